What follows belongs to an exercise in optimizing a design on an open flow for small area, a short achievable clock period and few clock cycles per item; a production flow would make more cautious choices. RTL that was checked went through simulation tests only; none was proved equivalent to the original. The runs stand in the order in which they began. Some may have run side by side, so a run need not build on the results above it, and the first need not be the original design. The series may have gaps, and a smaller design here may also do less where the tests do not look. The RTL of runs 2, 3, 6, 7, 12, 16, 17, 19 and 26 was laid out without a check of its function. Power figures rest on the tool's default switching activity, not on a simulated workload.

File: flow/config.mk
export PLATFORM = sky130hd
export DESIGN_NAME = seq_gcd
export DESIGN_NICKNAME = seq_gcd
export VERILOG_FILES = /design/flow/design.v
export SDC_FILE = /design/flow/constraint.sdc
export NUM_CORES = 4
export LEC_CHECK = 0
export CAP_MARGIN = 20
export CORE_MARGIN = 2
export CORE_UTILIZATION = 40
export SLEW_MARGIN = 20
File: flow/constraint.sdc
create_clock -name core_clock -period 70.0 [get_ports {clk}]
set_input_delay 14.0000 -clock core_clock [delete_from_list [all_inputs] [get_ports {clk}]]
set_output_delay 14.0000 -clock core_clock [all_outputs]
set_load 0.01 [all_outputs]
File: flow/design.v
`default_nettype none
module seq_gcd (
        clk,
        rst_n,        
	la_write_a,
	la_write_b,
        a_i,
        b_i,
        gcd_o,
	rdata,        
	ready
);
        input wire clk;
        input wire rst_n;        
	input wire [31:0] la_write_a;
	input wire [31:0] la_write_b;
        input wire [31:0] a_i;
        input wire [31:0] b_i;
        output reg [31:0] gcd_o;
	output reg [31:0] rdata;        
	output reg ready;
        reg [31:0] a_q;
        reg [31:0] b_q;
        wire [31:0] a_muxed;
        wire [31:0] b_muxed;
	wire la_load;
	reg done_o;
        reg CS;
        reg NS;
        reg load_int;		
        always @(posedge clk or negedge rst_n) begin : proc_seq
                if (~rst_n) begin
                        a_q <= 0;
                        b_q <= 0;
			gcd_o <= 0;
			rdata <= 0;
			ready <= 0;
                end
                else begin
                        a_q <= a_muxed;
                        b_q <= b_muxed;
			if (done_o) gcd_o <= a_q;
			if (done_o) ready <= 1'b1;
			else if (load_int) ready <= 1'b0;
                end
        end
	assign la_load = (&la_write_a)&(&la_write_b);
        assign a_muxed = (load_int ? a_i : b_q);
        assign b_muxed = (load_int ? b_i : a_q % b_q);		
        always @(posedge clk or negedge rst_n) begin : proc_update_state
                if (~rst_n)
                        CS <= 1'd0;
                else
                        CS <= NS;				
        end
        always @(*) begin : proc_compute_NS
                load_int = 1'b0;
                done_o = 1'b0;
                case (CS)
                        1'd0: begin
                                done_o = 1'b0;
                                load_int = la_load;
                                if (la_load)
                                        NS = 1'd1;
                                else
                                        NS = 1'd0;
                        end
                        1'd1: begin
                                load_int = 1'b0;
                                done_o = b_q == 0;
                                if (b_q == 0)
                                        NS = 1'd0;
                                else
                                        NS = 1'd1;
                        end
                endcase
        end
endmodule   
`default_nettype wire
File: flow/run.sh
#!/bin/bash
# synth_recipe.tcl (not shown) runs the flow's synth.tcl, then flattens the netlist and writes it again
# the make line also repeats each setting of config.mk as NAME=value (left out here)
make -C /OpenROAD-flow-scripts/flow DESIGN_CONFIG=/design/flow/config.mk WORK_HOME=/design/flow/orfs CLKGATE_MAP_FILE= SYNTH_SCRIPT=/design/flow/synth_recipe.tcl finish
==> flow_metrics.py, run 1 <==
metrics = {
    "global_routing": {
        "antenna_found_initial": 5,
        "grt_usage_pct": 33.9,
        "grt_pass1_wl_um": 228000,
        "grt_remaining_overflow": 0,
        "grt_pass1_vias": 36719,
        "grt_max_degree": 63,
    },
    "clocking": {
        "clk_latency_ns": 0.40,
        "clkSlewWorstSetupHoldPaths_ns": 0.09,
        "cts_root_buf": "clkbuf_16",
        "numCtsBuffers": 9,
        "h-tree-depth": 3,
        "cts_tree": "yes",
        "cts_buffer_depth": 2,
        "cts.sinks": 98,
    },
    "synthesis": {
        "syn_inst": 4860,
        "synth-edff-count": 0,
        "synth_seq_cells": 98,
        "postSynthAreaPerCell_um2": 7.05,
        "syn-cell-area_um2": 34200,
        "synth_cell_types": 96,
        "yosysWarnings": 1,
        "synth_xor_area_share_pct": 9.21,
        "synth_top_area_cell": "ha_1",
        "synth_mux_area_share_pct": 3.96,
        "synth_flop_cell": "dfrtp_1",
        "post_synth_main_area_contributors": "ha_1 19%, dfrtp_1 7.2%, a21oi_1 6.2%, xnor2_1 5.7%, nand2_1 5.3%",
        "ys_seq_area_share_pct": 7.16,
        "synth_top_family_by_area": "compound AO/OA/AOI/OAI gates",
        "synthArstFlopShare_pct": 100,
        "synthAdderAreaFrac_pct": 19.4,
        "synth-simple-area-share_pct": 22.7,
        "yosysTopAreaCellShare_pct": 19.3,
        "synth-compound-area-share_pct": 32.7,
    },
    "setup_path": {
        "crit_path_max_incr_delay_ns": 0.70,
        "cp-end-kind": "flip-flop",
        "worstPathArrival_ns": 67.44,
        "r2r_slack_ns": 2.84,
        "reg2reg_depth": 290,
        "required_ns": 70.28,
        "crit_path_start_kind": "flip-flop",
        "critPathMaxFanout": 37,
        "slowest_stage": "or4b_2",
        "critPathKind": "reg2reg",
        "r2r_end": "b_q[29]",
        "cpMostUsedCell": "ha_1",
        "reg2reg_from": "b_q[19]",
    },
    "floorplan": {
        "num_io_pins": 195,
        "start_util_pct": 40.3,
        "die_x_um": 297,
        "core-area_um2": 85000,
        "die-area_um2": 88000,
        "rows": 107,
        "die_h_um": 297,
    },
    "place": {
        "dpl.hpwl_um": 123000,
        "port_buffers": 162,
        "gp_congestion": 1.04,
    },
    "finish": {
        "final_common_cell": "ha_1",
        "nNetsFinal": 5832,
        "final_cell_mix": "526 x ha_1, 478 x nand2_1, 469 x nor2_1",
        "drive_above_1_share_pct": 13.0,
        "synthToLayoutAreaGrowth_pct": 18.0,
    },
    "timing": {
        "slew_headroom_pct": 39.0,
        "tightest_slew_ns": 0.915,
        "min_period_ns": 67.16,
        "hold_slack_ns": 0.483,
        "finalHoldViolCount": 0,
        "max_freq_mhz": 14.9,
        "finalCritPeriodShare_pct": 95.9,
        "setup_violations": 0,
        "finalClockSkew_ns": 0.0209,
        "slew_violations": 0,
    },
    "job": {
        "cap_violations": 0,
    },
    "run_status": {
        "outcome": "timing/DRC/antenna clean",
    },
    "detailed_routing": {
        "drc_errors": 0,
        "dr.pass1.iters": 5,
        "wl_per_cell_um": 24.5,
        "vias": 39758,
        "ant_nets": 0,
        "wl_um": 155000,
        "viasPerCell": 6.29,
        "drt_first_iter_violations": 3938,
    },
    "hold_path": {
        "min_to": "gcd_o[13]",
        "hp-start": "gcd_o[13]",
        "min_path_cells": 2,
        "hold_path.class": "reg2reg",
    },
}
[Yosys cell counts, drive strengths merged (42+ instances only)]
master,instances
a21o,181
o21ai,301
nand3,131
inv,214
o211ai,62
nand2,487
o21a,148
nand4,70
a31oi,76
xor2,138
nor2,483
o21bai,44
dfrtp,98
nor3,155
xnor2,222
clkbuf,135
mux2,84
and3,42
a21oi,424
ha,529
buf,63
a211oi,57
o31ai,44
[metrics by stage]
stage,cells,utilization [%],cell area (um2),TNS [ns],worst slack (ns)
after detailed placement,6254,45.5,38700,-85.92,-3.02
after global routing,6319,47.5,40400,-8.58,-0.390
after global placement,6254,45.5,38700,-83.24,-3.01
after CTS,6275,46.1,39200,0,0.0558
final,6322,47.5,40400,0,2.84
after floorplan,4891,-,34400,0,0.0210
[layer usage]
metal	vias to the layer above	global-route usage [%]	wire length (um)
li1	18766	-	-
met3	347	4.27	12900
met2	1774	55.3	68800
met1	18869	46.2	67300
met5	-	0	7
met4	2	11.2	6030
[area by class of cell]
cell class	count	area, um2
Multi-Input combinational cell	4382	31400
Fill cell	8673	44600
Clock buffer	10	229
Sequential cell	98	2460
Inverter	214	803
Tap cell	1144	1430
Antenna cell	3	7.51
Clock inverter	4	28.8
Timing Repair Buffer	467	4070
[state kept, by name (all words and copies together) (netlist names)]
name   cells
a_q       32
CS         1
gcd_o     32
b_q       32
ready      1
[critical path: cells and delay by family, from the launching register on]
family / cells / cell delay [ns]
compound gates: 153 / 34.97
simple gates: 67 / 14.53
mux: 6 / 1.73
fa+ha+maj: 31 / 9.53
flops: 1 / 0.46
buf+inv: 33 / 5.64
[worst max-delay path by stage]
| stage | end | start |
|---|---|---|
| floorplan | b_q[31] | b_q[31] |
| global placement | b_q[4] | b_q[10] |
| detailed placement | b_q[4] | b_q[10] |
| CTS | b_q[4] | b_q[10] |
| global route | b_q[26] | b_q[19] |
| finish | b_q[29] | b_q[19] |
[what timing repair did]
item,4_1_cts,5_1_grt
resized for setup,41,211
gates cloned,0,1
hold buffers,0,0
setup buffers,7,43
pin swaps,6,49
setup endpoints to repair,32,32
[logic make-up (layout without fill, tap and decap cells)]
logic type / count (synthesis) / count (layout)
buffers and inverters: 412 / 695
AOI/OAI and AO/OA: 1676 / 1677
xor gates and xnor gates: 360 / 360
other: 1 / 35
muxes: 125 / 125
adders and majority gates: 530 / 530
DFF: 98 / 98
and+or+nand+nor: 1658 / 1658
Testbench counts, summed over its fixed seeds: cycles 56,538, items 3,200.
Power of run 1 is not shown: the default activity estimate is doubtful for this run.
==> run 2: changes to the inputs <==
==> flow/design.v (replaced) <==
`default_nettype none
module seq_gcd (
	clk,
	rst_n,
	la_write_a,
	la_write_b,
	a_i,
	b_i,
	gcd_o,
	rdata,
	ready
);
	input wire clk;
	input wire rst_n;
	input wire [31:0] la_write_a;
	input wire [31:0] la_write_b;
	input wire [31:0] a_i;
	input wire [31:0] b_i;
	output wire [31:0] gcd_o;
	output wire [31:0] rdata;
	output reg ready;
	parameter NSTEP = 4;    
	parameter NSH = 1;      
	reg [31:0] a_q;
	reg [31:0] b_q;
	reg busy;
	wire la_load = (&la_write_a) & (&la_write_b);
	wire load = ~busy & la_load;
	wire [31:0] x = a_q | b_q;
	wire [31:0] m = x & (~x + 32'd1);
	wire [31:0] sa [0:NSTEP];
	wire [31:0] sb [0:NSTEP];
	wire ak0 = |(a_q & m);
	assign sa[0] = ak0 ? a_q : b_q;
	assign sb[0] = ak0 ? b_q : a_q;
	genvar i, j;
	generate
		for (i = 0; i < NSTEP; i = i + 1) begin : step
			wire [31:0] a = sa[i];
			wire [31:0] b = sb[i];
			wire bk = |(b & m);
			wire [32:0] d1 = {1'b0, b} - {1'b0, a};
			wire [31:0] d2 = a - b;
			wire ge = ~d1[32];
			wire [31:0] bs [0:NSH];
			assign bs[0] = ~bk ? {1'b0, b[31:1]} :
			               ge  ? {1'b0, d1[31:1]} : {1'b0, d2[31:1]};
			for (j = 0; j < NSH; j = j + 1) begin : sh
				wire k = |(bs[j] & m);
				assign bs[j+1] = k ? bs[j] : {1'b0, bs[j][31:1]};
			end
			assign sa[i+1] = (bk & ~ge) ? b : a;
			assign sb[i+1] = bs[NSH];
		end
	endgenerate
	always @(posedge clk) begin
		if (load) begin
			a_q <= a_i;
			b_q <= b_i;
		end else if (busy) begin
			a_q <= sa[NSTEP];
			b_q <= sb[NSTEP];
		end
	end
	wire fin = ~|sb[NSTEP];
	always @(posedge clk or negedge rst_n) begin
		if (~rst_n) begin
			busy <= 1'b0;
			ready <= 1'b0;
		end else begin
			if (load) begin
				busy <= 1'b1;
				ready <= 1'b0;
			end else if (busy & fin) begin
				busy <= 1'b0;
				ready <= 1'b1;
			end
		end
	end
	assign gcd_o = a_q;
	assign rdata = 32'd0;
endmodule
`default_nettype wire
--- a/flow/config.mk
+++ b/flow/config.mk
@@ -5,6 +5,7 @@
 export SDC_FILE = /design/flow/constraint.sdc
 export NUM_CORES = 4
 export LEC_CHECK = 0
+export ABC_AREA = 1
 export CAP_MARGIN = 20
 export CORE_MARGIN = 2
 export CORE_UTILIZATION = 40
==> flow_metrics.py, run 2 <==
metrics = {
    "setup_path": {
        "path_delay_family": "simple AND/OR/NAND/NOR gates",
        "critPathMaxFanout": 152,
        "r2r_slack_ns": 43.43,
        "reg2reg_depth": 116,
        "cp-end-kind": "flip-flop",
        "slowest_stage": "inv_1",
        "crit_path_max_incr_delay_ns": 0.76,
        "reg2reg_from": "a_q[8]",
        "crit_buf_inv": 10,
        "r2r_end": "busy",
        "crit_start": "a_q[8]",
        "cpMostUsedCell": "nand2_1",
        "crit_path_start_kind": "flip-flop",
        "crit_cells": 116,
        "worstPathArrival_ns": 26.80,
        "endpoint": "busy",
        "critPathKind": "reg2reg",
        "required_ns": 70.23,
    },
    "clocking": {
        "h-tree-depth": 3,
        "cts_tree": "yes",
        "cts_hold_buf": 0,
        "cts_root_buf": "clkbuf_16",
        "cts_setup_buffers": 0,
        "cts_resized": 0,
        "clkSlewWorstSetupHoldPaths_ns": 0.06,
        "clk_latency_ns": 0.34,
        "cts.sinks": 66,
        "numCtsBuffers": 9,
        "cts_buffer_depth": 2,
    },
    "floorplan": {
        "start_util_pct": 40.3,
        "num_io_pins": 195,
        "die_x_um": 275,
        "die-area_um2": 75400,
        "rows": 99,
        "core-area_um2": 72700,
        "die_h_um": 275,
    },
    "synthesis": {
        "post_synth_main_area_contributors": "nand2_1 27%, nand3_1 11%, inv_1 9.8%, ha_1 9.1%, edfxtp_1 6.6%",
        "syn-cell-area_um2": 29300,
        "synth_mux_area_share_pct": 0.205,
        "synth_seq_cells": 66,
        "synth_flop_cell": "edfxtp_1",
        "yosysWarnings": 1,
        "synth_top_area_cell": "nand2_1",
        "synth-compound-area-share_pct": 15.3,
        "synth_most_common_cell": "nand2_1",
        "ys_seq_area_share_pct": 6.74,
        "synthAdderAreaFrac_pct": 9.47,
        "synth_cell_types": 66,
        "synthArstFlopShare_pct": 3.03,
        "postSynthAreaPerCell_um2": 5.13,
        "synth_commonest_cells": "2079 x nand2_1, 766 x inv_1, 651 x nand3_1",
        "synth-edff-count": 64,
        "synth-simple-area-share_pct": 50.6,
        "yosysTopAreaCellShare_pct": 26.7,
        "synth_xor_area_share_pct": 2.78,
        "synth_top_family_by_area": "simple AND/OR/NAND/NOR gates",
        "syn_inst": 5710,
    },
    "detailed_routing": {
        "wl_um": 170000,
        "wl_per_cell_um": 25.2,
        "vias": 39748,
        "drt_first_iter_violations": 5807,
        "drc_errors": 0,
        "dr.pass1.iters": 8,
        "viasPerCell": 5.89,
        "ant_nets": 0,
    },
    "finish": {
        "final_cell_mix": "2078 x nand2_1, 765 x inv_1, 651 x nand3_1",
        "drive_above_1_share_pct": 3.71,
        "top_regs": "a_q (32), b_q (32)",
        "final_common_cell": "nand2_1",
        "synthToLayoutAreaGrowth_pct": 8.53,
        "nNetsFinal": 6131,
        "final_util_pct": 43.7,
    },
    "hold_path": {
        "hold_path.class": "reg2reg",
        "min_path_cells": 2,
    },
    "timing": {
        "finalClockSkew_ns": 0.00608,
        "finalHoldViolCount": 0,
        "slew_headroom_pct": 14.9,
        "max_freq_mhz": 37.6,
        "setup_violations": 0,
        "slew_violations": 0,
        "min_period_ns": 26.57,
        "setup_tns_ns": 0,
        "rsz0062_at_grt": "no",
        "tightest_slew_ns": 1.27,
        "finalCritPeriodShare_pct": 38.0,
    },
    "place": {
        "port_buffers": 162,
        "dpl.hpwl_um": 145000,
        "gp_congestion": 1.11,
    },
    "global_routing": {
        "grt_max_degree": 153,
        "grt_remaining_overflow": 0,
        "antenna_found_initial": 3,
        "grt_usage_pct": 43.4,
        "grt_pass1_wl_um": 240000,
        "grt_pass1_vias": 35104,
    },
    "power": {
        "irDropWorstVdd_uv": 10.5,
        "power.density_nw_per_um2": 4.33,
        "finalPower_w": 0.000138,
        "p_leak_nw": 16.8,
    },
    "job": {
        "cap_violations": 0,
    },
    "run_status": {
        "outcome": "timing/DRC/antenna clean",
    },
}
==> run 2: per-layer routing <==
metal / global-route usage [%] / wire, um
met1: 58.4 / 69900
met2: 65.1 / 70600
met3: 7.53 / 18100
met4: 24.6 / 11700
met5: 0 / 0
==> run 2: tightest hold or removal path, stage by stage, from the launching register on <==
cell and delay [ns]:
dfrtp_1 0.36, nand2_1 0.06, nand2_1 0.06
==> run 2: worst min-delay path by stage <==
stage / from / end / slack [ns]
2_1_floorplan: ready / ready / 0.51
3_3_place_gp: ready / ready / 0.49
3_5_place_dp: ready / ready / 0.48
4_1_cts: ready / ready / 0.50
5_1_grt: ready / ready / 0.54
6_report: ready / ready / 0.51
==> run 2: where the power goes <==
group	internal, W	switching [W]
logic	0.0000158	0.0000274
clock network	0.0000318	0.0000193
registers	0.0000433	0
total	0.0000910	0.0000468
==> run 2: cell families after synthesis <==
group | count (synthesis)
xor+xnor | 93
buf+inv | 1009
other cells | 2
flops | 66
fa+ha+maj | 218
simple gates | 3506
mux | 6
compound gates | 810
==> run 2: final cells by class <==
cell class | instances | area (um2)
Clock inverter | 7 | 105
Sequential cell | 66 | 1970
Antenna cell | 2 | 5.00
Inverter | 811 | 3050
Tap cell | 959 | 1200
Clock buffer | 9 | 225
Fill cell | 8375 | 40900
Multi-Input combinational cell | 4666 | 23100
Timing Repair Buffer | 229 | 2120
==> run 2: metrics by stage <==
step | instance area, um2 | instances | worst slack [ns] | hold slack (ns)
after floorplan | 29400 | 5741 | 53.73 | 0.515
after global placement | 31400 | 6730 | 44.76 | 0.495
after detailed placement | 31400 | 6731 | 44.51 | 0.477
after CTS | 31800 | 6747 | 44.45 | 0.503
after global routing | 31800 | 6747 | 41.44 | 0.539
final | 31800 | 6749 | 43.43 | 0.510
==> run 3: changes to the inputs <==
==> flow/flow/run.sh (new file) <==
#!/bin/bash
# Layout: the standard flow (standard synthesis unchanged), with the
# resizer's setup repair asked to leave MARGIN ns of slack on the design's
# own constraints, so that it sizes and buffers the datapath for speed.
set -euo pipefail
MARGIN=$(cat flow/margin.txt)
bash standard.sh SETUP_SLACK_MARGIN=$MARGIN finish > standard_flow.log 2>&1
==> flow/flow/margin.txt (new file) <==
54
==> flow/standard.sh (new file) <==
#!/bin/bash
# synth_recipe.tcl (not shown) runs the flow's synth.tcl, then flattens the netlist and writes it again
# the make line also repeats each setting of config.mk as NAME=value (left out here)
make -C /OpenROAD-flow-scripts/flow DESIGN_CONFIG=/design/flow/config.mk WORK_HOME=/design/flow/orfs CLKGATE_MAP_FILE= SYNTH_SCRIPT=/design/flow/synth_recipe.tcl "${@:-finish}"
removed: flow/run.sh
==> flow_metrics.py, run 3 <==
metrics = {
    "timing": {
        "max_freq_mhz": 56.7,
        "slew_headroom_pct": 10.2,
        "slew_violations": 0,
        "setup_violations": 0,
        "finalHoldViolCount": 0,
        "finalCritPeriodShare_pct": 25.2,
        "rsz0062_at_grt": "yes",
        "tightest_slew_ns": 1.34,
        "finalClockSkew_ns": 0.00829,
        "setup_tns_ns": 0,
        "min_period_ns": 17.64,
    },
    "power": {
        "seq_power_share_pct": 28.9,
        "intPower_w": 0.0000976,
        "p_comb_share_pct": 37.1,
        "netSwitchingFraction_pct": 34.9,
        "p_leak_nw": 20.6,
        "power.density_nw_per_um2": 3.62,
        "finalPower_w": 0.000150,
        "power.switching_w": 0.0000524,
        "clock_power_share_pct": 34.0,
        "irDropWorstVdd_uv": 11.2,
    },
    "synthesis": {
        "synth-compound-area-share_pct": 15.3,
        "synthAdderAreaFrac_pct": 9.47,
        "synth_mux_area_share_pct": 0.205,
        "yosysWarnings": 1,
        "syn-cell-area_um2": 29300,
        "postSynthAreaPerCell_um2": 5.13,
        "synth_seq_cells": 66,
        "syn_inst": 5710,
        "ys_seq_area_share_pct": 6.74,
        "synth_flop_cell": "edfxtp_1",
        "synth_top_family_by_area": "simple AND/OR/NAND/NOR gates",
        "synth_cell_types": 66,
        "synth-edff-count": 64,
        "synthArstFlopShare_pct": 3.03,
        "yosysTopAreaCellShare_pct": 26.7,
        "synth_top_area_cell": "nand2_1",
        "synth_xor_area_share_pct": 2.78,
        "synth_commonest_cells": "2079 x nand2_1, 766 x inv_1, 651 x nand3_1",
        "synth_most_common_cell": "nand2_1",
        "post_synth_main_area_contributors": "nand2_1 27%, nand3_1 11%, inv_1 9.8%, ha_1 9.1%, edfxtp_1 6.6%",
        "synth-simple-area-share_pct": 50.6,
    },
    "place": {
        "port_buffers": 162,
        "gp_congestion": 1.11,
        "dpl.hpwl_um": 145000,
    },
    "finish": {
        "drive_above_1_share_pct": 24.1,
        "final_cell_mix": "1762 x nand2_1, 724 x inv_1, 528 x nand3_1",
        "nNetsFinal": 6615,
        "regArea_um2": 1970,
        "top_regs": "a_q (32), b_q (32)",
        "final_common_cell": "nand2_1",
        "multi_input_area_um2": 28000,
        "nFillCells": 7504,
        "synthToLayoutAreaGrowth_pct": 41.6,
    },
    "global_routing": {
        "grt_pass1_wl_um": 270000,
        "grt_max_degree": 88,
        "grt_remaining_overflow": 0,
        "grt_pass1_vias": 39819,
        "grt_usage_pct": 48.9,
        "antenna_found_initial": 1,
    },
    "setup_path": {
        "reg2reg_depth": 127,
        "crit_path_max_incr_delay_ns": 0.57,
        "required_ns": 70.29,
        "crit_cells": 127,
        "crit_path_start_kind": "flip-flop",
        "crit_buf_inv": 25,
        "slowest_stage": "edfxtp_1",
        "worstPathArrival_ns": 17.93,
        "cpMostUsedCell": "nand2_1",
        "critPathKind": "reg2reg",
        "path_delay_family": "simple AND/OR/NAND/NOR gates",
        "cp-end-kind": "flip-flop",
        "critPathMaxFanout": 17,
    },
    "clocking": {
        "numCtsBuffers": 9,
        "clkSlewWorstSetupHoldPaths_ns": 0.06,
        "cts_tree": "yes",
        "cts_root_buf": "clkbuf_16",
        "cts.sinks": 66,
        "h-tree-depth": 3,
        "cts_buffer_depth": 2,
        "clk_latency_ns": 0.35,
    },
    "detailed_routing": {
        "wl_per_cell_um": 26.9,
        "vias": 44206,
        "wl_um": 195000,
        "viasPerCell": 6.11,
        "dr.pass1.iters": 9,
        "drt_first_iter_violations": 7380,
        "drc_errors": 0,
        "ant_nets": 0,
    },
    "floorplan": {
        "die_h_um": 275,
        "rows": 99,
        "die_x_um": 275,
        "die-area_um2": 75400,
        "num_io_pins": 195,
        "core-area_um2": 72700,
        "start_util_pct": 40.3,
    },
    "hold_path": {
        "min_path_cells": 2,
        "hold_path.class": "reg2reg",
    },
    "job": {
        "cap_violations": 0,
    },
    "run_status": {
        "outcome": "timing/DRC/antenna clean",
    },
}
[run 3: cell types whose count changed in the layout (fill, tap and decap cells not counted), moves of 62 or more]
cell,before,now
nand2_1,2078,1762
buf_4,67,377
nand2_2,24,258
nand3_1,651,528
o21ai_0,305,183
nand3_2,9,107
ha_1,212,116
nand2_4,5,86
o21ai_2,3,80
ha_4,0,71
nor2_1,488,426
[run 3: worst paths after layout]
path	start	to	slack, ns
setup / recovery	b_q[3]	ready	52.36
hold / removal	ready	ready	0.50
setup reg to reg	b_q[3]	ready	52.36
hold reg to reg	ready	ready	0.50
max in group asynchronous	rst_n	ready	56.06
min in group asynchronous	rst_n	busy	13.81
[run 3: repair_timing]
item                       4_1_cts  5_1_grt
hold buffers                     0        0
setup endpoints to repair      129      129
setup buffers                  312       96
pin swaps                      221      253
resized for setup              836      499
cloned                          65        5
hold endpoints to repair         0        0
[run 3: power by group through the flow]
stage	logic [W]	clock network (W)	registers [W]
finish	0.0000557	0.0000510	0.0000433
global route	0.0000586	0.0000526	0.0000433
CTS	0.0000490	0.0000511	0.0000434
detailed placement	0.0000416	0	0.0000442
global placement	0.0000417	0	0.0000442
floorplan	0.0000246	0	0.0000442
[run 3: per-layer routing]
metal	vias to the layer above	track usage, %	share of wire, %
met1	20277	61.3	37
met3	909	14.0	13
met5	-	0	0.0031
met2	3421	71.4	40
met4	2	35.5	9.5
li1	19597	-	-
[run 3: final cells by class]
class	instances	share of cell area, %
diodes	3	0.0181
clock buffers	9	0.543
clock inverters	7	0.241
inverters	811	7.50
multi-input cells	4703	67.6
flip-flops and latches	66	4.76
well taps	959	2.89
repair buffers	668	16.3
repair inverters	8	0.184
[run 3: worst reg2reg max path, delay by kind of cell, from the launching register on]
kind	cells	cell delay, ns
XOR/XNOR	2	0.57
AND/OR/NAND/NOR	77	9.14
multiplexers	1	0.23
adder cells (fa/ha/maj)	4	1.05
buffers and inverters	25	3.37
AO/OA/AOI/OAI	18	2.63
flip-flops	1	0.57
[run 3: stage by stage]
stage               utilization, %  worst slack (ns)  cell area, um2  instances  hold slack (ns)
floorplan                        -             54.00           29400       5741            0.515
global placement              43.3             44.14           31500       6732            0.470
detailed placement            43.3             43.86           31500       6736            0.476
CTS                           53.3             53.02           38800       7129            0.489
global route                  57.0             51.80           41400       7231            0.541
finish                        57.0             52.36           41500       7234            0.497
[run 3: cells by family (layout without fill, tap and decap cells)]
group           Yosys count  after routing
buf+inv                1009           1503
other cells               2             36
fa+ha+maj               218            218
simple gates           3506           3542
compound gates          810            811
mux                       6              6
xor+xnor                 93             93
flops                    66             66
==> run 4: changes to the inputs <==
==> flow/design.v (replaced) <==
`default_nettype none
module seq_gcd (
	clk,
	rst_n,
	la_write_a,
	la_write_b,
	a_i,
	b_i,
	gcd_o,
	rdata,
	ready
);
	input wire clk;
	input wire rst_n;
	input wire [31:0] la_write_a;
	input wire [31:0] la_write_b;
	input wire [31:0] a_i;
	input wire [31:0] b_i;
	output wire [31:0] gcd_o;
	output wire [31:0] rdata;
	output reg ready;
	parameter NSTEP = 4;    
	reg [31:0] a_q;
	reg [31:0] b_q;
	reg [4:0] k_q;
	reg busy;
	wire la_load = (&la_write_a) & (&la_write_b);
	wire load = ~busy & la_load;
	wire [31:0] sa [0:NSTEP];
	wire [31:0] sb [0:NSTEP];
	wire [4:0] sk [0:NSTEP];
	assign sa[0] = a_q;
	assign sb[0] = b_q;
	assign sk[0] = k_q;
	genvar i, l, j;
	generate
		for (i = 0; i < NSTEP; i = i + 1) begin : step
			wire [31:0] a = sa[i];
			wire [31:0] b = sb[i];
			wire [4:0] k = sk[i];
			wire bz = ~|b;
			wire kz = ~|k;
			wire c_put = bz & ~kz;            
			wire c_two = ~bz & ~a[0] & ~b[0];  
			wire c_bev = ~bz & a[0] & ~b[0];   
			wire c_aev = ~a[0] & b[0];         
			wire c_sub = a[0] & b[0];          
			wire [31:0] p0 = ~(a ^ b);
			wire [31:0] G [0:5];
			wire [31:0] P [0:5];
			assign G[0] = b & ~a;
			assign P[0] = p0;
			for (l = 0; l < 5; l = l + 1) begin : lv
				for (j = 0; j < 32; j = j + 1) begin : bt
					if (j & (1 << l)) begin : op
						localparam integer q = ((j >> l) << l) - 1;
						assign G[l+1][j] = G[l][j] | (P[l][j] & G[l][q]);
						assign P[l+1][j] = P[l][j] & P[l][q];
					end else begin : pass
						assign G[l+1][j] = G[l][j];
						assign P[l+1][j] = P[l][j];
					end
				end
			end
			wire [31:0] Gf = G[5];
			wire [31:0] Pf = P[5];
			wire ge = Gf[31] | Pf[31];
			wire [31:0] c1 = {Gf[30:0] | Pf[30:0], 1'b1};
			wire [31:0] c0n = {~Gf[30:0], 1'b1};
			wire [31:0] ad = p0 ^ (ge ? c1 : c0n);
			wire [31:0] xv = c_sub ? ad : c_aev ? a : b;
			wire [3:1] y = c_sub ? (a[3:1] ^ b[3:1]) : c_aev ? a[3:1] : b[3:1];
			wire y1 = y[1] | c_two;
			wire [31:0] s1 = y1 ? xv >> 1 : xv >> 2;
			wire [31:0] s2 = (y1 | y[2]) ? s1 : s1 >> 2;
			assign sb[i+1] = (~y1 & ~y[2] & y[3]) ? xv >> 3 : s2;
			assign sa[i+1] = c_put ? a << 1 :
			                 c_two ? a >> 1 :
			                 (c_aev | (c_sub & ~ge)) ? b : a;
			assign sk[i+1] = c_put ? k - 5'd1 : c_two ? k + 5'd1 : k;
		end
	endgenerate
	always @(posedge clk) begin
		if (load) begin
			a_q <= a_i;
			b_q <= b_i;
			k_q <= 5'd0;
		end else if (busy) begin
			a_q <= sa[NSTEP];
			b_q <= sb[NSTEP];
			k_q <= sk[NSTEP];
		end
	end
	wire fin = ~|sb[NSTEP] & ~|sk[NSTEP];
	always @(posedge clk or negedge rst_n) begin
		if (~rst_n) begin
			busy <= 1'b0;
			ready <= 1'b0;
		end else begin
			if (load) begin
				busy <= 1'b1;
				ready <= 1'b0;
			end else if (busy & fin) begin
				busy <= 1'b0;
				ready <= 1'b1;
			end
		end
	end
	assign gcd_o = a_q;
	assign rdata = 32'd0;
endmodule
`default_nettype wire
==> flow_metrics.py, run 4 <==
metrics = {
    "synthesis": {
        "synthArstFlopShare_pct": 2.82,
        "synth_cell_types": 61,
        "syn-cell-area_um2": 23800,
        "syn_inst": 4539,
        "synth_most_common_cell": "nand2_1",
        "postSynthAreaPerCell_um2": 5.25,
        "synth-edff-count": 64,
        "yosysWarnings": 1,
        "synth_top_area_cell": "nand2_1",
        "synth_seq_cells": 71,
        "yosysTopAreaCellShare_pct": 20.6,
        "ys_seq_area_share_pct": 8.70,
        "synth_commonest_cells": "1304 x nand2_1, 576 x inv_1, 525 x nand3_1",
        "synth_flop_cell": "edfxtp_1",
        "post_synth_main_area_contributors": "nand2_1 21%, nand3_1 11%, inv_1 9.1%, edfxtp_1 8.1%, ha_1 7.8%",
    },
    "hold_path": {
        "hold_path.class": "reg2reg",
    },
    "setup_path": {
        "critPathKind": "in2reg",
        "required_ns": 70.16,
        "crit_path_cell_trace": "clkdlybuf4s50_1, nand2_1, or3_4, nor4b_4, and2_4, nand2_8, buf_12, clkinv_8, nand2_1, o21ai_2",
        "cpMostUsedCell": "nand2_1",
        "crit_path_start_kind": "input port",
        "slowest_stage": "clkdlybuf4s50_1",
        "cp-end-kind": "flip-flop",
        "crit_buf_inv": 3,
        "path_delay_family": "simple AND/OR/NAND/NOR gates",
        "crit_path_max_incr_delay_ns": 0.45,
        "worstPathArrival_ns": 16.16,
        "critPathMaxFanout": 15,
    },
    "floorplan": {
        "rows": 89,
        "num_io_pins": 195,
        "die_h_um": 248,
        "die-area_um2": 61500,
        "die_x_um": 248,
        "start_util_pct": 40.4,
        "core-area_um2": 58900,
    },
    "detailed_routing": {
        "vias": 32355,
        "ant_nets": 0,
        "wl_um": 113000,
        "drc_errors": 0,
        "drt_first_iter_violations": 4646,
        "wl_per_cell_um": 20.6,
        "dr.pass1.iters": 8,
        "viasPerCell": 5.90,
    },
    "finish": {
        "final_cell_mix": "1280 x nand2_1, 541 x inv_1, 517 x nand3_1",
        "regArea_um2": 2070,
        "nNetsFinal": 4982,
        "multi_input_area_um2": 19500,
        "synthToLayoutAreaGrowth_pct": 21.5,
        "final_cell_area_um2": 28900,
        "final_common_cell": "nand2_1",
        "nFillCells": 6314,
        "n_antenna_cell": 0,
        "top_regs": "a_q (32), b_q (32), k_q (5)",
        "drive_above_1_share_pct": 12.3,
    },
    "global_routing": {
        "grt_pass1_wl_um": 162000,
        "grt_usage_pct": 33.8,
        "antenna_found_initial": 1,
        "grt_remaining_overflow": 0,
        "grt_max_degree": 69,
        "grt_pass1_vias": 27673,
    },
    "timing": {
        "setup_violations": 0,
        "finalClockSkew_ns": 0.00782,
        "slew_headroom_pct": 18.5,
        "setup_tns_ns": 0,
        "rsz0062_at_grt": "no",
        "tightest_slew_ns": 1.21,
        "min_period_ns": 16.00,
        "max_freq_mhz": 62.5,
        "finalHoldViolCount": 0,
        "finalCritPeriodShare_pct": 22.9,
        "slew_violations": 0,
    },
    "clocking": {
        "clkSlewWorstSetupHoldPaths_ns": 0.07,
        "h-tree-depth": 3,
        "cts_root_buf": "clkbuf_16",
        "cts_tree": "yes",
        "cts.sinks": 71,
        "cts_buffer_depth": 2,
        "numCtsBuffers": 9,
        "clk_latency_ns": 0.35,
    },
    "place": {
        "port_buffers": 162,
        "dpl.hpwl_um": 83200,
        "gp_congestion": 1.03,
        "place_area_um2": 25600,
    },
    "run_status": {
        "outcome": "timing/DRC/antenna clean",
    },
    "job": {
        "cap_violations": 0,
    },
}
-- run 4: cell type report --
type	count	share of cell area, %
clock buffers	9	0.779
clock inverters	7	0.277
inverters	606	8.22
multi-input cells	3641	67.6
flip-flops and latches	71	7.16
well taps	773	3.34
repair buffers	368	12.4
repair inverters	7	0.251
-- run 4: timing repair --
action | in CTS | in global routing
resized for setup | 139 | 276
setup buffers | 29 | 105
gates cloned | 9 | 19
hold buffers | 0 | 0
pin swaps | 9 | 64
endpoints found under the setup margin | 133 | 133
-- run 4: final timing paths --
path                       cells after the start  slack (ns)  endpoint           from
min                                            2        0.53     ready          ready
min reg2reg                                    2        0.53     ready          ready
max in group asynchronous                      1       56.03      busy          rst_n
min in group asynchronous                      1       13.83     ready          rst_n
max reg2reg                                  109       54.76      busy         a_q[0]
max                                           10       54.00    a_q[9]  la_write_b[8]
-- run 4: routing by layer --
layer | vias up | track usage (%) | wire length, um
li1 | 15322 | - | -
met1 | 14656 | 46.4 | 44700
met2 | 2032 | 51.9 | 48400
met3 | 345 | 5.86 | 13800
met4 | 0 | 14.4 | 6110
met5 | - | 0 | 0
-- run 4: per-stage QoR --
step                hold slack [ns]  cells  setup slack, ns  utilization, %
floorplan                     0.479   4570            54.01               -
global placement              0.531   5304            50.67            43.5
detailed placement            0.514   5304            50.47            43.5
CTS                           0.528   5358            54.00            45.3
global route                  0.572   5482            53.83            49.1
finish                        0.534   5482            54.00            49.1
-- run 4: cell families (layout without fill, tap and decap cells) --
group	count (synthesis)	after routing	synth area share (%)
and+or+nand+nor	2496	2503	44.9
AOI/OAI and AO/OA	930	931	22.3
adders and majority gates	148	148	7.78
muxes	1	1	0.0473
other	1	32	0.0157
DFF	71	71	8.70
buffers and inverters	866	997	15.4
xor gates and xnor gates	26	26	0.956
-- run 4: worst min-delay path: cells and delay by family (launching register included) --
kind / cells / cell delay, ns
flops: 1 / 0.37
simple gates: 1 / 0.07
compound gates: 1 / 0.06
Testbench counts for the RTL of run 4, summed over its fixed seeds: cycles 21,638, items 3,200.
Power of run 4 is not shown: the default activity estimate is doubtful for this run.
==> run 5: changes to the inputs <==
==> flow/run.sh (new file) <==
#!/bin/bash
# synth_recipe.tcl (not shown) runs the flow's synth.tcl, then flattens the netlist and writes it again
# the make line also repeats each setting of config.mk as NAME=value (left out here)
make -C /OpenROAD-flow-scripts/flow DESIGN_CONFIG=/design/flow/config.mk WORK_HOME=/design/flow/orfs CLKGATE_MAP_FILE= SYNTH_SCRIPT=/design/flow/synth_recipe.tcl finish
removed: flow/flow/run.sh
removed: flow/flow/margin.txt
removed: flow/standard.sh
==> flow_metrics.py, run 5 <==
metrics = {
    "setup_path": {
        "reg2reg_depth": 101,
        "cpMostUsedCell": "nand2_1",
        "reg2reg_from": "a_q[0]",
        "required_ns": 70.02,
        "crit_path_max_incr_delay_ns": 0.69,
        "slowest_stage": "o21ai_0",
        "cp-end-kind": "flip-flop",
        "worstPathArrival_ns": 20.13,
        "critPathKind": "reg2reg",
        "r2r_end": "a_q[18]",
        "crit_path_start_kind": "flip-flop",
        "critPathMaxFanout": 64,
        "r2r_slack_ns": 49.89,
    },
    "synthesis": {
        "post_synth_main_area_contributors": "nand2_1 21%, nand3_1 11%, inv_1 9.1%, edfxtp_1 8.1%, ha_1 7.8%",
        "syn_inst": 4539,
        "postSynthAreaPerCell_um2": 5.25,
        "yosysTopAreaCellShare_pct": 20.6,
        "synth_flop_cell": "edfxtp_1",
        "synth-edff-count": 64,
        "synth_top_area_cell": "nand2_1",
        "synth_commonest_cells": "1304 x nand2_1, 576 x inv_1, 525 x nand3_1",
        "yosysWarnings": 1,
        "syn-cell-area_um2": 23800,
        "synthArstFlopShare_pct": 2.82,
        "synth_most_common_cell": "nand2_1",
        "synth_seq_cells": 71,
        "synth_cell_types": 61,
        "ys_seq_area_share_pct": 8.70,
    },
    "clocking": {
        "cts.sinks": 71,
        "cts_resized": 0,
        "cts_setup_buffers": 0,
        "cts_root_buf": "clkbuf_16",
        "cts_tree": "yes",
        "clkSlewWorstSetupHoldPaths_ns": 0.06,
        "clk_latency_ns": 0.33,
        "cts_hold_buf": 0,
        "cts_buffer_depth": 2,
        "h-tree-depth": 3,
        "numCtsBuffers": 9,
    },
    "timing": {
        "slew_headroom_pct": 24.8,
        "setup_violations": 0,
        "slew_violations": 0,
        "rsz0062_at_grt": "no",
        "finalCritPeriodShare_pct": 28.7,
        "tightest_slew_ns": 1.12,
        "max_freq_mhz": 49.7,
        "finalClockSkew_ns": 0.0110,
        "setup_tns_ns": 0,
        "min_period_ns": 20.11,
        "finalHoldViolCount": 0,
        "hold_slack_ns": 0.512,
    },
    "place": {
        "gp_congestion": 1.01,
        "port_buffers": 162,
        "dpl.hpwl_um": 85900,
    },
    "floorplan": {
        "core-area_um2": 58900,
        "rows": 89,
        "die_h_um": 248,
        "num_io_pins": 195,
        "start_util_pct": 40.4,
        "die_x_um": 248,
        "die-area_um2": 61500,
    },
    "global_routing": {
        "grt_remaining_overflow": 0,
        "grt_pass1_wl_um": 160000,
        "grt_pass1_vias": 26089,
        "grt_usage_pct": 33.8,
        "antenna_found_initial": 1,
        "grt_max_degree": 75,
    },
    "job": {
        "cap_violations": 0,
    },
    "detailed_routing": {
        "wl_um": 109000,
        "viasPerCell": 5.77,
        "wl_per_cell_um": 20.4,
        "dr.pass1.iters": 9,
        "vias": 30744,
        "ant_nets": 0,
        "drt_first_iter_violations": 4584,
        "drc_errors": 0,
    },
    "finish": {
        "synthToLayoutAreaGrowth_pct": 8.79,
        "nNetsFinal": 4824,
        "top_regs": "a_q (32), b_q (32), k_q (5)",
        "drive_above_1_share_pct": 3.98,
        "nFillCells": 6571,
        "final_cell_mix": "1303 x nand2_1, 575 x inv_1, 523 x nand3_1",
        "n_antenna_cell": 0,
        "final_common_cell": "nand2_1",
    },
    "hold_path": {
        "min_path_cells": 2,
        "hold_path.class": "reg2reg",
        "min_to": "ready",
        "hp-start": "ready",
    },
    "run_status": {
        "outcome": "timing/DRC/antenna clean",
    },
}
==> run 5: cell counts after synthesis <==
Identical to the previous run, type by type.
==> run 5: layer usage <==
metal	vias to the layer above	track usage [%]	wire length (um)
met4	2	14.1	5050
li1	14963	-	-
met5	-	0	56
met3	227	4.68	11100
met1	13882	47.9	46000
met2	1670	50.8	46400
==> run 5: worst max-delay path, delay by kind of cell, from the launching register on <==
| kind | cells | cell delay [ns] |
|---|---|---|
| AND/OR/NAND/NOR | 43 | 6.11 |
| buffers and inverters | 17 | 4.10 |
| adder cells (fa/ha/maj) | 4 | 1.12 |
| flip-flops | 1 | 0.50 |
| AO/OA/AOI/OAI | 37 | 7.84 |
==> run 5: per-stage QoR <==
step	instance area [um2]	setup WS, ns	utilization [%]	instances
final	25900	49.89	44.0	5324
after global routing	25900	47.71	44.0	5324
after CTS	25900	50.50	43.9	5323
after detailed placement	25600	50.55	43.5	5307
after global placement	25600	50.83	43.5	5306
after floorplan	23900	53.40	-	4570
==> run 5: cell type report <==
type / count / area (um2) / share of cell area, %
Multi-Input combinational cell: 3633 / 18200 / 70.4
Inverter: 606 / 2270 / 8.78
Timing Repair Buffer: 225 / 2100 / 8.12
Sequential cell: 71 / 2070 / 8.00
Tap cell: 773 / 967 / 3.73
Clock buffer: 12 / 236 / 0.913
Clock inverter: 4 / 25.0 / 0.0966
==> run 5: worst max path at each step <==
| stage | startpoint | end | cells past startpoint |
|---|---|---|---|
| floorplan | la_write_b[24] | a_q[0] | 6 |
| global placement | a_q[0] | a_q[18] | 102 |
| detailed placement | a_q[0] | a_q[18] | 101 |
| CTS | a_q[0] | a_q[18] | 101 |
| global route | a_q[0] | a_q[18] | 101 |
| finish | a_q[0] | a_q[18] | 101 |
==> run 5: cell families (layout without fill, tap and decap cells) <==
kind of cell / Yosys count / count (layout) / share of synthesized area (%)
AND/OR/NAND/NOR: 2496 / 2496 / 44.9
buffers and inverters: 866 / 847 / 15.4
XOR/XNOR: 26 / 26 / 0.956
AO/OA/AOI/OAI: 930 / 930 / 22.3
multiplexers: 1 / 1 / 0.0473
adder cells (fa/ha/maj): 148 / 148 / 7.78
other: 1 / 32 / 0.0157
flip-flops: 71 / 71 / 8.70
Power of run 5 is not shown: the default activity estimate is doubtful for this run.
==> run 6: changes to the inputs <==
--- a/flow/design.v
+++ b/flow/design.v
@@ -19,7 +19,7 @@
 	output wire [31:0] gcd_o;
 	output wire [31:0] rdata;
 	output reg ready;
-	parameter NSTEP = 4;    
+	parameter NSTEP = 3;    
 	reg [31:0] a_q;
 	reg [31:0] b_q;
 	reg [4:0] k_q;
==> flow/flow/run.sh (new file) <==
#!/bin/bash
# Layout: the standard flow (standard synthesis unchanged), with the
# resizer's setup repair asked to leave MARGIN ns of slack on the design's
# own constraints, so that it sizes and buffers the datapath for speed.
set -euo pipefail
MARGIN=$(cat flow/margin.txt)
bash standard.sh SETUP_SLACK_MARGIN=$MARGIN finish > standard_flow.log 2>&1
==> flow/flow/margin.txt (new file) <==
54
==> flow/standard.sh (new file) <==
#!/bin/bash
# synth_recipe.tcl (not shown) runs the flow's synth.tcl, then flattens the netlist and writes it again
# the make line also repeats each setting of config.mk as NAME=value (left out here)
make -C /OpenROAD-flow-scripts/flow DESIGN_CONFIG=/design/flow/config.mk WORK_HOME=/design/flow/orfs CLKGATE_MAP_FILE= SYNTH_SCRIPT=/design/flow/synth_recipe.tcl "${@:-finish}"
removed: flow/run.sh
==> flow_metrics.py, run 6 <==
metrics = {
    "finish": {
        "fin_cells": 4246,
        "final_cell_area_um2": 21200,
        "final_common_cell": "nand2_1",
        "synthToLayoutAreaGrowth_pct": 9.92,
        "drive_above_1_share_pct": 4.35,
        "final_cell_mix": "999 x nand2_1, 441 x inv_1, 423 x nor2_1",
        "top_regs": "a_q (32), b_q (32), k_q (5)",
        "nNetsFinal": 3867,
        "n_antenna_cell": 0,
        "final_util_pct": 44.5,
    },
    "synthesis": {
        "synth_seq_cells": 71,
        "synth_most_common_cell": "nand2_1",
        "synth-edff-count": 64,
        "synthArstFlopShare_pct": 2.82,
        "synth_flop_cell": "edfxtp_1",
        "post_synth_main_area_contributors": "nand2_1 19%, edfxtp_1 9.9%, nand3_1 9.9%, inv_1 8.6%, nor2_1 8.2%",
        "syn_inst": 3589,
        "synth_cell_types": 59,
        "synth_top_area_cell": "nand2_1",
        "postSynthAreaPerCell_um2": 5.38,
        "synth_commonest_cells": "1000 x nand2_1, 443 x inv_1, 423 x nor2_1",
        "syn-cell-area_um2": 19300,
        "yosysTopAreaCellShare_pct": 19.4,
        "yosysWarnings": 1,
        "ys_seq_area_share_pct": 10.7,
    },
    "timing": {
        "setup_tns_ns": 0,
        "slew_headroom_pct": 24.7,
        "finalCritPeriodShare_pct": 22.5,
        "slew_violations": 0,
        "min_period_ns": 15.77,
        "finalHoldViolCount": 0,
        "max_freq_mhz": 63.4,
        "setup_violations": 0,
        "rsz0062_at_grt": "no",
        "tightest_slew_ns": 1.12,
        "finalClockSkew_ns": 0.00838,
    },
    "detailed_routing": {
        "wl_um": 80700,
        "wl_per_cell_um": 19.0,
        "drt_first_iter_violations": 3574,
        "ant_nets": 0,
        "drc_errors": 0,
        "viasPerCell": 5.65,
        "dr.pass1.iters": 6,
        "vias": 23999,
    },
    "hold_path": {
        "min_path_cells": 2,
        "hold_path.class": "reg2reg",
    },
    "setup_path": {
        "cpMostUsedCell": "nor2_1",
        "crit_buf_inv": 3,
        "critPathMaxFanout": 69,
        "crit_path_cell_trace": "clkdlybuf4s50_1, nand2_1, nor4_1, nand4_1, nor2_1, nor2_1, clkinvlp_4, buf_12",
        "worstPathArrival_ns": 15.78,
        "path_delay_family": "buffers and inverters",
        "crit_path_start_kind": "input port",
        "crit_path_max_incr_delay_ns": 0.45,
        "r2r_slack_ns": 55.13,
        "slowest_stage": "clkdlybuf4s50_1",
        "reg2reg_depth": 66,
        "crit_cells": 8,
        "critPathKind": "in2reg",
        "required_ns": 70.01,
        "cp-end-kind": "flip-flop",
    },
    "place": {
        "port_buffers": 162,
        "dpl.hpwl_um": 63800,
        "place_area_um2": 20900,
        "gp_congestion": 0.961,
        "post-place-cells": 4230,
    },
    "floorplan": {
        "die_h_um": 224,
        "rows": 80,
        "die_x_um": 224,
        "core-area_um2": 47700,
        "die-area_um2": 50100,
        "start_util_pct": 40.5,
        "num_io_pins": 195,
    },
    "clocking": {
        "cts_tree": "yes",
        "numCtsBuffers": 9,
        "cts_root_buf": "clkbuf_16",
        "h-tree-depth": 3,
        "cts.sinks": 71,
        "clkSlewWorstSetupHoldPaths_ns": 0.06,
        "clk_latency_ns": 0.36,
        "cts_buffer_depth": 2,
    },
    "global_routing": {
        "grt_max_degree": 90,
        "grt_pass1_vias": 20858,
        "grt_remaining_overflow": 0,
        "grt_usage_pct": 31.2,
        "grt_pass1_wl_um": 123000,
        "antenna_found_initial": 3,
    },
    "job": {
        "cap_violations": 0,
    },
    "run_status": {
        "outcome": "timing/DRC/antenna clean",
    },
}
run 6: changes by cell type after synthesis, sizes merged, moves of 27 or more:
cell,previous run,this run
a21oi,306,206
inv,597,456
buf,154,124
nand3,531,399
nor2,479,445
clkbuf,106,79
o211ai,115,66
nand2,1326,1025
ha,148,111
o21ai,358,314
run 6: per-layer routing:
| layer | track usage (%) | share of wire (%) | up-vias |
|---|---|---|---|
| met2 | 45.7 | 41 | 1267 |
| met5 | 0 | 0 | - |
| met4 | 13.4 | 4.5 | 0 |
| met1 | 45.1 | 44 | 10740 |
| met3 | 4.75 | 11 | 143 |
| li1 | - | - | 11849 |
run 6: path summary, 6_finish.rpt:
kind	startpoint	end
max in group asynchronous	rst_n	busy
min in group asynchronous	rst_n	ready
worst min register to register	ready	ready
worst max-delay path	la_write_a[21]	a_q[18]
worst max register to register	a_q[19]	busy
worst min-delay path	ready	ready
run 6: logic make-up (layout without fill, tap and decap cells):
group | after synthesis | count (layout) | share of synthesized area [%]
AND/OR/NAND/NOR | 2008 | 2008 | 44.9
AO/OA/AOI/OAI | 708 | 708 | 20.7
buffers and inverters | 664 | 675 | 15.2
adder cells (fa/ha/maj) | 111 | 111 | 7.19
flip-flops | 71 | 71 | 10.7
XOR/XNOR | 25 | 25 | 1.13
other | 1 | 32 | 0.0194
multiplexers | 1 | 1 | 0.0518
run 6: area by class of cell:
type | count | area (um2)
tap | 615 | 769
inverter | 461 | 1760
clock inverter | 6 | 36.3
fill | 5292 | 26500
multi-input combinational | 2885 | 14400
clock buffer | 10 | 229
timing repair buffer | 198 | 1920
sequential | 71 | 2070
run 6: worst register-to-register path, delay by kind of cell, from the launching register on:
family | cells | cell delay, ns
simple gates | 40 | 7.41
compound gates | 11 | 2.97
buf+inv | 11 | 2.40
fa+ha+maj | 3 | 1.15
flops | 1 | 0.59
xor+xnor | 1 | 0.24
run 6: per-stage QoR:
step	setup slack [ns]	hold slack, ns
floorplan	54.16	0.490
global placement	53.11	0.477
detailed placement	53.05	0.482
CTS	54.04	0.498
global route	54.01	0.552
finish	54.23	0.496
run 6: timing repair:
item,in CTS,in global routing
hold buffers,0,0
buffers inserted,0,0
setup endpoints to repair,125,132
resized for setup,5,9
hold endpoints to repair,0,0
gates cloned,0,0
Power of run 6 is not shown: the default activity estimate is doubtful for this run.
==> run 7: changes to the inputs <==
--- a/flow/design.v
+++ b/flow/design.v
@@ -40,9 +40,8 @@
 			wire [4:0] k = sk[i];
 			wire bz = ~|b;
 			wire kz = ~|k;
-			wire c_put = bz & ~kz;            
+			wire c_put = bz & ~kz;             
 			wire c_two = ~bz & ~a[0] & ~b[0];  
-			wire c_bev = ~bz & a[0] & ~b[0];   
 			wire c_aev = ~a[0] & b[0];         
 			wire c_sub = a[0] & b[0];          
 			wire [31:0] p0 = ~(a ^ b);
@@ -70,10 +69,15 @@
 			wire [31:0] ad = p0 ^ (ge ? c1 : c0n);
 			wire [31:0] xv = c_sub ? ad : c_aev ? a : b;
 			wire [3:1] y = c_sub ? (a[3:1] ^ b[3:1]) : c_aev ? a[3:1] : b[3:1];
-			wire y1 = y[1] | c_two;
-			wire [31:0] s1 = y1 ? xv >> 1 : xv >> 2;
-			wire [31:0] s2 = (y1 | y[2]) ? s1 : s1 >> 2;
-			assign sb[i+1] = (~y1 & ~y[2] & y[3]) ? xv >> 3 : s2;
+			wire [1:0] sh = c_two ? 2'd0 :
+			                y[1] ? 2'd0 :
+			                y[2] ? 2'd1 :
+			                y[3] ? 2'd2 :
+			                2'd3;
+			wire [31:0] s0 = xv >> 1;
+			wire [31:0] s1 = sh[0] ? s0 >> 1 : s0;
+			wire [31:0] s2 = sh[1] ? s1 >> 2 : s1;
+			assign sb[i+1] = s2;
 			assign sa[i+1] = c_put ? a << 1 :
 			                 c_two ? a >> 1 :
 			                 (c_aev | (c_sub & ~ge)) ? b : a;
@@ -85,7 +89,7 @@
 			a_q <= a_i;
 			b_q <= b_i;
 			k_q <= 5'd0;
-		end else if (busy) begin
+		end else begin
 			a_q <= sa[NSTEP];
 			b_q <= sb[NSTEP];
 			k_q <= sk[NSTEP];
==> flow_metrics.py, run 7 <==
metrics = {
    "synthesis": {
        "synthArstFlopShare_pct": 2.82,
        "synth_top_area_cell": "nand2_1",
        "synth_commonest_cells": "1046 x nand2_1, 484 x nand3_1, 463 x inv_1",
        "synth_flop_cell": "dfxtp_1",
        "yosysWarnings": 1,
        "synth_cell_types": 50,
        "post_synth_main_area_contributors": "nand2_1 22%, nand3_1 14%, inv_1 9.8%, ha_1 7.8%, dfxtp_1 7.8%",
        "synth_seq_cells": 71,
        "postSynthAreaPerCell_um2": 5.15,
        "yosysTopAreaCellShare_pct": 22.0,
        "syn-cell-area_um2": 17800,
        "synth-edff-count": 0,
        "ys_seq_area_share_pct": 8.03,
        "synth_most_common_cell": "nand2_1",
        "syn_inst": 3462,
    },
    "clocking": {
        "cts_hold_buf": 0,
        "numCtsBuffers": 9,
        "cts_buffer_depth": 2,
        "cts_tree": "yes",
        "clkSlewWorstSetupHoldPaths_ns": 0.07,
        "cts_root_buf": "clkbuf_16",
        "clk_latency_ns": 0.34,
        "h-tree-depth": 3,
        "cts.sinks": 71,
    },
    "detailed_routing": {
        "vias": 23434,
        "drc_errors": 0,
        "wl_per_cell_um": 19.5,
        "wl_um": 80200,
        "dr.pass1.iters": 8,
        "ant_nets": 0,
        "viasPerCell": 5.70,
        "drt_first_iter_violations": 2841,
    },
    "timing": {
        "finalClockSkew_ns": 0.0129,
        "setup_violations": 0,
        "tightest_slew_ns": 1.03,
        "slew_headroom_pct": 30.4,
        "rsz0062_at_grt": "yes",
        "slew_violations": 0,
        "max_freq_mhz": 62.8,
        "min_period_ns": 15.93,
        "setup_tns_ns": 0,
        "finalCritPeriodShare_pct": 22.8,
        "finalHoldViolCount": 0,
    },
    "floorplan": {
        "num_io_pins": 195,
        "die-area_um2": 46300,
        "die_h_um": 215,
        "core-area_um2": 44100,
        "start_util_pct": 40.4,
        "die_x_um": 215,
        "rows": 77,
    },
    "finish": {
        "final_cell_mix": "1045 x nand2_1, 483 x nand3_1, 463 x inv_1",
        "nFillCells": 5050,
        "nNetsFinal": 3752,
        "final_util_pct": 45.2,
        "drive_above_1_share_pct": 3.90,
        "n_antenna_cell": 0,
        "final_cell_area_um2": 19900,
        "synthToLayoutAreaGrowth_pct": 11.8,
        "top_regs": "a_q (32), b_q (32), k_q (5)",
        "final_common_cell": "nand2_1",
    },
    "place": {
        "place_area_um2": 19500,
        "gp_congestion": 1.02,
        "dpl.hpwl_um": 63000,
        "port_buffers": 162,
    },
    "setup_path": {
        "cpMostUsedCell": "buf_4",
        "r2r_slack_ns": 55.07,
        "r2r_end": "ready",
        "crit_path_cell_trace": "clkdlybuf4s50_1, nand4_1, or4_1, nor4_4, buf_4, buf_4, nand2_2, nor2_1, a21oi_1",
        "crit_path_max_incr_delay_ns": 0.58,
        "critPathKind": "in2reg",
        "required_ns": 70.21,
        "worstPathArrival_ns": 16.14,
        "crit_start": "la_write_b[18]",
        "crit_path_start_kind": "input port",
        "endpoint": "b_q[19]",
        "reg2reg_from": "a_q[7]",
        "slowest_stage": "or4_1",
        "cp-end-kind": "flip-flop",
        "critPathMaxFanout": 14,
        "reg2reg_depth": 66,
    },
    "global_routing": {
        "grt_usage_pct": 33.4,
        "grt_max_degree": 87,
        "grt_pass1_vias": 20577,
        "antenna_found_initial": 0,
        "grt_remaining_overflow": 0,
        "grt_pass1_wl_um": 122000,
    },
    "run_status": {
        "outcome": "timing/DRC/antenna clean",
    },
    "job": {
        "cap_violations": 0,
    },
    "hold_path": {
        "hp-start": "ready",
        "hold_path.class": "reg2reg",
    },
}
==> run 7: changes by cell type after synthesis, sizes merged, moves of 40 or more <==
cell | previous run | this run
nand3 | 399 | 489
dfxtp | 5 | 69
edfxtp | 64 | 0
o21ai | 314 | 262
nor2 | 445 | 248
nand2 | 1025 | 1069
nand4 | 71 | 31
==> run 7: worst min path at each step <==
| stage | cells past startpoint | end |
|---|---|---|
| 3_5_place_dp | 2 | ready |
| 3_3_place_gp | 2 | ready |
| 2_1_floorplan | 2 | busy |
| 5_1_grt | 2 | ready |
| 6_report | 2 | ready |
| 4_1_cts | 2 | ready |
==> run 7: logic make-up after synthesis <==
family                     share of synthesized area, %
and+or+nand+nor                                    45.3
DFF                                                8.03
buffers and inverters                              16.2
AOI/OAI and AO/OA                                  22.1
other                                            0.0210
xor gates and xnor gates                          0.541
adders and majority gates                          7.79
==> run 7: layer usage <==
| layer | global-route usage, % | vias to the layer above | part of all wire [%] |
|---|---|---|---|
| met4 | 15.5 | 0 | 5.3 |
| met3 | 5.72 | 220 | 11 |
| li1 | - | 11408 | - |
| met1 | 45.9 | 10509 | 42 |
| met2 | 50.5 | 1297 | 42 |
| met5 | 0 | - | 0 |
==> run 7: per-stage QoR <==
stage,hold WS (ns),instances,setup slack (ns)
after floorplan,0.463,3493,54.40
after global placement,0.466,4085,52.81
after detailed placement,0.472,4085,52.81
after CTS,0.490,4107,53.97
after global routing,0.538,4108,53.98
final,0.492,4108,54.07
==> run 7: what timing repair did <==
action	CTS	global route
setup buffers	4	0
pin swaps	2	1
gates cloned	2	1
resized for setup	8	5
setup endpoints to repair	71	67
==> run 7: critical path, delay by kind of cell <==
| kind | cells | cell delay, ns |
|---|---|---|
| compound gates | 1 | 0.05 |
| simple gates | 5 | 1.33 |
| buf+inv | 3 | 0.76 |
==> run 7: layout make-up <==
class	instances	area (um2)	area share (%)
clock buffer	9	225	1.13
clock inverter	7	60.1	0.301
inverter	486	1840	9.22
multi-input combinational	2741	13700	68.7
sequential	71	1430	7.18
tap	592	741	3.72
timing repair buffer	202	1950	9.80
Power of run 7 is not shown: the default activity estimate is doubtful for this run.
==> run 8: changes to the inputs <==
--- a/flow/design.v
+++ b/flow/design.v
@@ -67,14 +67,14 @@
 			wire [31:0] c1 = {Gf[30:0] | Pf[30:0], 1'b1};
 			wire [31:0] c0n = {~Gf[30:0], 1'b1};
 			wire [31:0] ad = p0 ^ (ge ? c1 : c0n);
-			wire [31:0] xv = c_sub ? ad : c_aev ? a : b;
-			wire [3:1] y = c_sub ? (a[3:1] ^ b[3:1]) : c_aev ? a[3:1] : b[3:1];
-			wire [1:0] sh = c_two ? 2'd0 :
-			                y[1] ? 2'd0 :
-			                y[2] ? 2'd1 :
-			                y[3] ? 2'd2 :
+			wire [31:0] xv = b[0] ? ad : b;
+			wire [2:0] y = b[0] ? (a[2:0] ^ b[2:0]) : b[2:0];
+			wire [1:0] sh = c_two ? 2'd1 :
+			                y[0] ? 2'd0 :
+			                y[1] ? 2'd1 :
+			                y[2] ? 2'd2 :
 			                2'd3;
-			wire [31:0] s0 = xv >> 1;
+			wire [31:0] s0 = xv;
 			wire [31:0] s1 = sh[0] ? s0 >> 1 : s0;
 			wire [31:0] s2 = sh[1] ? s1 >> 2 : s1;
 			assign sb[i+1] = s2;
==> flow_metrics.py, run 8 <==
metrics = {
    "run_status": {
        "outcome": "timing/DRC/antenna clean",
    },
    "clocking": {
        "cts.sinks": 71,
        "h-tree-depth": 3,
        "cts_root_buf": "clkbuf_16",
        "cts_tree": "yes",
        "cts_hold_buf": 0,
        "clkSlewWorstSetupHoldPaths_ns": 0.06,
        "numCtsBuffers": 9,
        "cts_buffer_depth": 2,
        "clk_latency_ns": 0.33,
    },
    "synthesis": {
        "synth_cell_types": 61,
        "post_synth_main_area_contributors": "nand2_1 21%, nand3_1 11%, ha_1 8.5%, dfxtp_1 8.4%, inv_1 8.0%",
        "synth-edff-count": 0,
        "yosysWarnings": 1,
        "yosysTopAreaCellShare_pct": 21.5,
        "synth_commonest_cells": "944 x nand2_1, 373 x nand3_1, 353 x inv_1",
        "ys_seq_area_share_pct": 8.68,
        "synth_top_area_cell": "nand2_1",
        "syn_inst": 3034,
        "synth_seq_cells": 71,
        "synthArstFlopShare_pct": 2.82,
        "synth_flop_cell": "dfxtp_1",
        "synth_most_common_cell": "nand2_1",
        "postSynthAreaPerCell_um2": 5.44,
        "syn-cell-area_um2": 16500,
    },
    "timing": {
        "slew_headroom_pct": 21.0,
        "tightest_slew_ns": 1.17,
        "slew_violations": 0,
        "finalHoldViolCount": 0,
        "setup_tns_ns": 0,
        "rsz0062_at_grt": "yes",
        "min_period_ns": 15.82,
        "finalCritPeriodShare_pct": 22.6,
        "max_freq_mhz": 63.2,
        "finalClockSkew_ns": 0.00800,
        "setup_violations": 0,
    },
    "finish": {
        "nNetsFinal": 3337,
        "n_antenna_cell": 0,
        "drive_above_1_share_pct": 5.45,
        "top_regs": "a_q (32), b_q (32), k_q (5)",
        "final_util_pct": 45.6,
        "synthToLayoutAreaGrowth_pct": 12.6,
        "final_cell_mix": "944 x nand2_1, 372 x nand3_1, 349 x inv_1",
        "final_common_cell": "nand2_1",
    },
    "global_routing": {
        "grt_usage_pct": 32.5,
        "antenna_found_initial": 1,
        "grt_pass1_vias": 18664,
        "grt_remaining_overflow": 0,
        "grt_max_degree": 69,
        "grt_pass1_wl_um": 110000,
    },
    "detailed_routing": {
        "wl_per_cell_um": 20.3,
        "wl_um": 73900,
        "vias": 20855,
        "route.met2.wl_um": 32600,
        "routed-wl-met3_um": 6160,
        "drt_first_iter_violations": 2456,
        "ant_nets": 0,
        "met1_length_um": 31600,
        "dr.pass1.iters": 6,
        "drc_errors": 0,
        "viasPerCell": 5.74,
        "top_layer": "met5",
    },
    "job": {
        "cap_violations": 0,
    },
    "floorplan": {
        "core-area_um2": 40700,
        "rows": 74,
        "die_h_um": 207,
        "start_util_pct": 40.5,
        "die-area_um2": 42900,
        "num_io_pins": 195,
        "die_x_um": 207,
    },
    "setup_path": {
        "cp-end-kind": "flip-flop",
        "cpMostUsedCell": "nand2_1",
        "critPathKind": "in2reg",
        "slowest_stage": "clkdlybuf4s50_1",
        "critPathMaxFanout": 52,
        "crit_path_cell_trace": "clkdlybuf4s50_1, nand4_1, nor4_1, nand2_1, nor2_1, nand2_1, clkinv_4, buf_12, mux2_2",
        "required_ns": 70.21,
        "crit_path_max_incr_delay_ns": 0.46,
        "worstPathArrival_ns": 16.04,
        "crit_path_start_kind": "input port",
    },
    "place": {
        "gp_congestion": 1.03,
        "port_buffers": 162,
        "dpl.hpwl_um": 60300,
    },
    "hold_path": {
        "hold_path.class": "reg2reg",
    },
}
run 8: area by class of cell:
class	instances	area, um2
inverters	370	1410
repair buffers	192	1870
clock inverters	5	82.6
flip-flops and latches	71	1430
clock buffers	11	233
repair inverters	1	5.00
fillers	4557	22200
multi-input cells	2450	12900
well taps	532	666
run 8: cell families (layout without fill, tap and decap cells):
logic type                 Yosys count  count (layout)  synth area share, %
and+or+nand+nor                   1619            1619                 42.8
muxes                               25              25                 1.67
other                                1              32               0.0227
DFF                                 71              71                 8.68
adders and majority gates          112             112                 8.50
buffers and inverters              545             579                 14.3
AOI/OAI and AO/OA                  610             611                 21.4
xor gates and xnor gates            51              51                 2.71
run 8: final timing paths:
check,cells past startpoint,from,slack [ns],end
setup / recovery,9,la_write_a[20],54.18,a_q[12]
hold / removal,2,ready,0.50,ready
setup reg to reg,77,b_q[0],55.18,busy
hold reg to reg,2,ready,0.50,ready
max in group asynchronous,1,rst_n,56.06,ready
min in group asynchronous,1,rst_n,13.82,busy
run 8: per-stage QoR:
step / hold WS [ns] / instance area (um2) / setup slack (ns) / cells
CTS: 0.495 / 18500 / 54.02 / 3627
detailed placement: 0.478 / 18200 / 53.35 / 3611
global route: 0.533 / 18600 / 53.96 / 3632
finish: 0.495 / 18600 / 54.18 / 3632
global placement: 0.469 / 18200 / 53.38 / 3611
floorplan: 0.463 / 16600 / 54.43 / 3065
run 8: per-layer routing:
layer  global-route usage, %  up-vias
li1                        -    10105
met1                    43.6     9620
met2                    52.3      991
met3                    4.15      137
met4                    13.7        2
met5                       0        -
run 8: critical path: cells and delay by family:
kind / cells / cell delay (ns)
and+or+nand+nor: 5 / 0.84
buffers and inverters: 3 / 0.80
muxes: 1 / 0.36
run 8: what timing repair did:
item                                   in CTS  in global routing
setup endpoints to repair                  34                 69
resized for setup                           5                 12
setup buffers                               0                  3
cloned                                      0                  2
endpoints found under the hold margin       0                  0
pin swaps                                   0                  1
Testbench counts for the RTL of run 8, summed over its fixed seeds: cycles 28,796, items 3,200.
Power of run 8 is not shown: the default activity estimate is doubtful for this run.
==> run 9: changes to the inputs <==
--- a/flow/config.mk
+++ b/flow/config.mk
@@ -8,5 +8,5 @@
 export ABC_AREA = 1
 export CAP_MARGIN = 20
 export CORE_MARGIN = 2
-export CORE_UTILIZATION = 40
+export CORE_UTILIZATION = 65
 export SLEW_MARGIN = 20
==> flow_metrics.py, run 9 <==
metrics = {
    "detailed_routing": {
        "ant_nets": 0,
        "dr.pass1.iters": 11,
        "wl_um": 70200,
        "drt_first_iter_violations": 3743,
        "viasPerCell": 6.45,
        "wl_per_cell_um": 20.5,
        "drc_errors": 0,
        "vias": 22100,
    },
    "setup_path": {
        "crit_path_start_kind": "input port",
        "critPathKind": "in2reg",
        "reg2reg_depth": 70,
        "crit_path_max_incr_delay_ns": 0.46,
        "reg2reg_from": "b_q[0]",
        "crit_path_cell_trace": "clkdlybuf4s50_1, nand4_1, nor4_4, nand2_1, nor2_1, nand2_1, clkinv_4, buf_12, mux2_2",
        "worstPathArrival_ns": 16.12,
        "cp-end-kind": "flip-flop",
        "r2r_end": "busy",
        "r2r_slack_ns": 55.09,
        "slowest_stage": "clkdlybuf4s50_1",
        "cpMostUsedCell": "nand2_1",
        "critPathMaxFanout": 33,
        "required_ns": 70.22,
    },
    "synthesis": {
        "postSynthAreaPerCell_um2": 5.44,
        "synthArstFlopShare_pct": 2.82,
        "synth_seq_cells": 71,
        "yosysWarnings": 1,
        "synth_flop_cell": "dfxtp_1",
        "syn-cell-area_um2": 16500,
        "synth_commonest_cells": "944 x nand2_1, 373 x nand3_1, 353 x inv_1",
        "ys_seq_area_share_pct": 8.68,
        "synth_top_area_cell": "nand2_1",
        "syn_inst": 3034,
        "synth_most_common_cell": "nand2_1",
        "yosysTopAreaCellShare_pct": 21.5,
        "synth-edff-count": 0,
        "synth_cell_types": 61,
        "post_synth_main_area_contributors": "nand2_1 21%, nand3_1 11%, ha_1 8.5%, dfxtp_1 8.4%, inv_1 8.0%",
    },
    "timing": {
        "setup_violations": 0,
        "slew_violations": 0,
        "tightest_slew_ns": 1.15,
        "setup_tns_ns": 0,
        "finalClockSkew_ns": 0.00541,
        "rsz0062_at_grt": "no",
        "max_freq_mhz": 62.9,
        "min_period_ns": 15.89,
        "finalCritPeriodShare_pct": 22.7,
        "finalHoldViolCount": 0,
        "slew_headroom_pct": 22.7,
    },
    "place": {
        "port_buffers": 162,
        "dpl.hpwl_um": 54600,
        "gp_congestion": 1.14,
    },
    "clocking": {
        "cts.sinks": 71,
        "h-tree-depth": 3,
        "cts_buffer_depth": 2,
        "clk_latency_ns": 0.34,
        "clkSlewWorstSetupHoldPaths_ns": 0.06,
        "cts_tree": "yes",
        "cts_root_buf": "clkbuf_16",
        "numCtsBuffers": 9,
    },
    "floorplan": {
        "die-area_um2": 26700,
        "die_h_um": 163,
        "die_x_um": 163,
        "num_io_pins": 195,
        "core-area_um2": 25000,
        "rows": 58,
        "start_util_pct": 65.9,
    },
    "finish": {
        "synthToLayoutAreaGrowth_pct": 11.3,
        "final_common_cell": "nand2_1",
        "n_antenna_cell": 0,
        "top_regs": "a_q (32), b_q (32), k_q (5)",
        "drive_above_1_share_pct": 5.45,
        "final_cell_mix": "944 x nand2_1, 372 x nand3_1, 351 x inv_1",
        "nNetsFinal": 3336,
    },
    "hold_path": {
        "hold_path.class": "reg2reg",
        "min_path_cells": 2,
        "min_to": "ready",
        "hp-start": "ready",
    },
    "global_routing": {
        "grt_max_degree": 69,
        "antenna_found_initial": 2,
        "grt_usage_pct": 50.0,
        "grt_pass1_wl_um": 104000,
        "grt_pass1_vias": 19027,
        "grt_remaining_overflow": 0,
    },
    "run_status": {
        "outcome": "timing/DRC/antenna clean",
    },
    "job": {
        "cap_violations": 0,
    },
}
==> run 9: metrics by stage <==
step	area (um2)	hold slack [ns]	util, %	instances	setup WS (ns)
2_1_floorplan	16600	0.463	-	3065	54.43
5_1_grt	18400	0.525	73.3	3429	54.03
3_3_place_gp	17900	0.468	71.5	3406	53.39
6_report	18400	0.485	73.3	3429	54.11
3_5_place_dp	17900	0.471	71.5	3406	53.34
4_1_cts	18300	0.490	73.0	3423	54.05
==> run 9: metal layers <==
layer | routed length [um] | track usage (%) | up-vias | share of wire, %
li1 | - | - | 10105 | -
met3 | 11100 | 15.7 | 410 | 16
met2 | 28300 | 74.3 | 1874 | 40
met4 | 6110 | 33.5 | 4 | 8.7
met5 | 21 | 0 | - | 0.030
met1 | 24600 | 61.6 | 9707 | 35
==> run 9: cell families (layout without fill, tap and decap cells) <==
kind of cell	count (synthesis)	after routing	synth area share, %
flops	71	71	8.68
fa+ha+maj	112	112	8.50
simple gates	1619	1619	42.8
compound gates	610	610	21.4
mux	25	25	1.67
other cells	1	32	0.0227
xor+xnor	51	51	2.71
buf+inv	545	579	14.3
==> run 9: area by class of cell <==
cell class	count	area, um2
clock buffers	11	253
clock inverters	5	78.8
well taps	330	413
repair buffers	193	1900
flip-flops and latches	71	1430
fillers	2270	6680
multi-input cells	2449	12900
inverters	370	1410
==> run 9: how the worst max path moves through the flow <==
stage / start / endpoint / cells after the start
finish: la_write_a[26] / a_q[23] / 9
global route: b_q[0] / busy / 78
CTS: la_write_a[18] / a_q[23] / 9
detailed placement: la_write_a[26] / a_q[23] / 9
global placement: la_write_a[18] / a_q[13] / 9
floorplan: la_write_a[22] / a_q[15] / 8
==> run 9: timing repair <==
item,in CTS,in global routing
setup buffers,0,6
endpoints found under the setup margin,42,67
resized for setup,4,9
gates cloned,1,0
hold buffers,0,0
==> run 9: worst max-delay path, delay by kind of cell <==
kind	cells	cell delay (ns)
mux	1	0.37
simple gates	5	0.89
buf+inv	3	0.83
Power of run 9 is not shown: the default activity estimate is doubtful for this run.
==> run 10: changes to the inputs <==
==> flow/flow/margin.txt (replaced) <==
55
--- a/flow/config.mk
+++ b/flow/config.mk
@@ -8,5 +8,5 @@
 export ABC_AREA = 1
 export CAP_MARGIN = 20
 export CORE_MARGIN = 2
-export CORE_UTILIZATION = 65
+export CORE_UTILIZATION = 40
 export SLEW_MARGIN = 20
==> flow_metrics.py, run 10 <==
metrics = {
    "hold_path": {
        "hp-start": "ready",
        "hold_path.class": "reg2reg",
        "min_to": "ready",
        "min_path_cells": 2,
    },
    "global_routing": {
        "antenna_found_initial": 1,
        "grt_max_degree": 69,
        "grt_busiest_layer": "met2",
        "gr-usage-met3_pct": 3.99,
        "grt_pass1_vias": 18885,
        "grt_pass1_wl_um": 113000,
        "gr-usage-met1_pct": 46.0,
        "grt_remaining_overflow": 0,
        "use_met2_pct": 53.0,
        "grt_usage_pct": 33.6,
    },
    "finish": {
        "drive_above_1_share_pct": 10.1,
        "final_cell_mix": "929 x nand2_1, 372 x nand3_1, 349 x inv_1",
        "regArea_um2": 1510,
        "top_regs": "a_q (32), b_q (32), k_q (5)",
        "n_antenna_cell": 0,
        "multi_input_area_um2": 13200,
        "fin_cells": 3662,
        "final_util_pct": 47.4,
        "synthToLayoutAreaGrowth_pct": 17.2,
        "nNetsFinal": 3367,
        "nFillCells": 4473,
        "final_common_cell": "nand2_1",
    },
    "timing": {
        "hold_slack_ns": 0.485,
        "setup_tns_ns": 0,
        "max_freq_mhz": 65.0,
        "setup_violations": 0,
        "rsz0062_at_grt": "yes",
        "slew_violations": 0,
        "slew_headroom_pct": 32.1,
        "finalHoldViolCount": 0,
        "min_period_ns": 15.39,
        "finalCritPeriodShare_pct": 22.0,
        "finalClockSkew_ns": 0.00805,
        "tightest_slew_ns": 1.01,
    },
    "setup_path": {
        "required_ns": 70.23,
        "cpMostUsedCell": "buf_12",
        "crit_path_start_kind": "input port",
        "path_delay_family": "simple AND/OR/NAND/NOR gates",
        "r2r_slack_ns": 55.83,
        "crit_path_cell_trace": "clkdlybuf4s15_1, nand4_1, nor4_1, nand2_1, nor2_1, nand2_2, clkinv_4, buf_12, buf_12, buf_16, mux2_4",
        "reg2reg_from": "b_q[0]",
        "reg2reg_depth": 78,
        "crit_path_max_incr_delay_ns": 0.29,
        "cp-end-kind": "flip-flop",
        "worstPathArrival_ns": 15.62,
        "critPathMaxFanout": 5,
        "crit_buf_inv": 5,
        "critPathKind": "in2reg",
        "slowest_stage": "mux2_4",
        "r2r_end": "busy",
    },
    "floorplan": {
        "start_util_pct": 40.5,
        "num_io_pins": 195,
        "die_h_um": 207,
        "die_x_um": 207,
        "core-area_um2": 40700,
        "die-area_um2": 42900,
        "rows": 74,
    },
    "synthesis": {
        "synth_most_common_cell": "nand2_1",
        "synth_commonest_cells": "944 x nand2_1, 373 x nand3_1, 353 x inv_1",
        "postSynthAreaPerCell_um2": 5.44,
        "synth_seq_cells": 71,
        "ys_seq_area_share_pct": 8.68,
        "post_synth_main_area_contributors": "nand2_1 21%, nand3_1 11%, ha_1 8.5%, dfxtp_1 8.4%, inv_1 8.0%",
        "yosysTopAreaCellShare_pct": 21.5,
        "synth-edff-count": 0,
        "syn-cell-area_um2": 16500,
        "synth_flop_cell": "dfxtp_1",
        "yosysWarnings": 1,
        "syn_inst": 3034,
        "synthArstFlopShare_pct": 2.82,
        "synth_cell_types": 61,
        "synth_top_area_cell": "nand2_1",
    },
    "clocking": {
        "cts_buffer_depth": 2,
        "cts_tree": "yes",
        "cts.sinks": 71,
        "clkSlewWorstSetupHoldPaths_ns": 0.06,
        "cts_root_buf": "clkbuf_16",
        "h-tree-depth": 3,
        "numCtsBuffers": 9,
        "clk_latency_ns": 0.35,
    },
    "run_status": {
        "outcome": "timing/DRC/antenna clean",
    },
    "place": {
        "post-place-cells": 3613,
        "port_buffers": 162,
        "gp_congestion": 1.04,
        "dpl.hpwl_um": 60700,
    },
    "detailed_routing": {
        "dr.pass1.iters": 10,
        "vias": 21248,
        "viasPerCell": 5.80,
        "wl_per_cell_um": 21.0,
        "drt_first_iter_violations": 2654,
        "ant_nets": 0,
        "drc_errors": 0,
        "wl_um": 77100,
    },
    "job": {
        "cap_violations": 0,
    },
}
## run 10: per-stage QoR
step	cell area (um2)	worst slack, ns
floorplan	16700	54.68
global placement	18200	53.56
detailed placement	18200	53.47
CTS	19000	54.60
global route	19300	54.53
finish	19300	54.61
## run 10: timing repair
item	4_1_cts	5_1_grt
buffers inserted	14	1
cloned	9	9
endpoints found under the setup margin	104	82
pin swaps	34	6
hold buffers	0	0
resized for setup	324	60
## run 10: tightest hold or removal path: stages, from the launching register on
cell and delay, ns:
dfrtp_1 0.35, nand2_1 0.05, nand2_1 0.05
## run 10: area by class of cell
class                   instances  area share (%)
clock buffers                   9            1.17
multi-input cells            2451            68.1
flip-flops and latches         71            7.81
repair buffers                221            11.7
clock inverters                 7           0.324
inverters                     370            7.36
well taps                     532            3.44
repair inverters                1          0.0841
## run 10: routing by layer
layer	share of wire [%]	vias up	wire length, um
li1	-	10184	-
met1	42	9779	32400
met2	44	1125	33700
met3	9.3	160	7200
met4	4.8	0	3720
met5	0	-	0
## run 10: worst max-delay path by stage
stage                     endpoint      startpoint  cells past startpoint  slack [ns]
after floorplan            a_q[15]  la_write_a[26]                      8       54.68
after global routing       a_q[23]   la_write_b[5]                     11       54.53
final                      a_q[27]  la_write_b[29]                     11       54.61
after CTS                   a_q[3]   la_write_b[5]                     11       54.60
after detailed placement    a_q[7]   la_write_b[2]                      9       53.47
after global placement      a_q[5]   la_write_b[6]                      9       53.56
## run 10: kinds of logic (layout without fill, tap and decap cells)
kind of cell | count (synthesis) | after routing | synth area share (%)
compound gates | 610 | 610 | 21.4
xor+xnor | 51 | 51 | 2.71
fa+ha+maj | 112 | 112 | 8.50
buf+inv | 545 | 608 | 14.3
flops | 71 | 71 | 8.68
mux | 25 | 25 | 1.67
other cells | 1 | 32 | 0.0227
simple gates | 1619 | 1621 | 42.8
Power of run 10 is not shown: the default activity estimate is doubtful for this run.
==> run 11: changes to the inputs <==
--- a/flow/design.v
+++ b/flow/design.v
@@ -45,24 +45,123 @@
 			wire c_aev = ~a[0] & b[0];         
 			wire c_sub = a[0] & b[0];          
 			wire [31:0] p0 = ~(a ^ b);
-			wire [31:0] G [0:5];
-			wire [31:0] P [0:5];
-			assign G[0] = b & ~a;
-			assign P[0] = p0;
-			for (l = 0; l < 5; l = l + 1) begin : lv
-				for (j = 0; j < 32; j = j + 1) begin : bt
-					if (j & (1 << l)) begin : op
-						localparam integer q = ((j >> l) << l) - 1;
-						assign G[l+1][j] = G[l][j] | (P[l][j] & G[l][q]);
-						assign P[l+1][j] = P[l][j] & P[l][q];
-					end else begin : pass
-						assign G[l+1][j] = G[l][j];
-						assign P[l+1][j] = P[l][j];
-					end
-				end
-			end
-			wire [31:0] Gf = G[5];
-			wire [31:0] Pf = P[5];
+			wire [31:0] g0 = b & ~a;
+			wire gn0 = g0[1] | (p0[1] & g0[0]);
+			wire pn0 = p0[1] & p0[0];
+			wire gn1 = g0[3] | (p0[3] & g0[2]);
+			wire pn1 = p0[3] & p0[2];
+			wire gn2 = g0[5] | (p0[5] & g0[4]);
+			wire pn2 = p0[5] & p0[4];
+			wire gn3 = g0[7] | (p0[7] & g0[6]);
+			wire pn3 = p0[7] & p0[6];
+			wire gn4 = g0[9] | (p0[9] & g0[8]);
+			wire pn4 = p0[9] & p0[8];
+			wire gn5 = g0[11] | (p0[11] & g0[10]);
+			wire pn5 = p0[11] & p0[10];
+			wire gn6 = g0[13] | (p0[13] & g0[12]);
+			wire pn6 = p0[13] & p0[12];
+			wire gn7 = g0[15] | (p0[15] & g0[14]);
+			wire pn7 = p0[15] & p0[14];
+			wire gn8 = g0[17] | (p0[17] & g0[16]);
+			wire pn8 = p0[17] & p0[16];
+			wire gn9 = g0[19] | (p0[19] & g0[18]);
+			wire pn9 = p0[19] & p0[18];
+			wire gn10 = g0[21] | (p0[21] & g0[20]);
+			wire pn10 = p0[21] & p0[20];
+			wire gn11 = g0[23] | (p0[23] & g0[22]);
+			wire pn11 = p0[23] & p0[22];
+			wire gn12 = g0[25] | (p0[25] & g0[24]);
+			wire pn12 = p0[25] & p0[24];
+			wire gn13 = g0[27] | (p0[27] & g0[26]);
+			wire pn13 = p0[27] & p0[26];
+			wire gn14 = g0[29] | (p0[29] & g0[28]);
+			wire pn14 = p0[29] & p0[28];
+			wire gn15 = g0[31] | (p0[31] & g0[30]);
+			wire pn15 = p0[31] & p0[30];
+			wire gn16 = gn1 | (pn1 & gn0);
+			wire pn16 = pn1 & pn0;
+			wire gn17 = gn3 | (pn3 & gn2);
+			wire pn17 = pn3 & pn2;
+			wire gn18 = gn5 | (pn5 & gn4);
+			wire pn18 = pn5 & pn4;
+			wire gn19 = gn7 | (pn7 & gn6);
+			wire pn19 = pn7 & pn6;
+			wire gn20 = gn9 | (pn9 & gn8);
+			wire pn20 = pn9 & pn8;
+			wire gn21 = gn11 | (pn11 & gn10);
+			wire pn21 = pn11 & pn10;
+			wire gn22 = gn13 | (pn13 & gn12);
+			wire pn22 = pn13 & pn12;
+			wire gn23 = gn15 | (pn15 & gn14);
+			wire pn23 = pn15 & pn14;
+			wire gn24 = gn17 | (pn17 & gn16);
+			wire pn24 = pn17 & pn16;
+			wire gn25 = gn19 | (pn19 & gn18);
+			wire pn25 = pn19 & pn18;
+			wire gn26 = gn21 | (pn21 & gn20);
+			wire pn26 = pn21 & pn20;
+			wire gn27 = gn23 | (pn23 & gn22);
+			wire pn27 = pn23 & pn22;
+			wire gn28 = gn25 | (pn25 & gn24);
+			wire pn28 = pn25 & pn24;
+			wire gn29 = gn27 | (pn27 & gn26);
+			wire pn29 = pn27 & pn26;
+			wire gn30 = gn29 | (pn29 & gn28);
+			wire pn30 = pn29 & pn28;
+			wire gn31 = gn26 | (pn26 & gn28);
+			wire pn31 = pn26 & pn28;
+			wire gn32 = gn18 | (pn18 & gn24);
+			wire pn32 = pn18 & pn24;
+			wire gn33 = gn20 | (pn20 & gn28);
+			wire pn33 = pn20 & pn28;
+			wire gn34 = gn22 | (pn22 & gn31);
+			wire pn34 = pn22 & pn31;
+			wire gn35 = gn2 | (pn2 & gn16);
+			wire pn35 = pn2 & pn16;
+			wire gn36 = gn4 | (pn4 & gn24);
+			wire pn36 = pn4 & pn24;
+			wire gn37 = gn6 | (pn6 & gn32);
+			wire pn37 = pn6 & pn32;
+			wire gn38 = gn8 | (pn8 & gn28);
+			wire pn38 = pn8 & pn28;
+			wire gn39 = gn10 | (pn10 & gn33);
+			wire pn39 = pn10 & pn33;
+			wire gn40 = gn12 | (pn12 & gn31);
+			wire pn40 = pn12 & pn31;
+			wire gn41 = gn14 | (pn14 & gn34);
+			wire pn41 = pn14 & pn34;
+			wire gn42 = g0[2] | (p0[2] & gn0);
+			wire pn42 = p0[2] & pn0;
+			wire gn43 = g0[4] | (p0[4] & gn16);
+			wire pn43 = p0[4] & pn16;
+			wire gn44 = g0[6] | (p0[6] & gn35);
+			wire pn44 = p0[6] & pn35;
+			wire gn45 = g0[8] | (p0[8] & gn24);
+			wire pn45 = p0[8] & pn24;
+			wire gn46 = g0[10] | (p0[10] & gn36);
+			wire pn46 = p0[10] & pn36;
+			wire gn47 = g0[12] | (p0[12] & gn32);
+			wire pn47 = p0[12] & pn32;
+			wire gn48 = g0[14] | (p0[14] & gn37);
+			wire pn48 = p0[14] & pn37;
+			wire gn49 = g0[16] | (p0[16] & gn28);
+			wire pn49 = p0[16] & pn28;
+			wire gn50 = g0[18] | (p0[18] & gn38);
+			wire pn50 = p0[18] & pn38;
+			wire gn51 = g0[20] | (p0[20] & gn33);
+			wire pn51 = p0[20] & pn33;
+			wire gn52 = g0[22] | (p0[22] & gn39);
+			wire pn52 = p0[22] & pn39;
+			wire gn53 = g0[24] | (p0[24] & gn31);
+			wire pn53 = p0[24] & pn31;
+			wire gn54 = g0[26] | (p0[26] & gn40);
+			wire pn54 = p0[26] & pn40;
+			wire gn55 = g0[28] | (p0[28] & gn34);
+			wire pn55 = p0[28] & pn34;
+			wire gn56 = g0[30] | (p0[30] & gn41);
+			wire pn56 = p0[30] & pn41;
+			wire [31:0] Gf = {gn30, gn56, gn41, gn55, gn34, gn54, gn40, gn53, gn31, gn52, gn39, gn51, gn33, gn50, gn38, gn49, gn28, gn48, gn37, gn47, gn32, gn46, gn36, gn45, gn24, gn44, gn35, gn43, gn16, gn42, gn0, g0[0]};
+			wire [31:0] Pf = {pn30, pn56, pn41, pn55, pn34, pn54, pn40, pn53, pn31, pn52, pn39, pn51, pn33, pn50, pn38, pn49, pn28, pn48, pn37, pn47, pn32, pn46, pn36, pn45, pn24, pn44, pn35, pn43, pn16, pn42, pn0, p0[0]};
 			wire ge = Gf[31] | Pf[31];
 			wire [31:0] c1 = {Gf[30:0] | Pf[30:0], 1'b1};
 			wire [31:0] c0n = {~Gf[30:0], 1'b1};
==> flow/flow/margin.txt (replaced) <==
54
==> flow_metrics.py, run 11 <==
metrics = {
    "run_status": {
        "outcome": "timing/DRC/antenna clean",
    },
    "global_routing": {
        "grt_pass1_wl_um": 106000,
        "grt_pass1_vias": 18053,
        "grt_max_degree": 71,
        "antenna_found_initial": 2,
        "grt_usage_pct": 33.0,
        "grt_remaining_overflow": 0,
    },
    "timing": {
        "rsz0062_at_grt": "no",
        "tightest_slew_ns": 1.15,
        "setup_tns_ns": 0,
        "finalCritPeriodShare_pct": 22.7,
        "finalClockSkew_ns": 0.0197,
        "slew_violations": 0,
        "max_freq_mhz": 63.0,
        "fin_ws_ns": 54.14,
        "slew_headroom_pct": 23.3,
        "min_period_ns": 15.86,
        "setup_violations": 0,
        "finalHoldViolCount": 0,
    },
    "finish": {
        "fin_cells": 3537,
        "final_cell_mix": "829 x nand2_1, 370 x inv_1, 360 x o21ai_0",
        "synthToLayoutAreaGrowth_pct": 12.6,
        "top_regs": "a_q (32), b_q (32), k_q (5)",
        "final_common_cell": "nand2_1",
        "final_cell_area_um2": 18100,
        "nNetsFinal": 3249,
        "drive_above_1_share_pct": 4.35,
    },
    "clocking": {
        "cts_buffer_depth": 2,
        "numCtsBuffers": 9,
        "cts_tree": "yes",
        "cts_root_buf": "clkbuf_16",
        "cts_hold_buf": 0,
        "clk_latency_ns": 0.36,
        "cts.sinks": 71,
        "h-tree-depth": 3,
        "clkSlewWorstSetupHoldPaths_ns": 0.08,
    },
    "synthesis": {
        "ys_seq_area_share_pct": 8.93,
        "synth_seq_cells": 71,
        "synth-edff-count": 0,
        "syn-cell-area_um2": 16000,
        "synthArstFlopShare_pct": 2.82,
        "synth_cell_types": 61,
        "post_synth_main_area_contributors": "nand2_1 19%, o21ai_0 11%, nand3_1 11%, ha_1 8.8%, inv_1 8.7%",
        "synth_flop_cell": "dfxtp_1",
        "yosysWarnings": 1,
        "synth_commonest_cells": "830 x nand2_1, 371 x inv_1, 360 x o21ai_0",
        "postSynthAreaPerCell_um2": 5.43,
        "yosysTopAreaCellShare_pct": 19.4,
        "synth_top_area_cell": "nand2_1",
        "syn_inst": 2951,
        "synth_most_common_cell": "nand2_1",
    },
    "floorplan": {
        "die_x_um": 204,
        "die-area_um2": 41700,
        "rows": 73,
        "die_h_um": 204,
        "core-area_um2": 39600,
        "num_io_pins": 195,
        "start_util_pct": 40.4,
    },
    "setup_path": {
        "critPathKind": "in2reg",
        "required_ns": 70.26,
        "crit_path_start_kind": "input port",
        "critPathMaxFanout": 47,
        "cp-end-kind": "flip-flop",
        "worstPathArrival_ns": 16.12,
    },
    "detailed_routing": {
        "drc_errors": 0,
        "vias": 20120,
        "ant_nets": 0,
        "wl_um": 70300,
        "wl_per_cell_um": 19.9,
        "dr.pass1.iters": 6,
        "viasPerCell": 5.69,
        "drt_first_iter_violations": 2108,
    },
    "place": {
        "dpl.hpwl_um": 56700,
        "port_buffers": 162,
        "place_area_um2": 17700,
        "place_ws_ns": 53.20,
        "post-place-cells": 3518,
        "gp_congestion": 0.971,
    },
    "job": {
        "cap_violations": 0,
    },
    "hold_path": {
        "hold_path.class": "reg2reg",
    },
}
-- run 11: cells by family after synthesis --
| group | Yosys count | share of synthesized area (%) |
|---|---|---|
| AOI/OAI and AO/OA | 683 | 23.9 |
| DFF | 71 | 8.93 |
| muxes | 5 | 0.336 |
| xor gates and xnor gates | 75 | 4.10 |
| adders and majority gates | 113 | 8.82 |
| other | 1 | 0.0234 |
| and+or+nand+nor | 1433 | 38.7 |
| buffers and inverters | 570 | 15.2 |
-- run 11: through the flow --
stage / utilization [%] / hold WS, ns
4_1_cts: 45.4 / 0.495
3_3_place_gp: 44.6 / 0.479
6_report: 45.5 / 0.490
2_1_floorplan: - / 0.463
3_5_place_dp: 44.6 / 0.475
5_1_grt: 45.5 / 0.529
-- run 11: critical path, cell delays in order --
cell and delay (ns):
clkdlybuf4s50_1 0.46, nand4_1 0.10, nor4_2 0.36, nand2_1 0.15, nor4_4 0.15, nand2_2 0.09
buf_12 0.19, clkinvlp_4 0.11, buf_12 0.16, mux2_2 0.34
-- run 11: routing by layer --
metal	vias up	part of all wire [%]	global-route usage [%]	wire length, um
met2	910	44	52.1	30900
met5	-	0.026	0	18
li1	9806	-	-	-
met3	125	9.1	4.59	6410
met1	9277	44	46.4	31000
met4	2	2.9	9.19	2010
-- run 11: what timing repair did --
action,4_1_cts,5_1_grt
pin swaps,1,3
gates cloned,0,1
endpoints found under the setup margin,51,40
buffers inserted,0,1
resized for setup,6,6
-- run 11: area by class of cell --
type / instances / area [um2]
Clock inverter: 7 / 61.3
Antenna cell: 1 / 2.50
Multi-Input combinational cell: 2341 / 12300
Tap cell: 525 / 657
Clock buffer: 9 / 225
Inverter: 393 / 1480
Fill cell: 4311 / 21600
Sequential cell: 71 / 1430
Timing Repair Buffer: 190 / 1880
-- run 11: worst paths after layout --
kind	from	slack [ns]	cells past startpoint	endpoint
worst max-delay path	la_write_b[30]	54.14	10	b_q[31]
worst min-delay path	ready	0.49	2	ready
worst max register to register	b_q[0]	55.46	60	ready
worst min register to register	ready	0.49	2	ready
max in group asynchronous	rst_n	56.07	1	ready
min in group asynchronous	rst_n	13.80	1	busy
Testbench counts for the RTL of run 11, summed over its fixed seeds: cycles 28,796, items 3,200.
Power of run 11 is not shown: the default activity estimate is doubtful for this run.
==> run 12: changes to the inputs <==
--- a/flow/design.v
+++ b/flow/design.v
@@ -167,16 +167,21 @@
 			wire [31:0] c0n = {~Gf[30:0], 1'b1};
 			wire [31:0] ad = p0 ^ (ge ? c1 : c0n);
 			wire [31:0] xv = b[0] ? ad : b;
-			wire [2:0] y = b[0] ? (a[2:0] ^ b[2:0]) : b[2:0];
-			wire [1:0] sh = c_two ? 2'd1 :
-			                y[0] ? 2'd0 :
-			                y[1] ? 2'd1 :
-			                y[2] ? 2'd2 :
-			                2'd3;
+			wire [6:0] y = b[0] ? (a[6:0] ^ b[6:0]) : b[6:0];
+			wire [2:0] sh = c_two ? 3'd1 :
+			                y[0] ? 3'd0 :
+			                y[1] ? 3'd1 :
+			                y[2] ? 3'd2 :
+			                y[3] ? 3'd3 :
+			                y[4] ? 3'd4 :
+			                y[5] ? 3'd5 :
+			                y[6] ? 3'd6 :
+			                3'd7;
 			wire [31:0] s0 = xv;
 			wire [31:0] s1 = sh[0] ? s0 >> 1 : s0;
 			wire [31:0] s2 = sh[1] ? s1 >> 2 : s1;
-			assign sb[i+1] = s2;
+			wire [31:0] s3 = sh[2] ? s2 >> 4 : s2;
+			assign sb[i+1] = s3;
 			assign sa[i+1] = c_put ? a << 1 :
 			                 c_two ? a >> 1 :
 			                 (c_aev | (c_sub & ~ge)) ? b : a;
==> flow_metrics.py, run 12 <==
metrics = {
    "synthesis": {
        "synth_seq_cells": 71,
        "yosysWarnings": 1,
        "synth_commonest_cells": "1038 x nand2_1, 567 x nand3_1, 375 x inv_1",
        "synth-edff-count": 0,
        "synth_cell_types": 59,
        "yosysTopAreaCellShare_pct": 22.2,
        "post_synth_main_area_contributors": "nand2_1 22%, nand3_1 16%, o21ai_0 8.3%, ha_1 8.1%, inv_1 8.0%",
        "ys_seq_area_share_pct": 8.15,
        "syn_inst": 3327,
        "synthArstFlopShare_pct": 2.82,
        "synth_flop_cell": "dfxtp_1",
        "synth_most_common_cell": "nand2_1",
        "postSynthAreaPerCell_um2": 5.28,
        "synth_top_area_cell": "nand2_1",
        "syn-cell-area_um2": 17600,
    },
    "floorplan": {
        "num_io_pins": 195,
        "rows": 76,
        "die-area_um2": 45600,
        "die_h_um": 214,
        "core-area_um2": 43200,
        "start_util_pct": 40.7,
        "die_x_um": 214,
    },
    "timing": {
        "finalHoldViolCount": 0,
        "slew_headroom_pct": 26.5,
        "max_freq_mhz": 63.0,
        "min_period_ns": 15.87,
        "finalClockSkew_ns": 0.0111,
        "finalCritPeriodShare_pct": 22.7,
        "rsz0062_at_grt": "yes",
        "setup_violations": 0,
        "tightest_slew_ns": 1.09,
        "setup_tns_ns": 0,
        "slew_violations": 0,
    },
    "setup_path": {
        "worstPathArrival_ns": 16.12,
        "crit_path_start_kind": "input port",
        "critPathMaxFanout": 35,
        "cp-end-kind": "flip-flop",
        "required_ns": 70.25,
        "critPathKind": "in2reg",
    },
    "clocking": {
        "cts.sinks": 71,
        "cts_buffer_depth": 2,
        "clk_latency_ns": 0.35,
        "cts_hold_buf": 0,
        "cts_tree": "yes",
        "cts_root_buf": "clkbuf_16",
        "numCtsBuffers": 9,
        "clkSlewWorstSetupHoldPaths_ns": 0.06,
        "h-tree-depth": 3,
    },
    "global_routing": {
        "gr-usage-met1_pct": 48.1,
        "grt_remaining_overflow": 0,
        "use_met2_pct": 51.6,
        "grt_pass1_vias": 20100,
        "antenna_found_initial": 1,
        "grt_usage_pct": 34.4,
        "gr-usage-met3_pct": 4.55,
        "grt_pass1_wl_um": 120000,
        "grt_max_degree": 72,
        "grt_busiest_layer": "met2",
    },
    "detailed_routing": {
        "drt_first_iter_violations": 2863,
        "viasPerCell": 5.82,
        "dr.pass1.iters": 6,
        "ant_nets": 0,
        "wl_um": 80400,
        "vias": 23041,
        "wl_per_cell_um": 20.3,
        "drc_errors": 0,
    },
    "job": {
        "cap_violations": 0,
    },
    "place": {
        "gp_congestion": 1.06,
        "dpl.hpwl_um": 64200,
        "port_buffers": 162,
    },
    "finish": {
        "nFillCells": 4822,
        "synthToLayoutAreaGrowth_pct": 12.0,
        "top_regs": "a_q (32), b_q (32), k_q (5)",
        "drive_above_1_share_pct": 4.24,
        "regArea_um2": 1430,
        "final_common_cell": "nand2_1",
        "final_cell_mix": "1036 x nand2_1, 567 x nand3_1, 372 x inv_1",
        "multi_input_area_um2": 13800,
        "nNetsFinal": 3612,
    },
    "hold_path": {
        "hold_path.class": "reg2reg",
    },
    "run_status": {
        "outcome": "timing/DRC/antenna clean",
    },
}
run 12: changes by cell type after synthesis, moves of 11 or more:
cell     delta
nand2_1   +208
nand3_1   +209
buf_2      +11
o21ai_0    -68
o22ai_1    +33
nor2_1     -21
run 12: final cells by class:
type	instances	area share (%)
Multi-Input combinational cell	2690	70.0
Timing Repair Buffer	195	9.69
Inverter	401	7.73
Sequential cell	71	7.29
Tap cell	585	3.72
Clock buffer	9	1.15
Clock inverter	7	0.414
Timing Repair inverter	1	0.0382
Antenna cell	1	0.0127
run 12: cell families after synthesis:
family / after synthesis / share of synthesized area (%)
AO/OA/AOI/OAI: 635 / 20.5
XOR/XNOR: 59 / 2.94
adder cells (fa/ha/maj): 113 / 8.05
buffers and inverters: 597 / 14.3
flip-flops: 71 / 8.15
multiplexers: 6 / 0.356
other: 1 / 0.0214
AND/OR/NAND/NOR: 1845 / 45.6
run 12: worst max-delay path: stages:
cell,delay [ns]
clkdlybuf4s50_1,0.49
nand4_1,0.10
nor4_1,0.37
nand2_1,0.17
nor4_1,0.19
nand2_1,0.08
buf_4,0.26
clkinvlp_4,0.15
buf_12,0.14
nand2_1,0.05
o21ai_0,0.09
run 12: through the flow:
| step | instances | instance area (um2) | hold slack, ns | utilization (%) | worst slack [ns] |
|---|---|---|---|---|---|
| 4_1_cts | 3954 | 19600 | 0.514 | 45.3 | 54.04 |
| 2_1_floorplan | 3358 | 17700 | 0.464 | - | 54.57 |
| 3_3_place_gp | 3937 | 19300 | 0.489 | 44.6 | 53.28 |
| 5_1_grt | 3960 | 19700 | 0.545 | 45.5 | 53.92 |
| 3_5_place_dp | 3937 | 19300 | 0.494 | 44.6 | 53.21 |
| 6_report | 3960 | 19700 | 0.504 | 45.5 | 54.13 |
run 12: worst paths after layout:
check / slack (ns) / startpoint / endpoint / cells after the start
setup / recovery: 54.13 / la_write_b[20] / a_q[26] / 11
hold / removal: 0.50 / ready / ready / 2
setup reg to reg: 54.95 / b_q[0] / busy / 68
hold reg to reg: 0.50 / ready / ready / 2
max in group asynchronous: 56.06 / rst_n / busy / 1
min in group asynchronous: 13.82 / rst_n / ready / 1
run 12: routing by layer:
metal / routed length (um) / vias to the layer above
met3: 7940 / 195
met2: 33600 / 1224
met4: 4600 / 0
met1: 34200 / 10529
li1: - / 11093
met5: 0 / -
run 12: timing repair:
action / CTS / global route
buffers inserted: 0 / 5
setup endpoints to repair: 34 / 69
gates cloned: 1 / 0
pin swaps: 0 / 0
resized for setup: 3 / 9
Power of run 12 is not shown: the default activity estimate is doubtful for this run.
==> run 13: changes to the inputs <==
--- a/flow/design.v
+++ b/flow/design.v
@@ -167,21 +167,16 @@
 			wire [31:0] c0n = {~Gf[30:0], 1'b1};
 			wire [31:0] ad = p0 ^ (ge ? c1 : c0n);
 			wire [31:0] xv = b[0] ? ad : b;
-			wire [6:0] y = b[0] ? (a[6:0] ^ b[6:0]) : b[6:0];
-			wire [2:0] sh = c_two ? 3'd1 :
-			                y[0] ? 3'd0 :
-			                y[1] ? 3'd1 :
-			                y[2] ? 3'd2 :
-			                y[3] ? 3'd3 :
-			                y[4] ? 3'd4 :
-			                y[5] ? 3'd5 :
-			                y[6] ? 3'd6 :
-			                3'd7;
+			wire [2:0] y = b[0] ? (a[2:0] ^ b[2:0]) : b[2:0];
+			wire [1:0] sh = c_two ? 2'd1 :
+			                y[0] ? 2'd0 :
+			                y[1] ? 2'd1 :
+			                y[2] ? 2'd2 :
+			                2'd3;
 			wire [31:0] s0 = xv;
 			wire [31:0] s1 = sh[0] ? s0 >> 1 : s0;
 			wire [31:0] s2 = sh[1] ? s1 >> 2 : s1;
-			wire [31:0] s3 = sh[2] ? s2 >> 4 : s2;
-			assign sb[i+1] = s3;
+			assign sb[i+1] = s2;
 			assign sa[i+1] = c_put ? a << 1 :
 			                 c_two ? a >> 1 :
 			                 (c_aev | (c_sub & ~ge)) ? b : a;
==> flow/flow/run.sh (replaced) <==
#!/bin/bash
set -euo pipefail
MARGIN=$(cat flow/margin.txt)
bash standard.sh SETUP_SLACK_MARGIN=$MARGIN \
  "BUFFER_PORTS_ARGS=-buffer_cell sky130_fd_sc_hd__buf_1" finish > standard_flow.log 2>&1
==> flow_metrics.py, run 13 <==
metrics = {
    "run_status": {
        "outcome": "timing/DRC/antenna clean",
    },
    "setup_path": {
        "worstPathArrival_ns": 16.06,
        "r2r_slack_ns": 55.67,
        "crit_path_start_kind": "input port",
        "critPathKind": "in2reg",
        "crit_path_cell_trace": "buf_1, nand4_1, nor4_1, nand2_1, nor4_2, nand2_2, inv_1, buf_4, nand2_1, o21ai_0",
        "cpMostUsedCell": "nand2_1",
        "slowest_stage": "buf_4",
        "crit_path_max_incr_delay_ns": 0.39,
        "required_ns": 70.26,
        "cp-end-kind": "flip-flop",
        "critPathMaxFanout": 36,
    },
    "synthesis": {
        "synth_top_area_cell": "nand2_1",
        "synth_commonest_cells": "830 x nand2_1, 371 x inv_1, 360 x o21ai_0",
        "post_synth_main_area_contributors": "nand2_1 19%, o21ai_0 11%, nand3_1 11%, ha_1 8.8%, inv_1 8.7%",
        "synth_most_common_cell": "nand2_1",
        "yosysWarnings": 1,
        "yosysTopAreaCellShare_pct": 19.4,
        "syn_inst": 2951,
        "synth_cell_types": 61,
        "synth_seq_cells": 71,
        "synth-edff-count": 0,
        "postSynthAreaPerCell_um2": 5.43,
        "synth_flop_cell": "dfxtp_1",
        "synthArstFlopShare_pct": 2.82,
        "syn-cell-area_um2": 16000,
        "ys_seq_area_share_pct": 8.93,
    },
    "floorplan": {
        "die_x_um": 204,
        "core-area_um2": 39600,
        "die_h_um": 204,
        "rows": 73,
        "num_io_pins": 195,
        "die-area_um2": 41700,
        "start_util_pct": 40.4,
    },
    "place": {
        "gp_congestion": 0.970,
        "port_buffers": 162,
        "place_ws_ns": 53.82,
        "dpl.hpwl_um": 55600,
    },
    "global_routing": {
        "use_met2_pct": 47.7,
        "grt_remaining_overflow": 0,
        "antenna_found_initial": 5,
        "grt_busiest_layer": "met2",
        "gr-usage-met1_pct": 45.9,
        "gr-usage-met3_pct": 4.34,
        "grt_usage_pct": 31.6,
        "grt_pass1_wl_um": 102000,
        "grt_max_degree": 70,
        "grt_pass1_vias": 17773,
    },
    "finish": {
        "multi_input_area_um2": 12300,
        "final_common_cell": "nand2_1",
        "nFillCells": 4513,
        "top_regs": "a_q (32), b_q (32), k_q (5)",
        "drive_above_1_share_pct": 4.28,
        "final_cell_mix": "830 x nand2_1, 371 x inv_1, 359 x o21ai_0",
        "final_util_pct": 42.9,
        "nNetsFinal": 3249,
        "regArea_um2": 1430,
        "synthToLayoutAreaGrowth_pct": 6.06,
    },
    "detailed_routing": {
        "dr.pass1.iters": 8,
        "wl_per_cell_um": 19.3,
        "wl_um": 68300,
        "drc_errors": 0,
        "ant_nets": 0,
        "vias": 20119,
        "drt_first_iter_violations": 2368,
        "viasPerCell": 5.68,
    },
    "clocking": {
        "clkSlewWorstSetupHoldPaths_ns": 0.06,
        "cts_root_buf": "clkbuf_16",
        "numCtsBuffers": 9,
        "cts_tree": "yes",
        "cts.sinks": 71,
        "cts_buffer_depth": 2,
        "h-tree-depth": 3,
        "clk_latency_ns": 0.35,
    },
    "timing": {
        "slew_headroom_pct": 22.9,
        "fin_ws_ns": 54.19,
        "setup_tns_ns": 0,
        "finalCritPeriodShare_pct": 22.6,
        "min_period_ns": 15.81,
        "max_freq_mhz": 63.3,
        "setup_violations": 0,
        "slew_violations": 0,
        "finalHoldViolCount": 0,
        "tightest_slew_ns": 1.14,
        "rsz0062_at_grt": "no",
        "finalClockSkew_ns": 0.00862,
    },
    "hold_path": {
        "hold_path.class": "reg2reg",
    },
    "job": {
        "cap_violations": 0,
    },
}
==> run 13: timing repair <==
action / 4_1_cts / 5_1_grt
gates resized for setup: 0 / 5
setup endpoints to repair: 0 / 65
hold buffers: 0 / 0
buffers inserted: 0 / 3
hold endpoints to repair: 0 / 0
==> run 13: critical path: cells and delay by family <==
family	cells	cell delay, ns
and+or+nand+nor	6	1.20
buffers and inverters	3	0.72
AOI/OAI and AO/OA	1	0.11
==> run 13: per-stage QoR <==
step	cell area (um2)	cells	hold slack [ns]
after CTS	16900	3529	0.509
after detailed placement	16600	3513	0.493
after global routing	17000	3538	0.538
final	17000	3539	0.504
after global placement	16600	3513	0.478
after floorplan	16100	2982	0.463
==> run 13: logic make-up (layout without fill, tap and decap cells) <==
logic type,count (synthesis),in the layout,synth area share [%]
AO/OA/AOI/OAI,683,683,23.9
flip-flops,71,71,8.93
adder cells (fa/ha/maj),113,113,8.82
AND/OR/NAND/NOR,1433,1435,38.7
other,1,35,0.0234
buffers and inverters,570,597,15.2
XOR/XNOR,75,75,4.10
multiplexers,5,5,0.336
==> run 13: final timing paths <==
| kind | cells past startpoint | to | from |
|---|---|---|---|
| worst min register to register | 2 | ready | ready |
| worst max register to register | 61 | ready | b_q[0] |
| worst max-delay path | 10 | a_q[30] | la_write_b[22] |
| max in group asynchronous | 1 | busy | rst_n |
| min in group asynchronous | 1 | ready | rst_n |
| worst min-delay path | 2 | ready | ready |
==> run 13: final cells by class <==
cell class	count	share of cell area [%]
Multi-Input combinational cell	2343	72.4
Tap cell	525	3.86
Clock buffer	9	1.32
Timing Repair inverter	1	0.0294
Sequential cell	71	8.42
Clock inverter	7	0.427
Timing Repair Buffer	187	4.73
Inverter	393	8.72
Antenna cell	3	0.0442
==> run 13: routing by layer <==
layer	vias up	part of all wire, %
li1	9808	-
met1	9220	45
met2	979	41
met3	112	9.7
met4	0	3.5
met5	-	0
Testbench counts for the RTL of run 13, summed over its fixed seeds: cycles 28,796, items 3,200.
Power of run 13 is not shown: the default activity estimate is doubtful for this run.
==> run 14: changes to the inputs <==
==> flow/flow/margin.txt (replaced) <==
54.6
==> flow_metrics.py, run 14 <==
metrics = {
    "run_status": {
        "outcome": "timing/DRC/antenna clean",
    },
    "setup_path": {
        "critPathKind": "in2reg",
        "crit_path_start_kind": "input port",
        "required_ns": 70.26,
        "r2r_slack_ns": 56.11,
        "crit_path_cell_trace": "clkbuf_2, nand4_1, nor4_2, nand2_1, nor4_2, nand2_2, clkbuf_16, clkinv_8, clkbuf_16, nand2_1, o21ai_1",
        "worstPathArrival_ns": 15.66,
        "r2r_end": "ready",
        "cp-end-kind": "flip-flop",
        "reg2reg_depth": 66,
        "critPathMaxFanout": 9,
        "slowest_stage": "nor4_2",
        "crit_path_max_incr_delay_ns": 0.32,
        "reg2reg_from": "a_q[17]",
    },
    "timing": {
        "finalHoldViolCount": 0,
        "setup_violations": 0,
        "slew_headroom_pct": 25.0,
        "setup_tns_ns": 0,
        "slew_violations": 0,
        "min_period_ns": 15.40,
        "tightest_slew_ns": 1.11,
        "rsz0062_at_grt": "yes",
        "finalClockSkew_ns": 0.00527,
        "finalCritPeriodShare_pct": 22.0,
        "max_freq_mhz": 64.9,
    },
    "synthesis": {
        "post_synth_main_area_contributors": "nand2_1 19%, o21ai_0 11%, nand3_1 11%, ha_1 8.8%, inv_1 8.7%",
        "synth-edff-count": 0,
        "synth_cell_types": 61,
        "synth_most_common_cell": "nand2_1",
        "yosysWarnings": 1,
        "syn_inst": 2951,
        "ys_seq_area_share_pct": 8.93,
        "synth_commonest_cells": "830 x nand2_1, 371 x inv_1, 360 x o21ai_0",
        "postSynthAreaPerCell_um2": 5.43,
        "syn-cell-area_um2": 16000,
        "synthArstFlopShare_pct": 2.82,
        "synth_top_area_cell": "nand2_1",
        "synth_flop_cell": "dfxtp_1",
        "yosysTopAreaCellShare_pct": 19.4,
        "synth_seq_cells": 71,
    },
    "place": {
        "dpl.hpwl_um": 53800,
        "port_buffers": 162,
        "gp_congestion": 0.986,
    },
    "finish": {
        "nFillCells": 4447,
        "final_cell_mix": "827 x nand2_1, 369 x inv_1, 358 x nand3_1",
        "final_common_cell": "nand2_1",
        "drive_above_1_share_pct": 5.37,
        "nNetsFinal": 3256,
        "top_regs": "a_q (32), b_q (32), k_q (5)",
        "synthToLayoutAreaGrowth_pct": 8.17,
        "n_antenna_cell": 0,
    },
    "detailed_routing": {
        "viasPerCell": 5.77,
        "wl_um": 68200,
        "ant_nets": 0,
        "wl_per_cell_um": 19.3,
        "dr.pass1.iters": 9,
        "drt_first_iter_violations": 2474,
        "drc_errors": 0,
        "vias": 20428,
    },
    "job": {
        "cap_violations": 0,
    },
    "clocking": {
        "clk_latency_ns": 0.34,
        "cts_tree": "yes",
        "cts.sinks": 71,
        "h-tree-depth": 3,
        "numCtsBuffers": 9,
        "clkSlewWorstSetupHoldPaths_ns": 0.06,
        "cts_hold_buf": 0,
        "cts_buffer_depth": 2,
        "cts_root_buf": "clkbuf_16",
    },
    "floorplan": {
        "die_h_um": 204,
        "die-area_um2": 41700,
        "num_io_pins": 195,
        "start_util_pct": 40.4,
        "rows": 73,
        "die_x_um": 204,
        "core-area_um2": 39600,
    },
    "hold_path": {
        "hp-start": "ready",
        "min_to": "ready",
        "hold_path.class": "reg2reg",
        "min_path_cells": 2,
    },
    "global_routing": {
        "antenna_found_initial": 0,
        "grt_remaining_overflow": 0,
        "grt_usage_pct": 31.5,
        "grt_max_degree": 68,
        "grt_pass1_wl_um": 103000,
        "grt_pass1_vias": 18057,
    },
}
run 14: cell types whose count changed in the layout (fill, tap and decap cells not counted), moves of 3 or more:
cell,delta
nand2_1,-3
buf_1,-3
o21ai_2,+3
o21ai_1,+13
diode_2,-3
clkbuf_16,+5
a21oi_1,-3
nor2_2,+11
nor2_1,-12
buf_16,+3
clkbuf_2,+3
o21ai_0,-16
run 14: critical path, delay by kind of cell:
kind | cells | cell delay, ns
buffers and inverters | 4 | 0.53
AND/OR/NAND/NOR | 6 | 1.03
AO/OA/AOI/OAI | 1 | 0.09
run 14: layout make-up:
type	instances	area, um2	area share [%]
well taps	525	657	3.79
clock inverters	6	86.3	0.498
multi-input cells	2342	12400	71.5
flip-flops and latches	71	1430	8.26
repair buffers	196	1040	6.02
inverters	393	1500	8.65
clock buffers	9	225	1.30
run 14: kinds of logic after synthesis:
kind of cell	share of synthesized area, %
buf+inv	15.2
compound gates	23.9
xor+xnor	4.10
flops	8.93
fa+ha+maj	8.82
mux	0.336
other cells	0.0234
simple gates	38.7
run 14: worst max path at each step:
stage | start | slack, ns | end
finish | la_write_b[21] | 54.60 | a_q[9]
global route | la_write_b[21] | 54.51 | a_q[20]
detailed placement | la_write_b[19] | 53.69 | a_q[12]
global placement | la_write_b[19] | 53.76 | a_q[0]
CTS | la_write_b[19] | 54.62 | b_q[3]
floorplan | la_write_b[6] | 54.60 | b_q[30]
run 14: repair_timing:
action,4_1_cts,5_1_grt
pin swaps,0,9
setup buffers,1,2
resized for setup,14,55
gates cloned,3,5
endpoints found under the setup margin,71,68
run 14: per-layer routing:
metal | vias up | wire, um | track usage, %
met4 | 0 | 2330 | 9.73
met2 | 1086 | 28000 | 47.1
met5 | - | 0 | 0
li1 | 9809 | - | -
met3 | 124 | 7570 | 4.82
met1 | 9409 | 30300 | 45.8
run 14: through the flow:
stage	utilization [%]	instances	hold slack, ns	area [um2]	worst slack, ns
6_report	43.7	3542	0.483	17300	54.60
5_1_grt	43.7	3542	0.529	17300	54.51
4_1_cts	43.2	3535	0.485	17100	54.62
3_5_place_dp	42.0	3516	0.470	16600	53.69
3_3_place_gp	42.0	3516	0.465	16600	53.76
2_1_floorplan	-	2982	0.463	16200	54.60
Power of run 14 is not shown: the default activity estimate is doubtful for this run.
==> run 15: changes to the inputs <==
--- a/flow/config.mk
+++ b/flow/config.mk
@@ -6,7 +6,7 @@
 export NUM_CORES = 4
 export LEC_CHECK = 0
 export ABC_AREA = 1
-export CAP_MARGIN = 20
+export CAP_MARGIN = 0
 export CORE_MARGIN = 2
 export CORE_UTILIZATION = 40
-export SLEW_MARGIN = 20
+export SLEW_MARGIN = 0
==> flow_metrics.py, run 15 <==
metrics = {
    "detailed_routing": {
        "viasPerCell": 5.77,
        "wl_per_cell_um": 19.3,
        "drc_errors": 0,
        "ant_nets": 0,
        "dr.pass1.iters": 9,
        "drt_first_iter_violations": 2474,
        "wl_um": 68200,
        "vias": 20428,
    },
    "global_routing": {
        "gr-usage-met3_pct": 4.82,
        "grt_busiest_layer": "met2",
        "use_met2_pct": 47.1,
        "gr-usage-met1_pct": 45.8,
        "grt_pass1_vias": 18057,
        "antenna_found_initial": 0,
        "grt_pass1_wl_um": 103000,
        "grt_max_degree": 68,
        "grt_remaining_overflow": 0,
        "grt_usage_pct": 31.5,
    },
    "job": {
        "cap_violations": 0,
    },
    "clocking": {
        "h-tree-depth": 3,
        "cts_tree": "yes",
        "cts_hold_buf": 0,
        "cts_root_buf": "clkbuf_16",
        "cts.sinks": 71,
        "clkSlewWorstSetupHoldPaths_ns": 0.06,
        "numCtsBuffers": 9,
        "cts_buffer_depth": 2,
        "clk_latency_ns": 0.34,
    },
    "place": {
        "port_buffers": 162,
        "dpl.hpwl_um": 53800,
        "gp_congestion": 0.986,
        "place_area_um2": 16600,
        "place_ws_ns": 53.69,
    },
    "synthesis": {
        "post_synth_main_area_contributors": "nand2_1 19%, o21ai_0 11%, nand3_1 11%, ha_1 8.8%, inv_1 8.7%",
        "synth_flop_cell": "dfxtp_1",
        "syn-cell-area_um2": 16000,
        "synthArstFlopShare_pct": 2.82,
        "synthAdderAreaFrac_pct": 8.82,
        "synth_seq_cells": 71,
        "synth-simple-area-share_pct": 38.7,
        "synth_most_common_cell": "nand2_1",
        "synth_mux_area_share_pct": 0.336,
        "yosysWarnings": 1,
        "synth_cell_types": 61,
        "synth_xor_area_share_pct": 4.10,
        "synth_top_area_cell": "nand2_1",
        "ys_seq_area_share_pct": 8.93,
        "syn_inst": 2951,
        "synth-compound-area-share_pct": 23.9,
        "synth_commonest_cells": "830 x nand2_1, 371 x inv_1, 360 x o21ai_0",
        "yosysTopAreaCellShare_pct": 19.4,
        "synth-edff-count": 0,
        "postSynthAreaPerCell_um2": 5.43,
        "synth_top_family_by_area": "simple AND/OR/NAND/NOR gates",
    },
    "timing": {
        "finalCritPeriodShare_pct": 22.0,
        "slew_headroom_pct": 25.0,
        "setup_tns_ns": 0,
        "setup_violations": 0,
        "rsz0062_at_grt": "yes",
        "max_freq_mhz": 64.9,
        "fin_ws_ns": 54.60,
        "tightest_slew_ns": 1.11,
        "finalClockSkew_ns": 0.00527,
        "min_period_ns": 15.40,
        "finalHoldViolCount": 0,
        "slew_violations": 0,
    },
    "finish": {
        "nNetsFinal": 3256,
        "n_antenna_cell": 0,
        "final_cell_mix": "827 x nand2_1, 369 x inv_1, 358 x nand3_1",
        "top_regs": "a_q (32), b_q (32), k_q (5)",
        "drive_above_1_share_pct": 5.37,
        "synthToLayoutAreaGrowth_pct": 8.17,
        "final_common_cell": "nand2_1",
        "final_cell_area_um2": 17300,
    },
    "floorplan": {
        "die_h_um": 204,
        "num_io_pins": 195,
        "die_x_um": 204,
        "die-area_um2": 41700,
        "start_util_pct": 40.4,
        "rows": 73,
        "core-area_um2": 39600,
    },
    "setup_path": {
        "critPathMaxFanout": 9,
        "crit_path_start_kind": "input port",
        "worstPathArrival_ns": 15.66,
        "slowest_stage": "nor4_2",
        "r2r_slack_ns": 56.11,
        "cp-end-kind": "flip-flop",
        "required_ns": 70.26,
        "crit_path_max_incr_delay_ns": 0.32,
        "crit_path_cell_trace": "clkbuf_2, nand4_1, nor4_2, nand2_1, nor4_2, nand2_2, clkbuf_16, clkinv_8, clkbuf_16, nand2_1, o21ai_1",
        "critPathKind": "in2reg",
    },
    "run_status": {
        "outcome": "timing/DRC/antenna clean",
    },
    "hold_path": {
        "hold_path.class": "reg2reg",
    },
}
run 15: cell counts in the layout (fill, tap and decap cells not counted):
No cell type changed its count.
run 15: cells by family after synthesis:
logic type | after synthesis
compound gates | 683
mux | 5
flops | 71
buf+inv | 570
simple gates | 1433
xor+xnor | 75
fa+ha+maj | 113
other cells | 1
run 15: cell type report:
class,instances,area [um2]
sequential,71,1430
timing repair buffer,196,1040
clock inverter,6,86.3
tap,525,657
fill,4447,22300
clock buffer,9,225
inverter,393,1500
multi-input combinational,2342,12400
run 15: path summary, 6_finish.rpt:
| path | depth (start not counted) | endpoint | start |
|---|---|---|---|
| max | 11 | a_q[9] | la_write_b[21] |
| min | 2 | ready | ready |
| max reg2reg | 66 | ready | a_q[17] |
| min reg2reg | 2 | ready | ready |
| max in group asynchronous | 1 | busy | rst_n |
| min in group asynchronous | 1 | ready | rst_n |
run 15: worst max-delay path: cells and delay by family:
family | cells | cell delay, ns
and+or+nand+nor | 6 | 1.03
buffers and inverters | 4 | 0.53
AOI/OAI and AO/OA | 1 | 0.09
run 15: per-stage QoR:
stage | hold WS [ns] | utilization [%] | instances
6_report | 0.483 | 43.7 | 3542
5_1_grt | 0.529 | 43.7 | 3542
4_1_cts | 0.485 | 43.2 | 3535
3_5_place_dp | 0.470 | 42.0 | 3516
3_3_place_gp | 0.465 | 42.0 | 3516
2_1_floorplan | 0.463 | - | 2982
run 15: timing repair:
action | 4_1_cts | 5_1_grt
gates cloned | 3 | 5
gates resized for setup | 14 | 55
buffers inserted | 1 | 2
pin swaps | 0 | 9
setup endpoints to repair | 71 | 68
run 15: metal layers:
| metal | vias to the layer above | wire length, um |
|---|---|---|
| li1 | 9809 | - |
| met1 | 9409 | 30300 |
| met2 | 1086 | 28000 |
| met3 | 124 | 7570 |
| met4 | 0 | 2330 |
| met5 | - | 0 |
Power of run 15 is not shown: the default activity estimate is doubtful for this run.
==> run 16: changes to the inputs <==
--- a/flow/design.v
+++ b/flow/design.v
@@ -19,7 +19,7 @@
 	output wire [31:0] gcd_o;
 	output wire [31:0] rdata;
 	output reg ready;
-	parameter NSTEP = 3;    
+	parameter NSTEP = 4;    
 	reg [31:0] a_q;
 	reg [31:0] b_q;
 	reg [4:0] k_q;
--- a/flow/config.mk
+++ b/flow/config.mk
@@ -6,7 +6,9 @@
 export NUM_CORES = 4
 export LEC_CHECK = 0
 export ABC_AREA = 1
-export CAP_MARGIN = 0
+export CAP_MARGIN = 20
 export CORE_MARGIN = 2
 export CORE_UTILIZATION = 40
-export SLEW_MARGIN = 0
+export CTS_BUF_LIST = sky130_fd_sc_hd__clkbuf_4 sky130_fd_sc_hd__clkbuf_8
+export PLACE_DENSITY = 0.8
+export SLEW_MARGIN = 20
==> flow_metrics.py, run 16 <==
metrics = {
    "detailed_routing": {
        "drc_errors": 0,
        "ant_nets": 0,
        "wl_um": 92000,
        "vias": 26989,
        "wl_per_cell_um": 20.3,
        "viasPerCell": 5.96,
        "dr.pass1.iters": 10,
        "drt_first_iter_violations": 4103,
    },
    "synthesis": {
        "synth_most_common_cell": "nand2_1",
        "synth_top_area_cell": "nand2_1",
        "synthArstFlopShare_pct": 2.82,
        "synth_cell_types": 61,
        "yosysTopAreaCellShare_pct": 21.2,
        "postSynthAreaPerCell_um2": 5.33,
        "synth_commonest_cells": "1141 x nand2_1, 434 x inv_1, 427 x nand3_1",
        "synth-edff-count": 0,
        "syn-cell-area_um2": 20200,
        "yosysWarnings": 1,
        "synth_flop_cell": "dfxtp_1",
        "ys_seq_area_share_pct": 7.10,
        "post_synth_main_area_contributors": "nand2_1 21%, nand3_1 11%, o21ai_0 9.4%, ha_1 9.3%, inv_1 8.1%",
        "syn_inst": 3787,
        "synth_seq_cells": 71,
    },
    "finish": {
        "nFillCells": 5330,
        "nNetsFinal": 4131,
        "drive_above_1_share_pct": 9.57,
        "final_cell_mix": "1130 x nand2_1, 426 x inv_1, 422 x nand3_1",
        "synthToLayoutAreaGrowth_pct": 13.7,
        "top_regs": "a_q (32), b_q (32), k_q (5)",
        "n_antenna_cell": 0,
        "final_common_cell": "nand2_1",
    },
    "setup_path": {
        "worstPathArrival_ns": 15.82,
        "reg2reg_depth": 94,
        "r2r_slack_ns": 55.04,
        "r2r_end": "busy",
        "crit_path_start_kind": "input port",
        "critPathMaxFanout": 7,
        "reg2reg_from": "a_q[14]",
        "cp-end-kind": "flip-flop",
        "crit_start": "la_write_b[10]",
        "critPathKind": "in2reg",
        "required_ns": 70.24,
        "endpoint": "b_q[3]",
    },
    "timing": {
        "setup_violations": 0,
        "slew_headroom_pct": 8.61,
        "rsz0062_at_grt": "yes",
        "finalClockSkew_ns": 0.00960,
        "finalHoldViolCount": 0,
        "min_period_ns": 15.58,
        "setup_tns_ns": 0,
        "finalCritPeriodShare_pct": 22.3,
        "slew_violations": 0,
        "tightest_slew_ns": 1.37,
        "max_freq_mhz": 64.2,
    },
    "clocking": {
        "clkSlewWorstSetupHoldPaths_ns": 0.08,
        "cts_tree": "yes",
        "cts_buffer_depth": 2,
        "numCtsBuffers": 9,
        "cts_root_buf": "clkbuf_8",
        "h-tree-depth": 3,
        "cts.sinks": 71,
        "cts_hold_buf": 0,
        "clk_latency_ns": 0.35,
    },
    "floorplan": {
        "rows": 82,
        "core-area_um2": 50000,
        "start_util_pct": 40.4,
        "die_h_um": 229,
        "die_x_um": 229,
        "num_io_pins": 195,
        "die-area_um2": 52200,
    },
    "global_routing": {
        "grt_pass1_vias": 22343,
        "grt_max_degree": 96,
        "grt_remaining_overflow": 0,
        "grt_usage_pct": 31.6,
        "antenna_found_initial": 2,
        "grt_pass1_wl_um": 130000,
    },
    "hold_path": {
        "hold_path.class": "reg2reg",
    },
    "place": {
        "port_buffers": 162,
        "gp_congestion": 1.06,
        "dpl.hpwl_um": 70200,
    },
    "job": {
        "cap_violations": 0,
    },
    "run_status": {
        "outcome": "timing/DRC/antenna clean",
    },
}
## run 16: through the flow
step | util [%] | instance area [um2] | hold WS (ns) | setup slack [ns] | instances
CTS | 43.0 | 21500 | 0.552 | 54.52 | 4494
global placement | 41.8 | 20900 | 0.535 | 50.85 | 4464
finish | 45.9 | 22900 | 0.614 | 54.42 | 4528
global route | 45.9 | 22900 | 0.626 | 54.16 | 4528
detailed placement | 41.8 | 20900 | 0.531 | 50.26 | 4464
floorplan | - | 20300 | 0.464 | 54.51 | 3818
## run 16: area by class of cell
class,count,area [um2],area share [%]
timing repair buffer,229,1400,6.10
timing repair inverter,2,21.3,0.0928
sequential,71,1440,6.28
clock buffer,9,124,0.540
multi-input combinational,3073,17200,75.0
inverter,465,1820,7.92
clock inverter,7,80.1,0.349
tap,672,841,3.67
## run 16: repair_timing
| action | in CTS | in global routing |
|---|---|---|
| resized for setup | 113 | 255 |
| cloned | 5 | 15 |
| endpoints found under the setup margin | 71 | 70 |
| pin swaps | 20 | 50 |
| buffers inserted | 9 | 19 |
## run 16: cells by family after synthesis
family / count (synthesis) / synth area share, %
XOR/XNOR: 99 / 4.30
multiplexers: 5 / 0.261
AND/OR/NAND/NOR: 1906 / 40.2
adder cells (fa/ha/maj): 150 / 9.30
buffers and inverters: 682 / 14.1
flip-flops: 71 / 7.10
AO/OA/AOI/OAI: 873 / 24.7
other: 1 / 0.0186
## run 16: worst min-delay path by stage
| stage | startpoint | endpoint | slack (ns) | depth (start not counted) |
|---|---|---|---|---|
| 2_1_floorplan | busy | busy | 0.46 | 2 |
| 3_3_place_gp | ready | ready | 0.54 | 2 |
| 3_5_place_dp | ready | ready | 0.53 | 2 |
| 4_1_cts | ready | ready | 0.55 | 2 |
| 5_1_grt | ready | ready | 0.63 | 2 |
| 6_report | ready | ready | 0.61 | 2 |
## run 16: layer usage
| layer | GRT usage [%] | wire length, um |
|---|---|---|
| met2 | 46.2 | 37400 |
| met3 | 5.60 | 11700 |
| met1 | 43.3 | 36200 |
| met5 | 0 | 20 |
| met4 | 18.3 | 6700 |
## run 16: critical path: stages
cell,delay [ns]
buf_1,0.06
nand4_1,0.11
nor4_2,0.30
nand4_1,0.20
nor4_4,0.27
nand2_2,0.15
buf_12,0.18
buf_16,0.15
buf_4,0.14
nor2_4,0.19
a21oi_4,0.05
Power of run 16 is not shown: the default activity estimate is doubtful for this run.
==> run 17: changes to the inputs <==
--- a/flow/design.v
+++ b/flow/design.v
@@ -19,7 +19,7 @@
 	output wire [31:0] gcd_o;
 	output wire [31:0] rdata;
 	output reg ready;
-	parameter NSTEP = 4;    
+	parameter NSTEP = 3;    
 	reg [31:0] a_q;
 	reg [31:0] b_q;
 	reg [4:0] k_q;
@@ -167,16 +167,21 @@
 			wire [31:0] c0n = {~Gf[30:0], 1'b1};
 			wire [31:0] ad = p0 ^ (ge ? c1 : c0n);
 			wire [31:0] xv = b[0] ? ad : b;
-			wire [2:0] y = b[0] ? (a[2:0] ^ b[2:0]) : b[2:0];
-			wire [1:0] sh = c_two ? 2'd1 :
-			                y[0] ? 2'd0 :
-			                y[1] ? 2'd1 :
-			                y[2] ? 2'd2 :
-			                2'd3;
+			wire [6:0] y = b[0] ? (a[6:0] ^ b[6:0]) : b[6:0];
+			wire [2:0] sh = c_two ? 3'd1 :
+			                y[0] ? 3'd0 :
+			                y[1] ? 3'd1 :
+			                y[2] ? 3'd2 :
+			                y[3] ? 3'd3 :
+			                y[4] ? 3'd4 :
+			                y[5] ? 3'd5 :
+			                y[6] ? 3'd6 :
+			                3'd7;
 			wire [31:0] s0 = xv;
 			wire [31:0] s1 = sh[0] ? s0 >> 1 : s0;
 			wire [31:0] s2 = sh[1] ? s1 >> 2 : s1;
-			assign sb[i+1] = s2;
+			wire [31:0] s3 = sh[2] ? s2 >> 4 : s2;
+			assign sb[i+1] = s3;
 			assign sa[i+1] = c_put ? a << 1 :
 			                 c_two ? a >> 1 :
 			                 (c_aev | (c_sub & ~ge)) ? b : a;
==> flow_metrics.py, run 17 <==
metrics = {
    "global_routing": {
        "grt_pass1_vias": 19483,
        "grt_pass1_wl_um": 106000,
        "grt_busiest_layer": "met2",
        "gr-usage-met3_pct": 6.18,
        "grt_max_degree": 86,
        "use_met2_pct": 42.3,
        "grt_remaining_overflow": 0,
        "grt_usage_pct": 29.5,
        "gr-usage-met1_pct": 41.3,
        "antenna_found_initial": 2,
    },
    "synthesis": {
        "synth_seq_cells": 71,
        "yosysWarnings": 1,
        "synth-simple-area-share_pct": 45.6,
        "synth_xor_area_share_pct": 2.94,
        "post_synth_main_area_contributors": "nand2_1 22%, nand3_1 16%, o21ai_0 8.3%, ha_1 8.1%, inv_1 8.0%",
        "synth_top_family_by_area": "simple AND/OR/NAND/NOR gates",
        "synth-compound-area-share_pct": 20.5,
        "synth_commonest_cells": "1038 x nand2_1, 567 x nand3_1, 375 x inv_1",
        "synth-edff-count": 0,
        "yosysTopAreaCellShare_pct": 22.2,
        "synth_mux_area_share_pct": 0.356,
        "synthAdderAreaFrac_pct": 8.05,
        "syn_inst": 3327,
        "synthArstFlopShare_pct": 2.82,
        "syn-cell-area_um2": 17600,
        "synth_flop_cell": "dfxtp_1",
        "postSynthAreaPerCell_um2": 5.28,
        "synth_most_common_cell": "nand2_1",
        "ys_seq_area_share_pct": 8.15,
        "synth_cell_types": 59,
        "synth_top_area_cell": "nand2_1",
    },
    "place": {
        "place_ws_ns": 53.61,
        "port_buffers": 162,
        "place_area_um2": 18200,
        "gp_congestion": 1.04,
        "dpl.hpwl_um": 55700,
    },
    "floorplan": {
        "start_util_pct": 40.7,
        "die_h_um": 214,
        "die-area_um2": 45600,
        "rows": 76,
        "die_x_um": 214,
        "num_io_pins": 195,
        "core-area_um2": 43200,
    },
    "job": {
        "cap_violations": 0,
    },
    "setup_path": {
        "critPathMaxFanout": 69,
        "worstPathArrival_ns": 15.60,
        "critPathKind": "in2reg",
        "required_ns": 70.26,
        "reg2reg_depth": 72,
        "crit_path_start_kind": "input port",
        "cp-end-kind": "flip-flop",
    },
    "hold_path": {
        "min_path_cells": 2,
        "hold_path.class": "reg2reg",
    },
    "finish": {
        "synthToLayoutAreaGrowth_pct": 5.74,
        "multi_input_area_um2": 13800,
        "final_util_pct": 43.0,
        "top_regs": "a_q (32), b_q (32), k_q (5)",
        "regArea_um2": 1430,
        "nFillCells": 4769,
        "drive_above_1_share_pct": 4.18,
        "final_cell_mix": "1036 x nand2_1, 567 x nand3_1, 372 x inv_1",
        "final_common_cell": "nand2_1",
        "nNetsFinal": 3608,
        "final_cell_area_um2": 18600,
    },
    "timing": {
        "rsz0062_at_grt": "yes",
        "slew_headroom_pct": 19.8,
        "fin_ws_ns": 54.66,
        "setup_tns_ns": 0,
        "max_freq_mhz": 65.2,
        "slew_violations": 0,
        "finalHoldViolCount": 0,
        "finalClockSkew_ns": 0.0152,
        "tightest_slew_ns": 1.19,
        "setup_violations": 0,
        "min_period_ns": 15.34,
        "finalCritPeriodShare_pct": 21.9,
    },
    "detailed_routing": {
        "viasPerCell": 5.83,
        "wl_per_cell_um": 17.7,
        "drc_errors": 0,
        "drt_first_iter_violations": 3585,
        "wl_um": 69800,
        "dr.pass1.iters": 6,
        "ant_nets": 0,
        "vias": 23075,
    },
    "clocking": {
        "cts_hold_buf": 0,
        "clkSlewWorstSetupHoldPaths_ns": 0.10,
        "numCtsBuffers": 9,
        "cts_buffer_depth": 2,
        "cts_tree": "yes",
        "cts_root_buf": "clkbuf_8",
        "clk_latency_ns": 0.36,
        "cts.sinks": 71,
        "h-tree-depth": 3,
    },
    "run_status": {
        "outcome": "timing/DRC/antenna clean",
    },
}
[run 17: changes by cell type in the layout (fill, tap and decap cells not counted), sizes merged, moves of 37 or more]
cell   previous run  this run
nand3           433       574
inv             456       398
nand2          1170      1054
ha              150       113
o21ai           454       316
a21oi           204       150
nor2            208       125
[run 17: worst paths after layout]
kind / startpoint / end / slack (ns)
min in group asynchronous: rst_n / ready / 13.42
min: ready / ready / 0.50
max: la_write_b[9] / a_q[3] / 54.66
min reg2reg: ready / ready / 0.50
max in group asynchronous: rst_n / busy / 56.42
max reg2reg: b_q[0] / busy / 55.68
[run 17: area by class of cell]
class	instances	share of cell area, %
Timing Repair inverter	2	0.0674
Timing Repair Buffer	190	4.81
Inverter	401	8.20
Clock inverter	7	0.330
Tap cell	585	3.94
Antenna cell	1	0.0135
Multi-Input combinational cell	2690	74.2
Sequential cell	71	7.72
Clock buffer	9	0.667
[run 17: cells by family after synthesis]
kind of cell,Yosys count
AOI/OAI and AO/OA,635
xor gates and xnor gates,59
adders and majority gates,113
buffers and inverters,597
DFF,71
muxes,6
other,1
and+or+nand+nor,1845
[run 17: worst max-delay path: stages]
cell	delay, ns
buf_1	0.10
nand4_1	0.17
nor4_4	0.33
nand2_1	0.12
nor2_1	0.10
nand2_1	0.08
clkinv_1	0.08
buf_12	0.24
mux2_2	0.36
[run 17: through the flow]
step | cells | hold slack [ns]
after floorplan | 3358 | 0.464
after global placement | 3929 | 0.484
after detailed placement | 3929 | 0.472
after CTS | 3949 | 0.504
after global routing | 3955 | 0.560
final | 3956 | 0.502
[run 17: metal layers]
| layer | part of all wire [%] | vias to the layer above |
|---|---|---|
| met4 | 6.3 | 2 |
| met3 | 14 | 234 |
| met2 | 39 | 1486 |
| met1 | 41 | 10260 |
| li1 | - | 11093 |
| met5 | 0.019 | - |
[run 17: timing repair]
action	4_1_cts	5_1_grt
setup endpoints to repair	33	69
pin swaps	0	3
resized for setup	4	19
gates cloned	1	2
endpoints found under the hold margin	0	0
buffers inserted	3	4
Power of run 17 is not shown: the default activity estimate is doubtful for this run.
==> run 18: changes to the inputs <==
--- a/flow/design.v
+++ b/flow/design.v
@@ -167,21 +167,16 @@
 			wire [31:0] c0n = {~Gf[30:0], 1'b1};
 			wire [31:0] ad = p0 ^ (ge ? c1 : c0n);
 			wire [31:0] xv = b[0] ? ad : b;
-			wire [6:0] y = b[0] ? (a[6:0] ^ b[6:0]) : b[6:0];
-			wire [2:0] sh = c_two ? 3'd1 :
-			                y[0] ? 3'd0 :
-			                y[1] ? 3'd1 :
-			                y[2] ? 3'd2 :
-			                y[3] ? 3'd3 :
-			                y[4] ? 3'd4 :
-			                y[5] ? 3'd5 :
-			                y[6] ? 3'd6 :
-			                3'd7;
+			wire [2:0] y = b[0] ? (a[2:0] ^ b[2:0]) : b[2:0];
+			wire [1:0] sh = c_two ? 2'd1 :
+			                y[0] ? 2'd0 :
+			                y[1] ? 2'd1 :
+			                y[2] ? 2'd2 :
+			                2'd3;
 			wire [31:0] s0 = xv;
 			wire [31:0] s1 = sh[0] ? s0 >> 1 : s0;
 			wire [31:0] s2 = sh[1] ? s1 >> 2 : s1;
-			wire [31:0] s3 = sh[2] ? s2 >> 4 : s2;
-			assign sb[i+1] = s3;
+			assign sb[i+1] = s2;
 			assign sa[i+1] = c_put ? a << 1 :
 			                 c_two ? a >> 1 :
 			                 (c_aev | (c_sub & ~ge)) ? b : a;
==> flow_metrics.py, run 18 <==
metrics = {
    "job": {
        "cap_violations": 0,
    },
    "timing": {
        "max_freq_mhz": 65.2,
        "slew_headroom_pct": 32.0,
        "finalClockSkew_ns": 0.0157,
        "setup_violations": 0,
        "tightest_slew_ns": 1.02,
        "min_period_ns": 15.33,
        "finalHoldViolCount": 0,
        "rsz0062_at_grt": "yes",
        "slew_violations": 0,
        "finalCritPeriodShare_pct": 21.9,
        "setup_tns_ns": 0,
    },
    "finish": {
        "regArea_um2": 1430,
        "nFillCells": 4344,
        "nNetsFinal": 3252,
        "top_regs": "a_q (32), b_q (32), k_q (5)",
        "drive_above_1_share_pct": 4.71,
        "multi_input_area_um2": 12300,
        "synthToLayoutAreaGrowth_pct": 6.61,
        "n_antenna_cell": 0,
        "final_common_cell": "nand2_1",
        "final_util_pct": 43.1,
        "final_cell_mix": "826 x nand2_1, 369 x inv_1, 358 x nand3_1",
    },
    "synthesis": {
        "synth_flop_cell": "dfxtp_1",
        "synth_top_family_by_area": "simple AND/OR/NAND/NOR gates",
        "synth_top_area_cell": "nand2_1",
        "syn-cell-area_um2": 16000,
        "post_synth_main_area_contributors": "nand2_1 19%, o21ai_0 11%, nand3_1 11%, ha_1 8.8%, inv_1 8.7%",
        "synth_most_common_cell": "nand2_1",
        "synth_xor_area_share_pct": 4.10,
        "synth-edff-count": 0,
        "yosysWarnings": 1,
        "synthAdderAreaFrac_pct": 8.82,
        "ys_seq_area_share_pct": 8.93,
        "syn_inst": 2951,
        "synth_mux_area_share_pct": 0.336,
        "synth-compound-area-share_pct": 23.9,
        "synth_commonest_cells": "830 x nand2_1, 371 x inv_1, 360 x o21ai_0",
        "synth_cell_types": 61,
        "synth-simple-area-share_pct": 38.7,
        "postSynthAreaPerCell_um2": 5.43,
        "yosysTopAreaCellShare_pct": 19.4,
        "synth_seq_cells": 71,
        "synthArstFlopShare_pct": 2.82,
    },
    "global_routing": {
        "grt_usage_pct": 26.7,
        "grt_remaining_overflow": 0,
        "grt_pass1_wl_um": 89200,
        "antenna_found_initial": 0,
        "grt_max_degree": 98,
        "grt_pass1_vias": 16805,
    },
    "setup_path": {
        "required_ns": 70.25,
        "critPathKind": "in2reg",
        "critPathMaxFanout": 12,
        "worstPathArrival_ns": 15.59,
        "crit_path_start_kind": "input port",
        "crit_start": "la_write_b[22]",
        "reg2reg_from": "b_q[0]",
        "cp-end-kind": "flip-flop",
    },
    "place": {
        "dpl.hpwl_um": 46700,
        "port_buffers": 162,
        "gp_congestion": 1.01,
    },
    "detailed_routing": {
        "ant_nets": 0,
        "dr.pass1.iters": 8,
        "viasPerCell": 5.70,
        "wl_um": 59800,
        "vias": 20169,
        "wl_per_cell_um": 16.9,
        "drc_errors": 0,
        "drt_first_iter_violations": 3036,
    },
    "floorplan": {
        "die_x_um": 204,
        "num_io_pins": 195,
        "rows": 73,
        "die-area_um2": 41700,
        "core-area_um2": 39600,
        "die_h_um": 204,
        "start_util_pct": 40.4,
    },
    "clocking": {
        "cts_hold_buf": 0,
        "cts_buffer_depth": 2,
        "cts_root_buf": "clkbuf_8",
        "cts.sinks": 71,
        "clk_latency_ns": 0.38,
        "h-tree-depth": 3,
        "cts_tree": "yes",
        "clkSlewWorstSetupHoldPaths_ns": 0.09,
        "numCtsBuffers": 9,
    },
    "hold_path": {
        "hp-start": "ready",
        "hold_path.class": "reg2reg",
    },
    "run_status": {
        "outcome": "timing/DRC/antenna clean",
    },
}
run 18: cells by family (layout without fill, tap and decap cells):
kind of cell               count (synthesis)  in the layout
AOI/OAI and AO/OA                        683            683
buffers and inverters                    570            602
and+or+nand+nor                         1433           1433
DFF                                       71             71
adders and majority gates                113            113
other                                      1             32
muxes                                      5              5
xor gates and xnor gates                  75             75
run 18: timing repair:
item / 4_1_cts / 5_1_grt
gates cloned: 1 / 7
pin swaps: 0 / 2
endpoints found under the hold margin: 0 / 0
endpoints found under the setup margin: 43 / 71
setup buffers: 0 / 5
gates resized for setup: 12 / 20
run 18: worst paths after layout:
check                      depth (start not counted)       to  slack [ns]
min in group asynchronous                          1     busy       13.38
min reg2reg                                        2    ready        0.49
max                                               10  a_q[19]       54.67
max in group asynchronous                          1     busy       56.50
max reg2reg                                       64     busy       56.05
min                                                2    ready        0.49
run 18: stage by stage:
step	instance area [um2]	hold slack, ns	std cells	worst slack, ns
6_report	17100	0.489	3539	54.67
5_1_grt	17100	0.545	3539	54.55
4_1_cts	16900	0.487	3527	54.62
3_5_place_dp	16600	0.465	3510	53.52
3_3_place_gp	16600	0.462	3510	53.10
2_1_floorplan	16200	0.463	2982	54.60
run 18: layout make-up:
cell class / instances / area share [%]
clock inverters: 6 / 0.395
repair inverters: 2 / 0.0805
clock buffers: 10 / 0.769
repair buffers: 191 / 5.51
multi-input cells: 2341 / 72.2
flip-flops and latches: 71 / 8.38
well taps: 525 / 3.84
inverters: 393 / 8.87
run 18: worst max-delay path, stage by stage:
cell,delay (ns)
buf_1,0.07
nand4_1,0.11
nor4_1,0.33
nand2_1,0.12
nor4_2,0.20
nand2_2,0.17
buf_4,0.20
clkbuf_16,0.18
o21ai_0,0.08
o21ai_0,0.13
run 18: routing by layer:
metal | track usage [%] | wire length [um] | vias to the layer above
li1 | - | - | 9809
met1 | 38.0 | 24400 | 8860
met2 | 40.4 | 24200 | 1304
met3 | 4.46 | 8140 | 196
met4 | 9.34 | 3070 | 0
met5 | 0 | 0 | -
Testbench counts for the RTL of run 18, summed over its fixed seeds: cycles 28,796, items 3,200.
Power of run 18 is not shown: the default activity estimate is doubtful for this run.
==> run 19: changes to the inputs <==
--- a/flow/design.v
+++ b/flow/design.v
@@ -194,7 +194,7 @@
 			k_q <= sk[NSTEP];
 		end
 	end
-	wire fin = ~|sb[NSTEP] & ~|sk[NSTEP];
+	wire fin = ~|sk[NSTEP] & (~|sb[NSTEP] | (sb[NSTEP][0] & (sa[NSTEP] == sb[NSTEP])));
 	always @(posedge clk or negedge rst_n) begin
 		if (~rst_n) begin
 			busy <= 1'b0;
==> flow_metrics.py, run 19 <==
metrics = {
    "timing": {
        "setup_tns_ns": 0,
        "finalClockSkew_ns": 0.0129,
        "tightest_slew_ns": 1.12,
        "max_freq_mhz": 65.5,
        "finalCritPeriodShare_pct": 21.8,
        "rsz0062_at_grt": "no",
        "finalHoldViolCount": 0,
        "min_period_ns": 15.28,
        "setup_violations": 0,
        "slew_violations": 0,
        "slew_headroom_pct": 24.3,
    },
    "synthesis": {
        "post_synth_main_area_contributors": "nand2_1 24%, nand3_1 13%, o21ai_0 10%, inv_1 9.2%, ha_1 8.4%",
        "synth-edff-count": 0,
        "synth_cell_types": 50,
        "yosysWarnings": 1,
        "syn-cell-area_um2": 16900,
        "synth_flop_cell": "dfxtp_1",
        "synth_top_area_cell": "nand2_1",
        "synth_most_common_cell": "nand2_1",
        "synthArstFlopShare_pct": 2.82,
        "synth_seq_cells": 71,
        "syn_inst": 3233,
        "synth_commonest_cells": "1067 x nand2_1, 440 x nand3_1, 412 x inv_1",
        "postSynthAreaPerCell_um2": 5.22,
        "ys_seq_area_share_pct": 8.48,
        "yosysTopAreaCellShare_pct": 23.7,
    },
    "detailed_routing": {
        "drt_first_iter_violations": 3223,
        "vias": 21840,
        "wl_per_cell_um": 17.4,
        "viasPerCell": 5.70,
        "dr.pass1.iters": 8,
        "wl_um": 66600,
        "drc_errors": 0,
        "ant_nets": 0,
    },
    "setup_path": {
        "crit_path_start_kind": "input port",
        "slowest_stage": "nor4_2",
        "critPathMaxFanout": 64,
        "crit_buf_inv": 3,
        "crit_path_max_incr_delay_ns": 0.36,
        "critPathKind": "in2reg",
        "cp-end-kind": "flip-flop",
        "cpMostUsedCell": "nand2_1",
        "worstPathArrival_ns": 15.56,
        "required_ns": 70.29,
        "path_delay_family": "simple AND/OR/NAND/NOR gates",
        "crit_path_cell_trace": "buf_1, nand4_1, nor4_2, nand2_1, nor2_1, nand2_1, clkinv_2, clkbuf_16, nand2_1, o21ai_0",
    },
    "run_status": {
        "outcome": "timing/DRC/antenna clean",
    },
    "finish": {
        "drive_above_1_share_pct": 3.37,
        "final_cell_mix": "1066 x nand2_1, 439 x nand3_1, 410 x inv_1",
        "final_common_cell": "nand2_1",
        "final_cell_area_um2": 17900,
        "nFillCells": 4569,
        "nNetsFinal": 3528,
        "n_antenna_cell": 0,
        "top_regs": "a_q (32), b_q (32), k_q (5)",
        "synthToLayoutAreaGrowth_pct": 5.74,
    },
    "clocking": {
        "h-tree-depth": 3,
        "clkSlewWorstSetupHoldPaths_ns": 0.08,
        "cts_root_buf": "clkbuf_8",
        "numCtsBuffers": 9,
        "clk_latency_ns": 0.38,
        "cts_tree": "yes",
        "cts.sinks": 71,
        "cts_buffer_depth": 2,
    },
    "floorplan": {
        "die-area_um2": 43900,
        "core-area_um2": 41900,
        "start_util_pct": 40.3,
        "die_x_um": 209,
        "num_io_pins": 195,
        "rows": 75,
        "die_h_um": 209,
    },
    "global_routing": {
        "grt_usage_pct": 28.9,
        "grt_max_degree": 130,
        "antenna_found_initial": 0,
        "grt_remaining_overflow": 0,
        "grt_pass1_vias": 18288,
        "grt_pass1_wl_um": 101000,
    },
    "place": {
        "port_buffers": 162,
        "place_area_um2": 17500,
        "gp_congestion": 1.08,
        "dpl.hpwl_um": 53500,
    },
    "hold_path": {
        "hold_path.class": "reg2reg",
    },
    "job": {
        "cap_violations": 0,
    },
}
-- run 19: cell types whose count changed after synthesis, moves of 8 or more --
cell	delta
nand3_1	+82
xor2_1	-8
nand3b_1	+8
nand4_1	+10
o211ai_1	-18
inv_1	+41
buf_4	+9
o21ai_1	+9
nor2_1	-11
a21oi_1	-35
nand2_1	+237
-- run 19: area by class of cell --
type,count,area (um2),share of cell area [%]
clock buffers,9,124,0.694
multi-input cells,2575,13000,72.7
flip-flops and latches,71,1430,8.02
inverters,434,1650,9.25
well taps,539,674,3.78
clock inverters,7,103,0.575
repair inverters,1,5.00,0.0280
repair buffers,193,895,5.01
-- run 19: metrics by stage --
stage               utilization [%]  hold WS [ns]  setup WS, ns  instances
floorplan                         -         0.463         54.60       3264
global placement               41.8         0.508         53.81       3806
detailed placement             41.8         0.480         53.75       3806
CTS                            42.4         0.499         54.63       3822
global route                   42.7         0.531         54.60       3829
finish                         42.7         0.520         54.72       3829
-- run 19: path summary, 6_finish.rpt --
check / from / end / slack (ns) / cells past startpoint
worst max register to register: b_q[0] / busy / 55.94 / 75
worst min register to register: ready / ready / 0.52 / 2
min in group asynchronous: rst_n / busy / 13.40 / 1
worst min-delay path: ready / ready / 0.52 / 2
max in group asynchronous: rst_n / busy / 56.47 / 1
worst max-delay path: la_write_b[5] / a_q[16] / 54.72 / 10
-- run 19: kinds of logic (layout without fill, tap and decap cells) --
group	count (synthesis)	in the layout	share of synthesized area, %
adder cells (fa/ha/maj)	113	113	8.37
other	1	32	0.0222
AO/OA/AOI/OAI	613	613	19.9
XOR/XNOR	73	73	3.79
buffers and inverters	618	644	15.6
AND/OR/NAND/NOR	1744	1744	43.9
flip-flops	71	71	8.48
-- run 19: worst min-delay path, cell delays in order (launching register included) --
cell	delay (ns)
dfrtp_1	0.37
nand2_1	0.06
nand2_1	0.06
-- run 19: timing repair --
action                                 CTS  global route
hold buffers                             0             0
endpoints found under the hold margin    0             0
setup endpoints to repair               67            70
pin swaps                                0             1
buffers inserted                         0             5
gates cloned                             0             2
gates resized for setup                  3            11
-- run 19: metal layers --
metal | global-route usage (%) | wire, um | vias to the layer above
met3 | 6.25 | 9240 | 202
met2 | 42.2 | 26700 | 1396
met5 | 0 | 0 | -
met1 | 40.0 | 26700 | 9645
li1 | - | - | 10597
met4 | 14.7 | 3930 | 0
Power of run 19 is not shown: the default activity estimate is doubtful for this run.
==> run 20: changes to the inputs <==
--- a/flow/design.v
+++ b/flow/design.v
@@ -194,7 +194,7 @@
 			k_q <= sk[NSTEP];
 		end
 	end
-	wire fin = ~|sk[NSTEP] & (~|sb[NSTEP] | (sb[NSTEP][0] & (sa[NSTEP] == sb[NSTEP])));
+	wire fin = ~|sb[NSTEP] & ~|sk[NSTEP];
 	always @(posedge clk or negedge rst_n) begin
 		if (~rst_n) begin
 			busy <= 1'b0;
==> flow/flow/margin.txt (replaced) <==
54.9
==> flow_metrics.py, run 20 <==
metrics = {
    "run_status": {
        "outcome": "timing/DRC/antenna clean",
    },
    "clocking": {
        "h-tree-depth": 3,
        "cts.sinks": 71,
        "cts_buffer_depth": 2,
        "clkSlewWorstSetupHoldPaths_ns": 0.09,
        "cts_root_buf": "clkbuf_8",
        "clk_latency_ns": 0.37,
        "cts_hold_buf": 0,
        "numCtsBuffers": 9,
        "cts_tree": "yes",
    },
    "timing": {
        "tightest_slew_ns": 0.991,
        "finalHoldViolCount": 0,
        "finalClockSkew_ns": 0.0133,
        "setup_tns_ns": 0,
        "rsz0062_at_grt": "yes",
        "finalCritPeriodShare_pct": 21.9,
        "slew_headroom_pct": 33.3,
        "max_freq_mhz": 65.2,
        "min_period_ns": 15.34,
        "slew_violations": 0,
        "setup_violations": 0,
    },
    "floorplan": {
        "die_x_um": 204,
        "num_io_pins": 195,
        "core-area_um2": 39600,
        "die_h_um": 204,
        "start_util_pct": 40.4,
        "rows": 73,
        "die-area_um2": 41700,
    },
    "detailed_routing": {
        "viasPerCell": 5.71,
        "drc_errors": 0,
        "dr.pass1.iters": 8,
        "ant_nets": 0,
        "wl_um": 59600,
        "vias": 20256,
        "drt_first_iter_violations": 3033,
        "wl_per_cell_um": 16.8,
    },
    "setup_path": {
        "cp-end-kind": "flip-flop",
        "crit_path_start_kind": "input port",
        "worstPathArrival_ns": 15.59,
        "critPathKind": "in2reg",
        "required_ns": 70.25,
        "critPathMaxFanout": 4,
    },
    "synthesis": {
        "post_synth_main_area_contributors": "nand2_1 19%, o21ai_0 11%, nand3_1 11%, ha_1 8.8%, inv_1 8.7%",
        "synthArstFlopShare_pct": 2.82,
        "synth_seq_cells": 71,
        "yosysWarnings": 1,
        "ys_seq_area_share_pct": 8.93,
        "synth-edff-count": 0,
        "synth_top_area_cell": "nand2_1",
        "syn_inst": 2951,
        "syn-cell-area_um2": 16000,
        "postSynthAreaPerCell_um2": 5.43,
        "synth_commonest_cells": "830 x nand2_1, 371 x inv_1, 360 x o21ai_0",
        "yosysTopAreaCellShare_pct": 19.4,
        "synth_cell_types": 61,
        "synth_most_common_cell": "nand2_1",
        "synth_flop_cell": "dfxtp_1",
    },
    "global_routing": {
        "grt_max_degree": 71,
        "antenna_found_initial": 0,
        "grt_pass1_wl_um": 91200,
        "grt_pass1_vias": 17203,
        "grt_remaining_overflow": 0,
        "grt_usage_pct": 27.4,
    },
    "finish": {
        "top_regs": "a_q (32), b_q (32), k_q (5)",
        "final_cell_mix": "822 x nand2_1, 370 x inv_1, 358 x nand3_1",
        "n_antenna_cell": 0,
        "nNetsFinal": 3260,
        "final_common_cell": "nand2_1",
        "drive_above_1_share_pct": 6.25,
        "nFillCells": 4327,
        "synthToLayoutAreaGrowth_pct": 8.02,
    },
    "hold_path": {
        "hold_path.class": "reg2reg",
    },
    "place": {
        "dpl.hpwl_um": 46900,
        "port_buffers": 162,
        "gp_congestion": 1.04,
    },
    "job": {
        "cap_violations": 0,
    },
}
[run 20: final timing paths]
kind / from / to / slack, ns / depth (start not counted)
min: ready / ready / 0.50 / 2
max reg2reg: b_q[0] / ready / 55.88 / 60
min in group asynchronous: rst_n / ready / 13.39 / 1
max: la_write_b[10] / b_q[30] / 54.66 / 10
min reg2reg: ready / ready / 0.50 / 2
max in group asynchronous: rst_n / busy / 56.49 / 1
[run 20: routing by layer]
metal / up-vias / part of all wire, % / track usage (%)
li1: 9830 / - / -
met1: 9067 / 41 / 38.4
met2: 1187 / 41 / 40.7
met3: 172 / 13 / 4.94
met4: 0 / 5.0 / 11.7
met5: - / 0 / 0
[run 20: kinds of logic after synthesis]
group	share of synthesized area, %
AOI/OAI and AO/OA	23.9
xor gates and xnor gates	4.10
adders and majority gates	8.82
buffers and inverters	15.2
DFF	8.93
muxes	0.336
other	0.0234
and+or+nand+nor	38.7
[run 20: layout make-up]
class / count / area (um2) / share of cell area, %
Sequential cell: 71 / 1440 / 8.33
Clock buffer: 11 / 139 / 0.802
Tap cell: 525 / 657 / 3.79
Clock inverter: 5 / 82.6 / 0.477
Inverter: 393 / 1480 / 8.56
Timing Repair Buffer: 201 / 1060 / 6.15
Multi-Input combinational cell: 2341 / 12400 / 71.9
[run 20: worst max-delay path: stages]
cell and delay, ns:
buf_1 0.08, nand4_1 0.12, nor4_2 0.31, nand2_1 0.10, nor4_2 0.17, nand2_2 0.13, clkbuf_16 0.18, clkinvlp_4 0.08
buf_6 0.12, mux2_4 0.30
[run 20: what timing repair did]
action	4_1_cts	5_1_grt
setup endpoints to repair	76	75
hold endpoints to repair	0	0
buffers inserted	10	0
pin swaps	4	6
gates resized for setup	35	66
gates cloned	4	2
[run 20: stage by stage]
stage | worst slack, ns | instance area, um2 | instances | util (%) | hold slack [ns]
2_1_floorplan | 54.62 | 16200 | 2982 | - | 0.463
3_3_place_gp | 53.57 | 16600 | 3515 | 42.0 | 0.466
3_5_place_dp | 53.54 | 16600 | 3515 | 42.0 | 0.484
4_1_cts | 54.73 | 17200 | 3545 | 43.3 | 0.501
5_1_grt | 54.59 | 17300 | 3547 | 43.7 | 0.537
6_report | 54.66 | 17300 | 3547 | 43.7 | 0.499
Testbench counts for the RTL of run 20, summed over its fixed seeds: cycles 28,796, items 3,200.
Power of run 20 is not shown: the default activity estimate is doubtful for this run.
==> run 21: changes to the inputs <==
--- a/flow/design.v
+++ b/flow/design.v
@@ -40,8 +40,11 @@
 			wire [4:0] k = sk[i];
 			wire bz = ~|b;
 			wire kz = ~|k;
-			wire c_put = bz & ~kz;             
-			wire c_two = ~bz & ~a[0] & ~b[0];  
+			localparam STRIP = (i == 0);
+			localparam PUT = (i == NSTEP - 1);
+			wire c_put = PUT & bz & ~kz;               
+			wire c_two = STRIP & ~bz & ~a[0] & ~b[0];  
+			wire c_ev2 = ~a[0] & ~b[0];                
 			wire c_aev = ~a[0] & b[0];         
 			wire c_sub = a[0] & b[0];          
 			wire [31:0] p0 = ~(a ^ b);
@@ -168,7 +171,7 @@
 			wire [31:0] ad = p0 ^ (ge ? c1 : c0n);
 			wire [31:0] xv = b[0] ? ad : b;
 			wire [2:0] y = b[0] ? (a[2:0] ^ b[2:0]) : b[2:0];
-			wire [1:0] sh = c_two ? 2'd1 :
+			wire [1:0] sh = c_ev2 ? {1'd0, c_two} :
 			                y[0] ? 2'd0 :
 			                y[1] ? 2'd1 :
 			                y[2] ? 2'd2 :
==> flow/flow/margin.txt (replaced) <==
54.6
==> flow_metrics.py, run 21 <==
metrics = {
    "synthesis": {
        "synth-edff-count": 0,
        "post_synth_main_area_contributors": "nand2_1 23%, nand3_1 11%, dfxtp_1 9.8%, ha_1 9.6%, o21ai_0 9.5%",
        "synth_most_common_cell": "nand2_1",
        "ys_seq_area_share_pct": 10.1,
        "syn_inst": 2574,
        "synth_seq_cells": 71,
        "synth_cell_types": 55,
        "synth_top_area_cell": "nand2_1",
        "synth_flop_cell": "dfxtp_1",
        "yosysTopAreaCellShare_pct": 23.1,
        "yosysWarnings": 1,
        "syn-cell-area_um2": 14100,
        "synthArstFlopShare_pct": 2.82,
        "synth_commonest_cells": "868 x nand2_1, 324 x nand3_1, 269 x o21ai_0",
        "postSynthAreaPerCell_um2": 5.48,
    },
    "floorplan": {
        "start_util_pct": 40.7,
        "die_h_um": 192,
        "core-area_um2": 34600,
        "die-area_um2": 36800,
        "die_x_um": 192,
        "num_io_pins": 195,
        "rows": 68,
    },
    "clocking": {
        "h-tree-depth": 3,
        "cts.sinks": 71,
        "cts_root_buf": "clkbuf_8",
        "clkSlewWorstSetupHoldPaths_ns": 0.08,
        "clk_latency_ns": 0.38,
        "cts_hold_buf": 0,
        "cts_buffer_depth": 2,
        "numCtsBuffers": 9,
        "cts_tree": "yes",
        "cts_setup_buffers": 0,
    },
    "timing": {
        "slew_violations": 0,
        "tightest_slew_ns": 1.02,
        "slew_headroom_pct": 31.9,
        "setup_tns_ns": 0,
        "rsz0062_at_grt": "yes",
        "min_period_ns": 15.30,
        "finalCritPeriodShare_pct": 21.9,
        "max_freq_mhz": 65.4,
        "finalHoldViolCount": 0,
        "setup_violations": 0,
        "finalClockSkew_ns": 0.0181,
    },
    "setup_path": {
        "critPathMaxFanout": 37,
        "cp-end-kind": "flip-flop",
        "worstPathArrival_ns": 15.61,
        "critPathKind": "in2reg",
        "crit_path_start_kind": "input port",
        "required_ns": 70.31,
    },
    "global_routing": {
        "grt_usage_pct": 27.8,
        "grt_pass1_vias": 15096,
        "grt_remaining_overflow": 0,
        "grt_pass1_wl_um": 80700,
        "antenna_found_initial": 2,
        "grt_max_degree": 65,
    },
    "finish": {
        "nNetsFinal": 2878,
        "final_common_cell": "nand2_1",
        "synthToLayoutAreaGrowth_pct": 5.98,
        "drive_above_1_share_pct": 4.84,
        "top_regs": "a_q (32), b_q (32), k_q (5)",
        "final_cell_mix": "866 x nand2_1, 324 x nand3_1, 269 x o21ai_0",
    },
    "detailed_routing": {
        "wl_per_cell_um": 16.9,
        "drc_errors": 0,
        "ant_nets": 0,
        "wl_um": 52500,
        "dr.pass1.iters": 8,
        "viasPerCell": 5.68,
        "vias": 17607,
        "drt_first_iter_violations": 2652,
    },
    "place": {
        "gp_congestion": 1.03,
        "dpl.hpwl_um": 42000,
        "port_buffers": 162,
    },
    "job": {
        "cap_violations": 0,
    },
    "hold_path": {
        "hold_path.class": "reg2reg",
    },
    "run_status": {
        "outcome": "timing/DRC/antenna clean",
    },
}
run 21: cell count changes after synthesis, moves of 11 or more:
cell / before / now
a21oi_1: 158 / 115
clkbuf_1: 89 / 60
inv_1: 371 / 231
nand2_1: 830 / 868
nand2_2: 13 / 24
nand3_1: 358 / 324
nand3b_1: 3 / 16
nor2_1: 134 / 95
o211ai_1: 78 / 67
o21ai_0: 360 / 269
xor2_1: 56 / 41
run 21: area by class of cell:
class | count | area [um2]
fillers | 3715 | 19700
multi-input cells | 2127 | 11100
flip-flops and latches | 71 | 1430
inverters | 253 | 971
repair buffers | 177 | 721
well taps | 455 | 569
clock buffers | 13 | 154
clock inverters | 3 | 43.8
repair inverters | 1 | 5.00
diodes | 1 | 2.50
run 21: metal layers:
metal / routed length (um) / vias to the layer above / global-route usage, % / share of wire, %
li1: - / 8620 / - / -
met1: 21500 / 7808 / 39.1 / 41
met3: 7780 / 131 / 7.05 / 15
met4: 1580 / 0 / 8.43 / 3.0
met2: 21500 / 1048 / 41.3 / 41
met5: 0 / - / 0 / 0
run 21: path summary, 6_finish.rpt:
path	startpoint	to	slack, ns	cells after the start
worst max register to register	b_q[0]	busy	55.71	76
worst max-delay path	la_write_b[6]	a_q[26]	54.70	10
min in group asynchronous	rst_n	ready	13.40	1
worst min register to register	ready	ready	0.49	2
max in group asynchronous	rst_n	busy	56.46	1
worst min-delay path	ready	ready	0.49	2
run 21: logic make-up (layout without fill, tap and decap cells):
family	count (synthesis)	in the layout	share of synthesized area (%)
AOI/OAI and AO/OA	514	514	20.6
xor gates and xnor gates	59	59	3.66
adders and majority gates	108	108	9.58
buffers and inverters	407	447	12.6
DFF	71	71	10.1
muxes	3	3	0.213
other	1	33	0.0266
and+or+nand+nor	1411	1411	43.2
run 21: critical path: stages:
cell and delay (ns):
buf_1 0.07, nand4_1 0.14, nor4_1 0.31, nand2_1 0.13, nor4_1 0.19, nand2_1 0.07
buf_4 0.27, inv_8 0.24, nand2_1 0.10, nand2_1 0.07
run 21: what timing repair did:
action / in CTS / in global routing
setup endpoints to repair: 68 / 71
gates cloned: 0 / 1
gates resized for setup: 2 / 9
run 21: through the flow:
step / cell area (um2) / hold WS (ns) / std cells / utilization [%] / setup WS [ns]
6_report: 14900 / 0.490 / 3101 / 43.2 / 54.70
5_1_grt: 14900 / 0.519 / 3100 / 43.2 / 54.51
4_1_cts: 14900 / 0.493 / 3099 / 43.1 / 54.62
3_5_place_dp: 14700 / 0.470 / 3083 / 42.5 / 54.02
3_3_place_gp: 14700 / 0.467 / 3083 / 42.5 / 54.08
2_1_floorplan: 14200 / 0.464 / 2605 / - / 54.61
Testbench counts for the RTL of run 21, summed over its fixed seeds: cycles 29,737, items 3,200.
Power of run 21 is not shown: the default activity estimate is doubtful for this run.
==> run 22: changes to the inputs <==
--- a/flow/config.mk
+++ b/flow/config.mk
@@ -10,5 +10,5 @@
 export CORE_MARGIN = 2
 export CORE_UTILIZATION = 40
 export CTS_BUF_LIST = sky130_fd_sc_hd__clkbuf_4 sky130_fd_sc_hd__clkbuf_8
-export PLACE_DENSITY = 0.8
+export PLACE_DENSITY = 0.9
 export SLEW_MARGIN = 20
==> flow_metrics.py, run 22 <==
metrics = {
    "floorplan": {
        "die_x_um": 192,
        "core-area_um2": 34600,
        "die_h_um": 192,
        "rows": 68,
        "die-area_um2": 36800,
        "start_util_pct": 40.7,
        "num_io_pins": 195,
    },
    "setup_path": {
        "cp-end-kind": "flip-flop",
        "reg2reg_from": "b_q[0]",
        "critPathMaxFanout": 36,
        "required_ns": 70.25,
        "crit_path_cell_trace": "buf_1, nand4_1, nor4_1, nand2_1, nor4_2, nand2_1, buf_6, a31oi_1",
        "r2r_end": "busy",
        "cpMostUsedCell": "nand2_1",
        "critPathKind": "in2reg",
        "r2r_slack_ns": 55.70,
        "reg2reg_depth": 75,
        "crit_path_max_incr_delay_ns": 0.37,
        "slowest_stage": "a31oi_1",
        "worstPathArrival_ns": 15.57,
        "crit_path_start_kind": "input port",
    },
    "synthesis": {
        "synth_cell_types": 55,
        "synthArstFlopShare_pct": 2.82,
        "synth_seq_cells": 71,
        "post_synth_main_area_contributors": "nand2_1 23%, nand3_1 11%, dfxtp_1 9.8%, ha_1 9.6%, o21ai_0 9.5%",
        "synth_flop_cell": "dfxtp_1",
        "synth-edff-count": 0,
        "postSynthAreaPerCell_um2": 5.48,
        "ys_seq_area_share_pct": 10.1,
        "yosysWarnings": 1,
        "synth_top_area_cell": "nand2_1",
        "synth_commonest_cells": "868 x nand2_1, 324 x nand3_1, 269 x o21ai_0",
        "synth_most_common_cell": "nand2_1",
        "yosysTopAreaCellShare_pct": 23.1,
        "syn_inst": 2574,
        "syn-cell-area_um2": 14100,
    },
    "hold_path": {
        "min_to": "ready",
        "hold_path.class": "reg2reg",
        "min_path_cells": 2,
        "hp-start": "ready",
    },
    "run_status": {
        "outcome": "timing/DRC/antenna clean",
    },
    "timing": {
        "max_freq_mhz": 65.3,
        "setup_violations": 0,
        "rsz0062_at_grt": "yes",
        "finalCritPeriodShare_pct": 21.9,
        "finalClockSkew_ns": 0.0185,
        "setup_tns_ns": 0,
        "slew_violations": 0,
        "min_period_ns": 15.32,
        "finalHoldViolCount": 0,
        "tightest_slew_ns": 1.04,
        "slew_headroom_pct": 30.7,
    },
    "clocking": {
        "h-tree-depth": 3,
        "cts_root_buf": "clkbuf_8",
        "cts_hold_buf": 0,
        "clkSlewWorstSetupHoldPaths_ns": 0.08,
        "cts.sinks": 71,
        "clk_latency_ns": 0.38,
        "numCtsBuffers": 9,
        "cts_buffer_depth": 2,
        "cts_tree": "yes",
    },
    "finish": {
        "drive_above_1_share_pct": 4.87,
        "top_regs": "a_q (32), b_q (32), k_q (5)",
        "n_antenna_cell": 0,
        "final_common_cell": "nand2_1",
        "synthToLayoutAreaGrowth_pct": 6.33,
        "final_cell_mix": "867 x nand2_1, 324 x nand3_1, 269 x o21ai_0",
        "nNetsFinal": 2881,
    },
    "detailed_routing": {
        "vias": 17967,
        "drc_errors": 0,
        "wl_um": 53400,
        "viasPerCell": 5.79,
        "drt_first_iter_violations": 2552,
        "dr.pass1.iters": 8,
        "ant_nets": 0,
        "wl_per_cell_um": 17.2,
    },
    "place": {
        "port_buffers": 162,
        "gp_congestion": 1.07,
        "dpl.hpwl_um": 42300,
    },
    "global_routing": {
        "grt_pass1_vias": 15162,
        "grt_pass1_wl_um": 81100,
        "antenna_found_initial": 1,
        "grt_remaining_overflow": 0,
        "grt_max_degree": 65,
        "grt_usage_pct": 28.0,
    },
    "job": {
        "cap_violations": 0,
    },
}
==> run 22: cell counts after synthesis <==
No cell type changed its count.
==> run 22: through the flow <==
step                hold WS (ns)  instances  instance area [um2]  utilization (%)  worst slack (ns)
floorplan                  0.464       2605                14200                -             54.61
global placement           0.467       3086                14700             42.5             54.08
detailed placement         0.469       3086                14700             42.5             53.88
CTS                        0.489       3102                14900             43.2             54.59
global route               0.517       3103                15000             43.3             54.57
finish                     0.490       3103                15000             43.3             54.68
==> run 22: layout make-up <==
type	instances	area, um2
clock buffer	12	159
clock inverter	4	52.6
fill	3635	19600
inverter	253	973
multi-input combinational	2127	11100
sequential	71	1430
tap	455	569
timing repair buffer	180	747
timing repair inverter	1	8.76
==> run 22: kinds of logic after synthesis <==
kind of cell	Yosys count	synth area share (%)
other	1	0.0266
buffers and inverters	407	12.6
AO/OA/AOI/OAI	514	20.6
flip-flops	71	10.1
XOR/XNOR	59	3.66
adder cells (fa/ha/maj)	108	9.58
multiplexers	3	0.213
AND/OR/NAND/NOR	1411	43.2
==> run 22: per-layer routing <==
metal / part of all wire, % / track usage (%) / up-vias
met5: 0.024 / 0 / -
li1: - / - / 8625
met2: 40 / 39.0 / 1224
met4: 5.6 / 15.2 / 2
met1: 39 / 38.3 / 7909
met3: 16 / 8.09 / 207
==> run 22: worst max-delay path, delay by kind of cell <==
family,cells,cell delay (ns)
AO/OA/AOI/OAI,1,0.37
buffers and inverters,2,0.36
AND/OR/NAND/NOR,5,0.83
==> run 22: worst max-delay path by stage <==
stage	end	cells past startpoint	startpoint
6_report	b_q[0]	8	la_write_b[7]
5_1_grt	busy	77	b_q[0]
4_1_cts	a_q[25]	10	la_write_b[7]
3_5_place_dp	a_q[18]	10	la_write_b[7]
3_3_place_gp	a_q[0]	10	la_write_b[22]
2_1_floorplan	k_q[0]	8	la_write_b[6]
==> run 22: repair_timing <==
item / CTS / global route
buffers inserted: 0 / 0
endpoints found under the setup margin: 66 / 71
gates cloned: 0 / 1
gates resized for setup: 4 / 9
Power of run 22 is not shown: the default activity estimate is doubtful for this run.
==> run 23: changes to the inputs <==
==> flow/flow/margin.txt (replaced) <==
54.3
--- a/flow/config.mk
+++ b/flow/config.mk
@@ -10,5 +10,5 @@
 export CORE_MARGIN = 2
 export CORE_UTILIZATION = 40
 export CTS_BUF_LIST = sky130_fd_sc_hd__clkbuf_4 sky130_fd_sc_hd__clkbuf_8
-export PLACE_DENSITY = 0.9
+export PLACE_DENSITY = 0.8
 export SLEW_MARGIN = 20
==> flow_metrics.py, run 23 <==
metrics = {
    "setup_path": {
        "critPathKind": "in2reg",
        "crit_path_start_kind": "input port",
        "required_ns": 70.28,
        "reg2reg_from": "b_q[0]",
        "r2r_slack_ns": 55.52,
        "cp-end-kind": "flip-flop",
        "r2r_end": "busy",
        "reg2reg_depth": 76,
        "worstPathArrival_ns": 15.70,
        "critPathMaxFanout": 37,
    },
    "finish": {
        "nFillCells": 3719,
        "final_cell_mix": "866 x nand2_1, 324 x nand3_1, 269 x o21ai_0",
        "regArea_um2": 1430,
        "top_regs": "a_q (32), b_q (32), k_q (5)",
        "final_cell_area_um2": 14900,
        "drive_above_1_share_pct": 4.80,
        "multi_input_area_um2": 11100,
        "final_common_cell": "nand2_1",
        "nNetsFinal": 2877,
        "synthToLayoutAreaGrowth_pct": 5.90,
    },
    "synthesis": {
        "ys_seq_area_share_pct": 10.1,
        "synth-edff-count": 0,
        "post_synth_main_area_contributors": "nand2_1 23%, nand3_1 11%, dfxtp_1 9.8%, ha_1 9.6%, o21ai_0 9.5%",
        "synth_cell_types": 55,
        "synth_seq_cells": 71,
        "synth_commonest_cells": "868 x nand2_1, 324 x nand3_1, 269 x o21ai_0",
        "postSynthAreaPerCell_um2": 5.48,
        "synth_flop_cell": "dfxtp_1",
        "yosysWarnings": 1,
        "syn_inst": 2574,
        "synth_top_area_cell": "nand2_1",
        "syn-cell-area_um2": 14100,
        "synth_most_common_cell": "nand2_1",
        "yosysTopAreaCellShare_pct": 23.1,
        "synthArstFlopShare_pct": 2.82,
    },
    "global_routing": {
        "antenna_found_initial": 2,
        "grt_pass1_wl_um": 80700,
        "grt_usage_pct": 27.8,
        "grt_max_degree": 65,
        "grt_pass1_vias": 15096,
        "grt_remaining_overflow": 0,
    },
    "detailed_routing": {
        "wl_per_cell_um": 16.9,
        "ant_nets": 0,
        "dr.pass1.iters": 8,
        "wl_um": 52500,
        "drc_errors": 0,
        "viasPerCell": 5.69,
        "vias": 17632,
        "drt_first_iter_violations": 2673,
    },
    "place": {
        "place_ws_ns": 54.02,
        "dpl.hpwl_um": 42000,
        "place_area_um2": 14700,
        "port_buffers": 162,
        "gp_congestion": 1.03,
    },
    "clocking": {
        "cts_resized": 0,
        "h-tree-depth": 3,
        "cts_buffer_depth": 2,
        "numCtsBuffers": 9,
        "clk_latency_ns": 0.38,
        "cts.sinks": 71,
        "cts_hold_buf": 0,
        "clkSlewWorstSetupHoldPaths_ns": 0.09,
        "cts_root_buf": "clkbuf_8",
        "cts_tree": "yes",
        "cts_setup_buffers": 0,
    },
    "timing": {
        "finalHoldViolCount": 0,
        "setup_violations": 0,
        "finalCritPeriodShare_pct": 22.0,
        "rsz0062_at_grt": "no",
        "fin_ws_ns": 54.58,
        "min_period_ns": 15.42,
        "max_freq_mhz": 64.9,
        "setup_tns_ns": 0,
        "slew_violations": 0,
        "slew_headroom_pct": 32.4,
        "finalClockSkew_ns": 0.0202,
        "tightest_slew_ns": 1.01,
        "hold_slack_ns": 0.493,
    },
    "floorplan": {
        "die_h_um": 192,
        "die-area_um2": 36800,
        "start_util_pct": 40.7,
        "num_io_pins": 195,
        "core-area_um2": 34600,
        "rows": 68,
        "die_x_um": 192,
    },
    "hold_path": {
        "hp-start": "ready",
        "min_path_cells": 2,
        "min_to": "ready",
        "hold_path.class": "reg2reg",
    },
    "job": {
        "cap_violations": 0,
    },
    "run_status": {
        "outcome": "timing/DRC/antenna clean",
    },
}
## run 23: cell count changes in the layout (fill, tap and decap cells not counted), sizes merged
cell and delta:
diode +2, clkinv +1, buf -3, clkbuf +1, inv -3
## run 23: per-stage QoR
step	instances	utilization, %
after detailed placement	3083	42.5
after floorplan	2605	-
final	3101	43.1
after CTS	3099	43.0
after global placement	3083	42.5
after global routing	3099	43.1
## run 23: worst max path at each step
stage,start,slack (ns),to
finish,la_write_b[6],54.58,a_q[0]
global route,b_q[0],54.31,busy
CTS,la_write_b[6],54.41,a_q[26]
detailed placement,la_write_b[6],54.02,a_q[0]
global placement,la_write_b[22],54.08,a_q[0]
floorplan,la_write_b[6],54.61,k_q[0]
## run 23: worst max-delay path, stage by stage
cell and delay (ns):
buf_1 0.07, nand4_1 0.13, nor4_1 0.30, nand2_1 0.13, nor4_1 0.19, nand2_1 0.07
buf_4 0.26, inv_4 0.35, nand2_1 0.10, o31ai_1 0.08
## run 23: layout make-up
cell class | instances | area share [%]
clock inverter | 3 | 0.293
timing repair buffer | 177 | 4.82
inverter | 253 | 6.44
sequential | 71 | 9.58
clock buffer | 13 | 1.03
tap | 455 | 3.81
multi-input combinational | 2127 | 74.0
antenna | 2 | 0.0335
## run 23: kinds of logic (layout without fill, tap and decap cells)
family	count (synthesis)	after routing	synth area share (%)
flops	71	71	10.1
xor+xnor	59	59	3.66
other cells	1	34	0.0266
mux	3	3	0.213
compound gates	514	514	20.6
fa+ha+maj	108	108	9.58
buf+inv	407	446	12.6
simple gates	1411	1411	43.2
## run 23: per-layer routing
metal	vias to the layer above	share of wire [%]	GRT usage [%]
li1	8616	-	-
met1	7840	41	39.1
met2	1058	41	41.3
met3	118	15	7.05
met4	0	2.8	8.43
met5	-	0	0
Power of run 23 is not shown: the default activity estimate is doubtful for this run.
==> run 24: changes to the inputs <==
==> flow/flow/margin.txt (replaced) <==
54.6
--- a/flow/config.mk
+++ b/flow/config.mk
@@ -5,7 +5,7 @@
 export SDC_FILE = /design/flow/constraint.sdc
 export NUM_CORES = 4
 export LEC_CHECK = 0
-export ABC_AREA = 1
+export ABC_AREA = 0
 export CAP_MARGIN = 20
 export CORE_MARGIN = 2
 export CORE_UTILIZATION = 40
==> flow_metrics.py, run 24 <==
metrics = {
    "synthesis": {
        "synthArstFlopShare_pct": 2.82,
        "synth_seq_cells": 71,
        "syn_inst": 2587,
        "yosysTopAreaCellShare_pct": 7.93,
        "synth_cell_types": 113,
        "synth_most_common_cell": "nor2_1",
        "syn-cell-area_um2": 17400,
        "postSynthAreaPerCell_um2": 6.74,
        "synth-edff-count": 0,
        "synth_flop_cell": "dfxtp_1",
        "synth_top_area_cell": "dfxtp_1",
        "yosysWarnings": 1,
        "ys_seq_area_share_pct": 8.21,
        "synth_commonest_cells": "267 x nor2_1, 261 x nand2_1, 254 x a21oi_1",
        "post_synth_main_area_contributors": "dfxtp_1 7.9%, ha_1 7.8%, a21oi_1 7.3%, mux2i_1 6.4%, nor2_1 5.8%",
    },
    "job": {
        "cap_violations": 0,
    },
    "floorplan": {
        "rows": 76,
        "die-area_um2": 45200,
        "start_util_pct": 40.5,
        "num_io_pins": 195,
        "die_h_um": 213,
        "die_x_um": 213,
        "core-area_um2": 43100,
    },
    "detailed_routing": {
        "wl_um": 77400,
        "viasPerCell": 6.78,
        "drt_first_iter_violations": 3464,
        "dr.pass1.iters": 9,
        "vias": 21873,
        "ant_nets": 0,
        "drc_errors": 0,
        "wl_per_cell_um": 24.0,
    },
    "timing": {
        "tightest_slew_ns": 1.24,
        "max_freq_mhz": 64.9,
        "rsz0062_at_grt": "yes",
        "min_period_ns": 15.41,
        "finalClockSkew_ns": 0.0132,
        "slew_headroom_pct": 16.7,
        "slew_violations": 0,
        "finalCritPeriodShare_pct": 22.0,
        "finalHoldViolCount": 0,
        "setup_violations": 0,
        "setup_tns_ns": 0,
    },
    "finish": {
        "final_common_cell": "nor2_1",
        "top_regs": "a_q (32), b_q (32), k_q (5)",
        "nFillCells": 4495,
        "drive_above_1_share_pct": 7.93,
        "nNetsFinal": 2869,
        "final_cell_mix": "265 x nor2_1, 260 x nand2_1, 250 x a21oi_1",
        "synthToLayoutAreaGrowth_pct": 6.33,
    },
    "clocking": {
        "numCtsBuffers": 9,
        "cts_tree": "yes",
        "clkSlewWorstSetupHoldPaths_ns": 0.09,
        "h-tree-depth": 3,
        "clk_latency_ns": 0.39,
        "cts_root_buf": "clkbuf_8",
        "cts.sinks": 71,
        "cts_buffer_depth": 2,
    },
    "place": {
        "dpl.hpwl_um": 59800,
        "gp_congestion": 1.07,
        "port_buffers": 162,
    },
    "setup_path": {
        "cp-end-kind": "flip-flop",
        "critPathMaxFanout": 14,
        "required_ns": 70.28,
        "crit_path_start_kind": "input port",
        "critPathKind": "in2reg",
        "worstPathArrival_ns": 15.69,
    },
    "global_routing": {
        "grt_pass1_vias": 19192,
        "grt_remaining_overflow": 0,
        "grt_max_degree": 68,
        "antenna_found_initial": 3,
        "grt_pass1_wl_um": 115000,
        "grt_usage_pct": 33.0,
    },
    "run_status": {
        "outcome": "timing/DRC/antenna clean",
    },
    "hold_path": {
        "hold_path.class": "reg2reg",
    },
}
-- run 24: logic make-up after synthesis --
group / synth area share, %
flops: 8.21
buf+inv: 8.41
fa+ha+maj: 7.75
simple gates: 26.4
mux: 8.79
xor+xnor: 4.17
compound gates: 36.2
other cells: 0.0215
-- run 24: path summary, 6_finish.rpt --
kind                                 from  endpoint  slack, ns  depth (start not counted)
min                                 ready     ready       0.55                          1
min in group asynchronous           rst_n     ready      13.40                          1
max                        la_write_a[28]   b_q[14]      54.59                          6
max in group asynchronous           rst_n      busy      56.47                          1
min reg2reg                         ready     ready       0.55                          1
max reg2reg                        b_q[0]      busy      54.93                         52
-- run 24: critical path, cell delays in order --
cell and delay [ns]:
buf_1 0.07, nand4_1 0.15, nor4_4 0.40, nand2_2 0.20, or3_4 0.56, mux2_2 0.31
-- run 24: per-stage QoR --
stage	utilization, %	instances	cell area, um2	hold WS [ns]	setup slack (ns)
3_3_place_gp	42.3	3202	18200	0.529	53.81
4_1_cts	42.8	3219	18400	0.546	54.54
3_5_place_dp	42.3	3202	18200	0.529	53.76
5_1_grt	43.0	3221	18500	0.560	54.53
6_report	43.0	3224	18500	0.548	54.59
2_1_floorplan	-	2618	17600	0.544	54.60
-- run 24: final cells by class --
cell class                      count  area [um2]  share of cell area, %
Timing Repair Buffer              215        1030                   5.56
Antenna cell                        3        7.51                 0.0405
Multi-Input combinational cell   2245       14800                   79.8
Inverter                           89         349                   1.88
Clock buffer                        9         124                  0.669
Tap cell                          585         732                   3.95
Sequential cell                    71        1430                   7.73
Clock inverter                      7        77.6                  0.419
-- run 24: layer usage --
| metal | GRT usage (%) | part of all wire (%) |
|---|---|---|
| met4 | 20.8 | 7.3 |
| met1 | 42.6 | 38 |
| met3 | 9.00 | 14 |
| met5 | 0 | 0 |
| met2 | 48.3 | 41 |
-- run 24: what timing repair did --
| item | 4_1_cts | 5_1_grt |
|---|---|---|
| cloned | 1 | 1 |
| endpoints found under the setup margin | 35 | 61 |
| pin swaps | 1 | 3 |
| buffers inserted | 0 | 1 |
| hold buffers | 0 | 0 |
| gates resized for setup | 3 | 18 |
| endpoints found under the hold margin | 0 | 0 |
Power of run 24 is not shown: the default activity estimate is doubtful for this run.
==> run 25: changes to the inputs <==
--- a/flow/design.v
+++ b/flow/design.v
@@ -47,8 +47,9 @@
 			wire c_ev2 = ~a[0] & ~b[0];                
 			wire c_aev = ~a[0] & b[0];         
 			wire c_sub = a[0] & b[0];          
-			wire [31:0] p0 = ~(a ^ b);
-			wire [31:0] g0 = b & ~a;
+			wire [31:0] ag = a & {32{b[0]}};
+			wire [31:0] p0 = ~(ag ^ b);
+			wire [31:0] g0 = b & ~ag;
 			wire gn0 = g0[1] | (p0[1] & g0[0]);
 			wire pn0 = p0[1] & p0[0];
 			wire gn1 = g0[3] | (p0[3] & g0[2]);
@@ -169,8 +170,8 @@
 			wire [31:0] c1 = {Gf[30:0] | Pf[30:0], 1'b1};
 			wire [31:0] c0n = {~Gf[30:0], 1'b1};
 			wire [31:0] ad = p0 ^ (ge ? c1 : c0n);
-			wire [31:0] xv = b[0] ? ad : b;
-			wire [2:0] y = b[0] ? (a[2:0] ^ b[2:0]) : b[2:0];
+			wire [31:0] xv = ad;
+			wire [2:0] y = ag[2:0] ^ b[2:0];
 			wire [1:0] sh = c_ev2 ? {1'd0, c_two} :
 			                y[0] ? 2'd0 :
 			                y[1] ? 2'd1 :
--- a/flow/config.mk
+++ b/flow/config.mk
@@ -5,7 +5,7 @@
 export SDC_FILE = /design/flow/constraint.sdc
 export NUM_CORES = 4
 export LEC_CHECK = 0
-export ABC_AREA = 0
+export ABC_AREA = 1
 export CAP_MARGIN = 20
 export CORE_MARGIN = 2
 export CORE_UTILIZATION = 40
==> flow_metrics.py, run 25 <==
metrics = {
    "run_status": {
        "outcome": "timing/DRC/antenna clean",
    },
    "global_routing": {
        "antenna_found_initial": 0,
        "grt_max_degree": 64,
        "grt_pass1_wl_um": 77900,
        "grt_usage_pct": 27.8,
        "grt_pass1_vias": 14589,
        "grt_remaining_overflow": 0,
    },
    "timing": {
        "setup_violations": 0,
        "finalClockSkew_ns": 0.0140,
        "rsz0062_at_grt": "no",
        "max_freq_mhz": 65.1,
        "slew_headroom_pct": 32.9,
        "setup_tns_ns": 0,
        "slew_violations": 0,
        "finalHoldViolCount": 0,
        "tightest_slew_ns": 1.00,
        "min_period_ns": 15.36,
        "finalCritPeriodShare_pct": 21.9,
    },
    "synthesis": {
        "syn_inst": 2481,
        "yosysWarnings": 1,
        "synthArstFlopShare_pct": 2.82,
        "synth_flop_cell": "dfxtp_1",
        "synth_most_common_cell": "nand2_1",
        "synth_commonest_cells": "870 x nand2_1, 215 x inv_1, 208 x nand3_1",
        "synth-edff-count": 0,
        "synth_seq_cells": 71,
        "ys_seq_area_share_pct": 10.7,
        "post_synth_main_area_contributors": "nand2_1 24%, dfxtp_1 10%, ha_1 9.0%, nand3_1 7.8%, o21ai_0 6.6%",
        "synth_top_area_cell": "nand2_1",
        "synth_cell_types": 56,
        "postSynthAreaPerCell_um2": 5.41,
        "yosysTopAreaCellShare_pct": 24.3,
        "syn-cell-area_um2": 13400,
    },
    "clocking": {
        "cts_root_buf": "clkbuf_8",
        "cts_buffer_depth": 2,
        "cts_tree": "yes",
        "cts.sinks": 71,
        "clk_latency_ns": 0.38,
        "clkSlewWorstSetupHoldPaths_ns": 0.07,
        "h-tree-depth": 3,
        "numCtsBuffers": 9,
    },
    "finish": {
        "top_regs": "a_q (32), b_q (32), k_q (5)",
        "nNetsFinal": 2800,
        "final_util_pct": 43.9,
        "drive_above_1_share_pct": 4.81,
        "final_cell_mix": "869 x nand2_1, 214 x inv_1, 208 x nand3_1",
        "final_common_cell": "nand2_1",
        "synthToLayoutAreaGrowth_pct": 8.97,
        "n_antenna_cell": 0,
        "final_cell_area_um2": 14600,
    },
    "hold_path": {
        "min_path_cells": 2,
        "hold_path.class": "reg2reg",
        "min_to": "ready",
        "hp-start": "ready",
    },
    "floorplan": {
        "die_h_um": 187,
        "die_x_um": 187,
        "num_io_pins": 195,
        "start_util_pct": 40.3,
        "core-area_um2": 33300,
        "die-area_um2": 35000,
        "rows": 67,
    },
    "detailed_routing": {
        "dr.pass1.iters": 7,
        "wl_per_cell_um": 17.0,
        "wl_um": 51400,
        "drc_errors": 0,
        "vias": 16988,
        "ant_nets": 0,
        "viasPerCell": 5.61,
        "drt_first_iter_violations": 2332,
    },
    "setup_path": {
        "r2r_slack_ns": 57.31,
        "reg2reg_depth": 67,
        "crit_path_start_kind": "input port",
        "critPathMaxFanout": 24,
        "r2r_end": "busy",
        "crit_start": "la_write_a[26]",
        "cp-end-kind": "flip-flop",
        "reg2reg_from": "b_q[0]",
        "required_ns": 70.24,
        "worstPathArrival_ns": 15.60,
        "critPathKind": "in2reg",
    },
    "job": {
        "cap_violations": 0,
    },
    "place": {
        "port_buffers": 162,
        "gp_congestion": 1.07,
        "dpl.hpwl_um": 41100,
        "place_area_um2": 14200,
    },
}
## run 25: changes by cell type in the layout (fill, tap and decap cells not counted), moves of 62 or more
cell and delta:
inv_1 +129, nand2_1 +609, a21oi_1 -148, nand3_1 +123, mux2i_1 -100, nor2_1 -62
## run 25: what timing repair did
action | CTS | global route
hold buffers | 0 | 0
pin swaps | 1 | 4
gates resized for setup | 11 | 15
gates cloned | 2 | 2
endpoints found under the setup margin | 51 | 56
setup buffers | 1 | 0
## run 25: final cells by class
cell class | instances | area [um2]
Inverter | 230 | 892
Clock buffer | 12 | 159
Tap cell | 448 | 561
Fill cell | 3624 | 18700
Timing Repair Buffer | 187 | 910
Multi-Input combinational cell | 2075 | 10600
Sequential cell | 71 | 1430
Clock inverter | 4 | 76.3
## run 25: worst max path at each step
| stage | endpoint | depth (start not counted) | slack, ns |
|---|---|---|---|
| floorplan | a_q[31] | 7 | 54.59 |
| global placement | b_q[31] | 9 | 53.81 |
| detailed placement | b_q[31] | 9 | 53.73 |
| CTS | b_q[23] | 9 | 54.66 |
| global route | a_q[16] | 7 | 54.58 |
| finish | b_q[31] | 9 | 54.64 |
## run 25: through the flow
step / instances / worst slack [ns] / hold WS [ns]
6_report: 3027 / 54.64 / 0.503
5_1_grt: 3027 / 54.58 / 0.512
4_1_cts: 3025 / 54.66 / 0.500
3_5_place_dp: 3006 / 53.73 / 0.481
3_3_place_gp: 3006 / 53.81 / 0.467
2_1_floorplan: 2512 / 54.59 / 0.477
## run 25: cells by family (layout without fill, tap and decap cells)
group                    count (synthesis)  count (layout)  synth area share [%]
XOR/XNOR                                65              65                  4.24
flip-flops                              71              71                  10.7
multiplexers                            11              11                 0.820
AO/OA/AOI/OAI                          441             441                  18.3
AND/OR/NAND/NOR                       1430            1430                  45.3
buffers and inverters                  366             433                  11.7
other                                    1              32                0.0279
adder cells (fa/ha/maj)                 96              96                  8.95
## run 25: metal layers
metal,global-route usage (%),vias to the layer above,wire length (um)
met5,0,-,0
met4,12.5,0,2630
met3,5.10,148,6170
met2,42.2,1021,21500
met1,38.0,7519,21100
li1,-,8300,-
## run 25: worst max-delay path, cell delays in order
cell and delay [ns]:
buf_1 0.10, nand4_1 0.11, or4_4 0.56, nor3_4 0.19, nand2_2 0.09, buf_12 0.17, clkinv_16 0.10, buf_16 0.15
o21ai_0 0.11
Testbench counts for the RTL of run 25, summed over its fixed seeds: cycles 29,737, items 3,200.
Power of run 25 is not shown: the default activity estimate is doubtful for this run.
==> run 26: changes to the inputs <==
--- a/flow/design.v
+++ b/flow/design.v
@@ -19,7 +19,7 @@
 	output wire [31:0] gcd_o;
 	output wire [31:0] rdata;
 	output reg ready;
-	parameter NSTEP = 3;    
+	parameter NSTEP = 4;    
 	reg [31:0] a_q;
 	reg [31:0] b_q;
 	reg [4:0] k_q;
==> flow_metrics.py, run 26 <==
metrics = {
    "run_status": {
        "outcome": "timing/DRC/antenna clean",
    },
    "detailed_routing": {
        "drt_first_iter_violations": 3562,
        "viasPerCell": 5.86,
        "wl_um": 71000,
        "drc_errors": 0,
        "wl_per_cell_um": 18.9,
        "vias": 22025,
        "dr.pass1.iters": 7,
        "ant_nets": 0,
    },
    "global_routing": {
        "grt_pass1_wl_um": 103000,
        "antenna_found_initial": 1,
        "grt_pass1_vias": 18680,
        "grt_usage_pct": 29.9,
        "grt_remaining_overflow": 0,
        "grt_max_degree": 64,
    },
    "finish": {
        "nNetsFinal": 3478,
        "synthToLayoutAreaGrowth_pct": 12.5,
        "top_regs": "a_q (32), b_q (32), k_q (5)",
        "drive_above_1_share_pct": 7.93,
        "n_antenna_cell": 0,
        "final_common_cell": "nand2_1",
        "final_cell_mix": "1085 x nand2_1, 302 x nand3_1, 290 x inv_1",
        "nFillCells": 4301,
    },
    "synthesis": {
        "synth-edff-count": 0,
        "synth-compound-area-share_pct": 20.0,
        "post_synth_main_area_contributors": "nand2_1 25%, ha_1 9.4%, nand3_1 9.2%, o21ai_0 8.7%, dfxtp_1 8.3%",
        "synth_commonest_cells": "1111 x nand2_1, 304 x nand3_1, 293 x inv_1",
        "synth_xor_area_share_pct": 4.65,
        "syn_inst": 3111,
        "synthAdderAreaFrac_pct": 9.44,
        "synth_top_area_cell": "nand2_1",
        "synth-simple-area-share_pct": 44.2,
        "synth_cell_types": 60,
        "yosysTopAreaCellShare_pct": 25.2,
        "postSynthAreaPerCell_um2": 5.33,
        "yosysWarnings": 1,
        "ys_seq_area_share_pct": 8.64,
        "synth_seq_cells": 71,
        "synth_mux_area_share_pct": 0.914,
        "synthArstFlopShare_pct": 2.82,
        "synth_top_family_by_area": "simple AND/OR/NAND/NOR gates",
        "synth_most_common_cell": "nand2_1",
        "syn-cell-area_um2": 16600,
        "synth_flop_cell": "dfxtp_1",
    },
    "floorplan": {
        "num_io_pins": 195,
        "rows": 74,
        "die_h_um": 208,
        "die-area_um2": 43100,
        "die_x_um": 208,
        "core-area_um2": 40800,
        "start_util_pct": 40.6,
    },
    "setup_path": {
        "cpMostUsedCell": "buf_12",
        "r2r_end": "busy",
        "slowest_stage": "or4_4",
        "crit_buf_inv": 4,
        "r2r_slack_ns": 55.42,
        "reg2reg_from": "b_q[0]",
        "worstPathArrival_ns": 15.70,
        "reg2reg_depth": 86,
        "critPathKind": "in2reg",
        "critPathMaxFanout": 5,
        "crit_path_max_incr_delay_ns": 0.54,
        "crit_path_start_kind": "input port",
        "crit_path_cell_trace": "buf_1, nand4_1, or2_4, or4_4, nor2_4, buf_12, nand2_8, buf_12, inv_8, o21ai_2",
        "path_delay_family": "simple AND/OR/NAND/NOR gates",
        "required_ns": 70.22,
        "cp-end-kind": "flip-flop",
    },
    "clocking": {
        "h-tree-depth": 3,
        "cts_root_buf": "clkbuf_8",
        "cts_hold_buf": 0,
        "cts_buffer_depth": 2,
        "cts.sinks": 71,
        "clk_latency_ns": 0.35,
        "cts_tree": "yes",
        "numCtsBuffers": 9,
        "clkSlewWorstSetupHoldPaths_ns": 0.08,
    },
    "timing": {
        "tightest_slew_ns": 1.01,
        "finalClockSkew_ns": 0.0123,
        "max_freq_mhz": 64.6,
        "setup_violations": 0,
        "finalCritPeriodShare_pct": 22.1,
        "min_period_ns": 15.47,
        "slew_headroom_pct": 32.8,
        "setup_tns_ns": 0,
        "slew_violations": 0,
        "finalHoldViolCount": 0,
        "rsz0062_at_grt": "yes",
    },
    "hold_path": {
        "min_to": "ready",
        "hp-start": "ready",
        "hold_path.class": "reg2reg",
        "min_path_cells": 2,
    },
    "place": {
        "port_buffers": 162,
        "gp_congestion": 1.10,
        "dpl.hpwl_um": 54200,
    },
    "job": {
        "cap_violations": 0,
    },
}
## run 26: changes by cell type after synthesis, moves of 10 or more
cell and change:
nand2_1 +241, o21ai_0 +113, nor2_1 -30, nand3_1 +96, o21ai_1 +17, inv_1 +78
xor2_1 +19, o21bai_1 +10, nor4_1 -15, clkbuf_1 +21, ha_1 +29
## run 26: worst min-delay path, stage by stage (launching register included)
cell and delay [ns]:
dfrtp_1 0.38, nand2_1 0.06, nand2_1 0.06
## run 26: layer usage
layer,vias to the layer above,GRT usage [%],routed length [um]
li1,10431,-,-
met1,9764,39.8,27100
met2,1496,44.9,29100
met3,332,5.28,8940
met4,2,18.5,5770
met5,-,0,13
## run 26: kinds of logic after synthesis
| family | after synthesis |
|---|---|
| mux | 15 |
| flops | 71 |
| other cells | 1 |
| fa+ha+maj | 125 |
| buf+inv | 481 |
| compound gates | 601 |
| xor+xnor | 88 |
| simple gates | 1729 |
## run 26: metrics by stage
step | cells | area [um2] | setup slack [ns] | utilization, % | hold WS (ns)
2_1_floorplan | 3142 | 16800 | 54.52 | - | 0.442
3_3_place_gp | 3685 | 17300 | 52.89 | 42.3 | 0.476
3_5_place_dp | 3685 | 17300 | 52.38 | 42.3 | 0.470
4_1_cts | 3718 | 17800 | 54.60 | 43.6 | 0.492
5_1_grt | 3760 | 18600 | 54.31 | 45.7 | 0.573
6_report | 3760 | 18600 | 54.53 | 45.7 | 0.534
## run 26: timing repair
action                                 CTS  global route
setup endpoints to repair               71            66
buffers inserted                        11            27
gates cloned                             6            15
pin swaps                                3            26
endpoints found under the hold margin    0             0
gates resized for setup                 33           125
## run 26: final cells by class
class,instances,area [um2],share of cell area (%)
well taps,532,666,3.57
multi-input cells,2599,13800,74.3
repair buffers,218,1110,5.98
clock inverters,5,81.3,0.436
inverters,313,1210,6.50
clock buffers,11,145,0.779
repair inverters,11,143,0.765
flip-flops and latches,71,1430,7.68
## run 26: worst max-delay path by stage
stage	from	to	slack (ns)	depth (start not counted)
floorplan	la_write_b[10]	a_q[0]	54.52	8
global placement	b_q[0]	busy	52.89	83
detailed placement	b_q[0]	busy	52.38	83
CTS	la_write_b[31]	a_q[2]	54.60	11
global route	b_q[0]	busy	54.31	85
finish	la_write_b[31]	a_q[25]	54.53	10
Power of run 26 is not shown: the default activity estimate is doubtful for this run.
==> run 27: changes to the inputs <==
--- a/flow/design.v
+++ b/flow/design.v
@@ -19,7 +19,7 @@
 	output wire [31:0] gcd_o;
 	output wire [31:0] rdata;
 	output reg ready;
-	parameter NSTEP = 4;    
+	parameter NSTEP = 3;    
 	reg [31:0] a_q;
 	reg [31:0] b_q;
 	reg [4:0] k_q;
==> flow/run.sh (new file) <==
#!/bin/bash
# synth_recipe.tcl (not shown) runs the flow's synth.tcl, then flattens the netlist and writes it again
# the make line also repeats each setting of config.mk as NAME=value (left out here)
make -C /OpenROAD-flow-scripts/flow DESIGN_CONFIG=/design/flow/config.mk WORK_HOME=/design/flow/orfs CLKGATE_MAP_FILE= SYNTH_SCRIPT=/design/flow/synth_recipe.tcl finish
removed: flow/flow/run.sh
removed: flow/flow/margin.txt
removed: flow/standard.sh
==> flow_metrics.py, run 27 <==
metrics = {
    "run_status": {
        "outcome": "timing/DRC/antenna clean",
    },
    "setup_path": {
        "r2r_slack_ns": 56.45,
        "crit_buf_inv": 5,
        "critPathKind": "in2reg",
        "required_ns": 70.22,
        "worstPathArrival_ns": 16.57,
        "crit_path_max_incr_delay_ns": 0.49,
        "crit_path_start_kind": "input port",
        "slowest_stage": "buf_4",
        "cp-end-kind": "flip-flop",
        "crit_path_cell_trace": "clkdlybuf4s50_1, inv_1, nor4_1, nand4_1, nor3_1, nand2_1, buf_4, inv_1, buf_4, o21ai_0",
        "path_delay_family": "buffers and inverters",
        "crit_cells": 10,
        "reg2reg_depth": 65,
        "critPathMaxFanout": 54,
    },
    "place": {
        "dpl.hpwl_um": 48100,
        "gp_congestion": 1.08,
        "port_buffers": 162,
        "place_ws_ns": 53.31,
    },
    "timing": {
        "tightest_slew_ns": 1.12,
        "slew_violations": 0,
        "setup_tns_ns": 0,
        "finalHoldViolCount": 0,
        "min_period_ns": 16.35,
        "finalClockSkew_ns": 0.0122,
        "setup_violations": 0,
        "finalCritPeriodShare_pct": 23.4,
        "slew_headroom_pct": 25.0,
        "hold_slack_ns": 0.494,
        "max_freq_mhz": 61.2,
        "fin_ws_ns": 53.65,
        "rsz0062_at_grt": "no",
    },
    "finish": {
        "final_cell_mix": "870 x nand2_1, 215 x inv_1, 208 x nand3_1",
        "drive_above_1_share_pct": 4.35,
        "n_antenna_cell": 0,
        "nNetsFinal": 2798,
        "final_util_pct": 46.2,
        "synthToLayoutAreaGrowth_pct": 14.6,
        "final_common_cell": "nand2_1",
        "top_regs": "a_q (32), b_q (32), k_q (5)",
    },
    "detailed_routing": {
        "drc_errors": 0,
        "drt_first_iter_violations": 1697,
        "wl_um": 57800,
        "vias": 16986,
        "ant_nets": 0,
        "viasPerCell": 5.62,
        "dr.pass1.iters": 8,
        "wl_per_cell_um": 19.1,
    },
    "clocking": {
        "numCtsBuffers": 9,
        "h-tree-depth": 3,
        "cts.sinks": 71,
        "cts_tree": "yes",
        "clk_latency_ns": 0.36,
        "cts_setup_buffers": 0,
        "clkSlewWorstSetupHoldPaths_ns": 0.08,
        "cts_resized": 0,
        "cts_buffer_depth": 2,
        "cts_hold_buf": 0,
        "cts_root_buf": "clkbuf_8",
    },
    "synthesis": {
        "synth_seq_cells": 71,
        "synth_top_area_cell": "nand2_1",
        "synth_cell_types": 56,
        "synth_flop_cell": "dfxtp_1",
        "yosysWarnings": 1,
        "syn-cell-area_um2": 13400,
        "yosysTopAreaCellShare_pct": 24.3,
        "syn_inst": 2481,
        "ys_seq_area_share_pct": 10.7,
        "synth-edff-count": 0,
        "synth_commonest_cells": "870 x nand2_1, 215 x inv_1, 208 x nand3_1",
        "post_synth_main_area_contributors": "nand2_1 24%, dfxtp_1 10%, ha_1 9.0%, nand3_1 7.8%, o21ai_0 6.6%",
        "synth_most_common_cell": "nand2_1",
        "synthArstFlopShare_pct": 2.82,
        "postSynthAreaPerCell_um2": 5.41,
    },
    "floorplan": {
        "rows": 67,
        "die_h_um": 187,
        "die-area_um2": 35000,
        "die_x_um": 187,
        "num_io_pins": 195,
        "core-area_um2": 33300,
        "start_util_pct": 40.3,
    },
    "hold_path": {
        "min_path_cells": 2,
        "hold_path.class": "reg2reg",
    },
    "global_routing": {
        "antenna_found_initial": 1,
        "grt_pass1_vias": 15072,
        "grt_remaining_overflow": 0,
        "grt_max_degree": 64,
        "grt_usage_pct": 31.9,
        "grt_pass1_wl_um": 87500,
    },
    "job": {
        "cap_violations": 0,
    },
}
run 27: changes by cell type in the layout (fill, tap and decap cells not counted), sizes merged, moves of 5 or more:
cell and delta:
a21oi -9, buf -193, clkdlybuf4s50 +162, clkinvlp -5
ha -29, inv -82, nand2 -246, nand3 -97
nor2 +28, nor3 -8, nor4 +15, o21ai -131
o21bai -10, xor2 -19
run 27: cell families after synthesis:
| logic type | synth area share (%) |
|---|---|
| fa+ha+maj | 8.95 |
| compound gates | 18.3 |
| buf+inv | 11.7 |
| mux | 0.820 |
| other cells | 0.0279 |
| simple gates | 45.3 |
| flops | 10.7 |
| xor+xnor | 4.24 |
run 27: worst register-to-register path, delay by kind of cell, from the launching register on:
| family | cells | cell delay, ns |
|---|---|---|
| compound gates | 17 | 4.92 |
| simple gates | 33 | 4.01 |
| fa+ha+maj | 3 | 1.11 |
| mux | 1 | 0.18 |
| flops | 1 | 0.32 |
| xor+xnor | 1 | 0.12 |
| buf+inv | 10 | 2.76 |
run 27: per-layer routing:
metal | GRT usage [%] | wire length, um | vias to the layer above | part of all wire (%)
li1 | - | - | 8297 | -
met4 | 15.6 | 3160 | 0 | 5.5
met3 | 3.85 | 4730 | 142 | 8.2
met2 | 52.2 | 26100 | 866 | 45
met5 | 0 | 0 | - | 0
met1 | 41.5 | 23800 | 7681 | 41
run 27: through the flow:
stage / cell area (um2) / instances
after floorplan: 13500 / 2512
after global placement: 15200 / 3009
after detailed placement: 15200 / 3009
after CTS: 15400 / 3025
after global routing: 15400 / 3025
final: 15400 / 3025
run 27: final timing paths:
kind	endpoint	from
worst max-delay path	b_q[31]	la_write_b[5]
min in group asynchronous	ready	rst_n
worst max register to register	busy	b_q[0]
worst min-delay path	ready	ready
max in group asynchronous	busy	rst_n
worst min register to register	ready	ready
run 27: cell type report:
| class | instances | area [um2] |
|---|---|---|
| Multi-Input combinational cell | 2075 | 10600 |
| Clock buffer | 10 | 131 |
| Tap cell | 448 | 561 |
| Sequential cell | 71 | 1430 |
| Fill cell | 3644 | 17900 |
| Inverter | 230 | 866 |
| Clock inverter | 6 | 45.0 |
| Timing Repair Buffer | 185 | 1790 |
Testbench counts for the RTL of run 27, summed over its fixed seeds: cycles 29,737, items 3,200.
Power of run 27 is not shown: the default activity estimate is doubtful for this run.
==> run 28: changes to the inputs <==
==> flow/flow/run.sh (new file) <==
#!/bin/bash
set -euo pipefail
MARGIN=$(cat flow/margin.txt)
bash standard.sh SETUP_SLACK_MARGIN=$MARGIN \
  "BUFFER_PORTS_ARGS=-buffer_cell sky130_fd_sc_hd__buf_1" finish > standard_flow.log 2>&1
==> flow/flow/margin.txt (new file) <==
54.6
==> flow/standard.sh (new file) <==
#!/bin/bash
# synth_recipe.tcl (not shown) runs the flow's synth.tcl, then flattens the netlist and writes it again
# the make line also repeats each setting of config.mk as NAME=value (left out here)
make -C /OpenROAD-flow-scripts/flow DESIGN_CONFIG=/design/flow/config.mk WORK_HOME=/design/flow/orfs CLKGATE_MAP_FILE= SYNTH_SCRIPT=/design/flow/synth_recipe.tcl "${@:-finish}"
--- a/flow/config.mk
+++ b/flow/config.mk
@@ -10,5 +10,5 @@
 export CORE_MARGIN = 2
 export CORE_UTILIZATION = 40
 export CTS_BUF_LIST = sky130_fd_sc_hd__clkbuf_4 sky130_fd_sc_hd__clkbuf_8
-export PLACE_DENSITY = 0.8
+export PLACE_DENSITY = 0.7
 export SLEW_MARGIN = 20
removed: flow/run.sh
==> flow_metrics.py, run 28 <==
metrics = {
    "place": {
        "port_buffers": 162,
        "dpl.hpwl_um": 47400,
        "gp_congestion": 1.01,
    },
    "clocking": {
        "numCtsBuffers": 9,
        "h-tree-depth": 3,
        "clkSlewWorstSetupHoldPaths_ns": 0.07,
        "cts.sinks": 71,
        "cts_tree": "yes",
        "cts_buffer_depth": 2,
        "cts_root_buf": "clkbuf_8",
        "clk_latency_ns": 0.36,
    },
    "floorplan": {
        "die-area_um2": 35000,
        "start_util_pct": 40.3,
        "die_x_um": 187,
        "die_h_um": 187,
        "core-area_um2": 33300,
        "num_io_pins": 195,
        "rows": 67,
    },
    "setup_path": {
        "r2r_slack_ns": 56.87,
        "critPathKind": "in2reg",
        "crit_path_start_kind": "input port",
        "reg2reg_depth": 63,
        "critPathMaxFanout": 24,
        "required_ns": 70.28,
        "worstPathArrival_ns": 15.63,
        "reg2reg_from": "b_q[0]",
        "r2r_end": "busy",
        "cp-end-kind": "flip-flop",
    },
    "hold_path": {
        "hp-start": "ready",
        "min_to": "ready",
        "min_path_cells": 2,
        "hold_path.class": "reg2reg",
    },
    "detailed_routing": {
        "vias": 17004,
        "drt_first_iter_violations": 1871,
        "viasPerCell": 5.62,
        "dr.pass1.iters": 6,
        "ant_nets": 0,
        "wl_per_cell_um": 19.2,
        "drc_errors": 0,
        "wl_um": 58300,
    },
    "synthesis": {
        "yosysTopAreaCellShare_pct": 24.3,
        "synth_flop_cell": "dfxtp_1",
        "post_synth_main_area_contributors": "nand2_1 24%, dfxtp_1 10%, ha_1 9.0%, nand3_1 7.8%, o21ai_0 6.6%",
        "synth_top_area_cell": "nand2_1",
        "syn-cell-area_um2": 13400,
        "synth-edff-count": 0,
        "synth_cell_types": 56,
        "synth_most_common_cell": "nand2_1",
        "ys_seq_area_share_pct": 10.7,
        "postSynthAreaPerCell_um2": 5.41,
        "yosysWarnings": 1,
        "synthArstFlopShare_pct": 2.82,
        "synth_commonest_cells": "870 x nand2_1, 215 x inv_1, 208 x nand3_1",
        "synth_seq_cells": 71,
        "syn_inst": 2481,
    },
    "run_status": {
        "outcome": "timing/DRC/antenna clean",
    },
    "timing": {
        "setup_tns_ns": 0,
        "finalCritPeriodShare_pct": 21.9,
        "setup_violations": 0,
        "min_period_ns": 15.35,
        "finalClockSkew_ns": 0.0132,
        "tightest_slew_ns": 1.02,
        "rsz0062_at_grt": "yes",
        "hold_slack_ns": 0.509,
        "max_freq_mhz": 65.2,
        "slew_headroom_pct": 32.1,
        "finalHoldViolCount": 0,
        "slew_violations": 0,
    },
    "finish": {
        "top_regs": "a_q (32), b_q (32), k_q (5)",
        "nNetsFinal": 2800,
        "synthToLayoutAreaGrowth_pct": 8.79,
        "final_common_cell": "nand2_1",
        "nFillCells": 3727,
        "multi_input_area_um2": 10600,
        "drive_above_1_share_pct": 4.89,
        "regArea_um2": 1430,
        "final_cell_mix": "869 x nand2_1, 214 x inv_1, 208 x nand3_1",
    },
    "global_routing": {
        "grt_remaining_overflow": 0,
        "gr-usage-met1_pct": 42.6,
        "grt_usage_pct": 32.0,
        "gr-usage-met3_pct": 4.35,
        "grt_pass1_vias": 15272,
        "grt_max_degree": 64,
        "use_met2_pct": 50.4,
        "grt_pass1_wl_um": 86600,
        "antenna_found_initial": 1,
        "grt_busiest_layer": "met2",
    },
    "job": {
        "cap_violations": 0,
    },
}
## run 28: area by class of cell
type | count | area share, %
multi-input combinational | 2075 | 72.9
clock inverter | 6 | 0.420
tap | 448 | 3.84
antenna | 1 | 0.0171
clock buffer | 10 | 0.900
timing repair buffer | 187 | 6.14
sequential | 71 | 9.80
inverter | 230 | 6.02
## run 28: repair_timing
item	4_1_cts	5_1_grt
cloned	1	3
gates resized for setup	10	15
pin swaps	0	1
endpoints found under the setup margin	54	55
hold buffers	0	0
buffers inserted	0	1
## run 28: critical path: stages
cell and delay, ns:
buf_1 0.14, nand4_1 0.12, or4_4 0.51, nor3_4 0.13, nand2_2 0.10, buf_12 0.18
clkinv_8 0.09, clkbuf_16 0.18, nor2_1 0.06, nor2_1 0.11
## run 28: metrics by stage
stage / setup slack, ns / utilization, % / instance area, um2 / std cells
final: 54.65 / 43.9 / 14600 / 3028
after global routing: 54.55 / 43.9 / 14600 / 3028
after CTS: 54.59 / 43.4 / 14400 / 3023
after detailed placement: 53.80 / 42.6 / 14200 / 3006
after global placement: 53.77 / 42.6 / 14200 / 3006
after floorplan: 54.59 / - / 13600 / 2512
## run 28: how the worst max path moves through the flow
stage                     slack (ns)            from  depth (start not counted)      end
after CTS                      54.59  la_write_a[26]                         10  b_q[10]
after global placement         53.77  la_write_b[29]                         10  b_q[31]
after global routing           54.55   la_write_a[1]                         11  b_q[10]
after detailed placement       53.80  la_write_b[29]                         10  b_q[31]
final                          54.65  la_write_a[28]                         10   b_q[7]
after floorplan                54.59  la_write_a[26]                          7  a_q[31]
## run 28: layer usage
metal	share of wire [%]	vias to the layer above	routed length [um]
li1	-	8309	-
met1	43	7747	24900
met2	44	816	25500
met3	8.1	132	4700
met4	5.5	0	3200
met5	0	-	0
## run 28: cell families after synthesis
family / Yosys count / share of synthesized area (%)
AO/OA/AOI/OAI: 441 / 18.3
XOR/XNOR: 65 / 4.24
adder cells (fa/ha/maj): 96 / 8.95
buffers and inverters: 366 / 11.7
flip-flops: 71 / 10.7
multiplexers: 11 / 0.820
other: 1 / 0.0279
AND/OR/NAND/NOR: 1430 / 45.3
Power of run 28 is not shown: the default activity estimate is doubtful for this run.

## static timing again, ports no longer ideal
No port has a modelled driver above. Below, the same layouts with a new extraction and two added sets of constraints.
Step 1: set_driving_cell puts a clkbuf_16 on clk and a buf_2 on each other input, an assumption about the parent block.
Step 2 moves the port delays by t, midway between the first and last clock arrival at a register: inputs arrive t later, outputs are due t later. That takes back most of the time a late clock gives input paths.
Slacks: ideal ports / drivers / drivers and shift; pairs: ideal ports / drivers.
run | shift t [ns] | setup WS [ns] | worst setup path after step 2 | pins driven straight from the clock port
run 1 | 0.430 | 2.836 / 2.836 / 2.836 | register to register | 1
run 2 | 0.386 | 43.427 / 43.427 / 43.427 | register to register | 1
run 3 | 0.394 | 52.363 / 52.363 / 52.363 | register to register | 1
run 4 | 0.381 | 54.000 / 53.995 / 53.614 | input to register | 1
run 5 | 0.365 | 49.890 / 49.890 / 49.890 | register to register | 1
run 6 | 0.402 | 54.229 / 54.233 / 53.831 | input to register | 1
run 7 | 0.388 | 54.072 / 54.094 / 53.706 | input to register | 1
run 8 | 0.367 | 54.176 / 54.189 / 53.822 | input to register | 1
run 9 | 0.369 | 54.107 / 54.117 / 53.748 | input to register | 1
run 10 | 0.388 | 54.614 / 54.625 / 54.237 | input to register | 1
run 11 | 0.402 | 54.136 / 54.158 / 53.756 | input to register | 1
run 12 | 0.390 | 54.130 / 54.151 / 53.762 | input to register | 1
run 13 | 0.384 | 54.193 / 54.211 / 53.828 | input to register | 1
run 14 | 0.385 | 54.599 / 54.621 / 54.237 | input to register | 1
run 15 | 0.385 | 54.599 / 54.621 / 54.237 | input to register | 1
run 16 | 0.378 | 54.422 / 54.423 / 54.045 | input to register | 1
run 17 | 0.390 | 54.659 / 54.669 / 54.279 | input to register | 1
run 18 | 0.412 | 54.668 / 54.668 / 54.256 | input to register | 1
run 19 | 0.413 | 54.725 / 54.730 / 54.317 | input to register | 1
run 20 | 0.404 | 54.660 / 54.673 / 54.269 | input to register | 1
run 21 | 0.421 | 54.702 / 54.715 / 54.294 | input to register | 1
run 22 | 0.419 | 54.684 / 54.709 / 54.290 | input to register | 1
run 23 | 0.423 | 54.581 / 54.599 / 54.176 | input to register | 1
run 24 | 0.422 | 54.590 / 54.601 / 54.179 | input to register | 1
run 25 | 0.407 | 54.644 / 54.656 / 54.249 | input to register | 1
run 26 | 0.372 | 54.527 / 54.527 / 54.155 | input to register | 1
run 27 | 0.387 | 53.651 / 53.651 / 53.264 | input to register | 1
run 28 | 0.402 | 54.651 / 54.677 / 54.275 | input to register | 1
After both steps setup and hold are still met in every run listed. The setup slack of run 18, which loses most, moves by 0.000 ns with the drivers and by -0.412 ns with both steps.
